Source: an optimization exercise on an open RTL-to-GDS flow (aim: small area, a short achievable clock period and few clock cycles). Production flows keep margins and buffers that such runs may drop.
Where RTL was checked, it was by simulation tests only, not by an equivalence proof against the original.
Order is by start time. A run may have started before the one above it ended, and the first run may already hold edits.
The series may have gaps, and a smaller design here may also do less where the tests do not look.
Only the layout flow was run in runs 5 to 14; the RTL was not checked for function there.
Power and IR drop assume default switching activity.

File: flow/run.sh
#!/bin/bash
# synth_recipe.tcl (not shown) runs the flow's synth.tcl, then flattens the netlist and writes it again
# the make line also repeats each setting of config.mk as NAME=value (left out here)
make -C /OpenROAD-flow-scripts/flow DESIGN_CONFIG=/design/flow/config.mk WORK_HOME=/design/flow/orfs CLKGATE_MAP_FILE= SYNTH_SCRIPT=/design/flow/synth_recipe.tcl finish
File: flow/config.mk
export PLATFORM = sky130hd
export DESIGN_NAME = MM
export DESIGN_NICKNAME = MM
export VERILOG_FILES = /design/flow/design.v
export SDC_FILE = /design/flow/constraint.sdc
export NUM_CORES = 4
export LEC_CHECK = 0
export CAP_MARGIN = 20
export CORE_MARGIN = 2
export CORE_UTILIZATION = 40
export PLACE_DENSITY = 0.6
export SLEW_MARGIN = 20
File: flow/constraint.sdc
create_clock -name core_clock -period 10.0 [get_ports {clk}]
set_input_delay 2.0000 -clock core_clock [delete_from_list [all_inputs] [get_ports {clk}]]
set_output_delay 2.0000 -clock core_clock [all_outputs]
set_load 0.01 [all_outputs]
File: flow/design.v
module MM(clk,i,j,reset,read,write,index,read_data,write_data,finish);
	input reset, clk;
	input [19:0]read_data;
	output [19:0]i, j;
	output read, write, index, finish;
	output [39:0]write_data;
	parameter IDLE = 4'b0000, MAT0 = 4'b0001, MAT1 = 4'b0010,
			  MULADD = 4'b0011, CHANGECOL1 = 4'b0100, WRITE = 4'b0101,
			  S1 = 4'b0111, S2 = 4'b1000, CHANGECOL2 = 4'b1010,
			  CHANGEROW1 =4'b1011;
	reg [3:0]state, next_state;
	reg [19:0]row1, col1, col2, next_row1, next_col1, next_col2;
	reg signed [19:0]a, b, next_a, next_b;
	reg readd, writee, indexx;
	reg [19:0]i_now,  j_now,  k, next_k, m,  next_m, n, next_n, ii, next_ii;
	reg signed [39:0]pres_sum, next_sum, write_data1;
	always@(posedge clk or posedge reset)begin
		if(reset)begin
			state <= IDLE;
			ii <= 20'd0;
			row1 <= 1'b0;
			col1 <= 1'b0;
			col2 <= 1'b0;
			m <= 1'b0;
			n <= 1'b0;
			k <= 1'b0;
			pres_sum <= 1'b0;
			a <= 0;
			b <= 0;
		end
		else begin
			state <= next_state;
			ii <= next_ii;
			row1 <= next_row1;
			col1 <= next_col1;
			col2 <= next_col2;
			m <= next_m;
			n <= next_n;
			k <= next_k;
			pres_sum <= next_sum;
			a <= next_a;
			b <= next_b;
		end
	end
	always@(*)begin
		next_state = state;
		next_ii = ii;
		next_row1 = row1;
		next_col1 = col1;
		next_col2 = col2;
		next_m = m;
		next_n = n;
		next_k = k;
		next_a = a;
		next_b = b;
		next_sum = pres_sum;
		readd = 1'b0;
		writee = 1'b0;
		indexx = 1'b0;
		i_now = 20'd0;
		j_now = 20'd0;
		write_data1 = 40'd0;
		case(state)
		  IDLE:begin
			next_state = (!reset)? S1 : IDLE;
		  end
		  S1:begin
			readd = 1'b1;
			writee = 1'b1;
			i_now = ii;
			next_row1 = (ii == 20'd0)? read_data : row1;
			next_col1 = (ii == 20'd1)? read_data : col1;
			next_col2 = (ii == 20'd2)? read_data : col2;
			next_state = (ii < 20'd3)? S2 : MAT0;
		  end
		  S2:begin
			next_ii = ii + 20'd1;
			next_state = S1;
		  end
		  MAT0:begin
			readd = 1'b1;
			writee = 1'b0;
			indexx = 1'b0;
			i_now = 1'b0 + m;
			j_now = 1'b0 + n;
			next_a = read_data;
			next_state = MAT1;
		  end
		  MAT1:begin
			readd = 1'b1;
			writee = 1'b0;
			indexx = 1'b1;
			i_now = 1'b0 + n;
			j_now = 1'b0 + k;
			next_b = read_data;
			next_state = MULADD;
		  end
		  MULADD:begin
			next_sum = pres_sum + a*b;
			next_state = CHANGECOL1;
		  end
		  CHANGECOL1:begin
			next_n = (n < col1-1)? n+1'b1 : 1'b0;
			next_state = (n < col1-1)? MAT0 : WRITE;
		  end
		  WRITE:begin
			readd = 1'b0;
			writee = 1'b1;
			write_data1 = pres_sum;
			next_state = CHANGECOL2;
		  end
		  CHANGECOL2:begin
			writee = 1'b0;
			next_k = (k < col2-1)? k+1'b1 : 1'b0;
			next_state = (k < col2-1)? MAT0 : CHANGEROW1;
			next_sum = 1'b0;
		  end
		  CHANGEROW1:begin
			if(m < row1-1)begin
				next_m = m + 1'b1;
				next_state = MAT0;
			end
			else begin
				next_m = m;
				next_n = col1;
				next_k = col2;
			end
		  end
		endcase
	end
	assign read = readd;
	assign write = writee;
	assign index = indexx;
	assign i = i_now;
	assign j = j_now;
	assign finish = (state == CHANGEROW1 && m == row1-1 && n == col1 && k == col2 && reset != 1'b1)? 1'b1 : 1'b0;
	assign write_data = write_data1; 
endmodule
==> qor.txt, run 1 <==
Status: timing/DRC/antenna clean
Met1 Use GR: 0.315
Max stage delay on crit path: 1000 ps
Final Hold Viols: 0
Fraction of layout cells with a size suffix above 1: 0.0602
Final HPWL DP: 64100 um
CP Max Fanout: 21
Pre-CTS setup slack: 1880 ps
Vias in the first global route: 23.3k
CP Launch Type: flop
Maximum number of pins on one net before global-route repair: 99
IO Port Bufs: 105
Max-cap viol count: 0
FF-to-FF End: pres_sum[38]$_DFFE_PP0P_
Post-route ant nets: 0
R2R Path Start: b[0]$_DFFE_PP0P_
Crit. End Element: flop
Delay-heaviest family, CP: adder cells
Total CTS buffers: 29
Latest clock arrival within the worst-skew pair: 600 ps
Min-Delay Startpoint: pres_sum[5]$_DFFE_PP0P_
Postcts setup bufs: 0
DRT Pass-1 Iters: 5
Clock sink count: 224
Synth warn: 1
Hold WS: 474 ps
Die height: 280 um
# fillers: 7381
Synthesis-stage register bit count: 224
Final Instance Area: 33300 sq um
Met2 GRT Util: 0.353
Remaining DRCs: 0
WHS Path Cells: 2
Fin worst setup slack: 1850 ps
First-pass GRT wire length: 135000 um
Slew @ Worst Pin: 1040 ps
Initial Utilization: 0.402
RSZ-0062 raised after global routing: no
Post-route setup TNS: 0 ps
Post-CTS Hold Buffers: 0
Unique masters post-synth: 72
GRT met3 Usage: 0.0293
Tot GR Track Use: 0.219
Min-Delay Path Class: reg2reg
Placed cell area: 32300 sq um
Cell count of the worst reg-to-reg path: 25
Syn Inst Count: 3325
CTS tree: yes
Seq/Total Area, Yosys: 0.184
Crit path time final: 8150 ps
Worst hold endpoint: pres_sum[5]$_DFFE_PP0P_
Cell taking the most area after synthesis: fa_1
Root Buffer: clkbuf_16
CTS H-tree lvls: 1
Slew HR: 0.307
Avg Inst Size Synth: 9.15 sq um
Top-count cell post-synth: inv_1
Synth cell count leaders: inv_1, fa_1, nand2_1
Row cnt: 101
Final setup viols: 0
Number of synthesized flops with an enable pin: 0
IO Pins: 106
Via count: 22.4k
Ranking of synthesized cells by area: fa_1, dfrtp_1, inv_1
Slew Limit Fails: 0
Drt wl/cell: 19.1 um
Worst-path clk slew: 60 ps
Gr busiest metal: met2
Netlist Area Pre-Place: 30400 sq um
Die ar.: 78300 sq um
Share of the synthesized area in the top cell type: 0.308
Drt via density: 5.18
Detailed Route Iter0 Violations: 1373
Initial antenna violation count: 4
CTS max path bufs: 3
R2r setup slk: 1850 ps
Crit path DAT: 8640 ps
Die width: 280 um
Max Clock Skew: 16.0 ps
Worst EP required: 10490 ps
DRT Wirelength: 82600 um
Highest-delay cell along the critical path: dfrtp_1
Fin crit share: 0.815
Primary FF master, synth: dfrtp_1
Post-synth ARST share: 1.00
Most used cell, CP: fa_1
P&R area growth vs syn: 9.29%
Global route overflow: 0
CP bufs+invs: 6
Final Net Count: 4006
Post_cts resized: 0
Peak Freq: 123 MHz
Placeable Area: 75700 sq um
Routability cong.: 0.887
Setup Crit Path Kind: reg2reg
[area by class of cell]
type	instances	area [sq um]	share of cell area
diodes	1	2.50	0.0000752
repair buffers	136	1280	0.0386
inverters	710	2670	0.0803
multi-input cells	2217	21500	0.647
well taps	978	1220	0.0368
clock inverters	13	139	0.00417
clock buffers	40	817	0.0246
flip-flops and latches	224	5610	0.169
[worst min-delay path: stages (launching register included)]
cell	delay, ps
dfrtp_1	340
nand2_1	40
o21ai_0	60
[per-layer routing]
metal | wire [um] | share of wire
met4 | 1730 | 0.021
met5 | 33 | 0.00040
met1 | 38400 | 0.46
met2 | 38200 | 0.46
met3 | 4280 | 0.052
[flip-flops by register name (all words and copies together), names as in the netlist]
signal	flops
pres_sum	40
a	20
b	20
col1	20
col2	20
ii	20
k	20
m	20
n	20
row1	20
state	4
[placed cells by master (no fill, tap or decap), types with 54 or more instances in the layout]
master,count
and2_1,192
o21ai_0,109
a21oi_1,54
nor2_1,75
fa_1,468
clkdlybuf4s50_1,105
dfrtp_1,224
nor3_1,74
mux2_2,93
ha_1,198
xnor2_1,112
inv_1,709
nand2_1,364
xor2_1,66
[how the worst max path moves through the flow]
stage | slack, ps | startpoint | end | cells past startpoint
finish | 1850 | b[0]$_DFFE_PP0P_ | pres_sum[38]$_DFFE_PP0P_ | 25
global route | 1430 | b[0]$_DFFE_PP0P_ | pres_sum[38]$_DFFE_PP0P_ | 25
CTS | 1820 | b[0]$_DFFE_PP0P_ | pres_sum[38]$_DFFE_PP0P_ | 25
detailed placement | 1880 | b[0]$_DFFE_PP0P_ | pres_sum[38]$_DFFE_PP0P_ | 25
global placement | 2030 | b[0]$_DFFE_PP0P_ | pres_sum[38]$_DFFE_PP0P_ | 25
floorplan | 1870 | reset | a[0]$_DFFE_PP0P_ | 1
[logic make-up (layout without fill, tap and decap cells)]
kind of cell    count (synthesis)  after routing  share of synthesized area
flops                         224            224                      0.184
other cells                     0              1                          0
buf+inv                       884            899                      0.110
mux                            94             94                     0.0347
compound gates                372            372                     0.0829
simple gates                  907            907                      0.148
xor+xnor                      178            178                     0.0512
fa+ha+maj                     666            666                      0.389
[per-stage QoR]
step / utilization / cells
floorplan: - / 3325
global placement: 0.427 / 4265
detailed placement: 0.427 / 4265
CTS: 0.439 / 4318
global route: 0.439 / 4318
finish: 0.439 / 4319
Testbench counts, summed over its fixed seeds: cycles 189,656.
Power of run 1 is left out: the tool's default activity adds up to more than one toggle a clock period on the data nets, which glitch-free logic cannot reach.
==> run 2, diff against run 1 <==
==> flow/design.v (replaced) <==
module MM(clk,i,j,reset,read,write,index,read_data,write_data,finish);
	input reset, clk;
	input [19:0]read_data;
	output [19:0]i, j;
	output read, write, index, finish;
	output [39:0]write_data;
	reg rd_o, wr_o, idx_o, fin_o;
	reg [9:0] i_o, j_o, x;
	reg [9:0] rm1, km1, cm1;
	reg alldone, wfin;
	reg q1, q2, q3;
	reg f1, f2, l1, l2, l3, e1, e2, e3;
	reg signed [19:0] a;
	reg [19:0] b, hb;
	reg [39:0] s, c, acc;
	wire hdr   = rd_o & wr_o;
	wire cur_b = rd_o & ~wr_o & idx_o;
	wire cur_a = rd_o & ~wr_o & ~idx_o;
	wire cur_w = wr_o & ~rd_o;
	wire lastn = (j_o == km1);
	wire lastc = (x == cm1);
	wire lastr = (i_o == rm1);
	wire need_w = q3 & l3;
	wire [9:0] hdr_m1 = read_data[9:0] - 10'd1;
	always @(posedge clk or posedge reset) begin
		if (reset) begin
			rd_o <= 1'b1;
			wr_o <= 1'b1;
			idx_o <= 1'b0;
			i_o <= 10'd0;
			fin_o <= 1'b0;
			alldone <= 1'b0;
			wfin <= 1'b0;
			q1 <= 1'b0;
			q2 <= 1'b0;
			q3 <= 1'b0;
		end else begin
			q1 <= cur_a;
			q2 <= q1;
			q3 <= q2;
			if (hdr) begin
				if (i_o[1]) begin
					rd_o <= 1'b1;
					wr_o <= 1'b0;
					idx_o <= 1'b1;
					i_o <= 10'd0;
				end else begin
					i_o <= i_o + 10'd1;
				end
			end else begin
				if (cur_b) begin
					i_o <= x;
					idx_o <= 1'b0;
				end else if (cur_a) begin
					idx_o <= 1'b1;
					if (!lastn) i_o <= j_o + 10'd1;
					else if (!lastc) i_o <= 10'd0;
					else if (!lastr) i_o <= 10'd0;
					if (lastn & lastc & lastr) alldone <= 1'b1;
				end
				if (need_w) begin
					rd_o <= 1'b0;
					wr_o <= 1'b1;
					wfin <= e3;
				end else if (alldone | (cur_a & lastn & lastc & lastr)) begin
					rd_o <= 1'b0;
					wr_o <= 1'b0;
				end else begin
					rd_o <= 1'b1;
					wr_o <= 1'b0;
				end
				if (cur_w & wfin) fin_o <= 1'b1;
			end
		end
	end
	always @(posedge clk) begin
		if (hdr) begin
			if (i_o[1:0] == 2'd0) rm1 <= hdr_m1;
			if (i_o[1:0] == 2'd1) km1 <= hdr_m1;
			if (i_o[1:0] == 2'd2) cm1 <= hdr_m1;
			j_o <= 10'd0;
			x <= 10'd0;
		end else if (cur_b) begin
			j_o <= i_o;
			x <= j_o;
		end else if (cur_a) begin
			x <= i_o;
			if (!lastn) j_o <= x;
			else if (!lastc) j_o <= x + 10'd1;
			else begin
				j_o <= 10'd0;
				x <= i_o + 10'd1;
			end
		end
	end
	always @(posedge clk) begin
		if (cur_b) b <= read_data;
		if (cur_a) begin
			a <= read_data;
			f1 <= (j_o == 10'd0);
			l1 <= lastn;
			e1 <= lastn & lastc & lastr;
		end
		if (q1) hb <= b;
		f2 <= f1;
		l2 <= l1;
		e2 <= l1 & e1;
		l3 <= l2;
		e3 <= e2;
	end
	wire ph_odd = q1;
	wire [21:0] a2 = ph_odd ? {a, 2'b00} : {{2{a[19]}}, a};
	wire [20:0] bx = ph_odd ? {b, 1'b0} : {hb[19:0], 1'b0};
	reg [39:0] row [0:4];
	reg [39:0] row5;
	reg [2:0] trp;
	reg neg, one, two;
	reg [22:0] sel, f;
	integer m;
	always @(*) begin
		row5 = -(40'h11111 << 22);
		for (m = 0; m < 5; m = m + 1) begin
			trp = ph_odd ? bx[4*m+2 +: 3] : bx[4*m +: 3];
			neg = trp[2] & ~(trp[1] & trp[0]);
			one = trp[1] ^ trp[0];
			two = (trp[2] & ~trp[1] & ~trp[0]) | (~trp[2] & trp[1] & trp[0]);
			sel = one ? {a2[21], a2} : (two ? {a2, 1'b0} : 23'd0);
			f = sel ^ {23{neg}};
			row[m] = {17'd0, ~f[22], f[21:0]} << (4*m);
			row5[4*m] = neg;
		end
	end
	wire [39:0] s1a = row[0] ^ row[1] ^ row[2];
	wire [39:0] c1a = {(row[0][38:0] & row[1][38:0]) | (row[0][38:0] & row[2][38:0]) | (row[1][38:0] & row[2][38:0]), 1'b0};
	wire [39:0] s1b = row[3] ^ row[4] ^ row5;
	wire [39:0] c1b = {(row[3][38:0] & row[4][38:0]) | (row[3][38:0] & row5[38:0]) | (row[4][38:0] & row5[38:0]), 1'b0};
	wire [39:0] s2 = s1a ^ c1a ^ s1b;
	wire [39:0] c2 = {(s1a[38:0] & c1a[38:0]) | (s1a[38:0] & s1b[38:0]) | (c1a[38:0] & s1b[38:0]), 1'b0};
	wire [39:0] s3 = s2 ^ c2 ^ c1b;
	wire [39:0] c3 = {(s2[38:0] & c2[38:0]) | (s2[38:0] & c1b[38:0]) | (c2[38:0] & c1b[38:0]), 1'b0};
	always @(posedge clk) begin
		if (q1 | q2) begin
			s <= s3;
			c <= c3;
		end
		if (q2 | q3) acc <= ((q2 & f2) ? 40'd0 : acc) + s + c;
	end
	assign read = rd_o;
	assign write = wr_o;
	assign index = idx_o;
	assign i = {10'd0, i_o};
	assign j = {10'd0, j_o};
	assign finish = fin_o;
	assign write_data = acc;
endmodule
==> qor.txt, run 2 <==
Status: timing/DRC/antenna clean (unchanged)
Vias in the first global route: 12.1k (was 23.3k)
CP Max Fanout: 78 (was 21)
Worst path cell trace: mux2_2 -> ha_1 -> a21oi_1 -> buf_4 -> a22oi_1 -> xor2_1 -> ha_1 -> fa_1 -> inv_1 -> fa_1
Most frequent cells in the layout: edfxtp_1, a21oi_1, xnor2_1 (was inv_1, fa_1, nand2_1)
IO Pins: 106 (unchanged)
Post-route ant nets: 0 (unchanged)
Final Hold Viols: 0 (unchanged)
Detailed Route Iter0 Violations: 1066 (was 1373)
Post_cts resized: 0 (unchanged)
CTS H-tree lvls: 1 (unchanged)
Via count: 12.2k (was 22.4k)
N_diodes: 0 (was 1)
Unique masters post-synth: 69 (was 72)
Top Registers: acc x40, s x39, c x35
Crit path time final: 4680 ps (was 8150 ps)
Highest-delay cell along the critical path: dfrtp_4 (was dfrtp_1)
Fin crit share: 0.468 (was 0.815)
Row cnt: 76 (was 101)
Reg power frac: 0.317
Slew HR: 0.313 (was 0.307)
Latest clock arrival within the worst-skew pair: 580 ps (was 600 ps)
Share of the synthesized area in the top cell type: 0.348 (was 0.308)
Cell taking the most area after synthesis: edfxtp_1 (was fa_1)
Delay-heaviest family, CP: adder cells (unchanged)
P&R area growth vs syn: 12.7% (was 9.29%)
Die height: 212 um (was 280 um)
First-pass GRT wire length: 69100 um (was 135000 um)
Multi-input combinational cell area: 9500 sq um (was 21500 sq um)
Post-CTS Hold Buffers: 0 (unchanged)
Initial antenna violation count: 0 (was 4)
Sw Share: 0.373
Max Clock Skew: 26.9 ps (was 16.0 ps)
Cell Pwr Density: 226 nW/um^2
Die width: 212 um (was 280 um)
Max stage delay on crit path: 1060 ps (was 1000 ps)
CTS max path bufs: 3 (unchanged)
Slew @ Worst Pin: 1030 ps (was 1040 ps)
Synthesis-stage register bit count: 245 (was 224)
Final Util: 0.455 (was 0.439)
Max reg flops: 40 (unchanged)
Clk network pwr share: 0.229
Internal cell power: 2760 uW
Sequential Area: 7020 sq um (was 5610 sq um)
Hold WS: 328 ps (was 474 ps)
Synth cell count leaders: edfxtp_1, a21oi_1, xnor2_1 (was inv_1, fa_1, nand2_1)
Final Net Count: 1871 (was 4006)
Slew Limit Fails: 0 (unchanged)
Min-Delay Path Class: reg2reg (unchanged)
Post-synth ARST share: 0.0776 (was 1.00)
Biggest register: acc (was pres_sum)
Primary FF master, synth: edfxtp_1 (was dfrtp_1)
Commonest non-fill, non-tap cell in the layout: edfxtp_1 (was inv_1)
Drt wl/cell: 19.3 um (was 19.1 um)
Initial Utilization: 0.404 (was 0.402)
Number of synthesized flops with an enable pin: 201 (was 0)
Final HPWL DP: 32200 um (was 64100 um)
Critical path depth in cells: 10 (was 25)
DRT Wirelength: 43500 um (was 82600 um)
IO Port Bufs: 85 (was 105)
DRT Pass-1 Iters: 5 (unchanged)
Net Sw Power: 1640 uW
Drt via density: 5.41 (was 5.18)
Postcts setup bufs: 0 (unchanged)
Root Buffer: clkbuf_16 (unchanged)
Seq/Total Area, Yosys: 0.405 (was 0.184)
Remaining DRCs: 0 (unchanged)
Post-route setup TNS: 0 ps (unchanged)
CTS tree: yes (unchanged)
WHS Path Cells: 0 (was 2)
Top-count cell post-synth: edfxtp_1 (was inv_1)
Setup Crit Path Kind: reg2reg (unchanged)
Routability cong.: 0.897 (was 0.887)
Synth warn: 2 (was 1)
Cell count of the worst reg-to-reg path: 10 (was 25)
Ranking of synthesized cells by area: edfxtp_1, fa_1, ha_1 (was fa_1, dfrtp_1, inv_1)
Peak Freq: 213 MHz (was 123 MHz)
Final setup viols: 0 (unchanged)
# fillers: 4007 (was 7381)
Placeable Area: 42900 sq um (was 75700 sq um)
Clock sink count: 245 (was 224)
Fraction of layout cells with a size suffix above 1: 0.0669 (was 0.0602)
Worst-path clk slew: 60 ps (about the same)
Die ar.: 45000 sq um (was 78300 sq um)
VDD IR max: 0.123 mV
Combinational cell fraction of total power: 0.454
Finished Layout Cells: 2259 (was 4319)
Lkg Pwr: 0.00761 uW
Worst EP required: 10300 ps (was 10490 ps)
CP Launch Type: flop (unchanged)
Crit. End Element: flop (unchanged)
Avg Inst Size Synth: 10.8 sq um (was 9.15 sq um)
Tot GR Track Use: 0.196 (was 0.219)
RSZ-0062 raised after global routing: no (unchanged)
Max-cap viol count: 0 (unchanged)
CP bufs+invs: 2 (was 6)
Syn Inst Count: 1611 (was 3325)
Crit path DAT: 4980 ps (was 8640 ps)
Netlist Area Pre-Place: 17300 sq um (was 30400 sq um)
Maximum number of pins on one net before global-route repair: 79 (was 99)
Total CTS buffers: 27 (was 29)
Global route overflow: 0 (unchanged)
DP Cell Count: 2208 (was 4265)
==> run 2: final cells by class <==
cell class / count / area share
multi-input cells: 1179 / 0.487
flip-flops and latches: 245 / 0.359
repair buffers: 105 / 0.0523
well taps: 585 / 0.0375
clock buffers: 30 / 0.0352
inverters: 95 / 0.0183
clock inverters: 20 / 0.0109
==> run 2: worst paths after layout <==
kind / end / slack (ps) / from
setup / recovery: s[25]$_DFFE_PP_ / 5320 / q1$_DFF_PP0_
hold / removal: l3$_DFF_P_ / 330 / l2$_DFF_P_
hold reg to reg: l3$_DFF_P_ / 330 / l2$_DFF_P_
setup reg to reg: s[25]$_DFFE_PP_ / 5320 / q1$_DFF_PP0_
min in group asynchronous: i_o[3]$_DFFE_PP0P_ / 1870 / reset
max in group asynchronous: q1$_DFF_PP0_ / 7560 / reset
==> run 2: logic make-up (layout without fill, tap and decap cells) <==
group                      after synthesis  count (layout)  synth area share
and+or+nand+nor                        391             391             0.116
muxes                                   53              53            0.0326
DFF                                    245             245             0.405
xor gates and xnor gates               212             212             0.108
other                                    1              20          0.000216
adders and majority gates              196             196             0.177
buffers and inverters                  206             250            0.0518
AOI/OAI and AO/OA                      307             307             0.109
==> run 2: per-layer routing <==
| metal | global-route usage | wire, um |
|---|---|---|
| met5 | 0 | 0 |
| met1 | 0.280 | 20000 |
| met3 | 0.0275 | 2930 |
| met2 | 0.305 | 19400 |
| met4 | 0.0646 | 1200 |
==> run 2: metrics by stage <==
step                      power [uW]  instance area [sq um]  setup slack [ps]
after global placement          3390                  18600              5400
final                           4410                  19500              5320
after floorplan                 2830                  17400              5660
after detailed placement        3400                  18600              5330
after CTS                       4420                  19500              5300
after global routing            4730                  19500              5050
==> run 2: power by group through the flow <==
stage | combinational (uW) | sequential, uW | clock [uW]
floorplan | 1380 | 1450 | 0
CTS | 1990 | 1400 | 1030
finish | 2000 | 1400 | 1010
global route | 2240 | 1420 | 1070
detailed placement | 1980 | 1420 | 0
global placement | 1970 | 1420 | 0
Testbench counts for the RTL of run 2, summed over its fixed seeds: cycles 94,744.
==> run 3, diff against run 2 <==
--- a/flow/design.v
+++ b/flow/design.v
@@ -10,8 +10,7 @@
 	reg alldone, wfin;
 	reg q1, q2, q3;
 	reg f1, f2, l1, l2, l3, e1, e2, e3;
-	reg signed [19:0] a;
-	reg [19:0] b, hb;
+	reg [19:0] b;
 	reg [39:0] s, c, acc;
 	wire hdr   = rd_o & wr_o;
 	wire cur_b = rd_o & ~wr_o & idx_o;
@@ -93,41 +92,46 @@
 			end
 		end
 	end
+	reg signed [21:0] a2;
+	reg [14:0] dg;
+	reg [14:0] dg_odd, dg_even;
+	reg [2:0] tp, te;
+	integer m;
+	always @(*) begin
+		for (m = 0; m < 5; m = m + 1) begin
+			tp = (m == 4) ? b[19:17] : b[4*m+1 +: 3];
+			te = (m == 0) ? {b[1:0], 1'b0} : b[4*m-1 +: 3];
+			dg_odd[3*m]   = tp[2] & ~(tp[1] & tp[0]);
+			dg_odd[3*m+1] = tp[1] ^ tp[0];
+			dg_odd[3*m+2] = (tp[2] & ~tp[1] & ~tp[0]) | (~tp[2] & tp[1] & tp[0]);
+			dg_even[3*m]   = te[2] & ~(te[1] & te[0]);
+			dg_even[3*m+1] = te[1] ^ te[0];
+			dg_even[3*m+2] = (te[2] & ~te[1] & ~te[0]) | (~te[2] & te[1] & te[0]);
+		end
+	end
 	always @(posedge clk) begin
 		if (cur_b) b <= read_data;
-		if (cur_a) begin
-			a <= read_data;
-			f1 <= (j_o == 10'd0);
-			l1 <= lastn;
-			e1 <= lastn & lastc & lastr;
-		end
-		if (q1) hb <= b;
+		a2 <= cur_a ? {read_data, 2'b00} : {{2{a2[21]}}, a2[21:2]};
+		dg <= cur_a ? dg_odd : (q1 ? dg_even : 15'd0);
+		f1 <= (j_o == 10'd0);
+		l1 <= lastn;
+		e1 <= lastn & lastc & lastr;
 		f2 <= f1;
 		l2 <= l1;
 		e2 <= l1 & e1;
 		l3 <= l2;
 		e3 <= e2;
 	end
-	wire ph_odd = q1;
-	wire [21:0] a2 = ph_odd ? {a, 2'b00} : {{2{a[19]}}, a};
-	wire [20:0] bx = ph_odd ? {b, 1'b0} : {hb[19:0], 1'b0};
 	reg [39:0] row [0:4];
 	reg [39:0] row5;
-	reg [2:0] trp;
-	reg neg, one, two;
 	reg [22:0] sel, f;
-	integer m;
 	always @(*) begin
 		row5 = -(40'h11111 << 22);
 		for (m = 0; m < 5; m = m + 1) begin
-			trp = ph_odd ? bx[4*m+2 +: 3] : bx[4*m +: 3];
-			neg = trp[2] & ~(trp[1] & trp[0]);
-			one = trp[1] ^ trp[0];
-			two = (trp[2] & ~trp[1] & ~trp[0]) | (~trp[2] & trp[1] & trp[0]);
-			sel = one ? {a2[21], a2} : (two ? {a2, 1'b0} : 23'd0);
-			f = sel ^ {23{neg}};
+			sel = dg[3*m+1] ? {a2[21], a2} : (dg[3*m+2] ? {a2, 1'b0} : 23'd0);
+			f = sel ^ {23{dg[3*m]}};
 			row[m] = {17'd0, ~f[22], f[21:0]} << (4*m);
-			row5[4*m] = neg;
+			row5[4*m] = dg[3*m];
 		end
 	end
 	wire [39:0] s1a = row[0] ^ row[1] ^ row[2];
@@ -139,11 +143,9 @@
 	wire [39:0] s3 = s2 ^ c2 ^ c1b;
 	wire [39:0] c3 = {(s2[38:0] & c2[38:0]) | (s2[38:0] & c1b[38:0]) | (c2[38:0] & c1b[38:0]), 1'b0};
 	always @(posedge clk) begin
-		if (q1 | q2) begin
-			s <= s3;
-			c <= c3;
-		end
-		if (q2 | q3) acc <= ((q2 & f2) ? 40'd0 : acc) + s + c;
+		s <= s3;
+		c <= c3;
+		acc <= ((q2 & f2) ? 40'd0 : acc) + s + c;
 	end
 	assign read = rd_o;
 	assign write = wr_o;
==> qor.txt, run 3 <==
Status: timing/DRC/antenna clean (unchanged)
Slew @ Worst Pin: 886 ps (was 1030 ps)
Post-route setup TNS: 0 ps (unchanged)
CTS max path bufs: 3 (unchanged)
Latest clock arrival within the worst-skew pair: 590 ps (was 580 ps)
Placed cell area: 17100 sq um (was 18600 sq um)
Internal cell power: 3370 uW (was 2760 uW)
Sequential Area: 5570 sq um (was 7020 sq um)
Fin worst setup slack: 5820 ps (was 5320 ps)
Tot GR Track Use: 0.186 (was 0.196)
Fin crit share: 0.418 (was 0.468)
VDD IR max: 0.150 mV (was 0.123 mV)
Cell taking the most area after synthesis: dfxtp_1 (was edfxtp_1)
Row cnt: 73 (was 76)
Top-count cell post-synth: nand2_1 (was edfxtp_1)
Initial antenna violation count: 0 (unchanged)
CTS tree: yes (unchanged)
Netlist Area Pre-Place: 16000 sq um (was 17300 sq um)
Maximum number of pins on one net before global-route repair: 53 (was 79)
Sw Share: 0.415 (was 0.373)
Synthesis-stage register bit count: 248 (was 245)
DRT Pass-1 Iters: 5 (unchanged)
Postcts setup bufs: 0 (unchanged)
Net Sw Power: 2390 uW (was 1640 uW)
CTS H-tree lvls: 1 (unchanged)
Commonest non-fill, non-tap cell in the layout: nand2_1 (was edfxtp_1)
Drt via density: 5.09 (was 5.41)
Crit path time final: 4180 ps (was 4680 ps)
Seq/Total Area, Yosys: 0.348 (was 0.405)
Clk network pwr share: 0.179 (was 0.229)
Final setup viols: 0 (unchanged)
Global route overflow: 0 (unchanged)
Worst-path clk slew: 60 ps (about the same)
Final Instance Area: 18000 sq um (was 19500 sq um)
First-pass GRT wire length: 63000 um (was 69100 um)
Max Clock Skew: 47.8 ps (was 26.9 ps)
Post-CTS Hold Buffers: 0 (unchanged)
Die ar.: 41600 sq um (was 45000 sq um)
Synth warn: 2 (unchanged)
Die height: 204 um (was 212 um)
Share of the synthesized area in the top cell type: 0.223 (was 0.348)
Max reg flops: 40 (unchanged)
R2r setup slk: 5820 ps (was 5320 ps)
Setup Crit Path Kind: reg2reg (unchanged)
Clock sink count: 248 (was 245)
Multi-input combinational cell area: 9550 sq um (was 9500 sq um)
Avg Inst Size Synth: 9.18 sq um (was 10.8 sq um)
Reg power frac: 0.253 (was 0.317)
R2R Path Start: q2$_DFF_PP0_ (was q1$_DFF_PP0_)
Fraction of layout cells with a size suffix above 1: 0.0444 (was 0.0669)
Biggest register: acc (unchanged)
Root Buffer: clkbuf_16 (unchanged)
Routability cong.: 0.876 (was 0.897)
Syn Inst Count: 1743 (was 1611)
Finished Layout Cells: 2303 (was 2259)
Initial Utilization: 0.404 (about the same)
Remaining DRCs: 0 (unchanged)
P&R area growth vs syn: 12.6% (was 12.7%)
Drt wl/cell: 16.7 um (was 19.3 um)
RSZ-0062 raised after global routing: no (unchanged)
Slew HR: 0.406 (was 0.313)
Pre-CTS setup slack: 5460 ps (was 5330 ps)
IO Pins: 106 (unchanged)
Final Hold Viols: 0 (unchanged)
Ranking of synthesized cells by area: dfxtp_1, fa_1, edfxtp_1 (was edfxtp_1, fa_1, ha_1)
Cell count of the worst reg-to-reg path: 13 (was 10)
Max-cap viol count: 0 (unchanged)
CP Max Fanout: 40 (was 78)
Combinational cell fraction of total power: 0.568 (was 0.454)
Post-synth ARST share: 0.0766 (was 0.0776)
Most frequent cells in the layout: nand2_1, dfxtp_1, o21ai_0 (was edfxtp_1, a21oi_1, xnor2_1)
Lkg Pwr: 0.00760 uW (was 0.00761 uW)
Die width: 204 um (was 212 um)
Detailed Route Iter0 Violations: 827 (was 1066)
Cell Pwr Density: 319 nW/um^2 (was 226 nW/um^2)
CP Launch Type: flop (unchanged)
Primary FF master, synth: dfxtp_1 (was edfxtp_1)
Crit path launch: q2$_DFF_PP0_ (was q1$_DFF_PP0_)
N_diodes: 0 (unchanged)
Worst EP required: 10440 ps (was 10300 ps)
Synth cell count leaders: nand2_1, dfxtp_1, o21ai_0 (was edfxtp_1, a21oi_1, xnor2_1)
DRT Wirelength: 38400 um (was 43500 um)
Final HPWL DP: 28600 um (was 32200 um)
Total CTS buffers: 28 (was 27)
IO Port Bufs: 85 (unchanged)
Top Registers: acc x40, s x39, c x35 (unchanged)
Slew Limit Fails: 0 (unchanged)
Vias in the first global route: 11.7k (was 12.1k)
FF-to-FF End: acc[39]$_DFF_P_ (was s[25]$_DFFE_PP_)
Crit path DAT: 4610 ps (was 4980 ps)
Crit. End Element: flop (unchanged)
Post_cts resized: 0 (unchanged)
Unique masters post-synth: 68 (was 69)
Via count: 11.7k (was 12.2k)
Placeable Area: 39600 sq um (was 42900 sq um)
Number of synthesized flops with an enable pin: 51 (was 201)
DP Cell Count: 2251 (was 2208)
Min-Delay Path Class: reg2reg (unchanged)
Final Net Count: 1979 (was 1871)
Peak Freq: 240 MHz (was 213 MHz)
Post-route ant nets: 0 (unchanged)
# fillers: 3820 (was 4007)
Worst Setup EP: acc[39]$_DFF_P_ (was s[25]$_DFFE_PP_)
-- run 3: worst min-delay path by stage --
stage | cells past startpoint | from | slack (ps) | end
floorplan | 0 | e2$_DFF_P_ | 310 | e3$_DFF_P_
global placement | 0 | l2$_DFF_P_ | 310 | l3$_DFF_P_
detailed placement | 0 | e2$_DFF_P_ | 320 | e3$_DFF_P_
CTS | 0 | e2$_DFF_P_ | 330 | e3$_DFF_P_
global route | 0 | e2$_DFF_P_ | 330 | e3$_DFF_P_
finish | 0 | e2$_DFF_P_ | 330 | e3$_DFF_P_
-- run 3: final cells by class --
type / instances / share of cell area
sequential: 248 / 0.309
timing repair buffer: 99 / 0.0530
multi-input combinational: 1289 / 0.530
tap: 525 / 0.0365
clock inverter: 13 / 0.00785
clock buffer: 39 / 0.0447
inverter: 90 / 0.0187
-- run 3: cell families (layout without fill, tap and decap cells) --
family                   after synthesis  count (layout)  synth area share
buffers and inverters                225             241            0.0599
flip-flops                           248             248             0.348
multiplexers                           3               3           0.00211
adder cells (fa/ha/maj)              201             201             0.196
AND/OR/NAND/NOR                      526             526             0.149
other                                  1              20          0.000234
AO/OA/AOI/OAI                        320             320             0.124
XOR/XNOR                             219             219             0.121
-- run 3: layer usage --
| layer | track usage | wire [um] | vias up |
|---|---|---|---|
| li1 | - | - | 5802 |
| met1 | 0.266 | 18700 | 5549 |
| met2 | 0.293 | 16800 | 319 |
| met3 | 0.0281 | 2190 | 52 |
| met4 | 0.0499 | 702 | 0 |
| met5 | 0 | 0 | - |
-- run 3: through the flow --
step | util | power (uW) | hold WS (ps)
after floorplan | - | 3890 | 310
after global placement | 0.431 | 4700 | 312
after detailed placement | 0.431 | 4740 | 317
after CTS | 0.455 | 5790 | 329
after global routing | 0.455 | 6260 | 333
final | 0.455 | 5760 | 327
-- run 3: power by group through the flow --
| stage | Sequential [uW] | Clock (uW) | Combinational, uW |
|---|---|---|---|
| finish | 1460 | 1030 | 3270 |
| global route | 1480 | 1090 | 3680 |
| CTS | 1470 | 1050 | 3270 |
| detailed placement | 1480 | 0 | 3250 |
| global placement | 1490 | 0 | 3210 |
| floorplan | 1450 | 0 | 2440 |
-- run 3: critical path: stages, from the launching register on --
cell	delay (ps)
dfrtp_1	350
nand2_2	340
and2_1	330
ha_1	280
ha_1	170
inv_1	70
fa_1	450
nand2b_1	190
a21oi_1	210
o2111ai_1	320
a211oi_1	680
o2111ai_1	240
a311oi_1	310
nor3_1	90
Testbench counts for the RTL of run 3, summed over its fixed seeds: cycles 94,744.
==> run 4, diff against run 3 <==
==> flow/flow/run.sh (new file) <==
#!/bin/bash
# The standard layout, with ORFS's timing repair aiming for a clock period
# well below the design's (the constraints themselves are unchanged).
set -euo pipefail
bash standard.sh SETUP_SLACK_MARGIN=6.9 finish > standard_flow.log 2>&1
==> flow/standard.sh (new file) <==
#!/bin/bash
# synth_recipe.tcl (not shown) runs the flow's synth.tcl, then flattens the netlist and writes it again
# the make line also repeats each setting of config.mk as NAME=value (left out here)
make -C /OpenROAD-flow-scripts/flow DESIGN_CONFIG=/design/flow/config.mk WORK_HOME=/design/flow/orfs CLKGATE_MAP_FILE= SYNTH_SCRIPT=/design/flow/synth_recipe.tcl "${@:-finish}"
removed: flow/run.sh
==> qor.txt, run 4 <==
Combinational cell fraction of total power: 0.642 (was 0.568)
Via count: 12.1k (was 11.7k)
Most frequent cells in the layout: nand2_1, dfxtp_1, o21ai_0 (unchanged)
Detailed Route Iter0 Violations: 756 (was 827)
Final HPWL DP: 28400 um (was 28600 um)
Gr busiest metal: met2 (unchanged)
CP bufs+invs: 3 (was 1)
Drt via density: 5.11 (was 5.09)
Latest clock arrival within the worst-skew pair: 570 ps (was 590 ps)
Status: timing/DRC/antenna clean (unchanged)
Met1 Use GR: 0.280 (was 0.266)
Max Clock Skew: 22.7 ps (was 47.8 ps)
Worst EP required: 10440 ps (about the same)
Clock sink count: 248 (unchanged)
IO Pins: 106 (unchanged)
DRT Wirelength: 41400 um (was 38400 um)
Primary FF master, synth: dfxtp_1 (unchanged)
First-pass GRT wire length: 66100 um (was 63000 um)
Sw Share: 0.416 (was 0.415)
Ranking of synthesized cells by area: dfxtp_1, fa_1, edfxtp_1 (unchanged)
Lkg Pwr: 0.00809 uW (was 0.00760 uW)
Placeable Area: 39600 sq um (unchanged)
Cell Pwr Density: 358 nW/um^2 (was 319 nW/um^2)
Highest-delay cell along the critical path: dfrtp_4 (was a211oi_1)
Synth warn: 2 (unchanged)
Internal cell power: 4030 uW (was 3370 uW)
N_diodes: 0 (unchanged)
Min-Delay Path Class: reg2reg (unchanged)
Synthesis-stage register bit count: 248 (unchanged)
Commonest non-fill, non-tap cell in the layout: nand2_1 (unchanged)
Syn Inst Count: 1743 (unchanged)
Drt wl/cell: 17.5 um (was 16.7 um)
Net Sw Power: 2870 uW (was 2390 uW)
Top Registers: acc x40, s x39, c x35 (unchanged)
Fraction of layout cells with a size suffix above 1: 0.203 (was 0.0444)
GRT met3 Usage: 0.0265 (was 0.0281)
Unique masters post-synth: 68 (unchanged)
Fin crit share: 0.333 (was 0.418)
CTS max path bufs: 3 (unchanged)
Delay-heaviest family, CP: simple AND/OR/NAND/NOR gates (was compound AO/OA/AOI/OAI gates)
Vias in the first global route: 11.9k (was 11.7k)
Crit path time final: 3330 ps (was 4180 ps)
CTS H-tree lvls: 1 (unchanged)
Tot GR Track Use: 0.198 (was 0.186)
Remaining DRCs: 0 (unchanged)
Netlist Area Pre-Place: 16000 sq um (unchanged)
Final Net Count: 2045 (was 1979)
Initial antenna violation count: 0 (unchanged)
Synth cell count leaders: nand2_1, dfxtp_1, o21ai_0 (unchanged)
Post-route setup TNS: 0 ps (unchanged)
P&R area growth vs syn: 20.4% (was 12.6%)
Slew @ Worst Pin: 868 ps (was 886 ps)
IO Port Bufs: 85 (unchanged)
DRT Pass-1 Iters: 5 (unchanged)
Peak Freq: 300 MHz (was 240 MHz)
Finished Layout Cells: 2369 (was 2303)
Worst path cell trace: buf_12 -> nand2_4 -> buf_12 -> and2_1 -> fa_1 -> ha_4 -> and3_1 -> nor2b_2 -> nand3_1 -> a211oi_2 -> buf_4 -> o2111ai_4 -> a311oi_2 -> nor3_1 (was nand2_2 -> and2_1 -> ha_1 -> ha_1 -> inv_1 -> fa_1 -> nand2b_1 -> a21oi_1 -> o2111ai_1 -> a211oi_1 -> o2111ai_1 -> a311oi_1 -> nor3_1)
Crit path DAT: 3770 ps (was 4610 ps)
Cell taking the most area after synthesis: dfxtp_1 (unchanged)
Reg power frac: 0.212 (was 0.253)
Number of synthesized flops with an enable pin: 51 (unchanged)
Crit. End Element: flop (unchanged)
CP Launch Type: flop (unchanged)
CTS tree: yes (unchanged)
Slew Limit Fails: 0 (unchanged)
Max reg flops: 40 (unchanged)
Row cnt: 73 (unchanged)
Max-cap viol count: 0 (unchanged)
Root Buffer: clkbuf_16 (unchanged)
Die height: 204 um (unchanged)
Post-synth ARST share: 0.0766 (unchanged)
Met2 GRT Util: 0.316 (was 0.293)
VDD IR max: 0.227 mV (was 0.150 mV)
Setup Crit Path Kind: reg2reg (unchanged)
Slew HR: 0.420 (was 0.406)
RSZ-0062 raised after global routing: yes (was no)
Die width: 204 um (unchanged)
Top-count cell post-synth: nand2_1 (unchanged)
Seq/Total Area, Yosys: 0.348 (unchanged)
Die ar.: 41600 sq um (unchanged)
# fillers: 3738 (was 3820)
Post-CTS Hold Buffers: 0 (unchanged)
Share of the synthesized area in the top cell type: 0.223 (unchanged)
Global route overflow: 0 (unchanged)
Total CTS buffers: 28 (unchanged)
Most used cell, CP: buf_12
Post-route ant nets: 0 (unchanged)
Routability cong.: 0.872 (was 0.876)
Maximum number of pins on one net before global-route repair: 53 (unchanged)
Final setup viols: 0 (unchanged)
Clk network pwr share: 0.146 (was 0.179)
Worst-path clk slew: 60 ps (about the same)
Max stage delay on crit path: 510 ps (was 680 ps)
Final Hold Viols: 0 (unchanged)
CP Max Fanout: 6 (was 40)
Biggest register: acc (unchanged)
DP Cell Count: 2249 (was 2251)
Avg Inst Size Synth: 9.18 sq um (unchanged)
Initial Utilization: 0.404 (unchanged)
==> run 4: final timing paths <==
check	from	to	slack (ps)	depth (start not counted)
max	q2$_DFF_PP0_	acc[39]$_DFF_P_	6670	14
min in group asynchronous	reset	alldone$_DFFE_PP0P_	1870	2
max in group asynchronous	reset	q2$_DFF_PP0_	7570	2
max reg2reg	q2$_DFF_PP0_	acc[39]$_DFF_P_	6670	14
min	f1$_DFF_P_	f2$_DFF_P_	330	0
min reg2reg	f1$_DFF_P_	f2$_DFF_P_	330	0
==> run 4: final cells by class <==
cell class / count / area (sq um) / share of cell area
tap: 525 / 657 / 0.0341
inverter: 90 / 363 / 0.0188
multi-input combinational: 1294 / 10400 / 0.539
timing repair buffer: 160 / 1260 / 0.0656
clock inverter: 16 / 123 / 0.00636
clock buffer: 36 / 808 / 0.0419
sequential: 248 / 5680 / 0.295
==> run 4: routing by layer <==
| metal | routed length, um | up-vias | share of wire |
|---|---|---|---|
| met3 | 2250 | 66 | 0.054 |
| met5 | 0 | - | 0 |
| met2 | 18400 | 379 | 0.45 |
| met1 | 19700 | 5720 | 0.48 |
| met4 | 1050 | 0 | 0.025 |
| li1 | - | 5951 | - |
==> run 4: stage by stage <==
stage | worst slack, ps | cell area, sq um | hold slack [ps] | total power, uW | util
4_1_cts | 6670 | 18900 | 327 | 6390 | 0.476
3_3_place_gp | 5920 | 17100 | 313 | 4720 | 0.432
2_1_floorplan | 6870 | 16200 | 310 | 3930 | -
3_5_place_dp | 5840 | 17100 | 314 | 4740 | 0.432
5_1_grt | 6580 | 19300 | 337 | 7410 | 0.486
6_report | 6670 | 19300 | 330 | 6900 | 0.486
==> run 4: timing repair <==
action                                  4_1_cts  5_1_grt
cloned                                        5        0
gates resized for setup                     435       70
setup buffers                                48       15
endpoints found under the setup margin      126       81
pin swaps                                    23       40
==> run 4: kinds of logic (layout without fill, tap and decap cells) <==
family | after synthesis | in the layout | share of synthesized area
AO/OA/AOI/OAI | 320 | 320 | 0.124
XOR/XNOR | 219 | 219 | 0.121
adder cells (fa/ha/maj) | 201 | 201 | 0.196
buffers and inverters | 225 | 302 | 0.0599
flip-flops | 248 | 248 | 0.348
multiplexers | 3 | 3 | 0.00211
other | 1 | 20 | 0.000234
AND/OR/NAND/NOR | 526 | 531 | 0.149
==> run 4: power by group through the flow <==
| stage | logic (uW) | clock network [uW] | registers [uW] |
|---|---|---|---|
| after floorplan | 2480 | 0 | 1450 |
| after global placement | 3230 | 0 | 1490 |
| after detailed placement | 3260 | 0 | 1480 |
| after CTS | 3890 | 1040 | 1460 |
| after global routing | 4840 | 1080 | 1490 |
| final | 4430 | 1010 | 1460 |
==> run 5, diff against run 4 <==
--- a/flow/design.v
+++ b/flow/design.v
@@ -6,27 +6,28 @@
 	output [39:0]write_data;
 	reg rd_o, wr_o, idx_o, fin_o;
 	reg [9:0] i_o, j_o, x;
-	reg [9:0] rm1, km1, cm1;
-	reg alldone, wfin;
+	reg [9:0] rr, kk, cc;
+	reg hs, alldone, wfin;
 	reg q1, q2, q3;
-	reg f1, f2, l1, l2, l3, e1, e2, e3;
+	reg f1, l1, l2, l3, e1, e2, e3, ld;
 	reg [19:0] b;
 	reg [39:0] s, c, acc;
 	wire hdr   = rd_o & wr_o;
 	wire cur_b = rd_o & ~wr_o & idx_o;
 	wire cur_a = rd_o & ~wr_o & ~idx_o;
 	wire cur_w = wr_o & ~rd_o;
-	wire lastn = (j_o == km1);
-	wire lastc = (x == cm1);
-	wire lastr = (i_o == rm1);
+	wire [9:0] i_inc = i_o + 10'd1;
+	wire [9:0] j_inc = j_o + 10'd1;
+	wire [9:0] x_inc = x + 10'd1;
+	wire lastn = (j_inc == kk);
+	wire lastc = (x_inc == cc);
+	wire lastr = (i_inc == rr);
 	wire need_w = q3 & l3;
-	wire [9:0] hdr_m1 = read_data[9:0] - 10'd1;
 	always @(posedge clk or posedge reset) begin
 		if (reset) begin
-			rd_o <= 1'b1;
-			wr_o <= 1'b1;
-			idx_o <= 1'b0;
-			i_o <= 10'd0;
+			rd_o <= 1'b0;
+			wr_o <= 1'b0;
+			hs <= 1'b0;
 			fin_o <= 1'b0;
 			alldone <= 1'b0;
 			wfin <= 1'b0;
@@ -37,26 +38,17 @@
 			q1 <= cur_a;
 			q2 <= q1;
 			q3 <= q2;
-			if (hdr) begin
+			if (!hs) begin
+				hs <= 1'b1;
+				rd_o <= 1'b1;
+				wr_o <= 1'b1;
+			end else if (hdr) begin
 				if (i_o[1]) begin
 					rd_o <= 1'b1;
 					wr_o <= 1'b0;
-					idx_o <= 1'b1;
-					i_o <= 10'd0;
-				end else begin
-					i_o <= i_o + 10'd1;
 				end
 			end else begin
-				if (cur_b) begin
-					i_o <= x;
-					idx_o <= 1'b0;
-				end else if (cur_a) begin
-					idx_o <= 1'b1;
-					if (!lastn) i_o <= j_o + 10'd1;
-					else if (!lastc) i_o <= 10'd0;
-					else if (!lastr) i_o <= 10'd0;
-					if (lastn & lastc & lastr) alldone <= 1'b1;
-				end
+				if (cur_a & lastn & lastc & lastr) alldone <= 1'b1;
 				if (need_w) begin
 					rd_o <= 1'b0;
 					wr_o <= 1'b1;
@@ -73,22 +65,38 @@
 		end
 	end
 	always @(posedge clk) begin
-		if (hdr) begin
-			if (i_o[1:0] == 2'd0) rm1 <= hdr_m1;
-			if (i_o[1:0] == 2'd1) km1 <= hdr_m1;
-			if (i_o[1:0] == 2'd2) cm1 <= hdr_m1;
+		if (!hs) begin
+			i_o <= 10'd0;
+		end else if (hdr) begin
+			if (i_o[1:0] == 2'd0) rr <= read_data[9:0];
+			if (i_o[1:0] == 2'd1) kk <= read_data[9:0];
+			if (i_o[1:0] == 2'd2) cc <= read_data[9:0];
+			if (i_o[1]) begin
+				i_o <= 10'd0;
+				idx_o <= 1'b1;
+			end else begin
+				i_o <= i_inc;
+			end
 			j_o <= 10'd0;
 			x <= 10'd0;
 		end else if (cur_b) begin
+			i_o <= x;
 			j_o <= i_o;
 			x <= j_o;
+			idx_o <= 1'b0;
 		end else if (cur_a) begin
+			idx_o <= 1'b1;
 			x <= i_o;
-			if (!lastn) j_o <= x;
-			else if (!lastc) j_o <= x + 10'd1;
-			else begin
+			if (!lastn) begin
+				i_o <= j_inc;
+				j_o <= x;
+			end else if (!lastc) begin
+				i_o <= 10'd0;
+				j_o <= x_inc;
+			end else begin
+				i_o <= 10'd0;
 				j_o <= 10'd0;
-				x <= i_o + 10'd1;
+				x <= i_inc;
 			end
 		end
 	end
@@ -116,7 +124,7 @@
 		f1 <= (j_o == 10'd0);
 		l1 <= lastn;
 		e1 <= lastn & lastc & lastr;
-		f2 <= f1;
+		ld <= q1 & f1;
 		l2 <= l1;
 		e2 <= l1 & e1;
 		l3 <= l2;
@@ -145,7 +153,7 @@
 	always @(posedge clk) begin
 		s <= s3;
 		c <= c3;
-		acc <= ((q2 & f2) ? 40'd0 : acc) + s + c;
+		acc <= (ld ? 40'd0 : acc) + s + c;
 	end
 	assign read = rd_o;
 	assign write = wr_o;
==> flow/flow/run.sh (replaced) <==
#!/bin/bash
# The standard layout, with ORFS's timing repair aiming for a clock period
# well below the design's (the constraints themselves are unchanged).
set -euo pipefail
bash standard.sh SETUP_SLACK_MARGIN=7.0 finish > standard_flow.log 2>&1
==> qor.txt, run 5 <==
CTS max path bufs: 3 (unchanged)
Number of synthesized flops with an enable pin: 72 (was 51)
Clock sink count: 249 (was 248)
Unique masters post-synth: 77 (was 68)
WHS Path Cells: 0 (unchanged)
Synth warn: 2 (unchanged)
Placeable Area: 40600 sq um (was 39600 sq um)
Detailed Route Iter0 Violations: 1067 (was 756)
Post-synth ARST share: 0.0361 (was 0.0766)
IO Port Bufs: 85 (unchanged)
Die width: 206 um (was 204 um)
CTS tree: yes (unchanged)
Fraction of layout cells with a size suffix above 1: 0.206 (was 0.203)
Finished Layout Cells: 2430 (was 2369)
Global route overflow: 0 (unchanged)
Delay-heaviest family, CP: compound AO/OA/AOI/OAI gates (was simple AND/OR/NAND/NOR gates)
CP Max Fanout: 5 (was 6)
Max reg flops: 40 (unchanged)
Slew @ Worst Pin: 871 ps (was 868 ps)
IO Pins: 106 (unchanged)
Seq/Total Area, Yosys: 0.351 (was 0.348)
Share of the synthesized area in the top cell type: 0.205 (was 0.223)
Root Buffer: clkbuf_16 (unchanged)
Latest clock arrival within the worst-skew pair: 560 ps (was 570 ps)
Die ar.: 42600 sq um (was 41600 sq um)
Cell taking the most area after synthesis: dfxtp_1 (unchanged)
CP bufs+invs: 2 (was 3)
Lkg Pwr: 0.00844 uW (was 0.00809 uW)
Max-cap viol count: 0 (unchanged)
CTS H-tree lvls: 1 (unchanged)
CP Launch Type: flop (unchanged)
Final Hold Viols: 0 (unchanged)
Fin crit share: 0.347 (was 0.333)
Worst EP required: 10480 ps (was 10440 ps)
Top-count cell post-synth: nand2_1 (unchanged)
Most frequent cells in the layout: nand2_1, o21ai_0, xnor2_1 (was nand2_1, dfxtp_1, o21ai_0)
Biggest register: acc (unchanged)
Synth cell count leaders: nand2_1, dfxtp_1, o21ai_0 (unchanged)
Syn Inst Count: 1765 (was 1743)
P&R area growth vs syn: 21.3% (was 20.4%)
Initial Utilization: 0.403 (was 0.404)
Commonest non-fill, non-tap cell in the layout: nand2_1 (unchanged)
Drt via density: 5.18 (was 5.11)
Placed cell area: 17500 sq um (was 17100 sq um)
Post-CTS Hold Buffers: 0 (unchanged)
Total CTS buffers: 29 (was 28)
Via count: 12.6k (was 12.1k)
DP Cell Count: 2286 (was 2249)
VDD IR max: 0.154 mV (was 0.227 mV)
Min-Delay Path Class: reg2reg (unchanged)
Vias in the first global route: 12.4k (was 11.9k)
Highest-delay cell along the critical path: fa_2 (was dfrtp_4)
Netlist Area Pre-Place: 16400 sq um (was 16000 sq um)
DRT Pass-1 Iters: 6 (was 5)
DRT Wirelength: 43700 um (was 41400 um)
Remaining DRCs: 0 (unchanged)
Setup Crit Path Kind: reg2reg (unchanged)
Post-route setup TNS: 0 ps (unchanged)
Slew Limit Fails: 0 (unchanged)
Primary FF master, synth: dfxtp_1 (unchanged)
Worst-path clk slew: 60 ps (about the same)
Slew HR: 0.417 (was 0.420)
Most used cell, CP: a211o_1 (was buf_12)
Row cnt: 74 (was 73)
Max stage delay on crit path: 550 ps (was 510 ps)
RSZ-0062 raised after global routing: yes (unchanged)
Post-route ant nets: 0 (unchanged)
Crit. End Element: flop (unchanged)
Initial antenna violation count: 0 (unchanged)
Drt wl/cell: 18.0 um (was 17.5 um)
Synthesis-stage register bit count: 249 (was 248)
Crit path DAT: 3950 ps (was 3770 ps)
Worst path cell trace: nand2b_4 -> fa_2 -> inv_2 -> ha_4 -> a211o_1 -> a211o_1 -> a211oi_4 -> buf_4 -> a21oi_2 -> a211o_1 -> a221o_1 -> a21oi_2 -> xnor2_1 (was buf_12 -> nand2_4 -> buf_12 -> and2_1 -> fa_1 -> ha_4 -> and3_1 -> nor2b_2 -> nand3_1 -> a211oi_2 -> buf_4 -> o2111ai_4 -> a311oi_2 -> nor3_1)
Status: timing/DRC/antenna clean (unchanged)
Final setup viols: 0 (unchanged)
Tot GR Track Use: 0.203 (was 0.198)
Ranking of synthesized cells by area: dfxtp_1, edfxtp_1, fa_1 (was dfxtp_1, fa_1, edfxtp_1)
Top Registers: acc x40, s x39, c x35 (unchanged)
Routability cong.: 0.881 (was 0.872)
Critical path depth in cells: 13 (was 14)
Maximum number of pins on one net before global-route repair: 45 (was 53)
Final HPWL DP: 29900 um (was 28400 um)
Max Clock Skew: 23.2 ps (was 22.7 ps)
Die height: 206 um (was 204 um)
Peak Freq: 288 MHz (was 300 MHz)
Cell Pwr Density: 278 nW/um^2 (was 358 nW/um^2)
Final Instance Area: 19900 sq um (was 19300 sq um)
Cell count of the worst reg-to-reg path: 13 (was 14)
N_diodes: 0 (unchanged)
First-pass GRT wire length: 68800 um (was 66100 um)
Crit path time final: 3470 ps (was 3330 ps)
Final Net Count: 2096 (was 2045)
Avg Inst Size Synth: 9.29 sq um (was 9.18 sq um)
## run 5: cell type report
class / count / area (sq um)
fillers: 3735 / 20800
multi-input cells: 1310 / 10300
flip-flops and latches: 249 / 5870
repair buffers: 187 / 1760
clock buffers: 37 / 817
well taps: 532 / 666
inverters: 98 / 368
clock inverters: 17 / 129
## run 5: what timing repair did
| item | in CTS | in global routing |
|---|---|---|
| gates resized for setup | 470 | 40 |
| cloned | 2 | 2 |
| pin swaps | 56 | 26 |
| setup endpoints to repair | 137 | 127 |
| buffers inserted | 67 | 19 |
## run 5: logic make-up after synthesis
kind of cell,Yosys count,share of synthesized area
compound gates,343,0.129
fa+ha+maj,199,0.190
simple gates,529,0.153
mux,4,0.00259
buf+inv,228,0.0597
other cells,2,0.000458
xor+xnor,211,0.115
flops,249,0.351
## run 5: worst paths after layout
kind	endpoint	startpoint	slack (ps)
setup / recovery	acc[24]$_DFF_P_	ld$_DFF_P_	6530
hold / removal	e3$_DFF_P_	e2$_DFF_P_	330
setup reg to reg	acc[24]$_DFF_P_	ld$_DFF_P_	6530
hold reg to reg	e3$_DFF_P_	e2$_DFF_P_	330
max in group asynchronous	rd_o$_DFFE_PP0P_	reset	8030
min in group asynchronous	alldone$_DFFE_PP0P_	reset	1700
## run 5: layer usage
metal	up-vias	global-route usage	share of wire
met5	-	0	0
li1	6112	-	-
met2	407	0.328	0.46
met4	0	0.0679	0.035
met1	5981	0.282	0.46
met3	98	0.0246	0.053
## run 5: metrics by stage
stage,setup slack [ps],total power (uW),util,hold slack (ps)
2_1_floorplan,6710,3200,-,310
3_3_place_gp,5980,3860,0.432,312
3_5_place_dp,5920,3910,0.432,315
4_1_cts,6490,5380,0.481,330
5_1_grt,6420,5910,0.489,338
6_report,6530,5530,0.489,328
## run 5: report_power, final
part | total, uW | leakage (uW) | internal, uW | switching, uW
clock network | 1050 | 0.000479 | 606 | 440
registers | 1540 | 0.00220 | 1310 | 233
logic | 2940 | 0.00577 | 1410 | 1530
==> run 6, diff against run 5 <==
==> flow/flow/run.sh (replaced) <==
#!/bin/bash
# The standard layout, with ORFS's timing repair aiming for a clock period
# well below the design's (the constraints themselves are unchanged).
set -euo pipefail
bash standard.sh SETUP_SLACK_MARGIN=6.8 finish > standard_flow.log 2>&1
==> qor.txt, run 6 <==
Worst Setup EP: acc[36]$_DFF_P_ (was acc[24]$_DFF_P_)
Slew @ Worst Pin: 854 ps (was 871 ps)
Maximum number of pins on one net before global-route repair: 45 (unchanged)
Cell taking the most area after synthesis: dfxtp_1 (unchanged)
First-pass GRT wire length: 67800 um (was 68800 um)
Vias in the first global route: 12.4k (about the same)
N_diodes: 0 (unchanged)
Sw Share: 0.397 (was 0.398)
Critical path depth in cells: 12 (was 13)
RSZ-0062 raised after global routing: yes (unchanged)
Remaining DRCs: 0 (unchanged)
Unique masters post-synth: 77 (unchanged)
P&R area growth vs syn: 18.1% (was 21.3%)
Cell Pwr Density: 277 nW/um^2 (was 278 nW/um^2)
CTS max path bufs: 3 (unchanged)
Final setup viols: 0 (unchanged)
Crit. End Element: flop (unchanged)
CP Max Fanout: 6 (was 5)
Initial antenna violation count: 0 (unchanged)
Min-Delay Path Class: reg2reg (unchanged)
Synth cell count leaders: nand2_1, dfxtp_1, o21ai_0 (unchanged)
Fin worst setup slack: 6540 ps (was 6530 ps)
Crit path time final: 3460 ps (was 3470 ps)
Pre-CTS setup slack: 5630 ps (was 5920 ps)
Netlist Area Pre-Place: 16400 sq um (unchanged)
Max Clock Skew: 30.2 ps (was 23.2 ps)
Post-synth ARST share: 0.0361 (unchanged)
Root Buffer: clkbuf_16 (unchanged)
Crit path launch: ld$_DFF_P_ (unchanged)
Die ar.: 42600 sq um (unchanged)
# fillers: 3769 (was 3735)
Worst path cell trace: nand2b_4 -> fa_1 -> inv_2 -> ha_4 -> a211o_1 -> a211o_1 -> a211oi_4 -> o21ai_4 -> a2111o_1 -> a31o_2 -> a21oi_2 -> xnor2_1 (was nand2b_4 -> fa_2 -> inv_2 -> ha_4 -> a211o_1 -> a211o_1 -> a211oi_4 -> buf_4 -> a21oi_2 -> a211o_1 -> a221o_1 -> a21oi_2 -> xnor2_1)
CP bufs+invs: 1 (was 2)
Highest-delay cell along the critical path: fa_1 (was fa_2)
Cell count of the worst reg-to-reg path: 12 (was 13)
Setup Crit Path Kind: reg2reg (unchanged)
Status: timing/DRC/antenna clean (unchanged)
Top Registers: acc x40, s x39, c x35 (unchanged)
Final HPWL DP: 29400 um (was 29900 um)
Multi-input combinational cell area: 10100 sq um (was 10300 sq um)
IO Pins: 106 (unchanged)
Lkg Pwr: 0.00819 uW (was 0.00844 uW)
Total CTS buffers: 30 (was 29)
Global route overflow: 0 (unchanged)
Internal cell power: 3230 uW (was 3330 uW)
Combinational cell fraction of total power: 0.513 (was 0.532)
Commonest non-fill, non-tap cell in the layout: nand2_1 (unchanged)
Clock sink count: 249 (unchanged)
Number of synthesized flops with an enable pin: 72 (unchanged)
CTS H-tree lvls: 1 (unchanged)
Peak Freq: 289 MHz (was 288 MHz)
Reg power frac: 0.281 (was 0.279)
R2R Path Start: ld$_DFF_P_ (unchanged)
Max reg flops: 40 (unchanged)
Synth warn: 2 (unchanged)
Avg Inst Size Synth: 9.29 sq um (unchanged)
Row cnt: 74 (unchanged)
R2r setup slk: 6540 ps (was 6530 ps)
Share of the synthesized area in the top cell type: 0.205 (unchanged)
Post-route setup TNS: 0 ps (unchanged)
Routability cong.: 0.915 (was 0.881)
Slew Limit Fails: 0 (unchanged)
Biggest register: acc (unchanged)
Via count: 12.4k (was 12.6k)
Drt via density: 5.16 (was 5.18)
Placeable Area: 40600 sq um (unchanged)
Latest clock arrival within the worst-skew pair: 580 ps (was 560 ps)
Seq/Total Area, Yosys: 0.351 (unchanged)
Final Net Count: 2060 (was 2096)
Sequential Area: 5820 sq um (was 5870 sq um)
Die width: 206 um (unchanged)
Fin crit share: 0.346 (was 0.347)
Synthesis-stage register bit count: 249 (unchanged)
Top-count cell post-synth: nand2_1 (unchanged)
VDD IR max: 0.150 mV (was 0.154 mV)
Initial Utilization: 0.403 (unchanged)
Post-route ant nets: 0 (unchanged)
Post-CTS Hold Buffers: 0 (unchanged)
Max-cap viol count: 0 (unchanged)
Net Sw Power: 2130 uW (was 2200 uW)
DRT Wirelength: 42300 um (was 43700 um)
Final Hold Viols: 0 (unchanged)
CTS tree: yes (unchanged)
Most frequent cells in the layout: nand2_1, o21ai_0, dfxtp_1 (was nand2_1, o21ai_0, xnor2_1)
Most used cell, CP: a211o_1 (unchanged)
Syn Inst Count: 1765 (unchanged)
Die height: 206 um (unchanged)
FF-to-FF End: acc[36]$_DFF_P_ (was acc[24]$_DFF_P_)
Ranking of synthesized cells by area: dfxtp_1, edfxtp_1, fa_1 (unchanged)
Worst-path clk slew: 60 ps (about the same)
Max stage delay on crit path: 520 ps (was 550 ps)
Primary FF master, synth: dfxtp_1 (unchanged)
Worst EP required: 10480 ps (about the same)
Clk network pwr share: 0.207 (was 0.189)
CP Launch Type: flop (unchanged)
DRT Pass-1 Iters: 6 (unchanged)
Fraction of layout cells with a size suffix above 1: 0.159 (was 0.206)
Slew HR: 0.430 (was 0.417)
Delay-heaviest family, CP: compound AO/OA/AOI/OAI gates (unchanged)
IO Port Bufs: 85 (unchanged)
Crit path DAT: 3940 ps (was 3950 ps)
Tot GR Track Use: 0.200 (was 0.203)
Detailed Route Iter0 Violations: 946 (was 1067)
Drt wl/cell: 17.6 um (was 18.0 um)
[run 6: power groups by stage]
| stage | Combinational (uW) | Clock (uW) | Sequential [uW] |
|---|---|---|---|
| detailed placement | 2330 | 0 | 1530 |
| CTS | 2510 | 1140 | 1510 |
| floorplan | 1730 | 0 | 1450 |
| global route | 3050 | 1170 | 1540 |
| global placement | 2280 | 0 | 1540 |
| finish | 2750 | 1110 | 1500 |
[run 6: final cells by class]
| type | count | share of cell area |
|---|---|---|
| timing repair buffer | 153 | 0.0706 |
| multi-input combinational | 1307 | 0.523 |
| tap | 532 | 0.0344 |
| inverter | 98 | 0.0190 |
| clock inverter | 15 | 0.00711 |
| sequential | 249 | 0.301 |
| clock buffer | 41 | 0.0452 |
[run 6: logic make-up after synthesis]
group           count (synthesis)  synth area share
mux                             4           0.00259
fa+ha+maj                     199             0.190
other cells                     2          0.000458
flops                         249             0.351
xor+xnor                      211             0.115
compound gates                343             0.129
buf+inv                       228            0.0597
simple gates                  529             0.153
[run 6: per-stage QoR]
stage / total power [uW] / area [sq um] / std cells / hold slack [ps] / utilization
2_1_floorplan: 3180 / 16500 / 1784 / 310 / -
3_3_place_gp: 3830 / 17500 / 2289 / 311 / 0.431
3_5_place_dp: 3860 / 17500 / 2289 / 324 / 0.431
4_1_cts: 5150 / 19100 / 2385 / 339 / 0.470
5_1_grt: 5750 / 19400 / 2395 / 348 / 0.477
6_report: 5360 / 19400 / 2395 / 337 / 0.477
[run 6: per-layer routing]
layer | routed length, um | track usage | part of all wire
met1 | 19700 | 0.278 | 0.47
met2 | 19200 | 0.327 | 0.45
met3 | 2160 | 0.0232 | 0.051
met4 | 1200 | 0.0605 | 0.028
met5 | 0 | 0 | 0
[run 6: worst register-to-register path: cells and delay by family (launching register included)]
| kind | cells | cell delay (ps) |
|---|---|---|
| buffers and inverters | 1 | 60 |
| adder cells (fa/ha/maj) | 2 | 730 |
| XOR/XNOR | 1 | 120 |
| AND/OR/NAND/NOR | 1 | 150 |
| AO/OA/AOI/OAI | 7 | 1910 |
| flip-flops | 1 | 390 |
[run 6: how the worst min path moves through the flow]
stage               start  depth (start not counted)          to  slack (ps)
6_report       e2$_DFF_P_                          0  e3$_DFF_P_         340
5_1_grt        e2$_DFF_P_                          0  e3$_DFF_P_         350
3_3_place_gp   e2$_DFF_P_                          0  e3$_DFF_P_         310
4_1_cts        e2$_DFF_P_                          0  e3$_DFF_P_         340
3_5_place_dp   e2$_DFF_P_                          0  e3$_DFF_P_         320
2_1_floorplan  e2$_DFF_P_                          0  e3$_DFF_P_         310
[run 6: timing repair]
item	in CTS	in global routing
endpoints found under the setup margin	98	60
buffers inserted	40	10
resized for setup	264	63
pin swaps	20	25
==> run 7, diff against run 6 <==
--- a/flow/design.v
+++ b/flow/design.v
@@ -8,8 +8,8 @@
 	reg [9:0] i_o, j_o, x;
 	reg [9:0] rr, kk, cc;
 	reg hs, alldone, wfin;
-	reg q1, q2, q3;
-	reg f1, l1, l2, l3, e1, e2, e3, ld;
+	reg q1, q2, q3, q4;
+	reg f1, l1, l2, l3, l4, e1, e2, e3, e4, ld, cm;
 	reg [19:0] b;
 	reg [39:0] s, c, acc;
 	wire hdr   = rd_o & wr_o;
@@ -22,7 +22,7 @@
 	wire lastn = (j_inc == kk);
 	wire lastc = (x_inc == cc);
 	wire lastr = (i_inc == rr);
-	wire need_w = q3 & l3;
+	wire need_w = q4 & l4;
 	always @(posedge clk or posedge reset) begin
 		if (reset) begin
 			rd_o <= 1'b0;
@@ -34,10 +34,12 @@
 			q1 <= 1'b0;
 			q2 <= 1'b0;
 			q3 <= 1'b0;
+			q4 <= 1'b0;
 		end else begin
 			q1 <= cur_a;
 			q2 <= q1;
 			q3 <= q2;
+			q4 <= q3;
 			if (!hs) begin
 				hs <= 1'b1;
 				rd_o <= 1'b1;
@@ -52,8 +54,8 @@
 				if (need_w) begin
 					rd_o <= 1'b0;
 					wr_o <= 1'b1;
-					wfin <= e3;
-				end else if (alldone | (cur_a & lastn & lastc & lastr)) begin
+					wfin <= e4;
+				end else if (alldone | (cur_a & lastn)) begin
 					rd_o <= 1'b0;
 					wr_o <= 1'b0;
 				end else begin
@@ -129,6 +131,8 @@
 		e2 <= l1 & e1;
 		l3 <= l2;
 		e3 <= e2;
+		l4 <= l3;
+		e4 <= e3;
 	end
 	reg [39:0] row [0:4];
 	reg [39:0] row5;
@@ -150,10 +154,18 @@
 	wire [39:0] c2 = {(s1a[38:0] & c1a[38:0]) | (s1a[38:0] & s1b[38:0]) | (c1a[38:0] & s1b[38:0]), 1'b0};
 	wire [39:0] s3 = s2 ^ c2 ^ c1b;
 	wire [39:0] c3 = {(s2[38:0] & c2[38:0]) | (s2[38:0] & c1b[38:0]) | (c2[38:0] & c1b[38:0]), 1'b0};
+	wire [39:0] am = ld ? 40'd0 : acc;
+	wire [39:0] ax = am ^ s ^ c;
+	wire [39:0] ay = {(am[38:0] & s[38:0]) | (am[38:0] & c[38:0]) | (s[38:0] & c[38:0]), 1'b0};
+	wire [19:0] sum_lo;
+	wire cout_lo;
+	assign {cout_lo, sum_lo} = {1'b0, ax[19:0]} + {1'b0, ay[19:0]};
+	wire [19:0] sum_hi = ax[39:20] + ay[39:20] + {19'd0, cm & ~ld};
 	always @(posedge clk) begin
 		s <= s3;
 		c <= c3;
-		acc <= (ld ? 40'd0 : acc) + s + c;
+		acc <= {sum_hi, sum_lo};
+		cm <= cout_lo;
 	end
 	assign read = rd_o;
 	assign write = wr_o;
==> flow/flow/run.sh (replaced) <==
#!/bin/bash
# The standard layout, with ORFS's timing repair aiming for a clock period
# well below the design's (the constraints themselves are unchanged).
set -euo pipefail
bash standard.sh SETUP_SLACK_MARGIN=7.0 finish > standard_flow.log 2>&1
==> qor.txt, run 7 <==
Netlist Area Pre-Place: 16600 sq um (was 16400 sq um)
Highest-delay cell along the critical path: fa_1 (unchanged)
Avg Inst Size Synth: 8.98 sq um (was 9.29 sq um)
Sw Share: 0.382 (was 0.397)
Met2 GRT Util: 0.320 (was 0.327)
N_diodes: 0 (unchanged)
Met1 Use GR: 0.259 (was 0.278)
Top Registers: acc x40, s x39, c x35 (unchanged)
First-pass GRT wire length: 66200 um (was 67800 um)
Tot GR Track Use: 0.190 (was 0.200)
Net Sw Power: 1990 uW (was 2130 uW)
GRT met3 Usage: 0.0210 (was 0.0232)
Internal cell power: 3230 uW (about the same)
Total CTS buffers: 28 (was 30)
Crit path time final: 3290 ps (was 3460 ps)
Cell taking the most area after synthesis: dfxtp_1 (unchanged)
Clk network pwr share: 0.201 (was 0.207)
Max-cap viol count: 0 (unchanged)
Fin worst setup slack: 6710 ps (was 6540 ps)
Seq/Total Area, Yosys: 0.352 (was 0.351)
CP Launch Type: flop (unchanged)
Maximum number of pins on one net before global-route repair: 45 (unchanged)
DRT Pass-1 Iters: 7 (was 6)
Initial Utilization: 0.406 (was 0.403)
CTS max path bufs: 3 (unchanged)
Crit path DAT: 3780 ps (was 3940 ps)
Worst-path clk slew: 70 ps (was 60 ps)
VDD IR max: 0.182 mV (was 0.150 mV)
Setup Crit Path Kind: reg2reg (unchanged)
Pre-CTS setup slack: 6350 ps (was 5630 ps)
Drt wl/cell: 16.8 um (was 17.6 um)
Row cnt: 74 (unchanged)
CP Max Fanout: 10 (was 6)
IO Pins: 106 (unchanged)
Post-route setup TNS: 0 ps (unchanged)
Share of the synthesized area in the top cell type: 0.207 (was 0.205)
Placeable Area: 40800 sq um (was 40600 sq um)
Status: timing/DRC/antenna clean (unchanged)
Post-synth ARST share: 0.0395 (was 0.0361)
Synthesis-stage register bit count: 253 (was 249)
RSZ-0062 raised after global routing: yes (unchanged)
Final Net Count: 2176 (was 2060)
Primary FF master, synth: dfxtp_1 (unchanged)
P&R area growth vs syn: 21.3% (was 18.1%)
Final Hold Viols: 0 (unchanged)
Min-Delay Path Class: reg2reg (unchanged)
Synth cell count leaders: nand2_1, inv_1, dfxtp_1 (was nand2_1, dfxtp_1, o21ai_0)
# fillers: 3814 (was 3769)
Slew @ Worst Pin: 888 ps (was 854 ps)
Slew Limit Fails: 0 (unchanged)
CTS tree: yes (unchanged)
Max reg flops: 40 (unchanged)
Commonest non-fill, non-tap cell in the layout: nand2_1 (unchanged)
Worst EP required: 10490 ps (was 10480 ps)
Lkg Pwr: 0.00878 uW (was 0.00819 uW)
Routability cong.: 0.904 (was 0.915)
Final setup viols: 0 (unchanged)
Peak Freq: 304 MHz (was 289 MHz)
Root Buffer: clkbuf_16 (unchanged)
Clock sink count: 253 (was 249)
Post-route ant nets: 0 (unchanged)
DRT Wirelength: 42100 um (was 42300 um)
Crit. End Element: flop (unchanged)
Ranking of synthesized cells by area: dfxtp_1, edfxtp_1, fa_1 (unchanged)
Gr busiest metal: met2 (unchanged)
Combinational cell fraction of total power: 0.511 (was 0.513)
CP bufs+invs: 2 (was 1)
Via count: 12.7k (was 12.4k)
Syn Inst Count: 1845 (was 1765)
Worst path cell trace: buf_12 -> nand2b_4 -> fa_1 -> inv_2 -> fa_2 -> a211oi_2 -> nor2_2 -> o311ai_2 -> o211ai_1 -> a2111oi_4 -> o31ai_1 -> a21oi_1 -> xnor2_1 (was nand2b_4 -> fa_1 -> inv_2 -> ha_4 -> a211o_1 -> a211o_1 -> a211oi_4 -> o21ai_4 -> a2111o_1 -> a31o_2 -> a21oi_2 -> xnor2_1)
Die height: 207 um (was 206 um)
Post-CTS Hold Buffers: 0 (unchanged)
Number of synthesized flops with an enable pin: 72 (unchanged)
Final HPWL DP: 28200 um (was 29400 um)
Cell Pwr Density: 260 nW/um^2 (was 277 nW/um^2)
Fin crit share: 0.329 (was 0.346)
Die ar.: 43100 sq um (was 42600 sq um)
IO Port Bufs: 85 (unchanged)
Initial antenna violation count: 0 (unchanged)
Top-count cell post-synth: nand2_1 (unchanged)
Die width: 207 um (was 206 um)
Fraction of layout cells with a size suffix above 1: 0.187 (was 0.159)
Detailed Route Iter0 Violations: 864 (was 946)
Max Clock Skew: 23.1 ps (was 30.2 ps)
Vias in the first global route: 12.2k (was 12.4k)
Remaining DRCs: 0 (unchanged)
Latest clock arrival within the worst-skew pair: 580 ps (about the same)
Global route overflow: 0 (unchanged)
Slew HR: 0.408 (was 0.430)
Unique masters post-synth: 69 (was 77)
Reg power frac: 0.288 (was 0.281)
Drt via density: 5.06 (was 5.16)
Most frequent cells in the layout: nand2_1, inv_1, o21ai_0 (was nand2_1, o21ai_0, dfxtp_1)
Biggest register: acc (unchanged)
CTS H-tree lvls: 1 (unchanged)
Synth warn: 2 (unchanged)
Delay-heaviest family, CP: compound AO/OA/AOI/OAI gates (unchanged)
Max stage delay on crit path: 490 ps (was 520 ps)
[run 7: changes by cell type in the layout (fill, tap and decap cells not counted), sizes merged, moves of 14 or more]
cell	previous run	this run
buf	86	169
clkbuf	48	34
clkdlybuf4s15	39	1
inv	100	218
nand2b	7	41
nor2b	53	21
o21ai	151	136
[run 7: layout make-up]
cell class / count / area [sq um] / share of cell area
multi-input cells: 1258 / 9890 / 0.492
flip-flops and latches: 253 / 5950 / 0.296
repair buffers: 194 / 1820 / 0.0907
inverters: 219 / 822 / 0.0409
clock buffers: 32 / 736 / 0.0366
well taps: 532 / 666 / 0.0331
clock inverters: 20 / 205 / 0.0102
[run 7: power by group through the flow]
stage               clock network (uW)  registers [uW]  logic [uW]
finish                            1050            1500        2670
global route                      1120            1530        2960
CTS                               1080            1500        2350
detailed placement                   0            1510        2020
global placement                     0            1510        1990
floorplan                            0            1430        1500
[run 7: cells by family (layout without fill, tap and decap cells)]
family | after synthesis | in the layout | share of synthesized area
simple gates | 522 | 522 | 0.146
other cells | 2 | 21 | 0.000453
mux | 4 | 4 | 0.00257
xor+xnor | 204 | 204 | 0.110
buf+inv | 353 | 465 | 0.0870
compound gates | 307 | 307 | 0.113
flops | 253 | 253 | 0.352
fa+ha+maj | 200 | 200 | 0.190
[run 7: worst paths after layout]
path,start,endpoint,slack (ps),depth (start not counted)
worst max-delay path,ld$_DFF_P_,acc[19]$_DFF_P_,6710,13
worst min-delay path,e2$_DFF_P_,e3$_DFF_P_,330,0
worst max register to register,ld$_DFF_P_,acc[19]$_DFF_P_,6710,13
worst min register to register,e2$_DFF_P_,e3$_DFF_P_,330,0
max in group asynchronous,reset,rd_o$_DFFE_PP0P_,8020,2
min in group asynchronous,reset,fin_o$_DFFE_PP0P_,1690,2
[run 7: repair_timing]
item	in CTS	in global routing
cloned	3	1
resized for setup	413	83
setup endpoints to repair	139	120
pin swaps	20	46
setup buffers	61	30
[run 7: per-stage QoR]
stage                     power (uW)  instances  hold slack, ps  utilization  instance area [sq um]
after floorplan                 2930       1864             310            -                  16700
after global placement          3500       2361             314        0.433                  17700
after detailed placement        3530       2361             315        0.433                  17700
after CTS                       4930       2477             329        0.477                  19500
after global routing            5610       2508             332        0.492                  20100
final                           5220       2508             326        0.492                  20100
[run 7: worst reg2reg max path, stage by stage, from the launching register on]
cell       delay [ps]
dfxtp_4           370
buf_12            140
nand2b_4          140
fa_1              490
inv_2              50
fa_2              390
a211oi_2          220
nor2_2            100
o311ai_2          250
o211ai_1          230
a2111oi_4         410
o31ai_1           130
a21oi_1           160
xnor2_1           130
[run 7: metal layers]
metal  share of wire  vias to the layer above
met5               0                        -
met2            0.48                      347
met4           0.019                        0
met3           0.048                       63
met1            0.46                     6092
li1                -                     6183
==> run 8, diff against run 7 <==
--- a/flow/design.v
+++ b/flow/design.v
@@ -157,10 +157,12 @@
 	wire [39:0] am = ld ? 40'd0 : acc;
 	wire [39:0] ax = am ^ s ^ c;
 	wire [39:0] ay = {(am[38:0] & s[38:0]) | (am[38:0] & c[38:0]) | (s[38:0] & c[38:0]), 1'b0};
-	wire [19:0] sum_lo;
-	wire cout_lo;
-	assign {cout_lo, sum_lo} = {1'b0, ax[19:0]} + {1'b0, ay[19:0]};
-	wire [19:0] sum_hi = ax[39:20] + ay[39:20] + {19'd0, cm & ~ld};
+	wire cin_h = cm & ~ld;
+	wire [20:0] add_lo = {1'b0, ax[19:0]} + {1'b0, ay[19:0]};
+	wire [20:0] add_hi = {ax[39:20], cin_h} + {ay[39:20], cin_h};
+	wire [19:0] sum_lo = add_lo[19:0];
+	wire cout_lo = add_lo[20];
+	wire [19:0] sum_hi = add_hi[20:1];
 	always @(posedge clk) begin
 		s <= s3;
 		c <= c3;
==> qor.txt, run 8 <==
Status: timing/DRC/antenna clean (unchanged)
Delay-heaviest family, CP: flip-flops (was compound AO/OA/AOI/OAI gates)
Share of the synthesized area in the top cell type: 0.210 (was 0.207)
Peak Freq: 307 MHz (was 304 MHz)
Initial antenna violation count: 0 (unchanged)
Slew @ Worst Pin: 1030 ps (was 888 ps)
CP Launch Type: flop (unchanged)
Pre-CTS setup slack: 6260 ps (was 6350 ps)
Top Registers: acc x40, s x39, c x35 (unchanged)
Vias in the first global route: 12.3k (was 12.2k)
Tot GR Track Use: 0.195 (was 0.190)
Placeable Area: 40000 sq um (was 40800 sq um)
Worst EP required: 8000 ps (was 10490 ps)
Cell Pwr Density: 256 nW/um^2 (was 260 nW/um^2)
Setup Crit Path Kind: reg2out (was reg2reg)
DRT Wirelength: 42200 um (was 42100 um)
N_diodes: 0 (unchanged)
Max-cap viol count: 0 (unchanged)
Max reg flops: 40 (unchanged)
Max Clock Skew: 22.5 ps (was 23.1 ps)
Final Net Count: 2149 (was 2176)
Synth cell count leaders: nand2_1, inv_1, dfxtp_1 (unchanged)
Initial Utilization: 0.407 (was 0.406)
RSZ-0062 raised after global routing: yes (unchanged)
Seq/Total Area, Yosys: 0.358 (was 0.352)
Synth warn: 2 (unchanged)
Post-synth ARST share: 0.0395 (unchanged)
DRT Pass-1 Iters: 5 (was 7)
Slew HR: 0.311 (was 0.408)
Latest clock arrival within the worst-skew pair: 560 ps (was 580 ps)
Drt wl/cell: 17.1 um (was 16.8 um)
Final setup viols: 0 (unchanged)
Synthesis-stage register bit count: 253 (unchanged)
Final HPWL DP: 27100 um (was 28200 um)
Final Hold Viols: 0 (unchanged)
Via count: 12.5k (was 12.7k)
Max stage delay on crit path: 410 ps (was 490 ps)
Top-count cell post-synth: nand2_1 (unchanged)
Root Buffer: clkbuf_16 (unchanged)
Slew Limit Fails: 0 (unchanged)
Post-route setup TNS: 0 ps (unchanged)
VDD IR max: 0.175 mV (was 0.182 mV)
Final Util: 0.509 (was 0.492)
Remaining DRCs: 0 (unchanged)
Commonest non-fill, non-tap cell in the layout: nand2_1 (unchanged)
Highest-delay cell along the critical path: dfxtp_4 (was fa_1)
Ranking of synthesized cells by area: dfxtp_1, edfxtp_1, fa_1 (unchanged)
# fillers: 3643 (was 3814)
Netlist Area Pre-Place: 16300 sq um (was 16600 sq um)
Lkg Pwr: 0.00890 uW (was 0.00878 uW)
Hold WS: 316 ps (was 326 ps)
Fin worst setup slack: 6750 ps (was 6710 ps)
Total CTS buffers: 28 (unchanged)
Cell taking the most area after synthesis: dfxtp_1 (unchanged)
Crit path DAT: 1250 ps (was 3780 ps)
Worst-path clk slew: 60 ps (was 70 ps)
Clock sink count: 253 (unchanged)
Min-Delay Path Class: reg2reg (unchanged)
Crit. End Element: primary output (was flop)
CTS H-tree lvls: 1 (unchanged)
Crit path time final: 3250 ps (was 3290 ps)
Number of synthesized flops with an enable pin: 72 (unchanged)
First-pass GRT wire length: 65200 um (was 66200 um)
CTS max path bufs: 3 (unchanged)
Row cnt: 73 (was 74)
Fin crit share: 0.325 (was 0.329)
Detailed Route Iter0 Violations: 845 (was 864)
Most frequent cells in the layout: nand2_1, inv_1, o21ai_0 (unchanged)
CP Max Fanout: 9 (was 10)
P&R area growth vs syn: 25.1% (was 21.3%)
Global route overflow: 0 (unchanged)
Drt via density: 5.06 (about the same)
IO Port Bufs: 85 (unchanged)
Primary FF master, synth: dfxtp_1 (unchanged)
Avg Inst Size Synth: 9.07 sq um (was 8.98 sq um)
Unique masters post-synth: 67 (was 69)
Worst path cell trace: dlygate4sd2_1 (was buf_12 -> nand2b_4 -> fa_1 -> inv_2 -> fa_2 -> a211oi_2 -> nor2_2 -> o311ai_2 -> o211ai_1 -> a2111oi_4 -> o31ai_1 -> a21oi_1 -> xnor2_1)
IO Pins: 106 (unchanged)
Die width: 206 um (was 207 um)
Biggest register: acc (unchanged)
Maximum number of pins on one net before global-route repair: 45 (unchanged)
Fraction of layout cells with a size suffix above 1: 0.209 (was 0.187)
Routability cong.: 0.887 (was 0.904)
Die height: 206 um (was 207 um)
Syn Inst Count: 1796 (was 1845)
CP bufs+invs: 1 (was 2)
Post-route ant nets: 0 (unchanged)
CTS tree: yes (unchanged)
Die ar.: 42400 sq um (was 43100 sq um)
[run 8: cell families after synthesis]
kind of cell | count (synthesis) | synth area share
AND/OR/NAND/NOR | 517 | 0.150
buffers and inverters | 329 | 0.0811
AO/OA/AOI/OAI | 292 | 0.107
flip-flops | 253 | 0.358
adder cells (fa/ha/maj) | 200 | 0.192
XOR/XNOR | 196 | 0.106
multiplexers | 7 | 0.00445
other | 2 | 0.000461
[run 8: what timing repair did]
action / CTS / global route
buffers inserted: 78 / 23
gates cloned: 2 / 4
pin swaps: 31 / 55
hold buffers: 0 / 0
endpoints found under the setup margin: 138 / 122
gates resized for setup: 437 / 96
[run 8: worst paths after layout]
path / startpoint / to / slack, ps / cells past startpoint
setup / recovery: i_o[1]$_SDFFE_PN0N_ / i[1] / 6750 / 1
hold / removal: e2$_DFF_P_ / e3$_DFF_P_ / 320 / 0
setup reg to reg: ld$_DFF_P_ / cm$_DFF_P_ / 6810 / 12
hold reg to reg: e2$_DFF_P_ / e3$_DFF_P_ / 320 / 0
max in group asynchronous: reset / rd_o$_DFFE_PP0P_ / 7980 / 2
min in group asynchronous: reset / fin_o$_DFFE_PP0P_ / 1720 / 2
[run 8: routing by layer]
metal / track usage / routed length [um]
met1: 0.264 / 18700
met2: 0.326 / 19700
met3: 0.0221 / 2360
met4: 0.0673 / 1400
met5: 0 / 0
[run 8: per-stage QoR]
stage | std cells | power [uW] | area, sq um
after floorplan | 1815 | 2960 | 16400
after global placement | 2315 | 3500 | 17500
after detailed placement | 2315 | 3540 | 17500
after CTS | 2447 | 5040 | 19700
after global routing | 2474 | 5610 | 20400
final | 2474 | 5210 | 20400
[run 8: power breakdown]
part	internal [uW]	total, uW	switching [uW]
registers	1310	1490	183
clock network	654	1080	427
logic	1340	2640	1290
[run 8: final cells by class]
cell class	instances	area [sq um]	area share
multi-input cells	1233	10000	0.492
flip-flops and latches	253	5940	0.292
repair buffers	206	1990	0.0977
clock buffers	37	817	0.0401
inverters	205	776	0.0381
well taps	525	657	0.0322
clock inverters	15	171	0.00841
==> run 9, diff against run 8 <==
--- a/flow/design.v
+++ b/flow/design.v
@@ -8,8 +8,8 @@
 	reg [9:0] i_o, j_o, x;
 	reg [9:0] rr, kk, cc;
 	reg hs, alldone, wfin;
-	reg q1, q2, q3, q4;
-	reg f1, l1, l2, l3, l4, e1, e2, e3, e4, ld, cm;
+	reg q1, q2, q3;
+	reg f1, l1, l2, l3, e1, e2, e3, ld;
 	reg [19:0] b;
 	reg [39:0] s, c, acc;
 	wire hdr   = rd_o & wr_o;
@@ -22,7 +22,7 @@
 	wire lastn = (j_inc == kk);
 	wire lastc = (x_inc == cc);
 	wire lastr = (i_inc == rr);
-	wire need_w = q4 & l4;
+	wire need_w = q3 & l3;
 	always @(posedge clk or posedge reset) begin
 		if (reset) begin
 			rd_o <= 1'b0;
@@ -34,12 +34,10 @@
 			q1 <= 1'b0;
 			q2 <= 1'b0;
 			q3 <= 1'b0;
-			q4 <= 1'b0;
 		end else begin
 			q1 <= cur_a;
 			q2 <= q1;
 			q3 <= q2;
-			q4 <= q3;
 			if (!hs) begin
 				hs <= 1'b1;
 				rd_o <= 1'b1;
@@ -54,8 +52,8 @@
 				if (need_w) begin
 					rd_o <= 1'b0;
 					wr_o <= 1'b1;
-					wfin <= e4;
-				end else if (alldone | (cur_a & lastn)) begin
+					wfin <= e3;
+				end else if (alldone | (cur_a & lastn & lastc & lastr)) begin
 					rd_o <= 1'b0;
 					wr_o <= 1'b0;
 				end else begin
@@ -66,40 +64,29 @@
 			end
 		end
 	end
+	wire s_h  = hs & hdr;
+	wire s_a1 = cur_a & ~lastn;
+	wire s_a2 = cur_a & lastn & ~lastc;
+	wire s_a3 = cur_a & lastn & lastc;
+	wire hold = hs & ~rd_o;
+	wire [9:0] i_d = ({10{s_h & ~i_o[1]}} & i_inc) | ({10{cur_b}} & x) |
+	                 ({10{s_a1}} & j_inc) | ({10{hold}} & i_o);
+	wire [9:0] j_d = ({10{cur_b}} & i_o) | ({10{s_a1}} & x) |
+	                 ({10{s_a2}} & x_inc) | ({10{hold}} & j_o);
+	wire idx_d = s_h | cur_a | (hold & idx_o);
 	always @(posedge clk) begin
-		if (!hs) begin
-			i_o <= 10'd0;
-		end else if (hdr) begin
+		i_o <= i_d;
+		j_o <= j_d;
+		idx_o <= idx_d;
+		if (s_h) begin
 			if (i_o[1:0] == 2'd0) rr <= read_data[9:0];
 			if (i_o[1:0] == 2'd1) kk <= read_data[9:0];
 			if (i_o[1:0] == 2'd2) cc <= read_data[9:0];
-			if (i_o[1]) begin
-				i_o <= 10'd0;
-				idx_o <= 1'b1;
-			end else begin
-				i_o <= i_inc;
-			end
-			j_o <= 10'd0;
 			x <= 10'd0;
 		end else if (cur_b) begin
-			i_o <= x;
-			j_o <= i_o;
 			x <= j_o;
-			idx_o <= 1'b0;
 		end else if (cur_a) begin
-			idx_o <= 1'b1;
-			x <= i_o;
-			if (!lastn) begin
-				i_o <= j_inc;
-				j_o <= x;
-			end else if (!lastc) begin
-				i_o <= 10'd0;
-				j_o <= x_inc;
-			end else begin
-				i_o <= 10'd0;
-				j_o <= 10'd0;
-				x <= i_inc;
-			end
+			x <= s_a3 ? i_inc : i_o;
 		end
 	end
 	reg signed [21:0] a2;
@@ -131,8 +118,6 @@
 		e2 <= l1 & e1;
 		l3 <= l2;
 		e3 <= e2;
-		l4 <= l3;
-		e4 <= e3;
 	end
 	reg [39:0] row [0:4];
 	reg [39:0] row5;
@@ -154,20 +139,10 @@
 	wire [39:0] c2 = {(s1a[38:0] & c1a[38:0]) | (s1a[38:0] & s1b[38:0]) | (c1a[38:0] & s1b[38:0]), 1'b0};
 	wire [39:0] s3 = s2 ^ c2 ^ c1b;
 	wire [39:0] c3 = {(s2[38:0] & c2[38:0]) | (s2[38:0] & c1b[38:0]) | (c2[38:0] & c1b[38:0]), 1'b0};
-	wire [39:0] am = ld ? 40'd0 : acc;
-	wire [39:0] ax = am ^ s ^ c;
-	wire [39:0] ay = {(am[38:0] & s[38:0]) | (am[38:0] & c[38:0]) | (s[38:0] & c[38:0]), 1'b0};
-	wire cin_h = cm & ~ld;
-	wire [20:0] add_lo = {1'b0, ax[19:0]} + {1'b0, ay[19:0]};
-	wire [20:0] add_hi = {ax[39:20], cin_h} + {ay[39:20], cin_h};
-	wire [19:0] sum_lo = add_lo[19:0];
-	wire cout_lo = add_lo[20];
-	wire [19:0] sum_hi = add_hi[20:1];
 	always @(posedge clk) begin
 		s <= s3;
 		c <= c3;
-		acc <= {sum_hi, sum_lo};
-		cm <= cout_lo;
+		acc <= (ld ? 40'd0 : acc) + s + c;
 	end
 	assign read = rd_o;
 	assign write = wr_o;
==> qor.txt, run 9 <==
Most used cell, CP: a221o_1
Final setup viols: 0 (unchanged)
Min-Delay Path Class: reg2reg (unchanged)
Crit path time final: 3740 ps (was 3250 ps)
Synth warn: 2 (unchanged)
Max Clock Skew: 26.2 ps (was 22.5 ps)
Clock sink count: 249 (was 253)
Share of the synthesized area in the top cell type: 0.240 (was 0.210)
Remaining DRCs: 0 (unchanged)
CTS H-tree lvls: 1 (unchanged)
Crit path launch: ld$_DFF_P_ (was i_o[1]$_SDFFE_PN0N_)
Global route overflow: 0 (unchanged)
Slew HR: 0.292 (was 0.311)
Max reg flops: 40 (unchanged)
CP Launch Type: flop (unchanged)
Post-CTS Hold Buffers: 0 (unchanged)
Final Net Count: 2037 (was 2149)
P&R area growth vs syn: 22.6% (was 25.1%)
Worst Setup EP: acc[38]$_DFF_P_ (was i[1])
Setup Crit Path Kind: reg2reg (was reg2out)
Peak Freq: 267 MHz (was 307 MHz)
Post-synth ARST share: 0.0361 (was 0.0395)
Fin crit share: 0.374 (was 0.325)
Synth cell count leaders: nand2_1, dfxtp_1, ha_1, o21ai_0, xnor2_1 (was nand2_1, inv_1, dfxtp_1)
Slew @ Worst Pin: 1060 ps (was 1030 ps)
Worst-path clk slew: 60 ps (about the same)
IO Pins: 106 (unchanged)
Fraction of layout cells with a size suffix above 1: 0.197 (was 0.209)
R2r setup slk: 6260 ps (was 6810 ps)
RSZ-0062 raised after global routing: yes (unchanged)
Crit path DAT: 4180 ps (was 1250 ps)
Via count: 12.1k (was 12.5k)
Max stage delay on crit path: 540 ps (was 410 ps)
DRT Wirelength: 39300 um (was 42200 um)
Status: timing/DRC/antenna clean (unchanged)
N_diodes: 0 (unchanged)
Highest-delay cell along the critical path: fa_1 (was dfxtp_4)
Maximum number of pins on one net before global-route repair: 49 (was 45)
Crit. End Element: flop (was primary output)
Initial Utilization: 0.406 (was 0.407)
Vias in the first global route: 12.4k (was 12.3k)
Synthesis-stage register bit count: 249 (was 253)
Worst path cell trace: buf_6 -> nor2b_4 -> fa_1 -> ha_4 -> and2_4 -> a221o_1 -> a221o_1 -> or3_4 -> o2111ai_4 -> a21oi_2 -> o21a_1 -> o21ai_2 -> o21ai_1 -> xor2_1 (was dlygate4sd2_1)
Cell taking the most area after synthesis: dfxtp_1 (unchanged)
Die width: 202 um (was 206 um)
Syn Inst Count: 1713 (was 1796)
Seq/Total Area, Yosys: 0.352 (was 0.358)
Number of synthesized flops with an enable pin: 51 (was 72)
Final HPWL DP: 26500 um (was 27100 um)
First-pass GRT wire length: 64800 um (was 65200 um)
Avg Inst Size Synth: 9.19 sq um (was 9.07 sq um)
Post-route setup TNS: 0 ps (unchanged)
Top-count cell post-synth: nand2_1 (unchanged)
R2R Path Start: ld$_DFF_P_ (unchanged)
Cell count of the worst reg-to-reg path: 14 (was 12)
Primary FF master, synth: dfxtp_1 (unchanged)
Most frequent cells in the layout: nand2_1, dfxtp_1, xnor2_1, o21ai_0, ha_1 (was nand2_1, inv_1, o21ai_0)
Total CTS buffers: 29 (was 28)
Netlist Area Pre-Place: 15700 sq um (was 16300 sq um)
Row cnt: 72 (was 73)
CTS tree: yes (unchanged)
Routability cong.: 0.851 (was 0.887)
Drt via density: 5.11 (was 5.06)
Commonest non-fill, non-tap cell in the layout: nand2_1 (unchanged)
Hold WS: 327 ps (was 316 ps)
CP bufs+invs: 1 (unchanged)
Biggest register: acc (unchanged)
IO Port Bufs: 85 (unchanged)
Delay-heaviest family, CP: compound AO/OA/AOI/OAI gates (was flip-flops)
Placeable Area: 38700 sq um (was 40000 sq um)
Root Buffer: clkbuf_16 (unchanged)
Critical path depth in cells: 14 (was 1)
CP Max Fanout: 7 (was 9)
Top Registers: acc x40, s x39, c x35 (unchanged)
Worst EP required: 10440 ps (was 8000 ps)
Post-route ant nets: 0 (unchanged)
FF-to-FF End: acc[38]$_DFF_P_ (was cm$_DFF_P_)
Ranking of synthesized cells by area: dfxtp_1, fa_1, edfxtp_1 (was dfxtp_1, edfxtp_1, fa_1)
Detailed Route Iter0 Violations: 647 (was 845)
Initial antenna violation count: 0 (unchanged)
Unique masters post-synth: 67 (unchanged)
Final Hold Viols: 0 (unchanged)
DRT Pass-1 Iters: 5 (unchanged)
Drt wl/cell: 16.7 um (was 17.1 um)
Die height: 202 um (was 206 um)
Slew Limit Fails: 0 (unchanged)
Max-cap viol count: 0 (unchanged)
Tot GR Track Use: 0.193 (was 0.195)
Latest clock arrival within the worst-skew pair: 570 ps (was 560 ps)
Die ar.: 41000 sq um (was 42400 sq um)
CTS max path bufs: 3 (unchanged)
run 9: area by class of cell:
| cell class | count | area [sq um] |
|---|---|---|
| fill | 3574 | 19400 |
| multi-input combinational | 1261 | 9920 |
| sequential | 249 | 5690 |
| timing repair buffer | 176 | 1710 |
| clock buffer | 40 | 808 |
| tap | 518 | 648 |
| inverter | 99 | 372 |
| clock inverter | 14 | 146 |
run 9: logic make-up (layout without fill, tap and decap cells):
logic type	Yosys count	count (layout)	share of synthesized area
AO/OA/AOI/OAI	316	316	0.125
XOR/XNOR	205	205	0.114
other	2	21	0.000477
multiplexers	6	6	0.00397
flip-flops	249	249	0.352
adder cells (fa/ha/maj)	199	199	0.198
AND/OR/NAND/NOR	514	514	0.148
buffers and inverters	222	329	0.0583
run 9: routing by layer:
| layer | wire length [um] | GRT usage | share of wire |
|---|---|---|---|
| met5 | 0 | 0 | 0 |
| met4 | 1000 | 0.0560 | 0.025 |
| met3 | 2500 | 0.0337 | 0.064 |
| met2 | 18800 | 0.328 | 0.48 |
| met1 | 17000 | 0.252 | 0.43 |
run 9: what timing repair did:
| item | in CTS | in global routing |
|---|---|---|
| endpoints found under the setup margin | 152 | 114 |
| buffers inserted | 61 | 17 |
| pin swaps | 31 | 24 |
| endpoints found under the hold margin | 0 | 0 |
| gates resized for setup | 478 | 47 |
run 9: worst reg2reg max path: stages, from the launching register on:
cell and delay, ps:
dfxtp_4 430, buf_6 130, nor2b_4 40, fa_1 540, ha_4 220, and2_4 140
a221o_1 320, a221o_1 360, or3_4 400, o2111ai_4 300, a21oi_2 130, o21a_1 250
o21ai_2 150, o21ai_1 90, xor2_1 140
run 9: per-stage QoR:
| step | cells | util | worst slack, ps | cell area (sq um) |
|---|---|---|---|---|
| 3_5_place_dp | 2225 | 0.438 | 5320 | 17000 |
| 4_1_cts | 2340 | 0.490 | 6310 | 19000 |
| 2_1_floorplan | 1732 | - | 6560 | 15900 |
| 5_1_grt | 2357 | 0.498 | 6150 | 19300 |
| 6_report | 2357 | 0.498 | 6260 | 19300 |
| 3_3_place_gp | 2225 | 0.438 | 5460 | 17000 |
run 9: worst min path at each step:
stage,start,end,slack (ps),depth (start not counted)
floorplan,e2$_DFF_P_,e3$_DFF_P_,310,0
global placement,l2$_DFF_P_,l3$_DFF_P_,310,0
detailed placement,l2$_DFF_P_,l3$_DFF_P_,320,0
CTS,l2$_DFF_P_,l3$_DFF_P_,330,0
global route,l2$_DFF_P_,l3$_DFF_P_,340,0
finish,l2$_DFF_P_,l3$_DFF_P_,330,0
Power of run 9 is not shown: the default activity estimate is doubtful for this run.
==> run 10, diff against run 9 <==
--- a/flow/design.v
+++ b/flow/design.v
@@ -8,8 +8,8 @@
 	reg [9:0] i_o, j_o, x;
 	reg [9:0] rr, kk, cc;
 	reg hs, alldone, wfin;
-	reg q1, q2, q3;
-	reg f1, l1, l2, l3, e1, e2, e3, ld;
+	reg q1, q2, q3, q4;
+	reg f1, l1, l2, l3, l4, e1, e2, e3, e4, ld, cm;
 	reg [19:0] b;
 	reg [39:0] s, c, acc;
 	wire hdr   = rd_o & wr_o;
@@ -22,7 +22,7 @@
 	wire lastn = (j_inc == kk);
 	wire lastc = (x_inc == cc);
 	wire lastr = (i_inc == rr);
-	wire need_w = q3 & l3;
+	wire need_w = q4 & l4;
 	always @(posedge clk or posedge reset) begin
 		if (reset) begin
 			rd_o <= 1'b0;
@@ -34,10 +34,12 @@
 			q1 <= 1'b0;
 			q2 <= 1'b0;
 			q3 <= 1'b0;
+			q4 <= 1'b0;
 		end else begin
 			q1 <= cur_a;
 			q2 <= q1;
 			q3 <= q2;
+			q4 <= q3;
 			if (!hs) begin
 				hs <= 1'b1;
 				rd_o <= 1'b1;
@@ -52,8 +54,8 @@
 				if (need_w) begin
 					rd_o <= 1'b0;
 					wr_o <= 1'b1;
-					wfin <= e3;
-				end else if (alldone | (cur_a & lastn & lastc & lastr)) begin
+					wfin <= e4;
+				end else if (alldone | (cur_a & lastn)) begin
 					rd_o <= 1'b0;
 					wr_o <= 1'b0;
 				end else begin
@@ -118,6 +120,8 @@
 		e2 <= l1 & e1;
 		l3 <= l2;
 		e3 <= e2;
+		l4 <= l3;
+		e4 <= e3;
 	end
 	reg [39:0] row [0:4];
 	reg [39:0] row5;
@@ -139,10 +143,20 @@
 	wire [39:0] c2 = {(s1a[38:0] & c1a[38:0]) | (s1a[38:0] & s1b[38:0]) | (c1a[38:0] & s1b[38:0]), 1'b0};
 	wire [39:0] s3 = s2 ^ c2 ^ c1b;
 	wire [39:0] c3 = {(s2[38:0] & c2[38:0]) | (s2[38:0] & c1b[38:0]) | (c2[38:0] & c1b[38:0]), 1'b0};
+	wire [39:0] am = ld ? 40'd0 : acc;
+	wire [39:0] ax = am ^ s ^ c;
+	wire [39:0] ay = {(am[38:0] & s[38:0]) | (am[38:0] & c[38:0]) | (s[38:0] & c[38:0]), 1'b0};
+	wire cin_h = cm & ~ld;
+	wire [20:0] add_lo = {1'b0, ax[19:0]} + {1'b0, ay[19:0]};
+	wire [20:0] add_hi = {ax[39:20], cin_h} + {ay[39:20], cin_h};
+	wire [19:0] sum_lo = add_lo[19:0];
+	wire cout_lo = add_lo[20];
+	wire [19:0] sum_hi = add_hi[20:1];
 	always @(posedge clk) begin
 		s <= s3;
 		c <= c3;
-		acc <= (ld ? 40'd0 : acc) + s + c;
+		acc <= {sum_hi, sum_lo};
+		cm <= cout_lo;
 	end
 	assign read = rd_o;
 	assign write = wr_o;
==> qor.txt, run 10 <==
Status: timing/DRC/antenna clean (unchanged)
Root Buffer: clkbuf_16 (unchanged)
N_diodes: 0 (unchanged)
Peak Freq: 306 MHz (was 267 MHz)
Fin crit share: 0.326 (was 0.374)
VDD IR max: 0.243 mV
Reg power frac: 0.246
Routability cong.: 0.882 (was 0.851)
Avg Inst Size Synth: 9.03 sq um (was 9.19 sq um)
Worst path cell trace: buf_12 -> nand2b_4 -> fa_1 -> inv_2 -> ha_4 -> a2111oi_4 -> o21ai_1 -> and3_4 -> o41ai_4 -> o21ai_2 -> a2111o_1 -> buf_4 -> nand4_1 -> nand3_1 (was buf_6 -> nor2b_4 -> fa_1 -> ha_4 -> and2_4 -> a221o_1 -> a221o_1 -> or3_4 -> o2111ai_4 -> a21oi_2 -> o21a_1 -> o21ai_2 -> o21ai_1 -> xor2_1)
Die height: 205 um (was 202 um)
Drt via density: 5.04 (was 5.11)
Seq/Total Area, Yosys: 0.347 (was 0.352)
Min-Delay Path Class: reg2reg (unchanged)
DRT Wirelength: 39900 um (was 39300 um)
Clk network pwr share: 0.162
Internal cell power: 4270 uW
Combinational cell fraction of total power: 0.592
Maximum number of pins on one net before global-route repair: 50 (was 49)
Via count: 12.5k (was 12.1k)
CTS max path bufs: 3 (unchanged)
Max-cap viol count: 0 (unchanged)
Max Clock Skew: 24.2 ps (was 26.2 ps)
Top-count cell post-synth: nand2_1 (unchanged)
Post-synth ARST share: 0.0395 (was 0.0361)
Total CTS buffers: 30 (was 29)
CTS tree: yes (unchanged)
R2r setup slk: 6740 ps (was 6260 ps)
IO Pins: 106 (unchanged)
Crit path DAT: 3700 ps (was 4180 ps)
Final Hold Viols: 0 (unchanged)
CP Max Fanout: 6 (was 7)
P&R area growth vs syn: 24.5% (was 22.6%)
Crit path time final: 3260 ps (was 3740 ps)
Final Util: 0.506 (was 0.498)
Syn Inst Count: 1793 (was 1713)
Post-CTS Hold Buffers: 0 (unchanged)
Netlist Area Pre-Place: 16200 sq um (was 15700 sq um)
Biggest register: acc (unchanged)
Share of the synthesized area in the top cell type: 0.237 (was 0.240)
Row cnt: 73 (was 72)
Number of synthesized flops with an enable pin: 51 (unchanged)
Die ar.: 42100 sq um (was 41000 sq um)
Cell Pwr Density: 359 nW/um^2
Synth warn: 2 (unchanged)
Final HPWL DP: 26400 um (was 26500 um)
Ranking of synthesized cells by area: dfxtp_1, fa_1, edfxtp_1 (unchanged)
First-pass GRT wire length: 64700 um (was 64800 um)
Placeable Area: 39800 sq um (was 38700 sq um)
Cell taking the most area after synthesis: dfxtp_1 (unchanged)
Primary FF master, synth: dfxtp_1 (unchanged)
CP bufs+invs: 3 (was 1)
RSZ-0062 raised after global routing: yes (unchanged)
Worst-path clk slew: 60 ps (about the same)
IO Port Bufs: 85 (unchanged)
Cell count of the worst reg-to-reg path: 14 (unchanged)
Detailed Route Iter0 Violations: 722 (was 647)
Top Registers: acc x40, s x39, c x35 (unchanged)
Worst hold endpoint: l4$_DFF_P_ (was l3$_DFF_P_)
Delay-heaviest family, CP: compound AO/OA/AOI/OAI gates (unchanged)
Commonest non-fill, non-tap cell in the layout: nand2_1 (unchanged)
Final Net Count: 2148 (was 2037)
Clock sink count: 253 (was 249)
Highest-delay cell along the critical path: fa_1 (unchanged)
Crit. End Element: flop (unchanged)
FF-to-FF End: acc[19]$_DFF_P_ (was acc[38]$_DFF_P_)
R2R Path Start: ld$_DFF_P_ (unchanged)
Drt wl/cell: 16.1 um (was 16.7 um)
Unique masters post-synth: 69 (was 67)
Initial Utilization: 0.407 (was 0.406)
Synth cell count leaders: nand2_1, dfxtp_1, inv_1 (was nand2_1, dfxtp_1, ha_1, o21ai_0, xnor2_1)
Min-Delay Startpoint: l3$_DFF_P_ (was l2$_DFF_P_)
Placed cell area: 17400 sq um (was 17000 sq um)
Net Sw Power: 2970 uW
Post-route setup TNS: 0 ps (unchanged)
Initial antenna violation count: 0 (unchanged)
Final setup viols: 0 (unchanged)
Most frequent cells in the layout: nand2_1, inv_1, buf_4 (was nand2_1, dfxtp_1, xnor2_1, o21ai_0, ha_1)
Post-route ant nets: 0 (unchanged)
Slew Limit Fails: 0 (unchanged)
Worst EP required: 10440 ps (about the same)
Setup Crit Path Kind: reg2reg (unchanged)
Global route overflow: 0 (unchanged)
WHS Path Cells: 0 (unchanged)
Fraction of layout cells with a size suffix above 1: 0.211 (was 0.197)
CP Launch Type: flop (unchanged)
Lkg Pwr: 0.00881 uW
Final Instance Area: 20200 sq um (was 19300 sq um)
Max reg flops: 40 (unchanged)
Vias in the first global route: 12.4k (about the same)
Latest clock arrival within the worst-skew pair: 580 ps (was 570 ps)
Tot GR Track Use: 0.192 (was 0.193)
Slew HR: 0.290 (was 0.292)
CTS H-tree lvls: 1 (unchanged)
Die width: 205 um (was 202 um)
Remaining DRCs: 0 (unchanged)
Slew @ Worst Pin: 1060 ps (about the same)
Sw Share: 0.410
DRT Pass-1 Iters: 7 (was 5)
Max stage delay on crit path: 520 ps (was 540 ps)
Synthesis-stage register bit count: 253 (was 249)
==> run 10: changes by cell type in the layout (fill, tap and decap cells not counted), moves of 7 or more <==
cell      change
and3_1       -12
nand2_1      -24
nor2b_1      -21
buf_4        +47
nand2b_1     +25
buf_6         -7
nor2_1       +10
inv_1        +79
nor3_1       +14
==> run 10: final cells by class <==
type | count | area, sq um
Sequential cell | 253 | 5790
Multi-Input combinational cell | 1241 | 9940
Fill cell | 3660 | 19700
Timing Repair Buffer | 217 | 2010
Clock inverter | 14 | 204
Tap cell | 525 | 657
Inverter | 183 | 689
Clock buffer | 42 | 878
==> run 10: per-layer routing <==
metal | up-vias | share of wire | global-route usage
li1 | 6094 | - | -
met1 | 5995 | 0.45 | 0.253
met2 | 321 | 0.47 | 0.321
met3 | 68 | 0.046 | 0.0244
met4 | 0 | 0.030 | 0.0709
met5 | - | 0 | 0
==> run 10: logic make-up (layout without fill, tap and decap cells) <==
family                   count (synthesis)  after routing  share of synthesized area
AO/OA/AOI/OAI                          299            299                      0.117
flip-flops                             253            253                      0.347
AND/OR/NAND/NOR                        513            513                      0.149
XOR/XNOR                               203            203                      0.111
buffers and inverters                  318            456                     0.0793
other                                    2             21                   0.000464
adder cells (fa/ha/maj)                200            200                      0.193
multiplexers                             5              5                    0.00324
==> run 10: per-stage QoR <==
stage                     setup slack [ps]  instances  power (uW)  hold slack, ps
after floorplan                       6860       1812        4210             310
after global placement                6450       2301        5050             313
after detailed placement              6370       2301        5110             312
after CTS                             6610       2443        7080             325
after global routing                  6580       2475        7910             336
final                                 6740       2475        7240             326
==> run 10: worst max-delay path by stage <==
| stage | startpoint | to | slack, ps | cells after the start |
|---|---|---|---|---|
| finish | ld$_DFF_P_ | acc[19]$_DFF_P_ | 6740 | 14 |
| global route | ld$_DFF_P_ | acc[37]$_DFF_P_ | 6580 | 14 |
| detailed placement | ld$_DFF_P_ | acc[38]$_DFF_P_ | 6370 | 12 |
| floorplan | ld$_DFF_P_ | acc[19]$_DFF_P_ | 6860 | 13 |
| CTS | ld$_DFF_P_ | acc[19]$_DFF_P_ | 6610 | 14 |
| global placement | ld$_DFF_P_ | acc[19]$_DFF_P_ | 6450 | 13 |
==> run 10: power groups by stage <==
stage / Combinational [uW] / Clock [uW] / Sequential [uW]
2_1_floorplan: 2620 / 0 / 1590
3_3_place_gp: 3260 / 0 / 1790
3_5_place_dp: 3330 / 0 / 1790
4_1_cts: 4090 / 1200 / 1780
5_1_grt: 4840 / 1250 / 1820
6_report: 4280 / 1170 / 1780
==> run 10: timing repair <==
action	in CTS	in global routing
resized for setup	487	50
pin swaps	44	23
endpoints found under the setup margin	140	108
cloned	2	0
setup buffers	84	32
==> run 11, diff against run 10 <==
--- a/flow/design.v
+++ b/flow/design.v
@@ -8,8 +8,8 @@
 	reg [9:0] i_o, j_o, x;
 	reg [9:0] rr, kk, cc;
 	reg hs, alldone, wfin;
-	reg q1, q2, q3, q4;
-	reg f1, l1, l2, l3, l4, e1, e2, e3, e4, ld, cm;
+	reg q1, q2, q3;
+	reg f1, l1, l2, l3, e1, e2, e3, ld;
 	reg [19:0] b;
 	reg [39:0] s, c, acc;
 	wire hdr   = rd_o & wr_o;
@@ -22,7 +22,7 @@
 	wire lastn = (j_inc == kk);
 	wire lastc = (x_inc == cc);
 	wire lastr = (i_inc == rr);
-	wire need_w = q4 & l4;
+	wire need_w = q3 & l3;
 	always @(posedge clk or posedge reset) begin
 		if (reset) begin
 			rd_o <= 1'b0;
@@ -34,12 +34,10 @@
 			q1 <= 1'b0;
 			q2 <= 1'b0;
 			q3 <= 1'b0;
-			q4 <= 1'b0;
 		end else begin
 			q1 <= cur_a;
 			q2 <= q1;
 			q3 <= q2;
-			q4 <= q3;
 			if (!hs) begin
 				hs <= 1'b1;
 				rd_o <= 1'b1;
@@ -54,8 +52,8 @@
 				if (need_w) begin
 					rd_o <= 1'b0;
 					wr_o <= 1'b1;
-					wfin <= e4;
-				end else if (alldone | (cur_a & lastn)) begin
+					wfin <= e3;
+				end else if (alldone | (cur_a & lastn & lastc & lastr)) begin
 					rd_o <= 1'b0;
 					wr_o <= 1'b0;
 				end else begin
@@ -120,8 +118,6 @@
 		e2 <= l1 & e1;
 		l3 <= l2;
 		e3 <= e2;
-		l4 <= l3;
-		e4 <= e3;
 	end
 	reg [39:0] row [0:4];
 	reg [39:0] row5;
@@ -143,20 +139,10 @@
 	wire [39:0] c2 = {(s1a[38:0] & c1a[38:0]) | (s1a[38:0] & s1b[38:0]) | (c1a[38:0] & s1b[38:0]), 1'b0};
 	wire [39:0] s3 = s2 ^ c2 ^ c1b;
 	wire [39:0] c3 = {(s2[38:0] & c2[38:0]) | (s2[38:0] & c1b[38:0]) | (c2[38:0] & c1b[38:0]), 1'b0};
-	wire [39:0] am = ld ? 40'd0 : acc;
-	wire [39:0] ax = am ^ s ^ c;
-	wire [39:0] ay = {(am[38:0] & s[38:0]) | (am[38:0] & c[38:0]) | (s[38:0] & c[38:0]), 1'b0};
-	wire cin_h = cm & ~ld;
-	wire [20:0] add_lo = {1'b0, ax[19:0]} + {1'b0, ay[19:0]};
-	wire [20:0] add_hi = {ax[39:20], cin_h} + {ay[39:20], cin_h};
-	wire [19:0] sum_lo = add_lo[19:0];
-	wire cout_lo = add_lo[20];
-	wire [19:0] sum_hi = add_hi[20:1];
 	always @(posedge clk) begin
 		s <= s3;
 		c <= c3;
-		acc <= {sum_hi, sum_lo};
-		cm <= cout_lo;
+		acc <= (ld ? 40'd0 : acc) + s + c;
 	end
 	assign read = rd_o;
 	assign write = wr_o;
==> flow/flow/run.sh (replaced) <==
#!/bin/bash
# The standard layout, with ORFS's timing repair aiming for a clock period
# well below the design's (the constraints themselves are unchanged), and
# repairing only the worst endpoints.
set -euo pipefail
bash standard.sh SETUP_SLACK_MARGIN=7.0 TNS_END_PERCENT=10 finish > standard_flow.log 2>&1
==> qor.txt, run 11 <==
Row cnt: 72 (was 73)
Sequential Area: 5580 sq um (was 5790 sq um)
Global route overflow: 0 (unchanged)
DRT Pass-1 Iters: 5 (was 7)
Crit path DAT: 4120 ps (was 3700 ps)
Cell count of the worst reg-to-reg path: 15 (was 14)
Die width: 202 um (was 205 um)
Biggest register: acc (unchanged)
Status: timing/DRC/antenna clean (unchanged)
FF-to-FF End: acc[37]$_DFF_P_ (was acc[19]$_DFF_P_)
Netlist Area Pre-Place: 15700 sq um (was 16200 sq um)
Worst-path clk slew: 60 ps (about the same)
Avg Inst Size Synth: 9.19 sq um (was 9.03 sq um)
Setup Crit Path Kind: reg2reg (unchanged)
Placeable Area: 38700 sq um (was 39800 sq um)
Fraction of layout cells with a size suffix above 1: 0.122 (was 0.211)
Commonest non-fill, non-tap cell in the layout: nand2_1 (unchanged)
Max reg flops: 40 (unchanged)
Crit path launch: ld$_DFF_P_ (unchanged)
Clock sink count: 249 (was 253)
Die height: 202 um (was 205 um)
Most frequent cells in the layout: nand2_1, dfxtp_1, xnor2_1, o21ai_0 (was nand2_1, inv_1, buf_4)
Post-synth ARST share: 0.0361 (was 0.0395)
CTS tree: yes (unchanged)
Post-CTS Hold Buffers: 0 (unchanged)
Initial Utilization: 0.406 (was 0.407)
CP Launch Type: flop (unchanged)
Maximum number of pins on one net before global-route repair: 49 (was 50)
Unique masters post-synth: 67 (was 69)
Ranking of synthesized cells by area: dfxtp_1, fa_1, edfxtp_1 (unchanged)
Detailed Route Iter0 Violations: 739 (was 722)
Max-cap viol count: 0 (unchanged)
Max Clock Skew: 31.1 ps (was 24.2 ps)
Worst EP required: 10450 ps (was 10440 ps)
P&R area growth vs syn: 19.7% (was 24.5%)
RSZ-0062 raised after global routing: yes (unchanged)
N_diodes: 0 (unchanged)
DRT Wirelength: 38500 um (was 39900 um)
Via count: 11.9k (was 12.5k)
Worst Setup EP: acc[37]$_DFF_P_ (was acc[19]$_DFF_P_)
Final Net Count: 2005 (was 2148)
CTS max path bufs: 3 (unchanged)
Post-route setup TNS: 0 ps (unchanged)
Final setup viols: 0 (unchanged)
Post-route ant nets: 0 (unchanged)
Top-count cell post-synth: nand2_1 (unchanged)
IO Port Bufs: 85 (unchanged)
Crit. End Element: flop (unchanged)
Share of the synthesized area in the top cell type: 0.240 (was 0.237)
Die ar.: 41000 sq um (was 42100 sq um)
First-pass GRT wire length: 63400 um (was 64700 um)
Synth warn: 2 (unchanged)
Slew HR: 0.314 (was 0.290)
Cell taking the most area after synthesis: dfxtp_1 (unchanged)
Latest clock arrival within the worst-skew pair: 580 ps (about the same)
Slew Limit Fails: 0 (unchanged)
Final HPWL DP: 26400 um (about the same)
R2r setup slk: 6320 ps (was 6740 ps)
Min-Delay Path Class: reg2reg (unchanged)
Slew @ Worst Pin: 1030 ps (was 1060 ps)
Syn Inst Count: 1713 (was 1793)
Crit path time final: 3680 ps (was 3260 ps)
IO Pins: 106 (unchanged)
Vias in the first global route: 12.1k (was 12.4k)
Synthesis-stage register bit count: 249 (was 253)
Peak Freq: 272 MHz (was 306 MHz)
Tot GR Track Use: 0.190 (was 0.192)
Drt via density: 5.11 (was 5.04)
R2R Path Start: ld$_DFF_P_ (unchanged)
Routability cong.: 0.865 (was 0.882)
Number of synthesized flops with an enable pin: 51 (unchanged)
Pre-CTS setup slack: 5340 ps (was 6370 ps)
Top Registers: acc x40, s x39, c x35 (unchanged)
Multi-input combinational cell area: 9900 sq um (was 9940 sq um)
Fin worst setup slack: 6320 ps (was 6740 ps)
Hold WS: 328 ps (was 326 ps)
Root Buffer: clkbuf_16 (unchanged)
CP Max Fanout: 7 (was 6)
# fillers: 3619 (was 3660)
Synth cell count leaders: nand2_1, dfxtp_1, ha_1, o21ai_0, xnor2_1 (was nand2_1, dfxtp_1, inv_1)
Initial antenna violation count: 0 (unchanged)
Fin crit share: 0.368 (was 0.326)
Total CTS buffers: 28 (was 30)
Primary FF master, synth: dfxtp_1 (unchanged)
Drt wl/cell: 16.6 um (was 16.1 um)
Remaining DRCs: 0 (unchanged)
CTS H-tree lvls: 1 (unchanged)
Seq/Total Area, Yosys: 0.352 (was 0.347)
Final Hold Viols: 0 (unchanged)
[run 11: kinds of logic (layout without fill, tap and decap cells)]
group                      after synthesis  count (layout)  share of synthesized area
xor gates and xnor gates               205             205                      0.114
muxes                                    6               6                    0.00397
AOI/OAI and AO/OA                      316             316                      0.125
other                                    2              21                   0.000477
adders and majority gates              199             199                      0.198
and+or+nand+nor                        514             514                      0.148
buffers and inverters                  222             296                     0.0583
DFF                                    249             249                      0.352
[run 11: through the flow]
| stage | cell area (sq um) | instances | util |
|---|---|---|---|
| 6_report | 18800 | 2324 | 0.486 |
| 2_1_floorplan | 15900 | 1732 | - |
| 5_1_grt | 18800 | 2324 | 0.486 |
| 3_5_place_dp | 16900 | 2225 | 0.437 |
| 4_1_cts | 18600 | 2310 | 0.481 |
| 3_3_place_gp | 16900 | 2225 | 0.437 |
[run 11: layout make-up]
cell class,count,area share
Clock inverter,18,0.0119
Multi-Input combinational cell,1261,0.525
Tap cell,518,0.0344
Sequential cell,249,0.296
Timing Repair Buffer,145,0.0714
Clock buffer,34,0.0411
Inverter,99,0.0197
[run 11: worst max-delay path: stages (launching register included)]
cell	delay, ps
dfxtp_4	460
buf_12	170
nor2b_4	40
fa_1	520
ha_4	250
a21oi_4	170
o211ai_1	200
a211oi_4	340
o31ai_4	160
a2111oi_4	340
buf_6	180
nor2_4	50
a211o_1	290
a31oi_1	150
o21bai_1	90
xor2_1	140
[run 11: metal layers]
layer  GRT usage  up-vias  share of wire
li1            -     5831              -
met1       0.245     5722           0.45
met2       0.329      271           0.48
met3      0.0271       57          0.050
met4      0.0566        0          0.021
met5           0        -              0
[run 11: worst min path at each step]
stage | startpoint | end | slack, ps | depth (start not counted)
6_report | e2$_DFF_P_ | e3$_DFF_P_ | 330 | 0
5_1_grt | e2$_DFF_P_ | e3$_DFF_P_ | 340 | 0
4_1_cts | e2$_DFF_P_ | e3$_DFF_P_ | 330 | 0
3_5_place_dp | e2$_DFF_P_ | e3$_DFF_P_ | 320 | 0
3_3_place_gp | l2$_DFF_P_ | l3$_DFF_P_ | 310 | 0
2_1_floorplan | e2$_DFF_P_ | e3$_DFF_P_ | 310 | 0
[run 11: what timing repair did]
item | CTS | global route
pin swaps | 30 | 13
gates resized for setup | 85 | 57
endpoints found under the setup margin | 150 | 157
buffers inserted | 33 | 14
Power of run 11 is not shown: the default activity estimate is doubtful for this run.
==> run 12, diff against run 11 <==
--- a/flow/design.v
+++ b/flow/design.v
@@ -6,85 +6,74 @@
 	output [39:0]write_data;
 	reg rd_o, wr_o, idx_o, fin_o;
 	reg [9:0] i_o, j_o, x;
-	reg [9:0] rr, kk, cc;
+	reg [9:0] rm1, km1, cm1;
 	reg hs, alldone, wfin;
-	reg q1, q2, q3;
-	reg f1, l1, l2, l3, e1, e2, e3, ld;
+	reg q1, q2, q3, q4;
+	reg ln, lc, lr, fz;
+	reg f1, l1, l2, l3, l4, e1, e2, e3, e4, ld, cm;
 	reg [19:0] b;
 	reg [39:0] s, c, acc;
 	wire hdr   = rd_o & wr_o;
 	wire cur_b = rd_o & ~wr_o & idx_o;
 	wire cur_a = rd_o & ~wr_o & ~idx_o;
 	wire cur_w = wr_o & ~rd_o;
-	wire [9:0] i_inc = i_o + 10'd1;
-	wire [9:0] j_inc = j_o + 10'd1;
-	wire [9:0] x_inc = x + 10'd1;
-	wire lastn = (j_inc == kk);
-	wire lastc = (x_inc == cc);
-	wire lastr = (i_inc == rr);
-	wire need_w = q3 & l3;
+	wire s_h   = hs & hdr;
+	wire hold  = hs & ~rd_o;
+	wire need_w = q4 & l4;
+	wire rd_d  = ~hs | hdr | (~need_w & ~alldone & ~(cur_a & ln));
+	wire wr_d  = ~hs | (hdr & ~i_o[1]) | (~hdr & need_w);
+	wire fin_d = hs & (fin_o | (cur_w & wfin));
+	always @(posedge clk) begin
+		rd_o <= rd_d;
+		wr_o <= wr_d;
+		fin_o <= fin_d;
+	end
 	always @(posedge clk or posedge reset) begin
 		if (reset) begin
-			rd_o <= 1'b0;
-			wr_o <= 1'b0;
 			hs <= 1'b0;
-			fin_o <= 1'b0;
 			alldone <= 1'b0;
 			wfin <= 1'b0;
 			q1 <= 1'b0;
 			q2 <= 1'b0;
 			q3 <= 1'b0;
+			q4 <= 1'b0;
 		end else begin
+			hs <= 1'b1;
 			q1 <= cur_a;
 			q2 <= q1;
 			q3 <= q2;
-			if (!hs) begin
-				hs <= 1'b1;
-				rd_o <= 1'b1;
-				wr_o <= 1'b1;
-			end else if (hdr) begin
-				if (i_o[1]) begin
-					rd_o <= 1'b1;
-					wr_o <= 1'b0;
-				end
-			end else begin
-				if (cur_a & lastn & lastc & lastr) alldone <= 1'b1;
-				if (need_w) begin
-					rd_o <= 1'b0;
-					wr_o <= 1'b1;
-					wfin <= e3;
-				end else if (alldone | (cur_a & lastn & lastc & lastr)) begin
-					rd_o <= 1'b0;
-					wr_o <= 1'b0;
-				end else begin
-					rd_o <= 1'b1;
-					wr_o <= 1'b0;
-				end
-				if (cur_w & wfin) fin_o <= 1'b1;
-			end
+			q4 <= q3;
+			if (cur_a & ln & lc & lr) alldone <= 1'b1;
+			if (hs & ~hdr & need_w) wfin <= e4;
 		end
 	end
-	wire s_h  = hs & hdr;
-	wire s_a1 = cur_a & ~lastn;
-	wire s_a2 = cur_a & lastn & ~lastc;
-	wire s_a3 = cur_a & lastn & lastc;
-	wire hold = hs & ~rd_o;
+	wire [9:0] i_inc = i_o + 10'd1;
+	wire [9:0] j_inc = j_o + 10'd1;
+	wire [9:0] x_inc = x + 10'd1;
+	wire s_a1 = cur_a & ~ln;
+	wire s_a2 = cur_a & ln & ~lc;
+	wire s_a3 = cur_a & ln & lc;
 	wire [9:0] i_d = ({10{s_h & ~i_o[1]}} & i_inc) | ({10{cur_b}} & x) |
 	                 ({10{s_a1}} & j_inc) | ({10{hold}} & i_o);
 	wire [9:0] j_d = ({10{cur_b}} & i_o) | ({10{s_a1}} & x) |
 	                 ({10{s_a2}} & x_inc) | ({10{hold}} & j_o);
 	wire idx_d = s_h | cur_a | (hold & idx_o);
+	wire [9:0] hdr_m1 = read_data[9:0] - 10'd1;
 	always @(posedge clk) begin
 		i_o <= i_d;
 		j_o <= j_d;
 		idx_o <= idx_d;
 		if (s_h) begin
-			if (i_o[1:0] == 2'd0) rr <= read_data[9:0];
-			if (i_o[1:0] == 2'd1) kk <= read_data[9:0];
-			if (i_o[1:0] == 2'd2) cc <= read_data[9:0];
+			if (i_o[1:0] == 2'd0) rm1 <= hdr_m1;
+			if (i_o[1:0] == 2'd1) km1 <= hdr_m1;
+			if (i_o[1:0] == 2'd2) cm1 <= hdr_m1;
 			x <= 10'd0;
 		end else if (cur_b) begin
 			x <= j_o;
+			ln <= (i_o == km1);
+			lc <= (j_o == cm1);
+			lr <= (x == rm1);
+			fz <= (i_o == 10'd0);
 		end else if (cur_a) begin
 			x <= s_a3 ? i_inc : i_o;
 		end
@@ -110,14 +99,16 @@
 		if (cur_b) b <= read_data;
 		a2 <= cur_a ? {read_data, 2'b00} : {{2{a2[21]}}, a2[21:2]};
 		dg <= cur_a ? dg_odd : (q1 ? dg_even : 15'd0);
-		f1 <= (j_o == 10'd0);
-		l1 <= lastn;
-		e1 <= lastn & lastc & lastr;
+		f1 <= fz;
+		l1 <= ln;
+		e1 <= ln & lc & lr;
 		ld <= q1 & f1;
 		l2 <= l1;
 		e2 <= l1 & e1;
 		l3 <= l2;
 		e3 <= e2;
+		l4 <= l3;
+		e4 <= e3;
 	end
 	reg [39:0] row [0:4];
 	reg [39:0] row5;
@@ -139,10 +130,20 @@
 	wire [39:0] c2 = {(s1a[38:0] & c1a[38:0]) | (s1a[38:0] & s1b[38:0]) | (c1a[38:0] & s1b[38:0]), 1'b0};
 	wire [39:0] s3 = s2 ^ c2 ^ c1b;
 	wire [39:0] c3 = {(s2[38:0] & c2[38:0]) | (s2[38:0] & c1b[38:0]) | (c2[38:0] & c1b[38:0]), 1'b0};
+	wire [39:0] am = ld ? 40'd0 : acc;
+	wire [39:0] ax = am ^ s ^ c;
+	wire [39:0] ay = {(am[38:0] & s[38:0]) | (am[38:0] & c[38:0]) | (s[38:0] & c[38:0]), 1'b0};
+	wire cin_h = cm & ~ld;
+	wire [20:0] add_lo = {1'b0, ax[19:0]} + {1'b0, ay[19:0]};
+	wire [20:0] add_hi = {ax[39:20], cin_h} + {ay[39:20], cin_h};
+	wire [19:0] sum_lo = add_lo[19:0];
+	wire cout_lo = add_lo[20];
+	wire [19:0] sum_hi = add_hi[20:1];
 	always @(posedge clk) begin
 		s <= s3;
 		c <= c3;
-		acc <= (ld ? 40'd0 : acc) + s + c;
+		acc <= {sum_hi, sum_lo};
+		cm <= cout_lo;
 	end
 	assign read = rd_o;
 	assign write = wr_o;
==> qor.txt, run 12 <==
Worst EP required: 10490 ps (was 10450 ps)
Compound-Gate Fraction of Synth Area: 0.110 (was 0.125)
Fin crit share: 0.309 (was 0.368)
Tot GR Track Use: 0.182 (was 0.190)
IO Pins: 106 (unchanged)
Final Hold Viols: 0 (unchanged)
DRT Wirelength: 38500 um (about the same)
Synth Area in Simple Gates: 0.138 (was 0.148)
Drt via density: 4.96 (was 5.11)
WHS Path Cells: 0 (unchanged)
Crit path time final: 3090 ps (was 3680 ps)
Max reg flops: 40 (unchanged)
Commonest non-fill, non-tap cell in the layout: nand2_1 (unchanged)
WL met3: 2460 um (was 1940 um)
Unique masters post-synth: 65 (was 67)
Latest clock arrival within the worst-skew pair: 570 ps (was 580 ps)
Maximum number of pins on one net before global-route repair: 45 (was 49)
M1 wire length: 17900 um (was 17200 um)
CTS H-tree lvls: 1 (unchanged)
Final Net Count: 2089 (was 2005)
Avg Inst Size Synth: 8.93 sq um (was 9.19 sq um)
Finished Layout Cells: 2414 (was 2324)
Seq/Total Area, Yosys: 0.354 (was 0.352)
CTS max path bufs: 3 (unchanged)
IO Port Bufs: 85 (unchanged)
Post-synthesis mux area share: 0.00201 (was 0.00397)
Crit. End Element: flop (unchanged)
DRT Pass-1 Iters: 7 (was 5)
Synth warn: 2 (unchanged)
Initial antenna violation count: 0 (unchanged)
Max Clock Skew: 22.2 ps (was 31.1 ps)
Initial Utilization: 0.406 (about the same)
Routability cong.: 0.852 (was 0.865)
Crit path DAT: 3580 ps (was 4120 ps)
Number of synthesized flops with an enable pin: 55 (was 51)
Setup Crit Path Kind: reg2reg (unchanged)
Share of the synthesized area in the top cell type: 0.241 (was 0.240)
Slew @ Worst Pin: 997 ps (was 1030 ps)
N_diodes: 0 (unchanged)
Fraction of layout cells with a size suffix above 1: 0.142 (was 0.122)
Synth cell count leaders: nand2_1, inv_1, dfxtp_1 (was nand2_1, dfxtp_1, ha_1, o21ai_0, xnor2_1)
Post-route setup TNS: 0 ps (unchanged)
Cell count of the worst reg-to-reg path: 12 (was 15)
Die width: 205 um (was 202 um)
Final Instance Area: 18800 sq um (about the same)
CTS tree: yes (unchanged)
Row cnt: 73 (was 72)
CP Launch Type: flop (unchanged)
Worst-path clk slew: 70 ps (was 60 ps)
Primary FF master, synth: dfxtp_1 (unchanged)
RSZ-0062 raised after global routing: yes (unchanged)
Remaining DRCs: 0 (unchanged)
Max-cap viol count: 0 (unchanged)
Vias in the first global route: 11.9k (was 12.1k)
Most frequent cells in the layout: nand2_1, inv_1, dfxtp_1 (was nand2_1, dfxtp_1, xnor2_1, o21ai_0)
Top sig layer: met4 (unchanged)
Total CTS buffers: 28 (unchanged)
Peak Freq: 323 MHz (was 272 MHz)
Final setup viols: 0 (unchanged)
Top-count cell post-synth: nand2_1 (unchanged)
Cell taking the most area after synthesis: dfxtp_1 (unchanged)
Post-CTS Hold Buffers: 0 (unchanged)
Die height: 205 um (was 202 um)
Slew HR: 0.333 (was 0.314)
Largest family of logic cells by synthesized area: adder cells (unchanged)
Biggest register: acc (unchanged)
Drt wl/cell: 15.9 um (was 16.6 um)
Placeable Area: 39800 sq um (was 38700 sq um)
Global route overflow: 0 (unchanged)
Detailed Route Iter0 Violations: 944 (was 739)
First-pass GRT wire length: 61900 um (was 63400 um)
Status: timing/DRC/antenna clean (unchanged)
Clock sink count: 257 (was 249)
Top Registers: acc x40, s x39, c x35 (unchanged)
Post-synth ARST share: 0.0272 (was 0.0361)
CP Max Fanout: 6 (was 7)
Final HPWL DP: 26500 um (was 26400 um)
Synth Area in XOR/XNOR: 0.117 (was 0.114)
Adder-Cell Fraction of Synth Area: 0.194 (was 0.198)
Placed cell area: 17300 sq um (was 16900 sq um)
Post-route ant nets: 0 (unchanged)
Ranking of synthesized cells by area: dfxtp_1, fa_1, edfxtp_1 (unchanged)
Synthesis-stage register bit count: 257 (was 249)
P&R area growth vs syn: 16.5% (was 19.7%)
Syn Inst Count: 1811 (was 1713)
Slew Limit Fails: 0 (unchanged)
Min-Delay Path Class: reg2reg (unchanged)
Via count: 12.0k (was 11.9k)
Root Buffer: clkbuf_16 (unchanged)
Die ar.: 42000 sq um (was 41000 sq um)
Length of routed met2 wiring: 17200 um (was 18500 um)
DP Cell Count: 2318 (was 2225)
Netlist Area Pre-Place: 16200 sq um (was 15700 sq um)
[run 12: cell types whose count changed after synthesis, sizes merged, moves of 6 or more]
cell,before,now
nor2b,53,18
o21ai,134,143
nand4,6,13
and3,21,10
a22oi,42,28
nand2,313,324
dfxtp,189,195
xnor2,112,118
nand2b,8,39
clkbuf,84,95
nand3,30,16
inv,99,202
[run 12: cells by family (layout without fill, tap and decap cells)]
family | Yosys count | after routing
fa+ha+maj | 200 | 200
other cells | 2 | 21
flops | 257 | 257
compound gates | 294 | 294
xor+xnor | 216 | 216
simple gates | 501 | 501
mux | 3 | 3
buf+inv | 338 | 397
[run 12: through the flow]
step                 util  setup WS, ps  hold slack, ps
finish              0.473          6910             328
global route        0.473          6810             330
CTS                 0.465          6920             328
detailed placement  0.434          6120             313
global placement    0.434          6200             312
floorplan               -          6830             310
[run 12: layout make-up]
type	count	area, sq um
fillers	3853	21000
multi-input cells	1235	9410
flip-flops and latches	257	5860
repair buffers	143	1130
clock buffers	34	785
inverters	202	758
well taps	525	657
clock inverters	18	234
[run 12: layer usage]
| metal | vias up | track usage |
|---|---|---|
| met2 | 377 | 0.289 |
| met5 | - | 0 |
| met4 | 0 | 0.0560 |
| met1 | 5610 | 0.255 |
| li1 | 5902 | - |
| met3 | 75 | 0.0272 |
[run 12: what timing repair did]
item,4_1_cts,5_1_grt
endpoints found under the setup margin,109,120
setup buffers,32,10
pin swaps,5,19
gates resized for setup,364,37
cloned,0,2
[run 12: worst paths after layout]
path,startpoint,endpoint,slack (ps)
max in group asynchronous,reset,q4$_DFF_PP0_,8130
hold / removal,l2$_DFF_P_,l3$_DFF_P_,330
min in group asynchronous,reset,hs$_DFF_PP0_,1650
hold reg to reg,l2$_DFF_P_,l3$_DFF_P_,330
setup reg to reg,ld$_DFF_P_,acc[37]$_DFF_P_,6910
setup / recovery,ld$_DFF_P_,acc[37]$_DFF_P_,6910
[run 12: critical path, stage by stage (launching register included)]
cell,delay [ps]
dfxtp_4,360
buf_12,130
nand2b_4,140
fa_1,490
inv_2,50
fa_2,360
a21o_1,220
a221o_2,430
a311oi_2,340
a2111oi_2,80
o21ai_1,160
and2b_1,150
xnor2_1,100
Power of run 12 is not shown: the default activity estimate is doubtful for this run.
==> run 13, diff against run 12 <==
--- a/flow/config.mk
+++ b/flow/config.mk
@@ -5,6 +5,7 @@
 export SDC_FILE = /design/flow/constraint.sdc
 export NUM_CORES = 4
 export LEC_CHECK = 0
+export ABC_AREA = 1
 export CAP_MARGIN = 20
 export CORE_MARGIN = 2
 export CORE_UTILIZATION = 40
==> qor.txt, run 13 <==
Maximum number of pins on one net before global-route repair: 43 (was 45)
Tot GR Track Use: 0.212 (was 0.182)
Post-route setup TNS: 0 ps (unchanged)
IO Port Bufs: 85 (unchanged)
First-pass GRT wire length: 74500 um (was 61900 um)
WHS Path Cells: 0 (unchanged)
Global route overflow: 0 (unchanged)
CP Max Fanout: 2 (was 6)
Cell count of the worst reg-to-reg path: 7 (was 12)
Post-synthesis mux area share: 0 (was 0.00201)
Crit path DAT: 1090 ps (was 3580 ps)
Final setup viols: 0 (unchanged)
Synth cell count leaders: inv_1, nand2_1, o21ai_0 (was nand2_1, inv_1, dfxtp_1)
Delay-heaviest family, CP: flip-flops (was compound AO/OA/AOI/OAI gates)
Commonest non-fill, non-tap cell in the layout: inv_1 (was nand2_1)
CP Launch Type: flop (unchanged)
Root Buffer: clkbuf_16 (unchanged)
Synth Area in Simple Gates: 0.151 (was 0.138)
CTS tree: yes (unchanged)
Final HPWL DP: 35700 um (was 26500 um)
Die ar.: 44300 sq um (was 42000 sq um)
Peak Freq: 324 MHz (was 323 MHz)
DRT Pass-1 Iters: 9 (was 7)
CTS H-tree lvls: 1 (unchanged)
Vias in the first global route: 13.8k (was 11.9k)
Netlist Area Pre-Place: 17000 sq um (was 16200 sq um)
Max reg flops: 40 (unchanged)
Primary FF master, synth: dfxtp_1 (unchanged)
Biggest register: acc (unchanged)
R2R Path Start: dg[5]$_DFF_P_ (was ld$_DFF_P_)
Seq/Total Area, Yosys: 0.336 (was 0.354)
Min-Delay Path Class: reg2reg (unchanged)
# fillers: 4190 (was 3853)
Die height: 210 um (was 205 um)
Clock sink count: 257 (unchanged)
Largest family of logic cells by synthesized area: adder cells (unchanged)
Most frequent cells in the layout: inv_1, nand2_1, o21ai_0 (was nand2_1, inv_1, dfxtp_1)
Max Clock Skew: 18.3 ps (was 22.2 ps)
Number of synthesized flops with an enable pin: 55 (unchanged)
Fin crit share: 0.309 (about the same)
IO Pins: 106 (unchanged)
Crit path time final: 3090 ps (about the same)
Initial antenna violation count: 5 (was 0)
Final Net Count: 2482 (was 2089)
Top-count cell post-synth: inv_1 (was nand2_1)
Fraction of layout cells with a size suffix above 1: 0.119 (was 0.142)
Cell taking the most area after synthesis: dfxtp_1 (unchanged)
Synth Area in XOR/XNOR: 0.0864 (was 0.117)
Max stage delay on crit path: 370 ps (was 490 ps)
Initial Utilization: 0.405 (was 0.406)
P&R area growth vs syn: 15.5% (was 16.5%)
DRT Wirelength: 48600 um (was 38500 um)
Die width: 210 um (was 205 um)
Avg Inst Size Synth: 7.92 sq um (was 8.93 sq um)
R2r setup slk: 7100 ps (was 6910 ps)
Drt wl/cell: 17.2 um (was 15.9 um)
Slew Limit Fails: 0 (unchanged)
Ranking of synthesized cells by area: dfxtp_1, fa_1, edfxtp_1 (unchanged)
Routability cong.: 0.955 (was 0.852)
RSZ-0062 raised after global routing: yes (unchanged)
Highest-delay cell along the critical path: dfxtp_2 (was fa_1)
Post-route ant nets: 0 (unchanged)
Top Registers: acc x40, s x39, c x35 (unchanged)
Min-Delay Startpoint: l2$_DFF_P_ (unchanged)
Share of the synthesized area in the top cell type: 0.229 (was 0.241)
Sequential Area: 5870 sq um (was 5860 sq um)
CP bufs+invs: 1 (was 2)
Synth warn: 2 (unchanged)
Post-synth ARST share: 0.0272 (unchanged)
CTS max path bufs: 3 (unchanged)
Drt via density: 5.05 (was 4.96)
Slew HR: 0.301 (was 0.333)
Hold WS: 325 ps (was 328 ps)
Detailed Route Iter0 Violations: 1232 (was 944)
Crit. End Element: primary output (was flop)
Status: timing/DRC/antenna clean (unchanged)
Worst hold endpoint: l3$_DFF_P_ (unchanged)
Worst-path clk slew: 70 ps (about the same)
Compound-Gate Fraction of Synth Area: 0.120 (was 0.110)
Setup Crit Path Kind: reg2out (was reg2reg)
Unique masters post-synth: 45 (was 65)
Placed cell area: 18200 sq um (was 17300 sq um)
Max-cap viol count: 0 (unchanged)
Syn Inst Count: 2152 (was 1811)
FF-to-FF End: s[19]$_DFF_P_ (was acc[37]$_DFF_P_)
Multi-input combinational cell area: 9300 sq um (was 9410 sq um)
Worst path cell trace: clkbuf_2 (was buf_12 -> nand2b_4 -> fa_1 -> inv_2 -> fa_2 -> a21o_1 -> a221o_2 -> a311oi_2 -> a2111oi_2 -> o21ai_1 -> and2b_1 -> xnor2_1)
Remaining DRCs: 0 (unchanged)
Latest clock arrival within the worst-skew pair: 590 ps (was 570 ps)
Placeable Area: 42000 sq um (was 39800 sq um)
Adder-Cell Fraction of Synth Area: 0.184 (was 0.194)
Final Instance Area: 19700 sq um (was 18800 sq um)
Final Hold Viols: 0 (unchanged)
Row cnt: 75 (was 73)
Synthesis-stage register bit count: 257 (unchanged)
Via count: 14.3k (was 12.0k)
Total CTS buffers: 31 (was 28)
Worst EP required: 8000 ps (was 10490 ps)
Slew @ Worst Pin: 1040 ps (was 997 ps)
-- run 13: cell types whose count changed after synthesis, sizes merged, moves of 13 or more --
cell	delta
inv	+234
clkbuf	-47
nand2	+62
nor3	+14
nand2b	-39
xor2	+51
nand3	+61
a22oi	-27
xnor2	-99
o21ai	+121
nor2b	-18
nor2	+70
a21o	-13
-- run 13: cell type report --
type                            count  area share
Timing Repair Buffer              129      0.0482
Tap cell                          539      0.0343
Clock buffer                       36      0.0415
Multi-Input combinational cell   1388       0.473
Antenna cell                        3    0.000382
Inverter                          437      0.0852
Clock inverter                     22      0.0139
Timing Repair inverter             16     0.00560
Sequential cell                   257       0.298
-- run 13: metrics by stage --
stage	util	cells	worst slack [ps]
2_1_floorplan	-	2171	7010
5_1_grt	0.468	2824	6860
3_3_place_gp	0.434	2712	6280
3_5_place_dp	0.434	2712	6300
4_1_cts	0.467	2791	6790
6_report	0.468	2827	6910
-- run 13: cell families after synthesis --
family                   Yosys count
AND/OR/NAND/NOR                  618
XOR/XNOR                         168
other                              2
flip-flops                       257
buffers and inverters            526
AO/OA/AOI/OAI                    381
adder cells (fa/ha/maj)          200
-- run 13: worst reg2reg max path, delay by kind of cell, from the launching register on --
| kind | cells | cell delay (ps) |
|---|---|---|
| fa+ha+maj | 3 | 1410 |
| flops | 1 | 370 |
| xor+xnor | 1 | 260 |
| buf+inv | 1 | 340 |
| compound gates | 2 | 410 |
-- run 13: worst max-delay path by stage --
stage	endpoint	depth (start not counted)	start	slack, ps
6_report	write_data[34]	1	acc[34]$_DFF_P_	6910
5_1_grt	km1[9]$_DFFE_PP_	6	read_data[2]	6860
4_1_cts	write_data[31]	1	acc[31]$_DFF_P_	6790
3_5_place_dp	km1[9]$_DFFE_PP_	6	read_data[2]	6300
3_3_place_gp	cm1[9]$_DFFE_PP_	6	read_data[2]	6280
2_1_floorplan	cm1[9]$_DFFE_PP_	5	read_data[1]	7010
-- run 13: layer usage --
| metal | track usage | share of wire |
|---|---|---|
| met1 | 0.272 | 0.43 |
| met2 | 0.367 | 0.48 |
| met3 | 0.0299 | 0.059 |
| met4 | 0.0758 | 0.033 |
| met5 | 0 | 0.00051 |
-- run 13: timing repair --
| item | 4_1_cts | 5_1_grt |
|---|---|---|
| hold buffers | 0 | 0 |
| pin swaps | 0 | 2 |
| resized for setup | 251 | 117 |
| setup buffers | 21 | 17 |
| endpoints found under the setup margin | 127 | 134 |
| cloned | 0 | 16 |
Power of run 13 is not shown: the default activity estimate is doubtful for this run.
==> run 14, diff against run 13 <==
--- a/flow/design.v
+++ b/flow/design.v
@@ -8,19 +8,19 @@
 	reg [9:0] i_o, j_o, x;
 	reg [9:0] rm1, km1, cm1;
 	reg hs, alldone, wfin;
-	reg q1, q2, q3, q4;
+	reg q1, q2, q3;
 	reg ln, lc, lr, fz;
-	reg f1, l1, l2, l3, l4, e1, e2, e3, e4, ld, cm;
+	reg f1, l1, l2, l3, e1, e2, e3, ldm;
 	reg [19:0] b;
-	reg [39:0] s, c, acc;
+	reg [39:0] sa, ca, wd;
 	wire hdr   = rd_o & wr_o;
 	wire cur_b = rd_o & ~wr_o & idx_o;
 	wire cur_a = rd_o & ~wr_o & ~idx_o;
 	wire cur_w = wr_o & ~rd_o;
 	wire s_h   = hs & hdr;
 	wire hold  = hs & ~rd_o;
-	wire need_w = q4 & l4;
-	wire rd_d  = ~hs | hdr | (~need_w & ~alldone & ~(cur_a & ln));
+	wire need_w = q3 & l3;
+	wire rd_d  = ~hs | hdr | (~need_w & ~alldone & ~(cur_a & ln & lc & lr));
 	wire wr_d  = ~hs | (hdr & ~i_o[1]) | (~hdr & need_w);
 	wire fin_d = hs & (fin_o | (cur_w & wfin));
 	always @(posedge clk) begin
@@ -36,15 +36,13 @@
 			q1 <= 1'b0;
 			q2 <= 1'b0;
 			q3 <= 1'b0;
-			q4 <= 1'b0;
 		end else begin
 			hs <= 1'b1;
 			q1 <= cur_a;
 			q2 <= q1;
 			q3 <= q2;
-			q4 <= q3;
 			if (cur_a & ln & lc & lr) alldone <= 1'b1;
-			if (hs & ~hdr & need_w) wfin <= e4;
+			if (hs & ~hdr & need_w) wfin <= e3;
 		end
 	end
 	wire [9:0] i_inc = i_o + 10'd1;
@@ -102,13 +100,11 @@
 		f1 <= fz;
 		l1 <= ln;
 		e1 <= ln & lc & lr;
-		ld <= q1 & f1;
+		ldm <= cur_a & fz;
 		l2 <= l1;
 		e2 <= l1 & e1;
 		l3 <= l2;
 		e3 <= e2;
-		l4 <= l3;
-		e4 <= e3;
 	end
 	reg [39:0] row [0:4];
 	reg [39:0] row5;
@@ -122,28 +118,24 @@
 			row5[4*m] = dg[3*m];
 		end
 	end
-	wire [39:0] s1a = row[0] ^ row[1] ^ row[2];
-	wire [39:0] c1a = {(row[0][38:0] & row[1][38:0]) | (row[0][38:0] & row[2][38:0]) | (row[1][38:0] & row[2][38:0]), 1'b0};
-	wire [39:0] s1b = row[3] ^ row[4] ^ row5;
-	wire [39:0] c1b = {(row[3][38:0] & row[4][38:0]) | (row[3][38:0] & row5[38:0]) | (row[4][38:0] & row5[38:0]), 1'b0};
-	wire [39:0] s2 = s1a ^ c1a ^ s1b;
-	wire [39:0] c2 = {(s1a[38:0] & c1a[38:0]) | (s1a[38:0] & s1b[38:0]) | (c1a[38:0] & s1b[38:0]), 1'b0};
-	wire [39:0] s3 = s2 ^ c2 ^ c1b;
-	wire [39:0] c3 = {(s2[38:0] & c2[38:0]) | (s2[38:0] & c1b[38:0]) | (c2[38:0] & c1b[38:0]), 1'b0};
-	wire [39:0] am = ld ? 40'd0 : acc;
-	wire [39:0] ax = am ^ s ^ c;
-	wire [39:0] ay = {(am[38:0] & s[38:0]) | (am[38:0] & c[38:0]) | (s[38:0] & c[38:0]), 1'b0};
-	wire cin_h = cm & ~ld;
-	wire [20:0] add_lo = {1'b0, ax[19:0]} + {1'b0, ay[19:0]};
-	wire [20:0] add_hi = {ax[39:20], cin_h} + {ay[39:20], cin_h};
-	wire [19:0] sum_lo = add_lo[19:0];
-	wire cout_lo = add_lo[20];
-	wire [19:0] sum_hi = add_hi[20:1];
+	wire [39:0] sm = ldm ? 40'd0 : sa;
+	wire [39:0] cmk = ldm ? 40'd0 : ca;
+	wire [39:0] s1a = sm ^ cmk ^ row[0];
+	wire [39:0] c1a = {(sm[38:0] & cmk[38:0]) | (sm[38:0] & row[0][38:0]) | (cmk[38:0] & row[0][38:0]), 1'b0};
+	wire [39:0] s1b = row[1] ^ row[2] ^ row[3];
+	wire [39:0] c1b = {(row[1][38:0] & row[2][38:0]) | (row[1][38:0] & row[3][38:0]) | (row[2][38:0] & row[3][38:0]), 1'b0};
+	wire [39:0] s2a = s1a ^ c1a ^ s1b;
+	wire [39:0] c2a = {(s1a[38:0] & c1a[38:0]) | (s1a[38:0] & s1b[38:0]) | (c1a[38:0] & s1b[38:0]), 1'b0};
+	wire [39:0] s2b = c1b ^ row[4] ^ row5;
+	wire [39:0] c2b = {(c1b[38:0] & row[4][38:0]) | (c1b[38:0] & row5[38:0]) | (row[4][38:0] & row5[38:0]), 1'b0};
+	wire [39:0] s3 = s2a ^ c2a ^ s2b;
+	wire [39:0] c3 = {(s2a[38:0] & c2a[38:0]) | (s2a[38:0] & s2b[38:0]) | (c2a[38:0] & s2b[38:0]), 1'b0};
+	wire [39:0] s4 = s3 ^ c3 ^ c2b;
+	wire [39:0] c4 = {(s3[38:0] & c3[38:0]) | (s3[38:0] & c2b[38:0]) | (c3[38:0] & c2b[38:0]), 1'b0};
 	always @(posedge clk) begin
-		s <= s3;
-		c <= c3;
-		acc <= {sum_hi, sum_lo};
-		cm <= cout_lo;
+		sa <= s4;
+		ca <= c4;
+		wd <= sa + ca;
 	end
 	assign read = rd_o;
 	assign write = wr_o;
@@ -151,5 +143,5 @@
 	assign i = {10'd0, i_o};
 	assign j = {10'd0, j_o};
 	assign finish = fin_o;
-	assign write_data = acc;
+	assign write_data = wd;
 endmodule
--- a/flow/config.mk
+++ b/flow/config.mk
@@ -5,7 +5,6 @@
 export SDC_FILE = /design/flow/constraint.sdc
 export NUM_CORES = 4
 export LEC_CHECK = 0
-export ABC_AREA = 1
 export CAP_MARGIN = 20
 export CORE_MARGIN = 2
 export CORE_UTILIZATION = 40
==> qor.txt, run 14 <==
CP Max Fanout: 5 (was 2)
Number of synthesized flops with an enable pin: 55 (unchanged)
Crit path DAT: 3460 ps (was 1090 ps)
Max Clock Skew: 28.0 ps (was 18.3 ps)
Synthesis-stage register bit count: 255 (was 257)
CP Launch Type: primary input (was flop)
Unique masters post-synth: 67 (was 45)
Syn Inst Count: 1954 (was 2152)
Max stage delay on crit path: 400 ps (was 370 ps)
Die width: 213 um (was 210 um)
Setup Crit Path Kind: in2reg (was reg2out)
Routability cong.: 0.907 (was 0.955)
Slew Limit Fails: 0 (unchanged)
Avg Inst Size Synth: 8.97 sq um (was 7.92 sq um)
Root Buffer: clkbuf_16 (unchanged)
Post-synth ARST share: 0.0235 (was 0.0272)
Post-route ant nets: 0 (unchanged)
Row cnt: 76 (was 75)
Clock sink count: 255 (was 257)
Placeable Area: 43200 sq um (was 42000 sq um)
Die height: 213 um (was 210 um)
Fin worst setup slack: 6880 ps (was 6910 ps)
Seq/Total Area, Yosys: 0.324 (was 0.336)
Final setup viols: 0 (unchanged)
Initial antenna violation count: 0 (was 5)
Post-route setup TNS: 0 ps (unchanged)
Detailed Route Iter0 Violations: 1150 (was 1232)
Crit path time final: 3120 ps (was 3090 ps)
Final Net Count: 2284 (was 2482)
IO Port Bufs: 85 (unchanged)
Final HPWL DP: 31600 um (was 35700 um)
Top-count cell post-synth: nand2_1 (was inv_1)
DRT Pass-1 Iters: 6 (was 9)
Slew @ Worst Pin: 922 ps (was 1040 ps)
Worst-path clk slew: 60 ps (was 70 ps)
Commonest non-fill, non-tap cell in the layout: nand2_1 (was inv_1)
Worst path cell trace: buf_2 -> or3_1 -> or3_4 -> or3b_4 -> xnor2_2 (was clkbuf_2)
Most frequent cells in the layout: nand2_1, xnor2_1, dfxtp_1 (was inv_1, nand2_1, o21ai_0)
DRT Wirelength: 45900 um (was 48600 um)
Crit path launch: read_data[3] (was acc[34]$_DFF_P_)
CTS tree: yes (unchanged)
Maximum number of pins on one net before global-route repair: 77 (was 43)
Initial Utilization: 0.406 (was 0.405)
Pre-CTS setup slack: 5790 ps (was 6300 ps)
Worst EP required: 10330 ps (was 8000 ps)
Ranking of synthesized cells by area: dfxtp_1, fa_1, edfxtp_1 (unchanged)
Via count: 13.5k (was 14.3k)
Primary FF master, synth: dfxtp_1 (unchanged)
Remaining DRCs: 0 (unchanged)
WHS Path Cells: 0 (unchanged)
Cell taking the most area after synthesis: dfxtp_1 (unchanged)
Highest-delay cell along the critical path: or3_4 (was dfxtp_2)
Final Hold Viols: 0 (unchanged)
Drt via density: 5.15 (was 5.05)
Min-Delay Path Class: reg2reg (unchanged)
RSZ-0062 raised after global routing: yes (unchanged)
R2R Path Start: dg[11]$_DFF_P_ (was dg[5]$_DFF_P_)
Synth warn: 2 (unchanged)
Max-cap viol count: 0 (unchanged)
Slew HR: 0.384 (was 0.301)
Fraction of layout cells with a size suffix above 1: 0.142 (was 0.119)
N_diodes: 0 (was 3)
Status: timing/DRC/antenna clean (unchanged)
CTS max path bufs: 3 (unchanged)
P&R area growth vs syn: 17.4% (was 15.5%)
Crit. End Element: flop (was primary output)
Share of the synthesized area in the top cell type: 0.222 (was 0.229)
Latest clock arrival within the worst-skew pair: 600 ps (was 590 ps)
CTS H-tree lvls: 1 (unchanged)
Die ar.: 45500 sq um (was 44300 sq um)
Tot GR Track Use: 0.201 (was 0.212)
Peak Freq: 320 MHz (was 324 MHz)
Total CTS buffers: 31 (unchanged)
Global route overflow: 0 (unchanged)
Drt wl/cell: 17.5 um (was 17.2 um)
Netlist Area Pre-Place: 17500 sq um (was 17000 sq um)
Synth cell count leaders: nand2_1, dfxtp_1, o21ai_0 (was inv_1, nand2_1, o21ai_0)
Top Registers: sa x40, wd x40, ca x37 (was acc x40, s x39, c x35)
IO Pins: 106 (unchanged)
Cell count of the worst reg-to-reg path: 11 (was 7)
Vias in the first global route: 13.3k (was 13.8k)
First-pass GRT wire length: 72900 um (was 74500 um)
Min-Delay Startpoint: l2$_DFF_P_ (unchanged)
Fin crit share: 0.312 (was 0.309)
[run 14: worst paths after layout]
check	slack, ps	endpoint
min reg2reg	330	l3$_DFF_P_
min in group asynchronous	1620	q2$_DFF_PP0_
min	330	l3$_DFF_P_
max	6880	km1[8]$_DFFE_PP_
max reg2reg	6900	sa[24]$_DFF_P_
max in group asynchronous	8190	q3$_DFF_PP0_
[run 14: through the flow]
step,util,instance area (sq um),cells,hold slack (ps)
2_1_floorplan,-,17700,1973,310
3_3_place_gp,0.432,18600,2506,315
3_5_place_dp,0.432,18700,2507,316
4_1_cts,0.471,20300,2619,333
5_1_grt,0.477,20600,2628,334
6_report,0.477,20600,2628,329
[run 14: cells by family after synthesis]
| logic type | share of synthesized area |
|---|---|
| XOR/XNOR | 0.106 |
| AND/OR/NAND/NOR | 0.163 |
| buffers and inverters | 0.0668 |
| other | 0.000429 |
| flip-flops | 0.324 |
| multiplexers | 0.00121 |
| adder cells (fa/ha/maj) | 0.226 |
| AO/OA/AOI/OAI | 0.112 |
[run 14: area by class of cell]
cell class,count,area [sq um]
Fill cell,4134,22600
Multi-Input combinational cell,1429,10800
Sequential cell,255,5870
Timing Repair Buffer,162,1460
Clock buffer,37,861
Tap cell,585,732
Inverter,139,539
Clock inverter,21,268
[run 14: critical path, delay by kind of cell]
kind / cells / cell delay [ps]
buffers and inverters: 1 / 130
XOR/XNOR: 1 / 150
AND/OR/NAND/NOR: 3 / 1170
[run 14: timing repair]
action	in CTS	in global routing
setup endpoints to repair	143	131
setup buffers	49	6
pin swaps	14	14
hold buffers	0	0
gates cloned	5	3
gates resized for setup	425	41
[run 14: routing by layer]
layer  part of all wire  up-vias  wire length (um)  GRT usage
met5                  0        -                 0          0
met4              0.023        0              1050     0.0496
met3              0.075       80              3430     0.0293
met2               0.44      541             20200      0.319
met1               0.46     6414             21100      0.290
li1                   -     6498                 -          -
Power of run 14 is not shown: the default activity estimate is doubtful for this run.
==> run 15, diff against run 14 <==
==> flow/design.v (replaced) <==
module MM(clk,i,j,reset,read,write,index,read_data,write_data,finish);
	input reset, clk;
	input [19:0]read_data;
	output [19:0]i, j;
	output read, write, index, finish;
	output [39:0]write_data;
	reg rd_o, wr_o, idx_o, fin_o;
	reg [9:0] i_o, j_o, x;
	reg [9:0] rr, kk, cc;
	reg hs, alldone, wfin;
	reg q1, q2, q3, q4;
	reg ln, lc, lr, fz;
	reg f1, l1, l2, l3, l4, e1, e2, e3, e4, ld, cm;
	reg [19:0] b;
	reg [39:0] s, c, acc;
	wire hdr   = rd_o & wr_o;
	wire cur_b = rd_o & ~wr_o & idx_o;
	wire cur_a = rd_o & ~wr_o & ~idx_o;
	wire cur_w = wr_o & ~rd_o;
	wire s_h   = hs & hdr;
	wire hold  = hs & ~rd_o;
	wire need_w = q4 & l4;
	wire rd_d  = ~hs | hdr | (~need_w & ~alldone & ~(cur_a & ln));
	wire wr_d  = ~hs | (hdr & ~i_o[1]) | (~hdr & need_w);
	wire fin_d = hs & (fin_o | (cur_w & wfin));
	always @(posedge clk) begin
		rd_o <= rd_d;
		wr_o <= wr_d;
		fin_o <= fin_d;
	end
	always @(posedge clk or posedge reset) begin
		if (reset) begin
			hs <= 1'b0;
			alldone <= 1'b0;
			wfin <= 1'b0;
			q1 <= 1'b0;
			q2 <= 1'b0;
			q3 <= 1'b0;
			q4 <= 1'b0;
		end else begin
			hs <= 1'b1;
			q1 <= cur_a;
			q2 <= q1;
			q3 <= q2;
			q4 <= q3;
			if (cur_a & ln & lc & lr) alldone <= 1'b1;
			if (hs & ~hdr & need_w) wfin <= e4;
		end
	end
	wire [9:0] i_inc = i_o + 10'd1;
	wire [9:0] j_inc = j_o + 10'd1;
	wire [9:0] x_inc = x + 10'd1;
	wire s_a1 = cur_a & ~ln;
	wire s_a2 = cur_a & ln & ~lc;
	wire s_a3 = cur_a & ln & lc;
	wire [9:0] i_d = ({10{s_h & ~i_o[1]}} & i_inc) | ({10{cur_b}} & x) |
	                 ({10{s_a1}} & j_inc) | ({10{hold}} & i_o);
	wire [9:0] j_d = ({10{cur_b}} & i_o) | ({10{s_a1}} & x) |
	                 ({10{s_a2}} & x_inc) | ({10{hold}} & j_o);
	wire idx_d = s_h | cur_a | (hold & idx_o);
	always @(posedge clk) begin
		i_o <= i_d;
		j_o <= j_d;
		idx_o <= idx_d;
		if (s_h) begin
			if (i_o[1:0] == 2'd0) rr <= read_data[9:0];
			if (i_o[1:0] == 2'd1) kk <= read_data[9:0];
			if (i_o[1:0] == 2'd2) cc <= read_data[9:0];
			x <= 10'd0;
		end else if (cur_b) begin
			x <= j_o;
			ln <= (i_inc == kk);
			lc <= (j_inc == cc);
			lr <= (x_inc == rr);
			fz <= (i_o == 10'd0);
		end else if (cur_a) begin
			x <= s_a3 ? i_inc : i_o;
		end
	end
	reg signed [21:0] a2;
	reg [14:0] dg;
	reg [14:0] dg_odd, dg_even;
	reg [2:0] tp, te;
	integer m;
	always @(*) begin
		for (m = 0; m < 5; m = m + 1) begin
			tp = (m == 4) ? b[19:17] : b[4*m+1 +: 3];
			te = (m == 0) ? {b[1:0], 1'b0} : b[4*m-1 +: 3];
			dg_odd[3*m]   = tp[2] & ~(tp[1] & tp[0]);
			dg_odd[3*m+1] = tp[1] ^ tp[0];
			dg_odd[3*m+2] = (tp[2] & ~tp[1] & ~tp[0]) | (~tp[2] & tp[1] & tp[0]);
			dg_even[3*m]   = te[2] & ~(te[1] & te[0]);
			dg_even[3*m+1] = te[1] ^ te[0];
			dg_even[3*m+2] = (te[2] & ~te[1] & ~te[0]) | (~te[2] & te[1] & te[0]);
		end
	end
	always @(posedge clk) begin
		if (cur_b) b <= read_data;
		a2 <= cur_a ? {read_data, 2'b00} : {{2{a2[21]}}, a2[21:2]};
		dg <= cur_a ? dg_odd : (q1 ? dg_even : 15'd0);
		f1 <= fz;
		l1 <= ln;
		e1 <= ln & lc & lr;
		ld <= q1 & f1;
		l2 <= l1;
		e2 <= l1 & e1;
		l3 <= l2;
		e3 <= e2;
		l4 <= l3;
		e4 <= e3;
	end
	reg [39:0] row [0:4];
	reg [39:0] row5;
	reg [22:0] sel, f;
	always @(*) begin
		row5 = -(40'h11111 << 22);
		for (m = 0; m < 5; m = m + 1) begin
			sel = dg[3*m+1] ? {a2[21], a2} : (dg[3*m+2] ? {a2, 1'b0} : 23'd0);
			f = sel ^ {23{dg[3*m]}};
			row[m] = {17'd0, ~f[22], f[21:0]} << (4*m);
			row5[4*m] = dg[3*m];
		end
	end
	wire [39:0] s1a = row[0] ^ row[1] ^ row[2];
	wire [39:0] c1a = {(row[0][38:0] & row[1][38:0]) | (row[0][38:0] & row[2][38:0]) | (row[1][38:0] & row[2][38:0]), 1'b0};
	wire [39:0] s1b = row[3] ^ row[4] ^ row5;
	wire [39:0] c1b = {(row[3][38:0] & row[4][38:0]) | (row[3][38:0] & row5[38:0]) | (row[4][38:0] & row5[38:0]), 1'b0};
	wire [39:0] s2 = s1a ^ c1a ^ s1b;
	wire [39:0] c2 = {(s1a[38:0] & c1a[38:0]) | (s1a[38:0] & s1b[38:0]) | (c1a[38:0] & s1b[38:0]), 1'b0};
	wire [39:0] s3 = s2 ^ c2 ^ c1b;
	wire [39:0] c3 = {(s2[38:0] & c2[38:0]) | (s2[38:0] & c1b[38:0]) | (c2[38:0] & c1b[38:0]), 1'b0};
	wire [39:0] am = ld ? 40'd0 : acc;
	wire [39:0] ax = am ^ s ^ c;
	wire [39:0] ay = {(am[38:0] & s[38:0]) | (am[38:0] & c[38:0]) | (s[38:0] & c[38:0]), 1'b0};
	wire cin_h = cm & ~ld;
	wire [20:0] add_lo = {1'b0, ax[19:0]} + {1'b0, ay[19:0]};
	wire [20:0] add_hi = {ax[39:20], cin_h} + {ay[39:20], cin_h};
	wire [19:0] sum_lo = add_lo[19:0];
	wire cout_lo = add_lo[20];
	wire [19:0] sum_hi = add_hi[20:1];
	always @(posedge clk) begin
		s <= s3;
		c <= c3;
		acc <= {sum_hi, sum_lo};
		cm <= cout_lo;
	end
	assign read = rd_o;
	assign write = wr_o;
	assign index = idx_o;
	assign i = {10'd0, i_o};
	assign j = {10'd0, j_o};
	assign finish = fin_o;
	assign write_data = acc;
endmodule
==> qor.txt, run 15 <==
Status: timing/DRC/antenna clean (unchanged)
Vias in the first global route: 12.0k (was 13.3k)
Min-Delay Path Class: reg2reg (unchanged)
Max stage delay on crit path: 350 ps (was 400 ps)
CP Launch Type: flop (was primary input)
Worst EP required: 8000 ps (was 10330 ps)
Post-synth ARST share: 0.0272 (was 0.0235)
Latest clock arrival within the worst-skew pair: 580 ps (was 600 ps)
Via count: 12.3k (was 13.5k)
Worst path cell trace: buf_12 -> buf_6 (was buf_2 -> or3_1 -> or3_4 -> or3b_4 -> xnor2_2)
IO Port Bufs: 85 (unchanged)
Routability cong.: 0.865 (was 0.907)
Syn Inst Count: 1854 (was 1954)
Final setup viols: 0 (unchanged)
P&R area growth vs syn: 16.6% (was 17.4%)
Highest-delay cell along the critical path: dfxtp_4 (was or3_4)
Crit path time final: 3150 ps (was 3120 ps)
Slew @ Worst Pin: 942 ps (was 922 ps)
CTS max path bufs: 3 (unchanged)
Post-route setup TNS: 0 ps (unchanged)
Root Buffer: clkbuf_16 (unchanged)
IO Pins: 106 (unchanged)
Biggest register: acc
DRT Wirelength: 38800 um (was 45900 um)
Die height: 206 um (was 213 um)
Most frequent cells in the layout: nand2_1, inv_1, dfxtp_1 (was nand2_1, xnor2_1, dfxtp_1)
Netlist Area Pre-Place: 16300 sq um (was 17500 sq um)
DP Cell Count: 2368 (was 2507)
RSZ-0062 raised after global routing: yes (unchanged)
Top-count cell post-synth: nand2_1 (unchanged)
Maximum number of pins on one net before global-route repair: 45 (was 77)
CTS tree: yes (unchanged)
Number of synthesized flops with an enable pin: 55 (unchanged)
Top Registers: acc x40, s x39, c x35 (was sa x40, wd x40, ca x37)
DRT Pass-1 Iters: 6 (unchanged)
CP bufs+invs: 2 (was 1)
Crit path DAT: 1150 ps (was 3460 ps)
Clock sink count: 257 (was 255)
Post-route ant nets: 0 (unchanged)
Row cnt: 74 (was 76)
Drt wl/cell: 15.8 um (was 17.5 um)
Cell taking the most area after synthesis: dfxtp_1 (unchanged)
Finished Layout Cells: 2454 (was 2628)
Slew HR: 0.371 (was 0.384)
Total CTS buffers: 29 (was 31)
Initial antenna violation count: 0 (unchanged)
Share of the synthesized area in the top cell type: 0.239 (was 0.222)
Drt via density: 5.00 (was 5.15)
CTS H-tree lvls: 1 (unchanged)
Ranking of synthesized cells by area: dfxtp_1, fa_1, edfxtp_1 (unchanged)
Max Clock Skew: 13.5 ps (was 28.0 ps)
N_diodes: 0 (unchanged)
Max reg flops: 40
Initial Utilization: 0.403 (was 0.406)
Fraction of layout cells with a size suffix above 1: 0.125 (was 0.142)
Synthesis-stage register bit count: 257 (was 255)
Global route overflow: 0 (unchanged)
Peak Freq: 317 MHz (was 320 MHz)
Worst-path clk slew: 60 ps (about the same)
Setup Crit Path Kind: reg2out (was in2reg)
Unique masters post-synth: 55 (was 67)
Max-cap viol count: 0 (unchanged)
Seq/Total Area, Yosys: 0.351 (was 0.324)
Slew Limit Fails: 0 (unchanged)
First-pass GRT wire length: 62700 um (was 72900 um)
Fin crit share: 0.315 (was 0.312)
Die width: 206 um (was 213 um)
CP Max Fanout: 2 (was 5)
Primary FF master, synth: dfxtp_1 (unchanged)
Avg Inst Size Synth: 8.81 sq um (was 8.97 sq um)
Pre-CTS setup slack: 6470 ps (was 5790 ps)
Synth cell count leaders: nand2_1, inv_1, dfxtp_1 (was nand2_1, dfxtp_1, o21ai_0)
Commonest non-fill, non-tap cell in the layout: nand2_1 (unchanged)
Final HPWL DP: 26700 um (was 31600 um)
Delay-heaviest family, CP: flip-flops (was simple AND/OR/NAND/NOR gates)
Tot GR Track Use: 0.184 (was 0.201)
Final Hold Viols: 0 (unchanged)
Detailed Route Iter0 Violations: 756 (was 1150)
Synth warn: 2 (unchanged)
Fin worst setup slack: 6850 ps (was 6880 ps)
Die ar.: 42500 sq um (was 45500 sq um)
Placeable Area: 40600 sq um (was 43200 sq um)
Remaining DRCs: 0 (unchanged)
Crit. End Element: primary output (was flop)
Final Net Count: 2120 (was 2284)
==> run 15: layout make-up <==
cell class,instances,area [sq um]
clock buffer,42,877
clock inverter,12,180
fill,3902,21500
inverter,202,758
multi-input combinational,1278,9510
sequential,257,5850
tap,532,666
timing repair buffer,131,1210
==> run 15: path summary, 6_finish.rpt <==
check / start / end / slack [ps] / cells after the start
worst max-delay path: idx_o$_DFF_P_ / index / 6850 / 2
worst min-delay path: e2$_DFF_P_ / e3$_DFF_P_ / 330 / 0
worst max register to register: ld$_DFF_P_ / cm$_DFF_P_ / 6980 / 12
worst min register to register: e2$_DFF_P_ / e3$_DFF_P_ / 330 / 0
max in group asynchronous: reset / q1$_DFF_PP0_ / 8130 / 2
min in group asynchronous: reset / hs$_DFF_PP0_ / 1660 / 2
==> run 15: worst register-to-register path, stage by stage (launching register included) <==
cell	delay, ps
dfxtp_4	360
buf_12	150
nand2b_1	160
fa_1	490
inv_1	70
ha_1	330
a211oi_2	330
o21ai_2	120
a21oi_2	200
o21ai_2	120
a21oi_1	250
o21ai_0	140
a21o_1	190
==> run 15: per-stage QoR <==
step,area [sq um],utilization,hold WS [ps]
after global routing,19000,0.470,334
final,19000,0.470,327
after floorplan,16400,-,310
after detailed placement,17400,0.430,316
after CTS,18900,0.465,328
after global placement,17400,0.430,311
==> run 15: kinds of logic after synthesis <==
family / synth area share
AO/OA/AOI/OAI: 0.114
adder cells (fa/ha/maj): 0.191
multiplexers: 0.00452
flip-flops: 0.351
buffers and inverters: 0.0830
XOR/XNOR: 0.113
other: 0.000460
AND/OR/NAND/NOR: 0.144
==> run 15: what timing repair did <==
item | 4_1_cts | 5_1_grt
endpoints found under the hold margin | 0 | 0
pin swaps | 3 | 16
endpoints found under the setup margin | 109 | 111
resized for setup | 289 | 56
hold buffers | 0 | 0
setup buffers | 24 | 5
cloned | 2 | 1
==> run 15: metal layers <==
| metal | vias up | GRT usage | part of all wire |
|---|---|---|---|
| li1 | 6049 | - | - |
| met1 | 5847 | 0.251 | 0.46 |
| met2 | 318 | 0.302 | 0.46 |
| met3 | 57 | 0.0251 | 0.054 |
| met4 | 0 | 0.0538 | 0.019 |
| met5 | - | 0 | 0 |
Testbench counts for the RTL of run 15, summed over its fixed seeds: cycles 98,480.
Power of run 15 is not shown: the default activity estimate is doubtful for this run.
==> run 16, diff against run 15 <==
==> flow/flow/run.sh (replaced) <==
#!/bin/bash
# The standard layout, with ORFS's timing repair aiming for a clock period
# well below the design's (the constraints themselves are unchanged),
# repairing only the worst endpoints, and with every port buffered by a
# plain buffer (not a delay cell) that the repair can resize.
set -euo pipefail
bash standard.sh SETUP_SLACK_MARGIN=7.0 TNS_END_PERCENT=10 \
  "BUFFER_PORTS_ARGS=-buffer_cell sky130_fd_sc_hd__buf_4" finish > standard_flow.log 2>&1
==> qor.txt, run 16 <==
Vias in the first global route: 11.9k (was 12.0k)
Max stage delay on crit path: 420 ps (was 350 ps)
Crit. End Element: primary output (unchanged)
Root Buffer: clkbuf_16 (unchanged)
Delay-heaviest family, CP: flip-flops (unchanged)
RSZ-0062 raised after global routing: yes (unchanged)
Biggest register: acc (unchanged)
R2r setup slk: 6920 ps (was 6980 ps)
Cell count of the worst reg-to-reg path: 13 (was 12)
Synthesis-stage register bit count: 257 (unchanged)
Max reg flops: 40 (unchanged)
IO Port Bufs: 85 (unchanged)
Synth warn: 2 (unchanged)
Detailed Route Iter0 Violations: 789 (was 756)
Initial Utilization: 0.403 (unchanged)
N_diodes: 0 (unchanged)
Slew Limit Fails: 0 (unchanged)
Post-route ant nets: 0 (unchanged)
Tot GR Track Use: 0.183 (was 0.184)
Routability cong.: 0.863 (was 0.865)
Fin crit share: 0.315 (about the same)
Most frequent cells in the layout: nand2_1, inv_1, dfxtp_1 (unchanged)
Synth cell count leaders: nand2_1, inv_1, dfxtp_1 (unchanged)
Highest-delay cell along the critical path: dfxtp_1 (was dfxtp_4)
Primary FF master, synth: dfxtp_1 (unchanged)
Placeable Area: 40600 sq um (unchanged)
Final HPWL DP: 26800 um (was 26700 um)
Final setup viols: 0 (unchanged)
Unique masters post-synth: 55 (unchanged)
Status: timing/DRC/antenna clean (unchanged)
Seq/Total Area, Yosys: 0.351 (unchanged)
Worst EP required: 8000 ps (about the same)
Peak Freq: 317 MHz (about the same)
DP Cell Count: 2368 (unchanged)
Cell taking the most area after synthesis: dfxtp_1 (unchanged)
Max Clock Skew: 16.4 ps (was 13.5 ps)
Remaining DRCs: 0 (unchanged)
Total CTS buffers: 29 (unchanged)
Post-route setup TNS: 0 ps (unchanged)
CTS H-tree lvls: 1 (unchanged)
CTS max path bufs: 3 (unchanged)
Min-Delay Path Class: reg2reg (unchanged)
Worst path cell trace: buf_4 (was buf_12 -> buf_6)
Slew @ Worst Pin: 890 ps (was 942 ps)
Via count: 12.2k (was 12.3k)
Drt via density: 5.01 (was 5.00)
Final Hold Viols: 0 (unchanged)
Final Util: 0.466 (was 0.470)
Share of the synthesized area in the top cell type: 0.239 (unchanged)
Top-count cell post-synth: nand2_1 (unchanged)
Die ar.: 42500 sq um (unchanged)
WHS Path Cells: 0 (unchanged)
Number of synthesized flops with an enable pin: 55 (unchanged)
FF-to-FF End: acc[39]$_DFF_P_ (was cm$_DFF_P_)
R2R Path Start: ld$_DFF_P_ (unchanged)
Ranking of synthesized cells by area: dfxtp_1, fa_1, edfxtp_1 (unchanged)
Post-synth ARST share: 0.0272 (unchanged)
CP Launch Type: flop (unchanged)
First-pass GRT wire length: 62200 um (was 62700 um)
CP bufs+invs: 1 (was 2)
Clock sink count: 257 (unchanged)
Worst-path clk slew: 60 ps (about the same)
Commonest non-fill, non-tap cell in the layout: nand2_1 (unchanged)
CP Max Fanout: 4 (was 2)
Die height: 206 um (unchanged)
Maximum number of pins on one net before global-route repair: 45 (unchanged)
Row cnt: 74 (unchanged)
Finished Layout Cells: 2442 (was 2454)
Worst hold endpoint: e4$_DFF_P_ (was e3$_DFF_P_)
Crit path time final: 3150 ps (about the same)
Min-Delay Startpoint: e3$_DFF_P_ (was e2$_DFF_P_)
Fraction of layout cells with a size suffix above 1: 0.127 (was 0.125)
CTS tree: yes (unchanged)
Post-CTS Hold Buffers: 0 (unchanged)
Latest clock arrival within the worst-skew pair: 570 ps (was 580 ps)
Critical path depth in cells: 1 (was 2)
Slew HR: 0.406 (was 0.371)
Top Registers: acc x40, s x39, c x35 (unchanged)
Syn Inst Count: 1854 (unchanged)
Drt wl/cell: 16.0 um (was 15.8 um)
Die width: 206 um (unchanged)
Avg Inst Size Synth: 8.81 sq um (unchanged)
IO Pins: 106 (unchanged)
Netlist Area Pre-Place: 16300 sq um (unchanged)
P&R area growth vs syn: 15.7% (was 16.6%)
DRT Wirelength: 39100 um (was 38800 um)
Global route overflow: 0 (unchanged)
Max-cap viol count: 0 (unchanged)
Crit path DAT: 1150 ps (about the same)
Final Net Count: 2108 (was 2120)
Initial antenna violation count: 0 (unchanged)
DRT Pass-1 Iters: 6 (unchanged)
Setup Crit Path Kind: reg2out (unchanged)
==> run 16: cell type report <==
class / count / area, sq um
Timing Repair Buffer: 119 / 1040
Clock buffer: 47 / 940
Inverter: 202 / 758
Fill cell: 3855 / 21700
Multi-Input combinational cell: 1278 / 9610
Sequential cell: 257 / 5800
Clock inverter: 7 / 78.8
Tap cell: 532 / 666
==> run 16: repair_timing <==
action | 4_1_cts | 5_1_grt
cloned | 3 | 1
setup endpoints to repair | 106 | 111
setup buffers | 8 | 8
pin swaps | 6 | 24
gates resized for setup | 59 | 50
endpoints found under the hold margin | 0 | 0
==> run 16: worst max path at each step <==
| stage | from | endpoint | slack, ps |
|---|---|---|---|
| floorplan | ld$_DFF_P_ | acc[17]$_DFF_P_ | 7030 |
| global placement | dg[1]$_DFF_P_ | s[13]$_DFF_P_ | 6400 |
| detailed placement | ld$_DFF_P_ | acc[18]$_DFF_P_ | 6510 |
| CTS | idx_o$_DFF_P_ | index | 6820 |
| global route | ld$_DFF_P_ | acc[39]$_DFF_P_ | 6780 |
| finish | j_o[9]$_DFF_P_ | j[9] | 6850 |
==> run 16: cells by family after synthesis <==
| kind of cell | after synthesis | share of synthesized area |
|---|---|---|
| adder cells (fa/ha/maj) | 199 | 0.191 |
| AO/OA/AOI/OAI | 313 | 0.114 |
| AND/OR/NAND/NOR | 528 | 0.144 |
| XOR/XNOR | 210 | 0.113 |
| multiplexers | 7 | 0.00452 |
| flip-flops | 257 | 0.351 |
| other | 2 | 0.000460 |
| buffers and inverters | 338 | 0.0830 |
==> run 16: stage by stage <==
stage                     setup WS, ps  hold slack, ps  instance area, sq um
after floorplan                   7030             310                 16400
after global placement            6400             312                 17200
after detailed placement          6510             320                 17200
after CTS                         6820             335                 18500
after global routing              6780             338                 18900
final                             6850             328                 18900
==> run 16: per-layer routing <==
layer / global-route usage / part of all wire
met2: 0.301 / 0.46
met5: 0 / 0
met4: 0.0574 / 0.026
met1: 0.247 / 0.46
met3: 0.0287 / 0.054
Power of run 16 is not shown: the default activity estimate is doubtful for this run.
==> run 17, diff against run 16 <==
==> flow/flow/run.sh (replaced) <==
#!/bin/bash
# The standard layout, with ORFS's timing repair aiming for a clock period
# well below the design's (the constraints themselves are unchanged),
# repairing only the worst endpoints, and free to resize cells across
# footprints.
set -euo pipefail
bash standard.sh SETUP_SLACK_MARGIN=7.0 TNS_END_PERCENT=10 MATCH_CELL_FOOTPRINT=0 finish > standard_flow.log 2>&1
==> qor.txt, run 17 <==
Cell taking the most area after synthesis: dfxtp_1 (unchanged)
IO Port Bufs: 85 (unchanged)
Post-route setup TNS: 0 ps (unchanged)
Ranking of synthesized cells by area: dfxtp_1, fa_1, edfxtp_1 (unchanged)
Most frequent cells in the layout: nand2_1, inv_1, dfxtp_1 (unchanged)
Final Hold Viols: 0 (unchanged)
Vias in the first global route: 11.9k (about the same)
Max-cap viol count: 0 (unchanged)
Avg Inst Size Synth: 8.81 sq um (unchanged)
Tot GR Track Use: 0.182 (was 0.183)
Slew Limit Fails: 0 (unchanged)
Fraction of layout cells with a size suffix above 1: 0.0869 (was 0.127)
CTS H-tree lvls: 1 (unchanged)
Final setup viols: 0 (unchanged)
Finished Layout Cells: 2442 (unchanged)
Post-synth ARST share: 0.0272 (unchanged)
Commonest non-fill, non-tap cell in the layout: nand2_1 (unchanged)
RSZ-0062 raised after global routing: yes (unchanged)
Primary FF master, synth: dfxtp_1 (unchanged)
Adder-Cell Fraction of Synth Area: 0.191 (unchanged)
Worst EP required: 8000 ps (about the same)
Min-Delay Startpoint: e2$_DFF_P_ (was e3$_DFF_P_)
Row cnt: 74 (unchanged)
Max stage delay on crit path: 350 ps (was 420 ps)
Peak Freq: 317 MHz (about the same)
Largest family of logic cells by synthesized area: adder cells (unchanged)
Initial antenna violation count: 0 (unchanged)
CP Max Fanout: 2 (was 4)
Via count: 12.2k (about the same)
First-pass GRT wire length: 62200 um (about the same)
Worst path cell trace: buf_12 -> buf_6 (was buf_4)
Highest-delay cell along the critical path: dfxtp_4 (was dfxtp_1)
Setup Crit Path Kind: reg2out (unchanged)
DRT Pass-1 Iters: 8 (was 6)
Min-Delay Path Class: reg2reg (unchanged)
Die width: 206 um (unchanged)
Syn Inst Count: 1854 (unchanged)
CTS max path bufs: 3 (unchanged)
Post-route ant nets: 0 (unchanged)
Top-count cell post-synth: nand2_1 (unchanged)
Post-CTS Hold Buffers: 0 (unchanged)
Synth cell count leaders: nand2_1, inv_1, dfxtp_1 (unchanged)
Final Net Count: 2108 (unchanged)
Status: timing/DRC/antenna clean (unchanged)
Post-synthesis mux area share: 0.00452 (unchanged)
Initial Utilization: 0.403 (unchanged)
Clock sink count: 257 (unchanged)
Slew @ Worst Pin: 939 ps (was 890 ps)
Detailed Route Iter0 Violations: 784 (was 789)
Netlist Area Pre-Place: 16300 sq um (unchanged)
Unique masters post-synth: 55 (unchanged)
Worst-path clk slew: 60 ps (about the same)
Final HPWL DP: 26700 um (was 26800 um)
R2R Path Start: ld$_DFF_P_ (unchanged)
CP Launch Type: flop (unchanged)
Slew HR: 0.373 (was 0.406)
Drt wl/cell: 15.7 um (was 16.0 um)
Biggest register: acc (unchanged)
Crit. End Element: primary output (unchanged)
DRT Wirelength: 38300 um (was 39100 um)
N_diodes: 0 (unchanged)
# fillers: 3893 (was 3855)
Fin crit share: 0.315 (about the same)
Placeable Area: 40600 sq um (unchanged)
Root Buffer: clkbuf_16 (unchanged)
Fin worst setup slack: 6850 ps (about the same)
Latest clock arrival within the worst-skew pair: 580 ps (was 570 ps)
Number of synthesized flops with an enable pin: 55 (unchanged)
Top Registers: acc x40, s x39, c x35 (unchanged)
Max Clock Skew: 14.8 ps (was 16.4 ps)
Seq/Total Area, Yosys: 0.351 (unchanged)
Die height: 206 um (unchanged)
Maximum number of pins on one net before global-route repair: 45 (unchanged)
IO Pins: 106 (unchanged)
Synth warn: 2 (unchanged)
Pre-CTS setup slack: 6470 ps (was 6510 ps)
Total CTS buffers: 29 (unchanged)
Share of the synthesized area in the top cell type: 0.239 (unchanged)
Die ar.: 42500 sq um (unchanged)
Drt via density: 4.98 (was 5.01)
DP Cell Count: 2368 (unchanged)
P&R area growth vs syn: 16.9% (was 15.7%)
Routability cong.: 0.865 (was 0.863)
Crit path DAT: 1150 ps (about the same)
Global route overflow: 0 (unchanged)
Crit path launch: idx_o$_DFF_P_ (was j_o[9]$_DFF_P_)
Synth Area in Simple Gates: 0.144 (unchanged)
Compound-Gate Fraction of Synth Area: 0.114 (unchanged)
CTS tree: yes (unchanged)
Remaining DRCs: 0 (unchanged)
Max reg flops: 40 (unchanged)
Crit path time final: 3150 ps (about the same)
Synth Area in XOR/XNOR: 0.113 (unchanged)
Synthesis-stage register bit count: 257 (unchanged)
-- run 17: cell counts after synthesis --
No cell type changed its count.
-- run 17: area by class of cell --
type | instances | area (sq um) | area share
Tap cell | 532 | 666 | 0.0349
Clock buffer | 42 | 877 | 0.0459
Sequential cell | 257 | 5820 | 0.305
Inverter | 202 | 758 | 0.0397
Timing Repair Buffer | 119 | 1290 | 0.0676
Clock inverter | 12 | 180 | 0.00944
Multi-Input combinational cell | 1278 | 9500 | 0.497
-- run 17: per-layer routing --
layer	vias to the layer above	part of all wire	routed length, um	global-route usage
met5	-	0	0	0
met4	0	0.019	723	0.0538
met3	53	0.053	2050	0.0249
met2	325	0.46	17800	0.299
met1	5776	0.46	17700	0.249
li1	6018	-	-	-
-- run 17: final timing paths --
kind / to / slack [ps] / depth (start not counted)
worst max-delay path: index / 6850 / 2
max in group asynchronous: alldone$_DFFE_PP0P_ / 8130 / 2
worst max register to register: cm$_DFF_P_ / 6980 / 12
worst min register to register: e3$_DFF_P_ / 330 / 0
min in group asynchronous: q4$_DFF_PP0_ / 1660 / 2
worst min-delay path: e3$_DFF_P_ / 330 / 0
-- run 17: through the flow --
step | hold slack [ps] | cell area (sq um) | utilization
after floorplan | 310 | 16400 | -
after global placement | 311 | 17400 | 0.430
after detailed placement | 316 | 17400 | 0.430
after CTS | 328 | 18900 | 0.466
after global routing | 331 | 19100 | 0.471
final | 325 | 19100 | 0.471
-- run 17: kinds of logic (layout without fill, tap and decap cells) --
family / count (synthesis) / after routing
buf+inv: 338 / 375
compound gates: 313 / 313
flops: 257 / 257
xor+xnor: 210 / 210
mux: 7 / 7
other cells: 2 / 21
fa+ha+maj: 199 / 199
simple gates: 528 / 528
-- run 17: critical path: cells and delay by family (launching register included) --
family,cells,cell delay [ps]
flops,1,350
buf+inv,2,230
-- run 17: timing repair --
action	in CTS	in global routing
resized for setup	151	44
setup endpoints to repair	109	111
gates cloned	2	1
pin swaps	3	16
setup buffers	12	5
Power of run 17 is not shown: the default activity estimate is doubtful for this run.
==> run 18, diff against run 17 <==
==> flow/flow/run.sh (replaced) <==
#!/bin/bash
# The standard layout, with ORFS's timing repair aiming for a clock period
# well below the design's (the constraints themselves are unchanged), and
# repairing only the worst endpoints.
set -euo pipefail
bash standard.sh SETUP_SLACK_MARGIN=7.0 TNS_END_PERCENT=10 finish > standard_flow.log 2>&1
--- a/flow/config.mk
+++ b/flow/config.mk
@@ -8,5 +8,7 @@
 export CAP_MARGIN = 20
 export CORE_MARGIN = 2
 export CORE_UTILIZATION = 40
+export CTS_CLUSTER_DIAMETER = 80
+export CTS_CLUSTER_SIZE = 24
 export PLACE_DENSITY = 0.6
 export SLEW_MARGIN = 20
==> qor.txt, run 18 <==
CTS tree: yes (unchanged)
First-pass GRT wire length: 62500 um (was 62200 um)
Delay-heaviest family, CP: flip-flops (unchanged)
Detailed Route Iter0 Violations: 866 (was 784)
Vias in the first global route: 12.0k (was 11.9k)
Final Hold Viols: 0 (unchanged)
Clock sink count: 257 (unchanged)
Die height: 206 um (unchanged)
Final Net Count: 2114 (was 2108)
Placed cell area: 17400 sq um (unchanged)
Finished Layout Cells: 2437 (was 2442)
Worst EP required: 8000 ps (about the same)
Via count: 12.3k (was 12.2k)
RSZ-0062 raised after global routing: yes (unchanged)
Post-route setup TNS: 0 ps (unchanged)
Biggest register: acc (unchanged)
Initial Utilization: 0.403 (unchanged)
Fraction of layout cells with a size suffix above 1: 0.112 (was 0.0869)
Most frequent cells in the layout: nand2_1, inv_1, dfxtp_1 (unchanged)
Final HPWL DP: 26700 um (unchanged)
Routability cong.: 0.865 (unchanged)
Slew HR: 0.375 (was 0.373)
Post-synth ARST share: 0.0272 (unchanged)
Synth warn: 2 (unchanged)
Ranking of synthesized cells by area: dfxtp_1, fa_1, edfxtp_1 (unchanged)
Seq/Total Area, Yosys: 0.351 (unchanged)
Status: timing/DRC/antenna clean (unchanged)
Crit path time final: 3130 ps (was 3150 ps)
CP Max Fanout: 2 (unchanged)
Share of the synthesized area in the top cell type: 0.239 (unchanged)
Synthesis-stage register bit count: 257 (unchanged)
Syn Inst Count: 1854 (unchanged)
N_diodes: 0 (unchanged)
Unique masters post-synth: 55 (unchanged)
Drt wl/cell: 16.0 um (was 15.7 um)
Die width: 206 um (unchanged)
CTS H-tree lvls: 1 (unchanged)
Maximum number of pins on one net before global-route repair: 45 (unchanged)
Max-cap viol count: 0 (unchanged)
Primary FF master, synth: dfxtp_1 (unchanged)
P&R area growth vs syn: 15.2% (was 16.9%)
Worst-path clk slew: 80 ps (was 60 ps)
CP bufs+invs: 1 (was 2)
Top Registers: acc x40, s x39, c x35 (unchanged)
Max stage delay on crit path: 370 ps (was 350 ps)
DRT Pass-1 Iters: 5 (was 8)
Die ar.: 42500 sq um (unchanged)
Top-count cell post-synth: nand2_1 (unchanged)
Latest clock arrival within the worst-skew pair: 530 ps (was 580 ps)
Post-route ant nets: 0 (unchanged)
Initial antenna violation count: 0 (unchanged)
IO Port Bufs: 85 (unchanged)
Total CTS buffers: 18 (was 29)
Final Util: 0.464 (was 0.471)
Avg Inst Size Synth: 8.81 sq um (unchanged)
Slew Limit Fails: 0 (unchanged)
Root Buffer: clkbuf_16 (unchanged)
DP Cell Count: 2368 (unchanged)
Fin crit share: 0.313 (was 0.315)
Peak Freq: 320 MHz (was 317 MHz)
DRT Wirelength: 39000 um (was 38300 um)
Crit path DAT: 1130 ps (was 1150 ps)
Setup Crit Path Kind: reg2out (unchanged)
Number of synthesized flops with an enable pin: 55 (unchanged)
Max reg flops: 40 (unchanged)
CP Launch Type: flop (unchanged)
Max Clock Skew: 17.3 ps (was 14.8 ps)
Slew @ Worst Pin: 937 ps (was 939 ps)
Remaining DRCs: 0 (unchanged)
Netlist Area Pre-Place: 16300 sq um (unchanged)
IO Pins: 106 (unchanged)
Min-Delay Path Class: reg2reg (unchanged)
Synth cell count leaders: nand2_1, inv_1, dfxtp_1 (unchanged)
Cell taking the most area after synthesis: dfxtp_1 (unchanged)
CTS max path bufs: 3 (unchanged)
Drt via density: 5.03 (was 4.98)
Tot GR Track Use: 0.183 (was 0.182)
Worst path cell trace: clkdlybuf4s15_1 (was buf_12 -> buf_6)
Crit. End Element: primary output (unchanged)
Final Instance Area: 18800 sq um (was 19100 sq um)
Row cnt: 74 (unchanged)
Placeable Area: 40600 sq um (unchanged)
Global route overflow: 0 (unchanged)
Highest-delay cell along the critical path: dfxtp_2 (was dfxtp_4)
Commonest non-fill, non-tap cell in the layout: nand2_1 (unchanged)
Final setup viols: 0 (unchanged)
==> run 18: cell count changes in the layout (fill, tap and decap cells not counted), moves of 6 or more <==
cell	change
clkdlybuf4s15_2	+33
dlymetal6s2s_1	-47
clkbuf_2	-6
clkbuf_16	-13
dfxtp_1	-10
clkdlybuf4s15_1	+14
buf_2	+6
buf_4	+16
dfxtp_2	+7
clkbuf_8	-6
==> run 18: per-layer routing <==
layer,share of wire,vias to the layer above,global-route usage
met5,0,-,0
met4,0.028,0,0.0582
met3,0.061,76,0.0216
met2,0.46,382,0.301
met1,0.45,5773,0.252
li1,-,6030,-
==> run 18: timing repair <==
action	CTS	global route
setup endpoints to repair	108	110
buffers inserted	27	5
endpoints found under the hold margin	0	0
pin swaps	3	22
hold buffers	0	0
resized for setup	278	38
cloned	3	2
==> run 18: cell families (layout without fill, tap and decap cells) <==
group           count (synthesis)  count (layout)  share of synthesized area
simple gates                  528             528                      0.144
buf+inv                       338             370                     0.0830
compound gates                313             313                      0.114
flops                         257             257                      0.351
xor+xnor                      210             210                      0.113
fa+ha+maj                     199             199                      0.191
mux                             7               7                    0.00452
other cells                     2              21                   0.000460
==> run 18: cell type report <==
cell class,count,area (sq um)
timing repair buffer,136,1390
inverter,202,758
fill,3919,21700
multi-input combinational,1278,9540
clock inverter,10,130
clock buffer,22,488
sequential,257,5840
tap,532,666
==> run 18: final timing paths <==
path,cells past startpoint,slack [ps],startpoint,to
worst max-delay path,1,6870,acc[2]$_DFF_P_,write_data[2]
worst min-delay path,0,340,l3$_DFF_P_,l4$_DFF_P_
worst max register to register,12,6970,ld$_DFF_P_,cm$_DFF_P_
max in group asynchronous,2,8080,reset,q4$_DFF_PP0_
min in group asynchronous,2,1700,reset,wfin$_DFFE_PP0P_
worst min register to register,0,340,l3$_DFF_P_,l4$_DFF_P_
==> run 18: metrics by stage <==
| stage | setup slack, ps | hold slack (ps) |
|---|---|---|
| after global routing | 6820 | 350 |
| after global placement | 6410 | 311 |
| after floorplan | 7030 | 310 |
| after CTS | 6860 | 343 |
| after detailed placement | 6470 | 316 |
| final | 6870 | 335 |
Power of run 18 is not shown: the default activity estimate is doubtful for this run.
==> run 19, diff against run 18 <==
==> flow/flow/run.sh (replaced) <==
#!/bin/bash
# The standard layout, with ORFS's timing repair aiming for a clock period
# well below the design's (the constraints themselves are unchanged),
# repairing only the worst endpoints, and with every port buffered by a
# plain buffer (not a delay cell).
set -euo pipefail
bash standard.sh SETUP_SLACK_MARGIN=7.0 TNS_END_PERCENT=10 \
  "BUFFER_PORTS_ARGS=-buffer_cell sky130_fd_sc_hd__buf_6" finish > standard_flow.log 2>&1
==> qor.txt, run 19 <==
Initial antenna violation count: 0 (unchanged)
Max Clock Skew: 21.4 ps (was 17.3 ps)
Fin crit share: 0.314 (was 0.313)
Highest-delay cell along the critical path: dfxtp_1 (was dfxtp_2)
Biggest register: acc (unchanged)
Drt via density: 5.05 (was 5.03)
Commonest non-fill, non-tap cell in the layout: nand2_1 (unchanged)
Die width: 206 um (unchanged)
CP bufs+invs: 1 (unchanged)
Max-cap viol count: 0 (unchanged)
IO Pins: 106 (unchanged)
DRT Wirelength: 39300 um (was 39000 um)
RSZ-0062 raised after global routing: yes (unchanged)
Top-count cell post-synth: nand2_1 (unchanged)
Synth warn: 2 (unchanged)
Delay-heaviest family, CP: flip-flops (unchanged)
Root Buffer: clkbuf_16 (unchanged)
Min-Delay Startpoint: e3$_DFF_P_ (was l3$_DFF_P_)
Die height: 206 um (unchanged)
Placeable Area: 40600 sq um (unchanged)
Initial Utilization: 0.403 (unchanged)
Peak Freq: 318 MHz (was 320 MHz)
Slew @ Worst Pin: 866 ps (was 937 ps)
Remaining DRCs: 0 (unchanged)
Share of the synthesized area in the top cell type: 0.239 (unchanged)
Worst hold endpoint: e4$_DFF_P_ (was l4$_DFF_P_)
Global route overflow: 0 (unchanged)
First-pass GRT wire length: 62700 um (was 62500 um)
Final HPWL DP: 26900 um (was 26700 um)
Post-route setup TNS: 0 ps (unchanged)
Cell count of the worst reg-to-reg path: 13 (was 12)
CP Max Fanout: 2 (unchanged)
Maximum number of pins on one net before global-route repair: 45 (unchanged)
Clock sink count: 257 (unchanged)
Slew HR: 0.423 (was 0.375)
Primary FF master, synth: dfxtp_1 (unchanged)
Crit path time final: 3140 ps (was 3130 ps)
Row cnt: 74 (unchanged)
Worst EP required: 8000 ps (about the same)
Top Registers: acc x40, s x39, c x35 (unchanged)
Crit path DAT: 1140 ps (was 1130 ps)
Worst path cell trace: buf_6 (was clkdlybuf4s15_1)
Post-route ant nets: 0 (unchanged)
Most frequent cells in the layout: nand2_1, inv_1, dfxtp_1 (unchanged)
Length of routed met2 wiring: 18000 um (was 17800 um)
R2r setup slk: 6930 ps (was 6970 ps)
Ranking of synthesized cells by area: dfxtp_1, fa_1, edfxtp_1 (unchanged)
Latest clock arrival within the worst-skew pair: 530 ps (about the same)
Max stage delay on crit path: 470 ps (was 370 ps)
CTS H-tree lvls: 1 (unchanged)
Cell taking the most area after synthesis: dfxtp_1 (unchanged)
Top sig layer: met4 (unchanged)
Avg Inst Size Synth: 8.81 sq um (unchanged)
Routability cong.: 0.863 (was 0.865)
M1 wire length: 18000 um (was 17700 um)
Crit. End Element: primary output (unchanged)
Total CTS buffers: 18 (unchanged)
# fillers: 3953 (was 3919)
Die ar.: 42500 sq um (unchanged)
Synthesis-stage register bit count: 257 (unchanged)
WL met3: 2210 um (was 2390 um)
Vias in the first global route: 12.0k (about the same)
Unique masters post-synth: 55 (unchanged)
Final Hold Viols: 0 (unchanged)
FF-to-FF End: acc[17]$_DFF_P_ (was cm$_DFF_P_)
WHS Path Cells: 0 (unchanged)
DRT Pass-1 Iters: 5 (unchanged)
Slew Limit Fails: 0 (unchanged)
CTS tree: yes (unchanged)
Netlist Area Pre-Place: 16300 sq um (unchanged)
Setup Crit Path Kind: reg2out (unchanged)
Synth cell count leaders: nand2_1, inv_1, dfxtp_1 (unchanged)
CTS max path bufs: 3 (unchanged)
Max reg flops: 40 (unchanged)
Final Net Count: 2103 (was 2114)
Seq/Total Area, Yosys: 0.351 (unchanged)
Detailed Route Iter0 Violations: 764 (was 866)
Number of synthesized flops with an enable pin: 55 (unchanged)
CP Launch Type: flop (unchanged)
R2R Path Start: ld$_DFF_P_ (unchanged)
Syn Inst Count: 1854 (unchanged)
N_diodes: 0 (unchanged)
Post-synth ARST share: 0.0272 (unchanged)
Drt wl/cell: 16.2 um (was 16.0 um)
IO Port Bufs: 85 (unchanged)
Status: timing/DRC/antenna clean (unchanged)
Tot GR Track Use: 0.183 (about the same)
P&R area growth vs syn: 15.2% (unchanged)
Via count: 12.2k (was 12.3k)
Min-Delay Path Class: reg2reg (unchanged)
Worst-path clk slew: 90 ps (was 80 ps)
Final setup viols: 0 (unchanged)
Fraction of layout cells with a size suffix above 1: 0.121 (was 0.112)
==> run 19: area by class of cell <==
class	count	area [sq um]	share of cell area
clock buffers	22	497	0.0264
clock inverters	10	138	0.00732
multi-input cells	1278	9560	0.508
flip-flops and latches	257	5810	0.309
well taps	532	666	0.0354
repair buffers	125	1390	0.0740
inverters	202	758	0.0403
==> run 19: how the worst max path moves through the flow <==
stage | from | endpoint | depth (start not counted)
5_1_grt | ld$_DFF_P_ | acc[17]$_DFF_P_ | 12
3_3_place_gp | ld$_DFF_P_ | acc[17]$_DFF_P_ | 12
3_5_place_dp | ld$_DFF_P_ | acc[17]$_DFF_P_ | 12
2_1_floorplan | ld$_DFF_P_ | acc[17]$_DFF_P_ | 12
6_report | acc[24]$_DFF_P_ | write_data[24] | 1
4_1_cts | idx_o$_DFF_P_ | index | 2
==> run 19: stage by stage <==
stage	std cells	instance area (sq um)	utilization	hold slack, ps	setup WS (ps)
global route	2426	18800	0.464	347	6800
CTS	2411	18400	0.455	337	6870
global placement	2369	17500	0.432	311	6560
detailed placement	2369	17500	0.432	320	6540
floorplan	1873	16400	-	310	7030
finish	2426	18800	0.464	333	6860
==> run 19: logic make-up (layout without fill, tap and decap cells) <==
| logic type | count (synthesis) | in the layout | synth area share |
|---|---|---|---|
| AO/OA/AOI/OAI | 313 | 313 | 0.114 |
| XOR/XNOR | 210 | 210 | 0.113 |
| adder cells (fa/ha/maj) | 199 | 199 | 0.191 |
| buffers and inverters | 338 | 359 | 0.0830 |
| flip-flops | 257 | 257 | 0.351 |
| multiplexers | 7 | 7 | 0.00452 |
| other | 2 | 21 | 0.000460 |
| AND/OR/NAND/NOR | 528 | 528 | 0.144 |
==> run 19: metal layers <==
| metal | vias to the layer above | track usage |
|---|---|---|
| li1 | 5999 | - |
| met1 | 5806 | 0.253 |
| met2 | 361 | 0.300 |
| met3 | 74 | 0.0186 |
| met4 | 0 | 0.0602 |
| met5 | - | 0 |
==> run 19: timing repair <==
item                       CTS  global route
hold buffers                 0             0
setup buffers                7            13
hold endpoints to repair     0             0
pin swaps                    7            23
setup endpoints to repair  101           109
gates cloned                 3             2
gates resized for setup     55            45
Power of run 19 is not shown: the default activity estimate is doubtful for this run.

[separate check: timing with driven ports]
No port has a modelled driver above. Below, the same layouts with a new extraction and two added sets of constraints. Step 1 (the two cells are an assumption about what drives the block):
set clk [get_ports {clk}]
set_driving_cell -lib_cell sky130_fd_sc_hd__clkbuf_16 $clk
set_driving_cell -lib_cell sky130_fd_sc_hd__buf_2 [delete_from_list [all_inputs] $clk]
Step 2, shift: input delay + t, output delay - t, t = (earliest + latest rising clock arrival at the registers) / 2. This alone moves slack from input paths to output paths. Three values: ideal ports, drivers, drivers and shift; two values: the first two.
run	t, ns	setup slack, ns	hold slack, ns	worst slew at a driven data input, ns
run 1	0.665	1.855 / 1.855 / 1.855	0.474 / 0.474 / 0.474	0.13
run 2	0.615	5.315 / 5.315 / 5.315	0.328 / 0.328 / 0.328	0.04
run 3	0.617	5.825 / 5.825 / 5.825	0.327 / 0.327 / 0.327	0.05
run 4	0.607	6.668 / 6.648 / 6.438	0.330 / 0.330 / 0.330	0.05
run 5	0.601	6.531 / 6.531 / 6.531	0.328 / 0.328 / 0.328	0.04
run 6	0.616	6.544 / 6.544 / 6.544	0.337 / 0.337 / 0.337	0.05
run 7	0.622	6.707 / 6.706 / 6.707	0.326 / 0.326 / 0.326	0.05
run 8	0.595	6.745 / 6.696 / 6.805	0.316 / 0.316 / 0.316	0.05
run 9	0.611	6.257 / 6.257 / 6.257	0.327 / 0.327 / 0.327	0.04
run 10	0.629	6.736 / 6.736 / 6.736	0.326 / 0.326 / 0.326	0.03
run 11	0.617	6.322 / 6.319 / 6.322	0.328 / 0.328 / 0.328	0.04
run 12	0.613	6.908 / 6.879 / 6.344	0.328 / 0.328 / 0.328	0.05
run 13	0.628	6.909 / 6.858 / 6.319	0.325 / 0.325 / 0.325	0.09
run 14	0.637	6.875 / 6.868 / 6.273	0.329 / 0.329 / 0.329	0.05
run 15	0.621	6.847 / 6.796 / 6.980	0.327 / 0.327 / 0.327	0.05
run 16	0.615	6.845 / 6.792 / 6.925	0.328 / 0.328 / 0.328	0.05
run 17	0.621	6.848 / 6.797 / 6.977	0.325 / 0.325 / 0.325	0.05
run 18	0.569	6.874 / 6.823 / 6.970	0.335 / 0.335 / 0.335	0.05
run 19	0.570	6.857 / 6.807 / 6.933	0.333 / 0.333 / 0.333	0.06
After both steps setup and hold are still met in every run listed. For run 14, which loses most, drivers alone change the setup slack by -0.007 ns; drivers and shift together by -0.602 ns.
